Background: an optimization exercise with open tools, aiming at small area. Do not read the settings as production practice. At most, simulation tests tie the RTL to the original design; equivalence was not proved. The runs stand in the order in which they began. Some may have run side by side, so a run need not build on the results above it, and the first need not be the original design. Not every run is shown, and edits may drop behaviour that the tests do not exercise. Function not checked in run 2: the RTL went through the layout flow alone.

$ cat flow/design.v
module int_action_rom #(
	parameter LC_INT_DEPTH = 13
)
(
	output	[4*LC_INT_DEPTH-1:0] int_func_id,
	output 	[(32*3)*LC_INT_DEPTH-1:0] int_payload,
	output	[2*LC_INT_DEPTH-1:0] int_cmd_len
);
wire	[4-1:0] int_func_array [0:LC_INT_DEPTH-1];
wire	[(32*3)-1:0] int_payload_array [0:LC_INT_DEPTH-1];
wire	[1:0] int_cmd_len_array [0:LC_INT_DEPTH-1];
genvar idx;
generate
	for (idx=0; idx<LC_INT_DEPTH; idx=idx+1)
	begin: INT_ACTION
		assign int_func_id[4*(idx+1)-1:4*idx] = int_func_array[idx];
		assign int_payload[(32*3)*(idx+1)-1:(32*3)*idx] = int_payload_array[idx];
		assign int_cmd_len[2*(idx+1)-1:2*idx] = int_cmd_len_array[idx];
	end
endgenerate
localparam RF_READ_INT_DEPTH = 3;
localparam RF_WRITE_INT_DEPTH = 3;
localparam MEM_READ_INT_DEPTH = 5;
wire	[7:0] rf_read_from [0:RF_READ_INT_DEPTH-1]; 
wire	[7:0] rf_read_length [0:RF_READ_INT_DEPTH-1]; 
wire	[7:0] rf_read_reply_addr[0:RF_READ_INT_DEPTH-1];  
wire	[7:0] rf_read_reply_loc[0:RF_READ_INT_DEPTH-1]; 
wire	[7:0] rf_write_to [0:5];
wire	[23:0] rf_write_data [0:5];
wire	[29:0] mem_read_start_addr [0:MEM_READ_INT_DEPTH-1];
wire	[7:0]  mem_read_reply_addr [0:MEM_READ_INT_DEPTH-1];
wire	[19:0] mem_read_length [0:MEM_READ_INT_DEPTH-1];
wire	[29:0] mem_read_reply_locs [0:MEM_READ_INT_DEPTH-1];
generate
	for (idx=0; idx<RF_READ_INT_DEPTH; idx=idx+1)
	begin: RF_READ_INT
		assign int_payload_array[idx] = (((rf_read_from[idx]<<24 | rf_read_length[idx]<<16 | rf_read_reply_addr[idx]<<8 | rf_read_reply_loc[idx])<<32*2) | {(32*2){1'b0}});	
		assign int_cmd_len_array[idx] = 2'b01;
		assign int_func_array[idx] = 4'h1;
	end
endgenerate
assign rf_read_from[0] = 8'h0;					 
assign rf_read_length[0] = 8'h0;				 
assign rf_read_reply_addr[0] = {4'd4, 4'h0}; 
assign rf_read_reply_loc[0] = 8'h0;				 
assign rf_read_from[1] = 8'h2;					 
assign rf_read_length[1] = 8'h4;				 
assign rf_read_reply_addr[1] = {4'd4, 4'h0};  
assign rf_read_reply_loc[1] = 8'h2;				 
assign rf_read_from[2] = 8'h0;					 
assign rf_read_length[2] = 8'd9;				 
assign rf_read_reply_addr[2] = {4'd4, 2'b01, 2'b00}; 
assign rf_read_reply_loc[2] = 8'd100;			 
generate
	for (idx=0; idx<RF_WRITE_INT_DEPTH; idx=idx+1)
	begin: RF_WRITE_INT
		assign int_func_array[RF_READ_INT_DEPTH+idx] = 4'h0;
	end
endgenerate
assign rf_write_to[0] = 8'b0;						 
assign rf_write_data[0] = 24'habcdef;				
assign int_cmd_len_array[RF_READ_INT_DEPTH] = 2'b01;					 
assign int_payload_array[RF_READ_INT_DEPTH] = (((rf_write_to[0]<<24 | rf_write_data[0])<<(32*2)) | {(32*2){1'b0}});	
assign rf_write_to[1] = 8'd1;						 
assign rf_write_data[1] = 24'h123456;				
assign rf_write_to[2] = 8'd3;						 
assign rf_write_data[2] = 24'h987654;				
assign int_cmd_len_array[RF_READ_INT_DEPTH+1] = 2'b10;					 
assign int_payload_array[RF_READ_INT_DEPTH+1] = (((rf_write_to[1]<<24 | rf_write_data[1])<<(32*2)) | ((rf_write_to[2]<<24 | rf_write_data[2])<<32) | {(32){1'b0}});	
assign rf_write_to[3] = 8'd2;						 
assign rf_write_data[3] = 24'h123321;				
assign rf_write_to[4] = 8'd4;						 
assign rf_write_data[4] = 24'habccba;				
assign rf_write_to[5] = 8'd6;						 
assign rf_write_data[5] = 24'h090785;				
assign int_cmd_len_array[RF_READ_INT_DEPTH+2] = 2'b11;				 
assign int_payload_array[RF_READ_INT_DEPTH+2] = ((rf_write_to[3]<<24 | rf_write_data[3])<<(32*2)) | ((rf_write_to[4]<<24 | rf_write_data[4])<<32) | (rf_write_to[5]<<24 | rf_write_data[5]);
generate
	for (idx=0; idx<MEM_READ_INT_DEPTH; idx=idx+1)
	begin: MEM_READ_INT
		assign int_payload_array[RF_READ_INT_DEPTH + RF_WRITE_INT_DEPTH + idx]	= ((((mem_read_reply_addr[idx]<<24) | (4'b0<<20) | mem_read_length[idx])<<(32*2)) | ((mem_read_start_addr[idx]<<2) | 2'b0)<<32) | ((mem_read_reply_locs[idx]<<2) | 2'b0);
	assign int_func_array[RF_READ_INT_DEPTH + RF_WRITE_INT_DEPTH + idx]		= 4'h3;
	end
endgenerate
assign mem_read_start_addr[0]	= 30'h0;			 
assign mem_read_reply_addr[0]	= {4'd4, 4'h2};  
assign mem_read_length[0]		= 20'd0;			 
assign mem_read_reply_locs[0]	= 30'd1;			 
assign int_cmd_len_array[RF_READ_INT_DEPTH+RF_WRITE_INT_DEPTH]	= 2'b11;
assign mem_read_start_addr[1]	= 30'h1;			 
assign mem_read_reply_addr[1]	= {4'd4, 4'h2};  
assign mem_read_length[1]		= 20'd4;			 
assign mem_read_reply_locs[1]	= 30'd2;			 
assign int_cmd_len_array[RF_READ_INT_DEPTH+RF_WRITE_INT_DEPTH+1]	= 2'b11;
assign mem_read_start_addr[2]	= 30'd100;			 
assign mem_read_reply_addr[2]	= {4'd3, 4'h0};  
assign mem_read_length[2]		= 20'd0;			 
assign mem_read_reply_locs[2]	= 30'd0;			 
assign int_cmd_len_array[RF_READ_INT_DEPTH+RF_WRITE_INT_DEPTH+2]	= 2'b10;
assign mem_read_start_addr[3]	= 30'd101;			 
assign mem_read_reply_addr[3]	= {4'd3, 4'h0};  
assign mem_read_length[3]		= 20'd3;			 
assign mem_read_reply_locs[3]	= 30'd0;			 
assign int_cmd_len_array[RF_READ_INT_DEPTH+RF_WRITE_INT_DEPTH+3]	= 2'b10;
assign mem_read_start_addr[4]	= 30'd0;			 
assign mem_read_reply_addr[4]	= {4'd4, 2'b01, 2'b01};  
assign mem_read_length[4]		= 20'd9;			 
assign mem_read_reply_locs[4]	= 30'd0;			 
assign int_cmd_len_array[RF_READ_INT_DEPTH+RF_WRITE_INT_DEPTH+4]	= 2'b10;
assign int_cmd_len_array[RF_READ_INT_DEPTH + RF_WRITE_INT_DEPTH + MEM_READ_INT_DEPTH]	= 2'b00;	 
assign int_func_array[RF_READ_INT_DEPTH + RF_WRITE_INT_DEPTH + MEM_READ_INT_DEPTH]		= 4'b0;		 
assign int_payload_array[RF_READ_INT_DEPTH + RF_WRITE_INT_DEPTH + MEM_READ_INT_DEPTH]	= 96'b0;	 
assign int_cmd_len_array[RF_READ_INT_DEPTH + RF_WRITE_INT_DEPTH + MEM_READ_INT_DEPTH + 1]	= 2'b01;	
assign int_func_array[RF_READ_INT_DEPTH + RF_WRITE_INT_DEPTH + MEM_READ_INT_DEPTH + 1]		= 4'b1100;	 
assign int_payload_array[RF_READ_INT_DEPTH + RF_WRITE_INT_DEPTH + MEM_READ_INT_DEPTH + 1]	= 96'b0;	 
endmodule
module layer_ctrl_v3 #(
	parameter LC_INT_DEPTH = 13,		
	parameter LC_MEM_STREAM_CHANNELS = 2,
	parameter LC_MEM_ADDR_WIDTH = 32,	 
	parameter LC_MEM_DATA_WIDTH = 32,	 
	parameter LC_RF_DEPTH = 256		 
)
(
	input		CLK,
	input		RESETn,
	output reg	[32-1:0] TX_ADDR,
	output reg	[32-1:0] TX_DATA, 
	output reg	TX_PEND,
	output reg	TX_REQ,
	input		TX_ACK, 
	output reg	TX_PRIORITY,
	input		[32-1:0] RX_ADDR,
	input		[32-1:0] RX_DATA, 
	input		RX_PEND,
	input		RX_REQ,
	output reg	RX_ACK, 
	input		RX_BROADCAST,
	input		RX_FAIL,
	input		TX_FAIL,
	input		TX_SUCC, 
	output reg	TX_RESP_ACK,
	input 		RELEASE_RST_FROM_MBUS,
	output 		MEM_REQ_OUT,
	output 		MEM_WRITE,
	input		MEM_ACK_IN,
	output reg	MEM_PEND,
	output reg	[LC_MEM_DATA_WIDTH-1:0] MEM_WR_DATA,
	input		[LC_MEM_DATA_WIDTH-1:0] MEM_RD_DATA,
	output reg	[LC_MEM_ADDR_WIDTH-3:0] MEM_ADDR,
	input		[4-1:0] PREFIX_ADDR_IN,
	input		[LC_INT_DEPTH-1:0] INT_VECTOR,
	output reg	[LC_INT_DEPTH-1:0] CLR_INT,
	input		[4*LC_INT_DEPTH-1:0] INT_FU_ID,
	input		[(32*3)*LC_INT_DEPTH-1:0] INT_CMD,
	input		[2*LC_INT_DEPTH-1:0] INT_CMD_LEN,
	input		[(24*LC_RF_DEPTH)-1:0] REG_RD_DATA,
	output reg	[24-1:0] REG_WR_DATA,
	output reg	[LC_RF_DEPTH-1:0] REG_WR_EN
);
function integer log2;
	input [31:0] value;
	for (log2=0; value>0; log2=log2+1)
	value = value>>1;
endfunction
function integer log2long;
	input [255:0] value;
	for (log2long=0; value>0; log2long=log2long+1)
	value = value>>1;
endfunction
wire	RESETn_local = (RESETn & (~RELEASE_RST_FROM_MBUS));
wire		[LC_INT_DEPTH-1:0] INT_VECTOR_clocked;
input_stabilizer_layer_ctrl input_stabilizer_layer_ctrl0[LC_INT_DEPTH-1:0]  (
		.clk(CLK),
		.reset(~RESETn_local),
		.a(INT_VECTOR),
		.a_clocked(INT_VECTOR_clocked)
);
parameter MAX_DMA_LENGTH = 20;  
localparam LC_STATE_IDLE		= 4'd0;
localparam LC_STATE_RF_READ 	= 4'd1;
localparam LC_STATE_RF_WRITE 	= 4'd2;
localparam LC_STATE_MEM_READ 	= 4'd3;
localparam LC_STATE_MEM_WRITE 	= 4'd4;
localparam LC_STATE_BUS_TX		= 4'd5;
localparam LC_STATE_WAIT_CPL	= 4'd6;
localparam LC_STATE_ERROR		= 4'd7;
localparam LC_STATE_INT_ARBI	= 4'd8;
localparam LC_STATE_INT_HANDLED	= 4'd9;
localparam LC_STATE_CLR_INT		= 4'd10;
localparam LC_STATE_STREAM_ALERT= 4'd11;
localparam LC_STATE_STREAM_WRITE= 4'd12;
localparam MEM_READ_WAIT_START_ADDRESS	= 3'd1;
localparam MEM_READ_WAIT_DEST_LOCATION	= 3'd2;
localparam MEM_READ_TX_DEST_LOC			= 3'd3;
localparam MEM_READ_ACCESS_READ			= 3'd4;
localparam MEM_READ_ACCESS_WAIT			= 3'd5;
localparam MEM_READ_TX_WAIT				= 3'd6;
localparam RF_WRITE_LOAD			= 3'd1;
localparam RF_WRITE_STREAM_COUNTER	= 3'd2;
localparam RF_WRITE_STREAM_LOAD		= 3'd3;
localparam RF_WRITE_CHECK			= 3'd4;
localparam RF_WRITE_RECEIVE			= 3'd5;
localparam RF_WRITE_INT_COPY		= 3'd6;
localparam STREAM_MEM_WRITE			= 3'd1;
localparam STREAM_MEM_WAIT			= 3'd2;
localparam STREAM_MEM_REG_UPDATE	= 3'd3;
localparam STREAM_RF_WRITE			= 3'd4;
localparam STREAM_RECEIVE			= 3'd5;
localparam STREAM_REG2_UPDATE	= 3'd0;
localparam STREAM_REG2_LOAD		= 3'd1;
localparam STREAM_REG2_WR_DELAY	= 3'd2;
localparam STREAM_REG3_UPDATE	= 3'd3;
localparam STREAM_REG3_LOAD		= 3'd4;
localparam STREAM_REG3_WR_DELAY	= 3'd5;
localparam STREAM_ERROR_CHECK	= 3'd6;
reg		TX_ACK_DL1, TX_ACK_DL2;
reg		RX_REQ_DL1, RX_REQ_DL2;
reg		TX_FAIL_DL1, TX_FAIL_DL2;
reg		TX_SUCC_DL1, TX_SUCC_DL2;
reg		RX_FAIL_DL1, RX_FAIL_DL2;
reg		RX_PEND_DL2;
reg		MEM_ACK_IN_DL1, MEM_ACK_IN_DL2;
reg		[3:0]	lc_state, next_lc_state, lc_return_state, next_lc_return_state;
reg		rx_pend_reg, next_rx_pend_reg;
reg		[2:0]	mem_sub_state, next_mem_sub_state;
reg		[MAX_DMA_LENGTH-1:0] dma_counter, next_dma_counter;
reg		[32-1:0] 	rx_dat_buffer, next_rx_dat_buffer;
reg		[32-1:0] 	next_tx_addr;
reg		[32-1:0]	next_tx_data;
reg		next_tx_pend;
reg		next_tx_req;
reg		next_priority;
reg		next_rx_ack;
reg		next_tx_resp_ack;
wire	[24-1:0] rf_in_array [0:LC_RF_DEPTH-1];
genvar unpk_idx; 
generate 
	for (unpk_idx=0; unpk_idx<(LC_RF_DEPTH); unpk_idx=unpk_idx+1)
	begin: UNPACK
		assign rf_in_array[unpk_idx] = REG_RD_DATA[((24)*(unpk_idx+1)-1):((24)*unpk_idx)]; 
	end
endgenerate
reg		[LC_RF_DEPTH-1:0] next_rf_load;
wire	[LC_RF_DEPTH-1:0] rf_load_temp = (1'b1<<(rx_dat_buffer[32-1:32-8]));
reg		[24-1:0] next_rf_dout;
wire	[8-1:0] rf_dma_length = rx_dat_buffer[23:16];
wire	[log2(LC_RF_DEPTH-1)-1:0] rf_idx_temp = rx_dat_buffer[(24+log2(LC_RF_DEPTH-1)-1):24];
wire	[(4 + 4)-1:0] rf_relay_addr = rx_dat_buffer[15:15-(4 + 4)+1];
reg		[log2(LC_RF_DEPTH-1)-1:0] rf_idx, next_rf_idx;
reg		mem_write, next_mem_write, mem_read, next_mem_read;
assign	MEM_REQ_OUT = (mem_write | mem_read);
assign	MEM_WRITE = mem_write;
reg		[LC_MEM_ADDR_WIDTH-3:0] next_mem_aout;
reg		[LC_MEM_DATA_WIDTH-1:0] next_mem_dout;
reg		next_mem_pend;
reg		[LC_INT_DEPTH-1:0] next_clr_int, int_vector_copied, next_int_vector_copied;
reg		[log2(LC_INT_DEPTH-1)-1:0] int_idx, next_int_idx;
reg		next_layer_interrupted, layer_interrupted;
wire	[4-1:0] interrupt_functional_id [0:LC_INT_DEPTH-1];
wire	[(32*3)-1:0] interrupt_payload [0:LC_INT_DEPTH-1];
wire	[1:0] interrupt_command_length [0:LC_INT_DEPTH-1];
reg		[1:0] int_cmd_cnt, next_int_cmd_cnt;
generate
	for (unpk_idx=0; unpk_idx<(LC_INT_DEPTH); unpk_idx=unpk_idx+1)
	begin: UNPACK_INT
		assign interrupt_functional_id[unpk_idx] = INT_FU_ID[((4)*(unpk_idx+1)-1):((4)*unpk_idx)]; 
		assign interrupt_payload[unpk_idx] = INT_CMD[((32*3)*(unpk_idx+1)-1):((32*3)*unpk_idx)]; 
		assign interrupt_command_length[unpk_idx] = INT_CMD_LEN[(2*(unpk_idx+1)-1):(2*unpk_idx)];
	end
endgenerate
wire	[24-1:0] stream_reg0 [0:LC_MEM_STREAM_CHANNELS-1];
wire	[24-1:0] stream_reg1 [0:LC_MEM_STREAM_CHANNELS-1];
wire	[24-1:0] stream_reg2 [0:LC_MEM_STREAM_CHANNELS-1];
wire	[24-1:0] stream_reg3 [0:LC_MEM_STREAM_CHANNELS-1];
wire	[4-3:0] STREAM_CH = RX_ADDR[4-3:0];
reg		[4-3:0] stream_channel, next_stream_channel;
reg		stream_alert_double_bf, next_stream_alert_double_bf;
reg		stream_alert_overflow, next_stream_alert_overflow;
reg		stream_alert_buf_full, next_stream_alert_buf_full;
reg		[2:0] stream_reg_update_state, next_stream_reg_update_state;
wire	stream_remaining	= (stream_reg3[stream_channel][19:0] < stream_reg2[stream_channel][19:0])? 1'b1 : 1'b0;
wire	stream_enable		= stream_reg2[stream_channel][24-1];
wire	stream_wrapping		= stream_reg2[stream_channel][24-2];
wire	stream_double_bf	= stream_reg2[stream_channel][24-3];
wire	[7:0] stream_alert_dest_address = stream_reg0[stream_channel][24-1:24-8];
wire	[LC_MEM_ADDR_WIDTH-3:0] stream_write_buffer_base = {stream_reg1[stream_channel][15:0], stream_reg0[stream_channel][15:2]};
wire	[LC_MEM_ADDR_WIDTH-3:0] stream_write_buffer_tagt= stream_write_buffer_base + stream_reg3[stream_channel][19:0];
wire	stream_enable_temp = ((rx_dat_buffer[24-1])==1'b1)? 1'b1: 1'b0;
wire	[LC_MEM_STREAM_CHANNELS-1:0] channel_enable_set;
localparam LC_MEM_STREAM_SYSREG_OFFSET = 16;
wire	[31:0] stream_reg2_param = (LC_RF_DEPTH - LC_MEM_STREAM_SYSREG_OFFSET - 1'b1 - (stream_channel<<2) - 1'b1);
wire	[31:0] stream_reg3_param = (LC_RF_DEPTH - LC_MEM_STREAM_SYSREG_OFFSET - 1'b1 - (stream_channel<<2));
wire	[8-1:0] stream_reg2_idx = stream_reg2_param[8-1:0];
wire	[8-1:0] stream_reg3_idx = stream_reg3_param[8-1:0];
generate
	for (unpk_idx=0; unpk_idx<(LC_MEM_STREAM_CHANNELS); unpk_idx=unpk_idx+1)
	begin: UNPACK_STREAM
		assign stream_reg0[unpk_idx] = rf_in_array[LC_RF_DEPTH-LC_MEM_STREAM_SYSREG_OFFSET-1-(4*unpk_idx)-3];	 
		assign stream_reg1[unpk_idx] = rf_in_array[LC_RF_DEPTH-LC_MEM_STREAM_SYSREG_OFFSET-1-(4*unpk_idx)-2];	 
		assign stream_reg2[unpk_idx] = rf_in_array[LC_RF_DEPTH-LC_MEM_STREAM_SYSREG_OFFSET-1-(4*unpk_idx)-1];	 
		assign stream_reg3[unpk_idx] = rf_in_array[LC_RF_DEPTH-LC_MEM_STREAM_SYSREG_OFFSET-1-(4*unpk_idx)];		 
		assign channel_enable_set[unpk_idx] = (rx_dat_buffer[32-1:32-8]==(LC_RF_DEPTH-LC_MEM_STREAM_SYSREG_OFFSET-1-(4*unpk_idx)-1))? stream_enable_temp : 1'b0;
	end
endgenerate
wire	[24-1:0] sys_reg_action	= rf_in_array[LC_RF_DEPTH-1];
wire	[24-1:0] sys_reg_bulk_mem = rf_in_array[LC_RF_DEPTH-LC_MEM_STREAM_SYSREG_OFFSET+2];
wire	bulk_enable = sys_reg_bulk_mem[24-1];
wire	bulk_ctrl_active = sys_reg_bulk_mem[24-2];
wire	[19:0] bulk_max_length = sys_reg_bulk_mem[19:0];
always @ (posedge CLK or negedge RESETn_local) 
begin
	if (~RESETn_local) 
		RX_PEND_DL2 <= 1'b0;
	else if (RX_REQ_DL1 & ~RX_REQ_DL2) 
		RX_PEND_DL2 <= RX_PEND;
	else if (~RX_REQ_DL1) 
		RX_PEND_DL2 <= 1'b0;
end
always @ (posedge CLK or negedge RESETn_local)
begin
	if (~RESETn_local)
	begin
		TX_ACK_DL1 <= 0;
		TX_ACK_DL2 <= 0;
		RX_REQ_DL1 <= 0;
		RX_REQ_DL2 <= 0;
		TX_FAIL_DL1 <= 0;
		TX_FAIL_DL2 <= 0;
		TX_SUCC_DL1 <= 0;
		TX_SUCC_DL2 <= 0;
		RX_FAIL_DL1 <= 0;
		RX_FAIL_DL2 <= 0;
		MEM_ACK_IN_DL1 <= 0;
		MEM_ACK_IN_DL2 <= 0;
	end
	else
	begin
		TX_ACK_DL1 <= TX_ACK;
		TX_ACK_DL2 <= TX_ACK_DL1;
		RX_REQ_DL1 <= RX_REQ;
		RX_REQ_DL2 <= RX_REQ_DL1;
		TX_FAIL_DL1 <= TX_FAIL;
		TX_FAIL_DL2 <= TX_FAIL_DL1;
		TX_SUCC_DL1 <= TX_SUCC;
		TX_SUCC_DL2 <= TX_SUCC_DL1;
		RX_FAIL_DL1 <= RX_FAIL;
		RX_FAIL_DL2 <= RX_FAIL_DL1;
		MEM_ACK_IN_DL1 <= MEM_ACK_IN;
		MEM_ACK_IN_DL2 <= MEM_ACK_IN_DL1;
	end
end
always @ (posedge CLK or negedge RESETn_local)
begin
	if (~RESETn_local)
	begin
		lc_state <= LC_STATE_IDLE;
		lc_return_state <= LC_STATE_IDLE;
		rx_pend_reg <= 0;
		mem_sub_state <= 0;
		dma_counter <= 0;
		rx_dat_buffer <= 0;
		TX_ADDR <= 0;
		TX_DATA <= 0;
		TX_REQ <= 0;
		TX_PEND <= 0;
		TX_PRIORITY<= 0;
		RX_ACK	<= 0;
		TX_RESP_ACK <= 0;
		REG_WR_EN <= 0;
		REG_WR_DATA <= 0;
		rf_idx <= 0;
		CLR_INT <= 0;
		int_idx <= 0;
		int_vector_copied <= 0;
		layer_interrupted <= 0;
		int_cmd_cnt <= 0;
		mem_write 	<= 0;
		mem_read 	<= 0;
		MEM_ADDR <= 0;
		MEM_WR_DATA <= 0;
		MEM_PEND <= 1'b0;
		stream_channel <= 0;
		stream_reg_update_state <= 0;
		stream_alert_double_bf <= 1'b0;
		stream_alert_overflow <= 1'b0;
		stream_alert_buf_full <= 1'b0;
	end
	else
	begin
		lc_state <= next_lc_state;
		lc_return_state <= next_lc_return_state;
		rx_pend_reg <= next_rx_pend_reg;
		mem_sub_state <= next_mem_sub_state;
		dma_counter <= next_dma_counter;
		rx_dat_buffer <= next_rx_dat_buffer;
		TX_ADDR <= next_tx_addr;
		TX_DATA <= next_tx_data;
		TX_REQ <= next_tx_req;
		TX_PEND <= next_tx_pend;
		TX_PRIORITY <= next_priority;
		RX_ACK	<= next_rx_ack;
		TX_RESP_ACK <= next_tx_resp_ack;
		REG_WR_EN <= next_rf_load;
		REG_WR_DATA <= next_rf_dout;
		rf_idx <= next_rf_idx;
		CLR_INT <= next_clr_int;
		int_idx <= next_int_idx;
		int_vector_copied <= next_int_vector_copied;
		layer_interrupted <= next_layer_interrupted;
		int_cmd_cnt <= next_int_cmd_cnt;
		mem_write	<= next_mem_write;
		mem_read 	<= next_mem_read;
		MEM_ADDR <= next_mem_aout;
		MEM_WR_DATA <= next_mem_dout;
		MEM_PEND <= next_mem_pend;
		stream_channel <= next_stream_channel;
		stream_reg_update_state <= next_stream_reg_update_state;
		stream_alert_double_bf <= next_stream_alert_double_bf;
		stream_alert_overflow <= next_stream_alert_overflow;
		stream_alert_buf_full <= next_stream_alert_buf_full;
	end
end
always @ *
begin
	next_lc_state 	= lc_state;
	next_lc_return_state = lc_return_state;
	next_rx_pend_reg= rx_pend_reg;
	next_mem_sub_state = mem_sub_state;
	next_dma_counter = dma_counter;
	next_rx_dat_buffer = rx_dat_buffer;
	next_tx_addr 	= TX_ADDR;
	next_tx_data 	= TX_DATA;
	next_tx_pend 	= TX_PEND;
	next_tx_req 	= TX_REQ;
	next_priority 	= TX_PRIORITY;
	next_rx_ack		= RX_ACK;
	next_tx_resp_ack= TX_RESP_ACK;
	next_rf_load 	= 0;
	next_rf_dout 	= REG_WR_DATA;
	next_rf_idx		= rf_idx;
	next_clr_int = CLR_INT;
	next_int_idx = int_idx;
	next_int_vector_copied = int_vector_copied;
	next_layer_interrupted = layer_interrupted;
	next_int_cmd_cnt = int_cmd_cnt;
	next_mem_aout	= MEM_ADDR;
	next_mem_dout	= MEM_WR_DATA;
	next_mem_write	= mem_write;
	next_mem_read	= mem_read;
	next_mem_pend	= MEM_PEND;
	next_stream_channel = stream_channel;
	next_stream_reg_update_state = stream_reg_update_state;
	next_stream_alert_double_bf = stream_alert_double_bf;
	next_stream_alert_overflow = stream_alert_overflow;
	next_stream_alert_buf_full = stream_alert_buf_full;
	if ((~(RX_REQ_DL2 | RX_FAIL_DL2)) & RX_ACK)
		next_rx_ack = 0;
	if (CLR_INT & (~INT_VECTOR_clocked))
		next_clr_int = 0;
	if (TX_ACK_DL2 & TX_REQ)
		next_tx_req = 0;
	if (TX_SUCC_DL2 | TX_FAIL_DL2)
		next_tx_resp_ack = 1;
	if ((~(TX_SUCC_DL2 | TX_FAIL_DL2)) & TX_RESP_ACK)
		next_tx_resp_ack = 0;
	if (TX_FAIL_DL2 & (~TX_RESP_ACK) & (TX_REQ))
		next_tx_req = 0;
	if (MEM_ACK_IN_DL2 & MEM_REQ_OUT)
	begin
		next_mem_read = 0;
		next_mem_write = 0;
	end
	case (lc_state)
		LC_STATE_IDLE:
		begin
			next_mem_sub_state = 0;
			next_tx_pend = 0;
			next_layer_interrupted = 0;
			next_mem_pend = 0;
			if (stream_alert_overflow | stream_alert_double_bf | stream_alert_buf_full)		 
				next_lc_state = LC_STATE_STREAM_ALERT;
			else
			if ((INT_VECTOR_clocked>0) && (CLR_INT==0))		 
			begin
				next_int_vector_copied = INT_VECTOR_clocked;
				next_lc_state = LC_STATE_INT_ARBI;
				next_int_idx = 0;
			end
			else
			begin
				if (RX_REQ_DL2 | RX_FAIL_DL2)							 
					next_rx_ack = 1;
				if (RX_REQ_DL2 & (~RX_ACK))	  
				begin
					next_rx_dat_buffer = RX_DATA;
					next_rx_pend_reg = RX_PEND_DL2;
					case (RX_ADDR[4-1:0])
						4'h1: begin next_lc_state = LC_STATE_RF_READ; end
						4'h0: begin next_lc_state = LC_STATE_RF_WRITE; end
						4'h3: begin next_lc_state = LC_STATE_MEM_READ; end
						4'h2: begin next_lc_state = LC_STATE_MEM_WRITE; end
						default: 
						begin 
							if ((RX_ADDR[4-1:4-2]==2'b01) && (STREAM_CH < LC_MEM_STREAM_CHANNELS))
							begin
								next_stream_channel = STREAM_CH;
								next_lc_state = LC_STATE_STREAM_WRITE;
							end
							else 
							if (RX_PEND_DL2)   
								next_lc_state = LC_STATE_ERROR; 
						end	
					endcase
				end
			end
		end
		LC_STATE_RF_READ:
		begin
			case (mem_sub_state)
				0:
				begin
					if (~rx_pend_reg)
					begin
						next_dma_counter = {{(MAX_DMA_LENGTH-8){1'b0}}, rf_dma_length};
						next_rf_idx = rf_idx_temp;
						next_mem_sub_state = 1;
						next_tx_addr = {{(32-(4 + 4)){1'b0}}, rf_relay_addr};
					end
					else	 
					begin 
						next_lc_state = LC_STATE_ERROR;
						next_mem_sub_state = 0;
					end
				end
				1:
				begin
					if (~TX_REQ & ~TX_ACK_DL2)
					begin
						next_tx_data = (((rx_dat_buffer[(32-24-1):0] + (rf_idx-rf_idx_temp))<<24) | rf_in_array[rf_idx]);
						next_tx_req = 1;
						next_lc_state = LC_STATE_BUS_TX;
						next_mem_sub_state = 2;
						next_lc_return_state = LC_STATE_RF_READ;
						if (dma_counter)
						begin
							next_tx_pend = 1;
							next_dma_counter = dma_counter - 1'b1;
						end
						else
							next_tx_pend = 0;
					end
				end
				2:
				begin
					if (rf_idx < {8{1'b1}})
						next_rf_idx = rf_idx + 1'b1;
					else
						next_rf_idx = 0;
					next_mem_sub_state = 1;
				end
			endcase
		end
		LC_STATE_RF_WRITE:
		begin
			case (mem_sub_state)
				0:
				begin
					next_rf_dout = rx_dat_buffer[24-1:0];
					next_mem_sub_state = RF_WRITE_LOAD;
				end
				RF_WRITE_LOAD:
				begin
					next_rf_load = rf_load_temp;
					if (channel_enable_set)	 
						next_mem_sub_state = RF_WRITE_STREAM_COUNTER;
					else
						next_mem_sub_state = RF_WRITE_CHECK;
				end
				RF_WRITE_STREAM_COUNTER:
				begin
					next_rf_dout = 0;		 
					next_mem_sub_state = RF_WRITE_STREAM_LOAD;
				end
				RF_WRITE_STREAM_LOAD:
				begin
					next_rf_load = (rf_load_temp<<1);
					next_mem_sub_state = RF_WRITE_CHECK;
				end
				RF_WRITE_CHECK:
				begin
					if (layer_interrupted)
						next_mem_sub_state = RF_WRITE_INT_COPY;
					else
					begin
						if (rx_pend_reg)
							next_mem_sub_state = RF_WRITE_RECEIVE;
						else
							next_lc_state = LC_STATE_IDLE;
					end
				end
				RF_WRITE_RECEIVE:
				begin
					if (RX_REQ_DL2 & (~RX_ACK))
					begin
						next_rx_ack = 1;
						next_mem_sub_state = 0;
						next_rx_dat_buffer = RX_DATA;
						next_rx_pend_reg = RX_PEND_DL2;
					end
					else if ((RX_FAIL_DL2) & (~RX_ACK))
					begin
						next_rx_ack = 1;
						next_lc_state = LC_STATE_IDLE;
					end
				end
				RF_WRITE_INT_COPY:
				begin
					next_mem_sub_state = 0;
					next_int_cmd_cnt = int_cmd_cnt + 1'b1;
					if (rx_pend_reg)
					begin
						if (int_cmd_cnt==interrupt_command_length[int_idx])
							next_rx_pend_reg = 1'b0;
						else
							next_rx_pend_reg = 1'b1;
						case(int_cmd_cnt)
							2'b10: begin next_rx_dat_buffer = interrupt_payload[int_idx][(32<<1)-1:32]; end
							2'b11: begin next_rx_dat_buffer = interrupt_payload[int_idx][32-1:0]; end
						endcase
					end
					else
						next_lc_state = LC_STATE_CLR_INT;
				end
			endcase
		end
		LC_STATE_MEM_READ:
		begin
			case (mem_sub_state)
				0:
				begin
					next_dma_counter = rx_dat_buffer[MAX_DMA_LENGTH-1:0];	
					next_tx_addr = {{(32-(4 + 4)){1'b0}}, rx_dat_buffer[32-1:32-(4 + 4)]};
					if (rx_pend_reg)
						next_mem_sub_state = MEM_READ_WAIT_START_ADDRESS;
					else  
						next_lc_state = LC_STATE_IDLE;
				end
				MEM_READ_WAIT_START_ADDRESS:
				begin
					if (layer_interrupted)
					begin
						next_tx_pend = 1;
						next_mem_aout = interrupt_payload[int_idx][(32<<1)-1:32+2];  
						if (interrupt_command_length[int_idx]==2'b11)
							next_mem_sub_state = MEM_READ_WAIT_DEST_LOCATION;
						else
							next_mem_sub_state = MEM_READ_ACCESS_READ;
					end
					else
					begin
						if (RX_REQ_DL2 & (~RX_ACK))
						begin
							next_tx_pend = 1;
							next_rx_ack = 1;
							next_mem_aout = RX_DATA[32-1:2];  
							if (RX_PEND_DL2)
								next_mem_sub_state = MEM_READ_WAIT_DEST_LOCATION;
							else 
								next_mem_sub_state = MEM_READ_ACCESS_READ;
						end
						else if (RX_FAIL_DL2 & (~RX_ACK))
						begin
							next_rx_ack = 1;
							next_lc_state = LC_STATE_IDLE;
						end
					end
				end
				MEM_READ_WAIT_DEST_LOCATION:
				begin
					if (layer_interrupted)
					begin
						next_tx_data = (interrupt_payload[int_idx][32-1:0] & 32'hfffffffc);  
						next_mem_sub_state = MEM_READ_TX_DEST_LOC;
					end
					else
					begin
						if (RX_REQ_DL2 & (~RX_ACK))
						begin
							next_rx_ack = 1;
							next_tx_data = (RX_DATA & 32'hfffffffc);	 
							if (RX_PEND_DL2)  
							begin
								next_rx_pend_reg = 1;
								next_mem_sub_state = 0;
								next_lc_state = LC_STATE_ERROR;
							end
							else 
								next_mem_sub_state = MEM_READ_TX_DEST_LOC;
						end
						else if (RX_FAIL_DL2 & (~RX_ACK))
						begin
							next_rx_ack = 1;
							next_lc_state = LC_STATE_IDLE;
						end
					end
				end
				MEM_READ_TX_DEST_LOC:
				begin
					if (~TX_REQ & ~TX_ACK_DL2)
					begin
						next_tx_req = 1;
						next_mem_sub_state = MEM_READ_ACCESS_READ;
						next_lc_state = LC_STATE_BUS_TX;
						next_lc_return_state = LC_STATE_MEM_READ;
					end
				end
				MEM_READ_ACCESS_READ:
				begin
					if (~MEM_REQ_OUT)
					begin
						next_mem_read = 1;
						next_mem_sub_state = MEM_READ_ACCESS_WAIT;
						if (dma_counter)
							next_mem_pend = 1'b1;
						else
							next_mem_pend = 1'b0;
					end
				end
				MEM_READ_ACCESS_WAIT:
				begin
					if (MEM_ACK_IN_DL2)  
						next_mem_sub_state = MEM_READ_TX_WAIT;
				end
				MEM_READ_TX_WAIT:
				begin
					if (~TX_REQ & ~TX_ACK_DL2)
					begin
						next_tx_req = 1;
						next_tx_data = MEM_RD_DATA;
						next_lc_state = LC_STATE_BUS_TX;
						next_lc_return_state = LC_STATE_MEM_READ;
						next_mem_sub_state = MEM_READ_ACCESS_READ;
						next_mem_aout = MEM_ADDR + 1'b1;
						if (dma_counter)
						begin
							next_dma_counter = dma_counter - 1'b1;
							next_tx_pend = 1;
						end
						else
							next_tx_pend = 0;
					end
				end
			endcase
		end
		LC_STATE_MEM_WRITE:
		begin
			case (mem_sub_state)
				0:
				begin
					next_mem_aout = rx_dat_buffer[LC_MEM_ADDR_WIDTH-1:2];
					next_dma_counter = bulk_max_length;
					if (~rx_pend_reg)  
						next_lc_state = LC_STATE_IDLE;
					else if (~bulk_enable)	 
					begin
						next_mem_sub_state = 0;
						next_lc_state = LC_STATE_ERROR;
					end
					else
						next_mem_sub_state = 1;
				end
				1:
				begin
					if (RX_REQ_DL2 & (~RX_ACK))
					begin
						next_rx_ack = 1;
						next_mem_sub_state = 2;
						next_mem_dout = RX_DATA[LC_MEM_DATA_WIDTH-1:0];
						next_rx_pend_reg = RX_PEND_DL2;
					end
					else if (RX_FAIL_DL2 & (~RX_ACK))
					begin
						next_rx_ack = 1;
						next_lc_state = LC_STATE_IDLE;
					end
				end
				2:
				begin
					if (~MEM_REQ_OUT)
					begin
						next_mem_write = 1;
						next_mem_sub_state = 3;
						if ((bulk_ctrl_active) && (dma_counter==0))
							next_mem_pend = 0;
						else
							next_mem_pend = rx_pend_reg;
					end
				end
				3:
				begin
					if (MEM_ACK_IN_DL2)
					begin
						if (rx_pend_reg)
						begin
							if ((dma_counter>0) || (~bulk_ctrl_active))
							begin
								if (bulk_ctrl_active)
									next_dma_counter = dma_counter - 1'b1;
								next_mem_aout = MEM_ADDR + 1'b1;
								next_mem_sub_state = 1;
							end
							else
							begin
								next_mem_sub_state = 0;
								next_lc_state = LC_STATE_ERROR;
							end
						end
						else 
							next_lc_state = LC_STATE_IDLE;
					end
				end
			endcase
		end
		LC_STATE_STREAM_WRITE:
		begin
			case (mem_sub_state)
				0:
				begin
					if (stream_enable)
					begin
						next_mem_aout = stream_write_buffer_tagt;
						next_mem_dout = rx_dat_buffer;
						next_mem_pend = ((stream_wrapping & rx_pend_reg) | (rx_pend_reg & stream_remaining));
						next_mem_sub_state = STREAM_MEM_WRITE;
					end
					else
					begin
						if (rx_pend_reg)
						begin
							next_mem_sub_state = 0;
							next_lc_state = LC_STATE_ERROR;
						end
						else
							next_lc_state = LC_STATE_IDLE;
					end
				end
				STREAM_MEM_WRITE:
				begin
					if (~MEM_REQ_OUT)
					begin
						next_mem_write = 1;
						next_mem_sub_state = STREAM_MEM_WAIT;
					end
				end
				STREAM_MEM_WAIT:
				begin
					next_dma_counter = 1;
					next_stream_reg_update_state = STREAM_REG2_UPDATE;
					if (MEM_ACK_IN_DL2)
						next_mem_sub_state = STREAM_MEM_REG_UPDATE;
				end
				STREAM_MEM_REG_UPDATE:
				begin
					case (stream_reg_update_state)
						STREAM_REG2_UPDATE:
						begin
							next_stream_reg_update_state = STREAM_REG3_UPDATE;
							if (~stream_remaining)
							begin
								if (~stream_wrapping)
								begin
									next_rf_dout = (1'b0<<(24-1)) | stream_reg2[stream_channel][24-2:0];  
									next_stream_reg_update_state = STREAM_REG2_LOAD;
								end
								if (stream_alert_buf_full)
									next_stream_alert_overflow = 1'b1;
								else
									next_stream_alert_buf_full = 1'b1;
							end
						end
						STREAM_REG2_LOAD:
						begin
							next_rf_load = (1'b1<<stream_reg2_idx);
							next_stream_reg_update_state = STREAM_REG2_WR_DELAY;
						end
						STREAM_REG2_WR_DELAY:
						begin
							if (dma_counter)
								next_dma_counter = dma_counter - 1'b1;
							else
							begin
								next_dma_counter = 1;
								next_stream_reg_update_state = STREAM_REG3_UPDATE;
							end
						end
						STREAM_REG3_UPDATE:
						begin
							next_stream_reg_update_state = STREAM_ERROR_CHECK;
							if (stream_remaining)
							begin
								next_rf_dout = (4'b0<<20) | (stream_reg3[stream_channel][19:0] + 1'b1);
								next_stream_reg_update_state = STREAM_REG3_LOAD;
								if ((stream_reg3[stream_channel][18:0]==stream_reg2[stream_channel][19:1]) && (stream_double_bf))
									next_stream_alert_double_bf = 1'b1;
							end
							else
							begin
								if (stream_wrapping)
								begin
									next_stream_reg_update_state = STREAM_REG3_LOAD;
									next_rf_dout = 0;		 
								end
							end
						end
						STREAM_REG3_LOAD:
						begin
							next_rf_load = (1'b1<<stream_reg3_idx);
							next_stream_reg_update_state = STREAM_REG3_WR_DELAY;
						end
						STREAM_REG3_WR_DELAY:
						begin
							if (dma_counter)
								next_dma_counter = dma_counter - 1'b1;
							else
							begin
								next_dma_counter = 1;
								next_stream_reg_update_state = STREAM_ERROR_CHECK;
							end
						end
						STREAM_ERROR_CHECK:
						begin
							if ((~stream_enable) & (rx_pend_reg))
							begin
								next_mem_sub_state = 0;
								next_lc_state = LC_STATE_ERROR;
							end
							else if (MEM_PEND)
								next_mem_sub_state = STREAM_RECEIVE;
							else
								next_lc_state = LC_STATE_IDLE;
						end
					endcase
				end
				STREAM_RECEIVE:
				begin
					if (RX_REQ_DL2 & (~RX_ACK))
					begin
						next_rx_ack = 1;
						next_mem_sub_state = 0;
						next_rx_dat_buffer = RX_DATA;
						next_rx_pend_reg = RX_PEND_DL2;
					end
					else if ((RX_FAIL_DL2) & (~RX_ACK))
					begin
						next_rx_ack = 1;
						next_lc_state = LC_STATE_IDLE;
					end
				end
			endcase
		end
		LC_STATE_STREAM_ALERT:
		begin
			if (~TX_REQ & ~TX_ACK_DL2)
			begin
				next_tx_req = 1;
				next_tx_addr = {{(32-(4 + 4)){1'b0}}, stream_alert_dest_address};
				next_tx_data = {stream_reg1[stream_channel][24-1:24-8], PREFIX_ADDR_IN, 2'b01, stream_channel, 
								stream_enable, stream_alert_buf_full, stream_alert_double_bf, stream_alert_overflow, 12'b0};
				next_tx_pend = 0;
				next_lc_state = LC_STATE_BUS_TX;
				next_stream_alert_double_bf = 1'b0;
				next_stream_alert_overflow = 1'b0;
				next_stream_alert_buf_full = 1'b0;
			end
		end
		LC_STATE_BUS_TX:
		begin  
			if (TX_FAIL_DL2)
				next_lc_state = LC_STATE_CLR_INT;
			else if (TX_ACK_DL2)
			begin
				if (TX_PEND)
					next_lc_state = lc_return_state;
				else
					next_lc_state = LC_STATE_WAIT_CPL;
			end
		end
		LC_STATE_WAIT_CPL:
		begin
			if (TX_SUCC_DL2 | TX_FAIL_DL2)
				next_lc_state = LC_STATE_CLR_INT;
		end
		LC_STATE_INT_ARBI:
		begin
			if (int_vector_copied[0])
				next_lc_state = LC_STATE_INT_HANDLED;
			else
			begin
				next_int_vector_copied = (int_vector_copied>>1);
				next_int_idx = int_idx + 1;
			end
		end
		LC_STATE_INT_HANDLED:
		begin
			next_layer_interrupted = 1;
			if ((interrupt_command_length[int_idx])==2'b00)
				next_lc_state = LC_STATE_CLR_INT;
			else
			begin
				next_rx_dat_buffer = interrupt_payload[int_idx][(32*3)-1:(32<<1)];
				case (interrupt_functional_id[int_idx])
					4'h0: begin next_lc_state = LC_STATE_RF_WRITE; next_rx_pend_reg = interrupt_command_length[int_idx][1]; next_int_cmd_cnt = 2; end
					4'h1: begin next_lc_state = LC_STATE_RF_READ; next_rx_pend_reg = 0; end
					4'h3: begin next_lc_state = LC_STATE_MEM_READ; next_rx_pend_reg = 1; end
					default: begin next_lc_state = LC_STATE_CLR_INT; end	 
				endcase
			end
		end
		LC_STATE_ERROR:
		begin
			case (mem_sub_state)
				0:
				begin
					if (RX_REQ_DL2 & (~RX_ACK))
					begin
						next_rx_pend_reg = RX_PEND_DL2;
						next_mem_sub_state = 1;
					end
				end
				1:
				begin
					if (~rx_pend_reg)
					begin
						next_rx_ack = 1;
						next_lc_state = LC_STATE_IDLE;
					end
					else if (RX_FAIL_DL2)
					begin
						next_rx_ack = 1;
						next_lc_state = LC_STATE_IDLE;
					end
				end
			endcase
		end
		LC_STATE_CLR_INT:
		begin
			next_lc_state = LC_STATE_IDLE;
			if (layer_interrupted)
				next_clr_int = (1'b1 << int_idx);
		end
		default:
		begin
		end
	endcase
end
endmodule
module input_stabilizer_layer_ctrl (
	input clk,
	input reset,
	input a,
	output a_clocked
);
	reg [1:0] a_reg;
   always @ (posedge reset or posedge clk)
     if (reset)
       a_reg <= 2'b00;  
     else
       a_reg <= {a,a_reg[1]};
	 assign a_clocked = a_reg[0];
endmodule  
module layer_ctrl_top (
	input		CLK,
	input		RESETn,
	output		[32-1:0] TX_ADDR,
	output		[32-1:0] TX_DATA,
	output		TX_PEND,
	output		TX_REQ,
	input		TX_ACK,
	output		TX_PRIORITY,
	input		[32-1:0] RX_ADDR,
	input		[32-1:0] RX_DATA,
	input		RX_PEND,
	input		RX_REQ,
	output		RX_ACK,
	input		RX_BROADCAST,
	input		RX_FAIL,
	input		TX_FAIL,
	input		TX_SUCC,
	output		TX_RESP_ACK,
	output		MEM_REQ_OUT,
	output		MEM_WRITE,
	input		MEM_ACK_IN,
	output		MEM_PEND,
	output		[31:0] MEM_WR_DATA,
	input		[31:0] MEM_RD_DATA,
	output		[29:0] MEM_ADDR,
	input		[4-1:0] PREFIX_ADDR_IN,
	input		[12:0] INT_VECTOR,
	output		[12:0] CLR_INT,
	input		[24*64-1:0] REG_RD_DATA,
	output		[23:0] REG_WR_DATA,
	output		[63:0] REG_WR_EN
);
wire	[4*13-1:0] int_func_id;
wire	[(32*3)*13-1:0] int_payload;
wire	[2*13-1:0] int_cmd_len;
int_action_rom #(.LC_INT_DEPTH(13)) ir0 (
	.int_func_id(int_func_id),
	.int_payload(int_payload),
	.int_cmd_len(int_cmd_len)
);
layer_ctrl_v3 #(
	.LC_INT_DEPTH(13),
	.LC_MEM_STREAM_CHANNELS(2),
	.LC_MEM_ADDR_WIDTH(32),
	.LC_MEM_DATA_WIDTH(32),
	.LC_RF_DEPTH(64)
) lc0 (
	.CLK(CLK),
	.RESETn(RESETn),
	.TX_ADDR(TX_ADDR),
	.TX_DATA(TX_DATA),
	.TX_PEND(TX_PEND),
	.TX_REQ(TX_REQ),
	.TX_ACK(TX_ACK),
	.TX_PRIORITY(TX_PRIORITY),
	.RX_ADDR(RX_ADDR),
	.RX_DATA(RX_DATA),
	.RX_PEND(RX_PEND),
	.RX_REQ(RX_REQ),
	.RX_ACK(RX_ACK),
	.RX_BROADCAST(RX_BROADCAST),
	.RX_FAIL(RX_FAIL),
	.TX_FAIL(TX_FAIL),
	.TX_SUCC(TX_SUCC),
	.TX_RESP_ACK(TX_RESP_ACK),
	.RELEASE_RST_FROM_MBUS(1'b0),
	.MEM_REQ_OUT(MEM_REQ_OUT),
	.MEM_WRITE(MEM_WRITE),
	.MEM_ACK_IN(MEM_ACK_IN),
	.MEM_PEND(MEM_PEND),
	.MEM_WR_DATA(MEM_WR_DATA),
	.MEM_RD_DATA(MEM_RD_DATA),
	.MEM_ADDR(MEM_ADDR),
	.PREFIX_ADDR_IN(PREFIX_ADDR_IN),
	.INT_VECTOR(INT_VECTOR),
	.CLR_INT(CLR_INT),
	.INT_FU_ID(int_func_id),
	.INT_CMD(int_payload),
	.INT_CMD_LEN(int_cmd_len),
	.REG_RD_DATA(REG_RD_DATA),
	.REG_WR_DATA(REG_WR_DATA),
	.REG_WR_EN(REG_WR_EN)
);
endmodule
$ cat flow/config.mk
export PLATFORM = sky130hd
export DESIGN_NAME = layer_ctrl_top
export DESIGN_NICKNAME = layer_ctrl_top
export VERILOG_FILES = /design/flow/design.v
export SDC_FILE = /design/flow/constraint.sdc
export NUM_CORES = 4
export LEC_CHECK = 0
export CAP_MARGIN = 30
export CORE_AREA = 6 6 674 674
export DIE_AREA = 0 0 680 680
export PLACE_DENSITY = 0.35
export SLEW_MARGIN = 40
$ cat flow/run.sh
#!/bin/bash
# synth_recipe.tcl (not shown) runs the flow's synth.tcl, then flattens the netlist and writes it again
# the make line also repeats each setting of config.mk as NAME=value (left out here)
make -C /OpenROAD-flow-scripts/flow DESIGN_CONFIG=/design/flow/config.mk WORK_HOME=/design/flow/orfs CLKGATE_MAP_FILE= SYNTH_SCRIPT=/design/flow/synth_recipe.tcl finish
$ cat flow/constraint.sdc
create_clock -name core_clock -period 10.0 [get_ports {CLK}]
set_input_delay 2.0000 -clock core_clock [delete_from_list [all_inputs] [get_ports {CLK}]]
set_output_delay 2.0000 -clock core_clock [all_outputs]
set_load 0.01 [all_outputs]
==> impl_results.md, run 1 <==
- Dpl hpwl: ~650,000 um
- Cell Area, Synth: ~34,000 um^2
- Worst EP arrival: around 6.6 ns
- Cells after synthesis: between 4,000 and 5,000
- Sequential-to-total area share from yosys stat: between 20% and 30%
- Clock skew: about 0.12 ns
- First-pass GRT wire length: between 800,000 and 900,000 um
- R2R Setup Slk: 4.47 ns
- Ys flop type: dfrtp_1
- IO Count: about 1,900
- Final count of pins violating max slew: 0
- Crit. Startpoint: REG_RD_DATA[1040]
- Register area: 8650 um^2
- Crit path buf inv count: 2
- Multi-input logic area: about 24,000 um^2
- Distinct cells, synth: around 110
- DRC violations left: 0
- Crit-path cells: clkdlybuf4s50_1 > mux2i_1 > inv_1 > ha_1 > nand2_1 > a211oi_1 > o21ai_1 > a31oi_1 > mux2_2 > o31ai_1 > a31oi_1
- Fillers: 50,813
- Commonest non-fill, non-tap cells in the layout: clkdlybuf4s50_1, a22oi_1, nand2_1, dfrtp_1, nor2_1
- CTS Hold Bufs: 0
- H-tree Lvls: 2
- Pin count of the biggest net entering global routing: between 70 and 80
- Yosys reg bits: around 350
- Tightest Hold Check Type: flip-flop to flip-flop
- Slew margin rel.: 22.7%
- Hold Vio Cnt, Final: 0
- Area grow syn2layout: 90.6%
- CTS sink count: between 300 and 400
- Setup CP Type: input pin to flip-flop
- FMAX: ~0.17 GHz
- Family with the most delay on the worst path: compound AO/OA/AOI/OAI gates
- Crit Reg-Reg Endpoint: lc0.REG_WR_DATA[9]
- Routability-driven placement congestion ratio: around 1
- Core area: 443,000 um^2
- CTS Buf Count: around 50
- Final setup viols: 0
- Tmin final: about 6 ns
- WP data required: about 11 ns
- Critical Path End Type: flip-flop
- Routed WL per cell: ~57 um
- Mean Syn Cell Area: about 7.7 um^2
- Setup_tns: 0 ns
- Hold EP: lc0.TX_FAIL_DL2
- CP max-delay cell: mux2i_1
- Vias in the first global route: 51,558
- Most flops, register: lc0.REG_WR_EN
- CP Launch Type: input pin
- Drt first pass iters: 7
- Max incr delay on CP: approximately 0.7 ns
- Share of layout cells above drive strength 1: about a tenth
- R2R cell count: 13
- Yosys warns: 35
- Most common cell after layout, fill and taps aside: clkdlybuf4s50_1
- Iter 0 DRT Violations: ~8,800
- EDFF count, synth: 0
- Max_cap viols: 0
- Outcome: finished clean
- RSZ-0062 raised after global routing: no
- Vias: 57,763
- Num rows: roughly 240
- IO Port Bufs: 1,839
- ANT nets after route: 0
- Antenna violations before repair: approximately 800
- Hold_ws: about 0.33 ns
- Worst-Skew Late Latency: approximately 0.76 ns
- Post-CTS Repair Setup Buffers: 0
- Root Buffer: clkbuf_16
- Total gr overflow: 0
- Hold Startpoint: lc0.TX_FAIL_DL1
- Fin crit share: ~60%
- Die area: approximately 460,000 um^2
- GRT Util Overall: approximately 30%
- Worst r2r src: lc0.stream_channel[0]
- CTS tree: yes
- Worst hold stages: 0
- Drt total wl: about 730,000 um
- Ys async rst share: 100%
- Cts repair resizes: 0
- CTS clock-pin slew for the worst setup and hold paths: ~0.070 ns
- Worst-margin pin slew: ~1.2 ns
- Vias per cell: between 4 and 5
- Chip width: 680 um
- Die Y: 680 um
- Most repeated library cell on the critical path: a31oi_1
- Peak fanout along the critical path: 5
- Initial Util: under 10%
- CTS max path bufs: 3
- Final Net Count: 7,968
- Max reg flops: 64
## stage by stage
step,util (%),area (um^2),cells,setup WS [ns]
4_1_cts,14.2,62800,12178,4.01
2_1_floorplan,-,34000,4433,5.23
6_report,14.6,64600,12925,3.99
3_3_place_gp,13.6,60400,12043,3.22
3_5_place_dp,13.8,61100,12089,3.23
5_1_grt,14.5,64300,12803,3.97
## metal layers
layer  vias up  share of wire (%)  track usage (%)
met5         -               0.23                0
met4       254                8.9             21.8
met3      1545                 10             11.6
met2      5124                 44             46.2
met1     29327                 37             33.7
li1      21513                  -                -
## cell type report
type | instances | area share, %
diodes | 746 | 2.89
clock inverters | 26 | 0.590
repair buffers | 2133 | 32.1
multi-input cells | 3612 | 37.0
flip-flops and latches | 345 | 13.4
inverters | 96 | 0.557
clock buffers | 63 | 2.04
well taps | 5904 | 11.4
## kinds of logic (layout without fill, tap and decap cells)
logic type               Yosys count  count (layout)  share of synthesized area (%)
AO/OA/AOI/OAI                   1768            1768                           36.2
XOR/XNOR                         106             106                           2.74
adder cells (fa/ha/maj)           72              72                           2.72
buffers and inverters            476            2318                           6.91
flip-flops                       345             345                           25.5
multiplexers                     138             138                           4.39
other                              1             771                         0.0111
AND/OR/NAND/NOR                 1503            1503                           21.5
## worst max path at each step
stage                         end  slack (ns)  cells past startpoint
4_1_cts          lc0.MEM_ADDR[29]        4.01                     11
3_3_place_gp   lc0.REG_WR_DATA[0]        3.22                     12
6_report         lc0.MEM_ADDR[29]        3.99                     11
5_1_grt          lc0.MEM_ADDR[29]        3.97                     11
3_5_place_dp     lc0.MEM_ADDR[29]        3.23                     11
2_1_floorplan    lc0.MEM_ADDR[24]        5.23                     11
## synth_stat cells (33+ instances only)
cell	count	area share (%)
a22o_1	38	0.98
mux2i_1	77	2.3
nand3_1	91	1.3
mux2_2	55	1.8
nor4_1	42	0.77
dfrtp_1	345	25
clkbuf_1	157	1.7
inv_1	95	1.1
nor3_1	115	1.7
and3_1	40	0.74
nand2_1	522	5.8
xor2_1	46	1.2
a31oi_1	65	1.2
buf_4	52	1.2
o22ai_1	97	1.8
xnor2_1	60	1.5
o21ai_0	206	3.0
nor2_1	358	4.0
a22oi_1	710	16
nand4_1	124	2.3
buf_2	128	1.9
ha_1	69	2.5
a221oi_1	44	1.1
a21oi_1	272	4.0
a211oi_1	35	0.77
a222oi_1	33	0.97
## worst reg2reg max path: stages, from the launching register on
cell and delay, ns:
dfrtp_4 0.78, buf_4 0.72, mux2i_1 0.75, inv_1 0.28, ha_1 0.37, nand4_1 0.16, nor3_1 0.07, a22o_1 0.20
a21o_1 0.25, o21ai_1 0.65, mux2i_1 0.24, o32ai_4 0.14, buf_4 0.41, mux2_2 0.45
Power of run 1 is not shown: the default activity estimate is doubtful for this run.
==> run 2: changes to the inputs <==
--- a/flow/design.v
+++ b/flow/design.v
@@ -115,68 +115,50 @@
 assign int_payload_array[RF_READ_INT_DEPTH + RF_WRITE_INT_DEPTH + MEM_READ_INT_DEPTH + 1]	= 96'b0;	 
 endmodule
 module layer_ctrl_v3 #(
-	parameter LC_INT_DEPTH = 13,		
+	parameter LC_INT_DEPTH = 13,
 	parameter LC_MEM_STREAM_CHANNELS = 2,
-	parameter LC_MEM_ADDR_WIDTH = 32,	 
-	parameter LC_MEM_DATA_WIDTH = 32,	 
-	parameter LC_RF_DEPTH = 256		 
+	parameter LC_MEM_ADDR_WIDTH = 32,
+	parameter LC_MEM_DATA_WIDTH = 32,
+	parameter LC_RF_DEPTH = 64
 )
 (
 	input		CLK,
 	input		RESETn,
-	output reg	[32-1:0] TX_ADDR,
-	output reg	[32-1:0] TX_DATA, 
+	output		[31:0] TX_ADDR,
+	output reg	[31:0] TX_DATA,
 	output reg	TX_PEND,
 	output reg	TX_REQ,
-	input		TX_ACK, 
-	output reg	TX_PRIORITY,
-	input		[32-1:0] RX_ADDR,
-	input		[32-1:0] RX_DATA, 
+	input		TX_ACK,
+	output		TX_PRIORITY,
+	input		[31:0] RX_ADDR,
+	input		[31:0] RX_DATA,
 	input		RX_PEND,
 	input		RX_REQ,
-	output reg	RX_ACK, 
+	output reg	RX_ACK,
 	input		RX_BROADCAST,
 	input		RX_FAIL,
 	input		TX_FAIL,
-	input		TX_SUCC, 
+	input		TX_SUCC,
 	output reg	TX_RESP_ACK,
 	input 		RELEASE_RST_FROM_MBUS,
 	output 		MEM_REQ_OUT,
 	output 		MEM_WRITE,
 	input		MEM_ACK_IN,
 	output reg	MEM_PEND,
-	output reg	[LC_MEM_DATA_WIDTH-1:0] MEM_WR_DATA,
-	input		[LC_MEM_DATA_WIDTH-1:0] MEM_RD_DATA,
-	output reg	[LC_MEM_ADDR_WIDTH-3:0] MEM_ADDR,
-	input		[4-1:0] PREFIX_ADDR_IN,
-	input		[LC_INT_DEPTH-1:0] INT_VECTOR,
-	output reg	[LC_INT_DEPTH-1:0] CLR_INT,
-	input		[4*LC_INT_DEPTH-1:0] INT_FU_ID,
-	input		[(32*3)*LC_INT_DEPTH-1:0] INT_CMD,
-	input		[2*LC_INT_DEPTH-1:0] INT_CMD_LEN,
-	input		[(24*LC_RF_DEPTH)-1:0] REG_RD_DATA,
-	output reg	[24-1:0] REG_WR_DATA,
-	output reg	[LC_RF_DEPTH-1:0] REG_WR_EN
+	output		[31:0] MEM_WR_DATA,
+	input		[31:0] MEM_RD_DATA,
+	output reg	[29:0] MEM_ADDR,
+	input		[3:0] PREFIX_ADDR_IN,
+	input		[12:0] INT_VECTOR,
+	output		[12:0] CLR_INT,
+	input		[4*13-1:0] INT_FU_ID,
+	input		[96*13-1:0] INT_CMD,
+	input		[2*13-1:0] INT_CMD_LEN,
+	input		[24*64-1:0] REG_RD_DATA,
+	output		[23:0] REG_WR_DATA,
+	output		[63:0] REG_WR_EN
 );
-function integer log2;
-	input [31:0] value;
-	for (log2=0; value>0; log2=log2+1)
-	value = value>>1;
-endfunction
-function integer log2long;
-	input [255:0] value;
-	for (log2long=0; value>0; log2long=log2long+1)
-	value = value>>1;
-endfunction
 wire	RESETn_local = (RESETn & (~RELEASE_RST_FROM_MBUS));
-wire		[LC_INT_DEPTH-1:0] INT_VECTOR_clocked;
-input_stabilizer_layer_ctrl input_stabilizer_layer_ctrl0[LC_INT_DEPTH-1:0]  (
-		.clk(CLK),
-		.reset(~RESETn_local),
-		.a(INT_VECTOR),
-		.a_clocked(INT_VECTOR_clocked)
-);
-parameter MAX_DMA_LENGTH = 20;  
 localparam LC_STATE_IDLE		= 4'd0;
 localparam LC_STATE_RF_READ 	= 4'd1;
 localparam LC_STATE_RF_WRITE 	= 4'd2;
@@ -205,7 +187,6 @@
 localparam STREAM_MEM_WRITE			= 3'd1;
 localparam STREAM_MEM_WAIT			= 3'd2;
 localparam STREAM_MEM_REG_UPDATE	= 3'd3;
-localparam STREAM_RF_WRITE			= 3'd4;
 localparam STREAM_RECEIVE			= 3'd5;
 localparam STREAM_REG2_UPDATE	= 3'd0;
 localparam STREAM_REG2_LOAD		= 3'd1;
@@ -221,100 +202,91 @@
 reg		RX_FAIL_DL1, RX_FAIL_DL2;
 reg		RX_PEND_DL2;
 reg		MEM_ACK_IN_DL1, MEM_ACK_IN_DL2;
-reg		[3:0]	lc_state, next_lc_state, lc_return_state, next_lc_return_state;
+reg		[12:0] INT_VECTOR_DL1, INT_VECTOR_clocked;
+reg		[3:0]	lc_state, next_lc_state;
 reg		rx_pend_reg, next_rx_pend_reg;
 reg		[2:0]	mem_sub_state, next_mem_sub_state;
-reg		[MAX_DMA_LENGTH-1:0] dma_counter, next_dma_counter;
-reg		[32-1:0] 	rx_dat_buffer, next_rx_dat_buffer;
-reg		[32-1:0] 	next_tx_addr;
-reg		[32-1:0]	next_tx_data;
-reg		next_tx_pend;
-reg		next_tx_req;
-reg		next_priority;
-reg		next_rx_ack;
-reg		next_tx_resp_ack;
-wire	[24-1:0] rf_in_array [0:LC_RF_DEPTH-1];
-genvar unpk_idx; 
-generate 
-	for (unpk_idx=0; unpk_idx<(LC_RF_DEPTH); unpk_idx=unpk_idx+1)
-	begin: UNPACK
-		assign rf_in_array[unpk_idx] = REG_RD_DATA[((24)*(unpk_idx+1)-1):((24)*unpk_idx)]; 
-	end
-endgenerate
-reg		[LC_RF_DEPTH-1:0] next_rf_load;
-wire	[LC_RF_DEPTH-1:0] rf_load_temp = (1'b1<<(rx_dat_buffer[32-1:32-8]));
-reg		[24-1:0] next_rf_dout;
-wire	[8-1:0] rf_dma_length = rx_dat_buffer[23:16];
-wire	[log2(LC_RF_DEPTH-1)-1:0] rf_idx_temp = rx_dat_buffer[(24+log2(LC_RF_DEPTH-1)-1):24];
-wire	[(4 + 4)-1:0] rf_relay_addr = rx_dat_buffer[15:15-(4 + 4)+1];
-reg		[log2(LC_RF_DEPTH-1)-1:0] rf_idx, next_rf_idx;
+reg		next_tx_pend, next_tx_req, next_rx_ack, next_tx_resp_ack;
+reg		wr_v, next_wr_v;
+reg		clr_v, next_clr_v;
+reg		layer_interrupted, next_layer_interrupted;
 reg		mem_write, next_mem_write, mem_read, next_mem_read;
+reg		stream_alert_double_bf, next_stream_alert_double_bf;
+reg		stream_alert_overflow, next_stream_alert_overflow;
+reg		stream_alert_buf_full, next_stream_alert_buf_full;
+reg		[19:0] dma_counter, next_dma_counter;
+reg		[31:0] rx_dat_buffer, next_rx_dat_buffer;
+reg		[7:0]	tx_addr, next_tx_addr;
+reg		[31:0] next_tx_data;
+reg		[5:0]	wr_idx, next_wr_idx;
+reg		[5:0]	rf_idx, next_rf_idx;
+reg		[3:0]	int_idx, next_int_idx;
+reg		[1:0]	int_cmd_cnt, next_int_cmd_cnt;
+reg		[29:0] next_mem_aout;
+reg		next_mem_pend;
+reg		stream_channel, next_stream_channel;
+reg		[2:0] stream_reg_update_state, next_stream_reg_update_state;
+assign	TX_ADDR = {24'b0, tx_addr};
+assign	TX_PRIORITY = 1'b0;
+assign	CLR_INT = clr_v ? (13'd1 << int_idx) : 13'd0;
 assign	MEM_REQ_OUT = (mem_write | mem_read);
 assign	MEM_WRITE = mem_write;
-reg		[LC_MEM_ADDR_WIDTH-3:0] next_mem_aout;
-reg		[LC_MEM_DATA_WIDTH-1:0] next_mem_dout;
-reg		next_mem_pend;
-reg		[LC_INT_DEPTH-1:0] next_clr_int, int_vector_copied, next_int_vector_copied;
-reg		[log2(LC_INT_DEPTH-1)-1:0] int_idx, next_int_idx;
-reg		next_layer_interrupted, layer_interrupted;
-wire	[4-1:0] interrupt_functional_id [0:LC_INT_DEPTH-1];
-wire	[(32*3)-1:0] interrupt_payload [0:LC_INT_DEPTH-1];
-wire	[1:0] interrupt_command_length [0:LC_INT_DEPTH-1];
-reg		[1:0] int_cmd_cnt, next_int_cmd_cnt;
+assign	MEM_WR_DATA = rx_dat_buffer;
+assign	REG_WR_DATA = rx_dat_buffer[23:0];
+assign	REG_WR_EN = wr_v ? (64'd1 << wr_idx) : 64'd0;
+wire	[23:0] rf_in_array [0:63];
+genvar gi;
 generate
-	for (unpk_idx=0; unpk_idx<(LC_INT_DEPTH); unpk_idx=unpk_idx+1)
-	begin: UNPACK_INT
-		assign interrupt_functional_id[unpk_idx] = INT_FU_ID[((4)*(unpk_idx+1)-1):((4)*unpk_idx)]; 
-		assign interrupt_payload[unpk_idx] = INT_CMD[((32*3)*(unpk_idx+1)-1):((32*3)*unpk_idx)]; 
-		assign interrupt_command_length[unpk_idx] = INT_CMD_LEN[(2*(unpk_idx+1)-1):(2*unpk_idx)];
+	for (gi=0; gi<64; gi=gi+1)
+	begin: UNPACK
+		assign rf_in_array[gi] = REG_RD_DATA[24*gi +: 24];
 	end
 endgenerate
-wire	[24-1:0] stream_reg0 [0:LC_MEM_STREAM_CHANNELS-1];
-wire	[24-1:0] stream_reg1 [0:LC_MEM_STREAM_CHANNELS-1];
-wire	[24-1:0] stream_reg2 [0:LC_MEM_STREAM_CHANNELS-1];
-wire	[24-1:0] stream_reg3 [0:LC_MEM_STREAM_CHANNELS-1];
-wire	[4-3:0] STREAM_CH = RX_ADDR[4-3:0];
-reg		[4-3:0] stream_channel, next_stream_channel;
-reg		stream_alert_double_bf, next_stream_alert_double_bf;
-reg		stream_alert_overflow, next_stream_alert_overflow;
-reg		stream_alert_buf_full, next_stream_alert_buf_full;
-reg		[2:0] stream_reg_update_state, next_stream_reg_update_state;
-wire	stream_remaining	= (stream_reg3[stream_channel][19:0] < stream_reg2[stream_channel][19:0])? 1'b1 : 1'b0;
-wire	stream_enable		= stream_reg2[stream_channel][24-1];
-wire	stream_wrapping		= stream_reg2[stream_channel][24-2];
-wire	stream_double_bf	= stream_reg2[stream_channel][24-3];
-wire	[7:0] stream_alert_dest_address = stream_reg0[stream_channel][24-1:24-8];
-wire	[LC_MEM_ADDR_WIDTH-3:0] stream_write_buffer_base = {stream_reg1[stream_channel][15:0], stream_reg0[stream_channel][15:2]};
-wire	[LC_MEM_ADDR_WIDTH-3:0] stream_write_buffer_tagt= stream_write_buffer_base + stream_reg3[stream_channel][19:0];
-wire	stream_enable_temp = ((rx_dat_buffer[24-1])==1'b1)? 1'b1: 1'b0;
-wire	[LC_MEM_STREAM_CHANNELS-1:0] channel_enable_set;
-localparam LC_MEM_STREAM_SYSREG_OFFSET = 16;
-wire	[31:0] stream_reg2_param = (LC_RF_DEPTH - LC_MEM_STREAM_SYSREG_OFFSET - 1'b1 - (stream_channel<<2) - 1'b1);
-wire	[31:0] stream_reg3_param = (LC_RF_DEPTH - LC_MEM_STREAM_SYSREG_OFFSET - 1'b1 - (stream_channel<<2));
-wire	[8-1:0] stream_reg2_idx = stream_reg2_param[8-1:0];
-wire	[8-1:0] stream_reg3_idx = stream_reg3_param[8-1:0];
+wire	[7:0] rf_dma_length = rx_dat_buffer[23:16];
+wire	[5:0] rf_idx_temp = rx_dat_buffer[29:24];
+wire	[7:0] rf_relay_addr = rx_dat_buffer[15:8];
+wire	[3:0] interrupt_functional_id [0:12];
+wire	[95:0] interrupt_payload [0:12];
+wire	[1:0] interrupt_command_length [0:12];
 generate
-	for (unpk_idx=0; unpk_idx<(LC_MEM_STREAM_CHANNELS); unpk_idx=unpk_idx+1)
-	begin: UNPACK_STREAM
-		assign stream_reg0[unpk_idx] = rf_in_array[LC_RF_DEPTH-LC_MEM_STREAM_SYSREG_OFFSET-1-(4*unpk_idx)-3];	 
-		assign stream_reg1[unpk_idx] = rf_in_array[LC_RF_DEPTH-LC_MEM_STREAM_SYSREG_OFFSET-1-(4*unpk_idx)-2];	 
-		assign stream_reg2[unpk_idx] = rf_in_array[LC_RF_DEPTH-LC_MEM_STREAM_SYSREG_OFFSET-1-(4*unpk_idx)-1];	 
-		assign stream_reg3[unpk_idx] = rf_in_array[LC_RF_DEPTH-LC_MEM_STREAM_SYSREG_OFFSET-1-(4*unpk_idx)];		 
-		assign channel_enable_set[unpk_idx] = (rx_dat_buffer[32-1:32-8]==(LC_RF_DEPTH-LC_MEM_STREAM_SYSREG_OFFSET-1-(4*unpk_idx)-1))? stream_enable_temp : 1'b0;
+	for (gi=0; gi<13; gi=gi+1)
+	begin: UNPACK_INT
+		assign interrupt_functional_id[gi] = INT_FU_ID[4*gi +: 4];
+		assign interrupt_payload[gi] = INT_CMD[96*gi +: 96];
+		assign interrupt_command_length[gi] = INT_CMD_LEN[2*gi +: 2];
 	end
 endgenerate
-wire	[24-1:0] sys_reg_action	= rf_in_array[LC_RF_DEPTH-1];
-wire	[24-1:0] sys_reg_bulk_mem = rf_in_array[LC_RF_DEPTH-LC_MEM_STREAM_SYSREG_OFFSET+2];
-wire	bulk_enable = sys_reg_bulk_mem[24-1];
-wire	bulk_ctrl_active = sys_reg_bulk_mem[24-2];
+reg		[3:0] int_first;
+integer k;
+always @*
+begin
+	int_first = 4'd0;
+	for (k=12; k>=0; k=k-1)
+		if (INT_VECTOR_clocked[k])
+			int_first = k;
+end
+wire	[23:0] stream_reg0 = stream_channel ? rf_in_array[40] : rf_in_array[44];
+wire	[23:0] stream_reg1 = stream_channel ? rf_in_array[41] : rf_in_array[45];
+wire	[23:0] stream_reg2 = stream_channel ? rf_in_array[42] : rf_in_array[46];
+wire	[23:0] stream_reg3 = stream_channel ? rf_in_array[43] : rf_in_array[47];
+wire	stream_remaining	= (stream_reg3[19:0] < stream_reg2[19:0]);
+wire	stream_enable		= stream_reg2[23];
+wire	stream_wrapping		= stream_reg2[22];
+wire	stream_double_bf	= stream_reg2[21];
+wire	[29:0] stream_write_buffer_base = {stream_reg1[15:0], stream_reg0[15:2]};
+wire	[29:0] stream_write_buffer_tagt = stream_write_buffer_base + stream_reg3[19:0];
+wire	channel_enable_set = ((rx_dat_buffer[31:24] == 8'd46) | (rx_dat_buffer[31:24] == 8'd42)) & rx_dat_buffer[23];
+wire	[23:0] sys_reg_bulk_mem = rf_in_array[50];
+wire	bulk_enable = sys_reg_bulk_mem[23];
+wire	bulk_ctrl_active = sys_reg_bulk_mem[22];
 wire	[19:0] bulk_max_length = sys_reg_bulk_mem[19:0];
-always @ (posedge CLK or negedge RESETn_local) 
+always @ (posedge CLK or negedge RESETn_local)
 begin
-	if (~RESETn_local) 
+	if (~RESETn_local)
 		RX_PEND_DL2 <= 1'b0;
-	else if (RX_REQ_DL1 & ~RX_REQ_DL2) 
+	else if (RX_REQ_DL1 & ~RX_REQ_DL2)
 		RX_PEND_DL2 <= RX_PEND;
-	else if (~RX_REQ_DL1) 
+	else if (~RX_REQ_DL1)
 		RX_PEND_DL2 <= 1'b0;
 end
 always @ (posedge CLK or negedge RESETn_local)
@@ -333,6 +305,8 @@
 		RX_FAIL_DL2 <= 0;
 		MEM_ACK_IN_DL1 <= 0;
 		MEM_ACK_IN_DL2 <= 0;
+		INT_VECTOR_DL1 <= 0;
+		INT_VECTOR_clocked <= 0;
 	end
 	else
 	begin
@@ -348,6 +322,8 @@
 		RX_FAIL_DL2 <= RX_FAIL_DL1;
 		MEM_ACK_IN_DL1 <= MEM_ACK_IN;
 		MEM_ACK_IN_DL2 <= MEM_ACK_IN_DL1;
+		INT_VECTOR_DL1 <= INT_VECTOR;
+		INT_VECTOR_clocked <= INT_VECTOR_DL1;
 	end
 end
 always @ (posedge CLK or negedge RESETn_local)
@@ -355,33 +331,17 @@
 	if (~RESETn_local)
 	begin
 		lc_state <= LC_STATE_IDLE;
-		lc_return_state <= LC_STATE_IDLE;
 		rx_pend_reg <= 0;
 		mem_sub_state <= 0;
-		dma_counter <= 0;
-		rx_dat_buffer <= 0;
-		TX_ADDR <= 0;
-		TX_DATA <= 0;
 		TX_REQ <= 0;
 		TX_PEND <= 0;
-		TX_PRIORITY<= 0;
 		RX_ACK	<= 0;
 		TX_RESP_ACK <= 0;
-		REG_WR_EN <= 0;
-		REG_WR_DATA <= 0;
-		rf_idx <= 0;
-		CLR_INT <= 0;
-		int_idx <= 0;
-		int_vector_copied <= 0;
+		wr_v <= 0;
+		clr_v <= 0;
 		layer_interrupted <= 0;
-		int_cmd_cnt <= 0;
 		mem_write 	<= 0;
 		mem_read 	<= 0;
-		MEM_ADDR <= 0;
-		MEM_WR_DATA <= 0;
-		MEM_PEND <= 1'b0;
-		stream_channel <= 0;
-		stream_reg_update_state <= 0;
 		stream_alert_double_bf <= 1'b0;
 		stream_alert_overflow <= 1'b0;
 		stream_alert_buf_full <= 1'b0;
@@ -389,63 +349,58 @@
 	else
 	begin
 		lc_state <= next_lc_state;
-		lc_return_state <= next_lc_return_state;
 		rx_pend_reg <= next_rx_pend_reg;
 		mem_sub_state <= next_mem_sub_state;
-		dma_counter <= next_dma_counter;
-		rx_dat_buffer <= next_rx_dat_buffer;
-		TX_ADDR <= next_tx_addr;
-		TX_DATA <= next_tx_data;
 		TX_REQ <= next_tx_req;
 		TX_PEND <= next_tx_pend;
-		TX_PRIORITY <= next_priority;
 		RX_ACK	<= next_rx_ack;
 		TX_RESP_ACK <= next_tx_resp_ack;
-		REG_WR_EN <= next_rf_load;
-		REG_WR_DATA <= next_rf_dout;
-		rf_idx <= next_rf_idx;
-		CLR_INT <= next_clr_int;
-		int_idx <= next_int_idx;
-		int_vector_copied <= next_int_vector_copied;
+		wr_v <= next_wr_v;
+		clr_v <= next_clr_v;
 		layer_interrupted <= next_layer_interrupted;
-		int_cmd_cnt <= next_int_cmd_cnt;
 		mem_write	<= next_mem_write;
 		mem_read 	<= next_mem_read;
-		MEM_ADDR <= next_mem_aout;
-		MEM_WR_DATA <= next_mem_dout;
-		MEM_PEND <= next_mem_pend;
-		stream_channel <= next_stream_channel;
-		stream_reg_update_state <= next_stream_reg_update_state;
 		stream_alert_double_bf <= next_stream_alert_double_bf;
 		stream_alert_overflow <= next_stream_alert_overflow;
 		stream_alert_buf_full <= next_stream_alert_buf_full;
 	end
 end
+always @ (posedge CLK)
+begin
+	dma_counter <= next_dma_counter;
+	rx_dat_buffer <= next_rx_dat_buffer;
+	tx_addr <= next_tx_addr;
+	TX_DATA <= next_tx_data;
+	wr_idx <= next_wr_idx;
+	rf_idx <= next_rf_idx;
+	int_idx <= next_int_idx;
+	int_cmd_cnt <= next_int_cmd_cnt;
+	MEM_ADDR <= next_mem_aout;
+	MEM_PEND <= next_mem_pend;
+	stream_channel <= next_stream_channel;
+	stream_reg_update_state <= next_stream_reg_update_state;
+end
 always @ *
 begin
 	next_lc_state 	= lc_state;
-	next_lc_return_state = lc_return_state;
 	next_rx_pend_reg= rx_pend_reg;
 	next_mem_sub_state = mem_sub_state;
 	next_dma_counter = dma_counter;
 	next_rx_dat_buffer = rx_dat_buffer;
-	next_tx_addr 	= TX_ADDR;
+	next_tx_addr 	= tx_addr;
 	next_tx_data 	= TX_DATA;
 	next_tx_pend 	= TX_PEND;
 	next_tx_req 	= TX_REQ;
-	next_priority 	= TX_PRIORITY;
 	next_rx_ack		= RX_ACK;
 	next_tx_resp_ack= TX_RESP_ACK;
-	next_rf_load 	= 0;
-	next_rf_dout 	= REG_WR_DATA;
+	next_wr_v		= 1'b0;
+	next_wr_idx		= rx_dat_buffer[29:24];
 	next_rf_idx		= rf_idx;
-	next_clr_int = CLR_INT;
+	next_clr_v = clr_v;
 	next_int_idx = int_idx;
-	next_int_vector_copied = int_vector_copied;
 	next_layer_interrupted = layer_interrupted;
 	next_int_cmd_cnt = int_cmd_cnt;
 	next_mem_aout	= MEM_ADDR;
-	next_mem_dout	= MEM_WR_DATA;
 	next_mem_write	= mem_write;
 	next_mem_read	= mem_read;
 	next_mem_pend	= MEM_PEND;
@@ -456,8 +411,8 @@
 	next_stream_alert_buf_full = stream_alert_buf_full;
 	if ((~(RX_REQ_DL2 | RX_FAIL_DL2)) & RX_ACK)
 		next_rx_ack = 0;
-	if (CLR_INT & (~INT_VECTOR_clocked))
-		next_clr_int = 0;
+	if (clr_v & (~INT_VECTOR_clocked[int_idx]))
+		next_clr_v = 0;
 	if (TX_ACK_DL2 & TX_REQ)
 		next_tx_req = 0;
 	if (TX_SUCC_DL2 | TX_FAIL_DL2)
@@ -477,40 +432,37 @@
 			next_mem_sub_state = 0;
 			next_tx_pend = 0;
 			next_layer_interrupted = 0;
-			next_mem_pend = 0;
-			if (stream_alert_overflow | stream_alert_double_bf | stream_alert_buf_full)		 
+			if (stream_alert_overflow | stream_alert_double_bf | stream_alert_buf_full)
 				next_lc_state = LC_STATE_STREAM_ALERT;
-			else
-			if ((INT_VECTOR_clocked>0) && (CLR_INT==0))		 
+			else if ((INT_VECTOR_clocked != 0) && (~clr_v))
 			begin
-				next_int_vector_copied = INT_VECTOR_clocked;
+				next_int_idx = int_first;
+				next_dma_counter = {16'b0, int_first};
 				next_lc_state = LC_STATE_INT_ARBI;
-				next_int_idx = 0;
 			end
 			else
 			begin
-				if (RX_REQ_DL2 | RX_FAIL_DL2)							 
+				if (RX_REQ_DL2 | RX_FAIL_DL2)
 					next_rx_ack = 1;
-				if (RX_REQ_DL2 & (~RX_ACK))	  
+				if (RX_REQ_DL2 & (~RX_ACK))
 				begin
 					next_rx_dat_buffer = RX_DATA;
 					next_rx_pend_reg = RX_PEND_DL2;
-					case (RX_ADDR[4-1:0])
+					case (RX_ADDR[3:0])
 						4'h1: begin next_lc_state = LC_STATE_RF_READ; end
 						4'h0: begin next_lc_state = LC_STATE_RF_WRITE; end
 						4'h3: begin next_lc_state = LC_STATE_MEM_READ; end
 						4'h2: begin next_lc_state = LC_STATE_MEM_WRITE; end
-						default: 
-						begin 
-							if ((RX_ADDR[4-1:4-2]==2'b01) && (STREAM_CH < LC_MEM_STREAM_CHANNELS))
+						default:
+						begin
+							if ((RX_ADDR[3:2]==2'b01) && (RX_ADDR[1]==1'b0))
 							begin
-								next_stream_channel = STREAM_CH;
+								next_stream_channel = RX_ADDR[0];
 								next_lc_state = LC_STATE_STREAM_WRITE;
 							end
-							else 
-							if (RX_PEND_DL2)   
-								next_lc_state = LC_STATE_ERROR; 
-						end	
+							else if (RX_PEND_DL2)   
+								next_lc_state = LC_STATE_ERROR;
+						end
 					endcase
 				end
 			end
@@ -522,13 +474,13 @@
 				begin
 					if (~rx_pend_reg)
 					begin
-						next_dma_counter = {{(MAX_DMA_LENGTH-8){1'b0}}, rf_dma_length};
+						next_dma_counter = {12'b0, rf_dma_length};
 						next_rf_idx = rf_idx_temp;
 						next_mem_sub_state = 1;
-						next_tx_addr = {{(32-(4 + 4)){1'b0}}, rf_relay_addr};
+						next_tx_addr = rf_relay_addr;
 					end
 					else	 
-					begin 
+					begin
 						next_lc_state = LC_STATE_ERROR;
 						next_mem_sub_state = 0;
 					end
@@ -537,12 +489,11 @@
 				begin
 					if (~TX_REQ & ~TX_ACK_DL2)
 					begin
-						next_tx_data = (((rx_dat_buffer[(32-24-1):0] + (rf_idx-rf_idx_temp))<<24) | rf_in_array[rf_idx]);
+						next_tx_data = {rx_dat_buffer[7:0] + {2'b0, rf_idx} - {2'b0, rf_idx_temp}, rf_in_array[rf_idx]};
 						next_tx_req = 1;
 						next_lc_state = LC_STATE_BUS_TX;
 						next_mem_sub_state = 2;
-						next_lc_return_state = LC_STATE_RF_READ;
-						if (dma_counter)
+						if (dma_counter != 0)
 						begin
 							next_tx_pend = 1;
 							next_dma_counter = dma_counter - 1'b1;
@@ -553,10 +504,7 @@
 				end
 				2:
 				begin
-					if (rf_idx < {8{1'b1}})
-						next_rf_idx = rf_idx + 1'b1;
-					else
-						next_rf_idx = 0;
+					next_rf_idx = rf_idx + 1'b1;
 					next_mem_sub_state = 1;
 				end
 			endcase
@@ -566,12 +514,11 @@
 			case (mem_sub_state)
 				0:
 				begin
-					next_rf_dout = rx_dat_buffer[24-1:0];
 					next_mem_sub_state = RF_WRITE_LOAD;
 				end
 				RF_WRITE_LOAD:
 				begin
-					next_rf_load = rf_load_temp;
+					next_wr_v = (rx_dat_buffer[31:30] == 2'b00);
 					if (channel_enable_set)	 
 						next_mem_sub_state = RF_WRITE_STREAM_COUNTER;
 					else
@@ -579,12 +526,13 @@
 				end
 				RF_WRITE_STREAM_COUNTER:
 				begin
-					next_rf_dout = 0;		 
+					next_rx_dat_buffer[23:0] = 24'd0;		 
 					next_mem_sub_state = RF_WRITE_STREAM_LOAD;
 				end
 				RF_WRITE_STREAM_LOAD:
 				begin
-					next_rf_load = (rf_load_temp<<1);
+					next_wr_v = 1'b1;
+					next_wr_idx = {rx_dat_buffer[29:25], 1'b1};
 					next_mem_sub_state = RF_WRITE_CHECK;
 				end
 				RF_WRITE_CHECK:
@@ -625,13 +573,16 @@
 						else
 							next_rx_pend_reg = 1'b1;
 						case(int_cmd_cnt)
-							2'b10: begin next_rx_dat_buffer = interrupt_payload[int_idx][(32<<1)-1:32]; end
-							2'b11: begin next_rx_dat_buffer = interrupt_payload[int_idx][32-1:0]; end
+							2'b10: begin next_rx_dat_buffer = interrupt_payload[int_idx][63:32]; end
+							2'b11: begin next_rx_dat_buffer = interrupt_payload[int_idx][31:0]; end
 						endcase
 					end
 					else
 						next_lc_state = LC_STATE_CLR_INT;
 				end
+				default:
+				begin
+				end
 			endcase
 		end
 		LC_STATE_MEM_READ:
@@ -639,11 +590,11 @@
 			case (mem_sub_state)
 				0:
 				begin
-					next_dma_counter = rx_dat_buffer[MAX_DMA_LENGTH-1:0];	
-					next_tx_addr = {{(32-(4 + 4)){1'b0}}, rx_dat_buffer[32-1:32-(4 + 4)]};
+					next_dma_counter = rx_dat_buffer[19:0];
+					next_tx_addr = rx_dat_buffer[31:24];
 					if (rx_pend_reg)
 						next_mem_sub_state = MEM_READ_WAIT_START_ADDRESS;
-					else  
+					else
 						next_lc_state = LC_STATE_IDLE;
 				end
 				MEM_READ_WAIT_START_ADDRESS:
@@ -651,7 +602,7 @@
 					if (layer_interrupted)
 					begin
 						next_tx_pend = 1;
-						next_mem_aout = interrupt_payload[int_idx][(32<<1)-1:32+2];  
+						next_mem_aout = interrupt_payload[int_idx][63:34];
 						if (interrupt_command_length[int_idx]==2'b11)
 							next_mem_sub_state = MEM_READ_WAIT_DEST_LOCATION;
 						else
@@ -663,10 +614,10 @@
 						begin
 							next_tx_pend = 1;
 							next_rx_ack = 1;
-							next_mem_aout = RX_DATA[32-1:2];  
+							next_mem_aout = RX_DATA[31:2];
 							if (RX_PEND_DL2)
 								next_mem_sub_state = MEM_READ_WAIT_DEST_LOCATION;
-							else 
+							else
 								next_mem_sub_state = MEM_READ_ACCESS_READ;
 						end
 						else if (RX_FAIL_DL2 & (~RX_ACK))
@@ -680,7 +631,7 @@
 				begin
 					if (layer_interrupted)
 					begin
-						next_tx_data = (interrupt_payload[int_idx][32-1:0] & 32'hfffffffc);  
+						next_tx_data = {interrupt_payload[int_idx][31:2], 2'b00};
 						next_mem_sub_state = MEM_READ_TX_DEST_LOC;
 					end
 					else
@@ -688,14 +639,14 @@
 						if (RX_REQ_DL2 & (~RX_ACK))
 						begin
 							next_rx_ack = 1;
-							next_tx_data = (RX_DATA & 32'hfffffffc);	 
+							next_tx_data = {RX_DATA[31:2], 2'b00};
 							if (RX_PEND_DL2)  
 							begin
 								next_rx_pend_reg = 1;
 								next_mem_sub_state = 0;
 								next_lc_state = LC_STATE_ERROR;
 							end
-							else 
+							else
 								next_mem_sub_state = MEM_READ_TX_DEST_LOC;
 						end
 						else if (RX_FAIL_DL2 & (~RX_ACK))
@@ -712,7 +663,6 @@
 						next_tx_req = 1;
 						next_mem_sub_state = MEM_READ_ACCESS_READ;
 						next_lc_state = LC_STATE_BUS_TX;
-						next_lc_return_state = LC_STATE_MEM_READ;
 					end
 				end
 				MEM_READ_ACCESS_READ:
@@ -721,10 +671,7 @@
 					begin
 						next_mem_read = 1;
 						next_mem_sub_state = MEM_READ_ACCESS_WAIT;
-						if (dma_counter)
-							next_mem_pend = 1'b1;
-						else
-							next_mem_pend = 1'b0;
+						next_mem_pend = (dma_counter != 0);
 					end
 				end
 				MEM_READ_ACCESS_WAIT:
@@ -739,10 +686,9 @@
 						next_tx_req = 1;
 						next_tx_data = MEM_RD_DATA;
 						next_lc_state = LC_STATE_BUS_TX;
-						next_lc_return_state = LC_STATE_MEM_READ;
 						next_mem_sub_state = MEM_READ_ACCESS_READ;
 						next_mem_aout = MEM_ADDR + 1'b1;
-						if (dma_counter)
+						if (dma_counter != 0)
 						begin
 							next_dma_counter = dma_counter - 1'b1;
 							next_tx_pend = 1;
@@ -751,6 +697,9 @@
 							next_tx_pend = 0;
 					end
 				end
+				default:
+				begin
+				end
 			endcase
 		end
 		LC_STATE_MEM_WRITE:
@@ -758,7 +707,7 @@
 			case (mem_sub_state)
 				0:
 				begin
-					next_mem_aout = rx_dat_buffer[LC_MEM_ADDR_WIDTH-1:2];
+					next_mem_aout = rx_dat_buffer[31:2];
 					next_dma_counter = bulk_max_length;
 					if (~rx_pend_reg)  
 						next_lc_state = LC_STATE_IDLE;
@@ -776,7 +725,7 @@
 					begin
 						next_rx_ack = 1;
 						next_mem_sub_state = 2;
-						next_mem_dout = RX_DATA[LC_MEM_DATA_WIDTH-1:0];
+						next_rx_dat_buffer = RX_DATA;
 						next_rx_pend_reg = RX_PEND_DL2;
 					end
 					else if (RX_FAIL_DL2 & (~RX_ACK))
@@ -803,7 +752,7 @@
 					begin
 						if (rx_pend_reg)
 						begin
-							if ((dma_counter>0) || (~bulk_ctrl_active))
+							if ((dma_counter != 0) || (~bulk_ctrl_active))
 							begin
 								if (bulk_ctrl_active)
 									next_dma_counter = dma_counter - 1'b1;
@@ -816,10 +765,13 @@
 								next_lc_state = LC_STATE_ERROR;
 							end
 						end
-						else 
+						else
 							next_lc_state = LC_STATE_IDLE;
 					end
 				end
+				default:
+				begin
+				end
 			endcase
 		end
 		LC_STATE_STREAM_WRITE:
@@ -830,7 +782,6 @@
 					if (stream_enable)
 					begin
 						next_mem_aout = stream_write_buffer_tagt;
-						next_mem_dout = rx_dat_buffer;
 						next_mem_pend = ((stream_wrapping & rx_pend_reg) | (rx_pend_reg & stream_remaining));
 						next_mem_sub_state = STREAM_MEM_WRITE;
 					end
@@ -870,7 +821,7 @@
 							begin
 								if (~stream_wrapping)
 								begin
-									next_rf_dout = (1'b0<<(24-1)) | stream_reg2[stream_channel][24-2:0];  
+									next_rx_dat_buffer[23:0] = {1'b0, stream_reg2[22:0]};  
 									next_stream_reg_update_state = STREAM_REG2_LOAD;
 								end
 								if (stream_alert_buf_full)
@@ -881,12 +832,13 @@
 						end
 						STREAM_REG2_LOAD:
 						begin
-							next_rf_load = (1'b1<<stream_reg2_idx);
+							next_wr_v = 1'b1;
+							next_wr_idx = {3'b101, ~stream_channel, 2'b10};
 							next_stream_reg_update_state = STREAM_REG2_WR_DELAY;
 						end
 						STREAM_REG2_WR_DELAY:
 						begin
-							if (dma_counter)
+							if (dma_counter != 0)
 								next_dma_counter = dma_counter - 1'b1;
 							else
 							begin
@@ -899,9 +851,9 @@
 							next_stream_reg_update_state = STREAM_ERROR_CHECK;
 							if (stream_remaining)
 							begin
-								next_rf_dout = (4'b0<<20) | (stream_reg3[stream_channel][19:0] + 1'b1);
+								next_rx_dat_buffer[23:0] = {4'b0, stream_reg3[19:0]} + 24'd1;
 								next_stream_reg_update_state = STREAM_REG3_LOAD;
-								if ((stream_reg3[stream_channel][18:0]==stream_reg2[stream_channel][19:1]) && (stream_double_bf))
+								if ((stream_reg3[18:0]==stream_reg2[19:1]) && (stream_double_bf))
 									next_stream_alert_double_bf = 1'b1;
 							end
 							else
@@ -909,18 +861,19 @@
 								if (stream_wrapping)
 								begin
 									next_stream_reg_update_state = STREAM_REG3_LOAD;
-									next_rf_dout = 0;		 
+									next_rx_dat_buffer[23:0] = 24'd0;		 
 								end
 							end
 						end
 						STREAM_REG3_LOAD:
 						begin
-							next_rf_load = (1'b1<<stream_reg3_idx);
+							next_wr_v = 1'b1;
+							next_wr_idx = {3'b101, ~stream_channel, 2'b11};
 							next_stream_reg_update_state = STREAM_REG3_WR_DELAY;
 						end
 						STREAM_REG3_WR_DELAY:
 						begin
-							if (dma_counter)
+							if (dma_counter != 0)
 								next_dma_counter = dma_counter - 1'b1;
 							else
 							begin
@@ -940,6 +893,9 @@
 							else
 								next_lc_state = LC_STATE_IDLE;
 						end
+						default:
+						begin
+						end
 					endcase
 				end
 				STREAM_RECEIVE:
@@ -957,6 +913,9 @@
 						next_lc_state = LC_STATE_IDLE;
 					end
 				end
+				default:
+				begin
+				end
 			endcase
 		end
 		LC_STATE_STREAM_ALERT:
@@ -964,8 +923,8 @@
 			if (~TX_REQ & ~TX_ACK_DL2)
 			begin
 				next_tx_req = 1;
-				next_tx_addr = {{(32-(4 + 4)){1'b0}}, stream_alert_dest_address};
-				next_tx_data = {stream_reg1[stream_channel][24-1:24-8], PREFIX_ADDR_IN, 2'b01, stream_channel, 
+				next_tx_addr = stream_reg0[23:16];
+				next_tx_data = {stream_reg1[23:16], PREFIX_ADDR_IN, 2'b01, 1'b0, stream_channel,
 								stream_enable, stream_alert_buf_full, stream_alert_double_bf, stream_alert_overflow, 12'b0};
 				next_tx_pend = 0;
 				next_lc_state = LC_STATE_BUS_TX;
@@ -981,7 +940,7 @@
 			else if (TX_ACK_DL2)
 			begin
 				if (TX_PEND)
-					next_lc_state = lc_return_state;
+					next_lc_state = mem_sub_state[1] ? LC_STATE_RF_READ : LC_STATE_MEM_READ;
 				else
 					next_lc_state = LC_STATE_WAIT_CPL;
 			end
@@ -993,13 +952,10 @@
 		end
 		LC_STATE_INT_ARBI:
 		begin
-			if (int_vector_copied[0])
+			if (dma_counter == 0)
 				next_lc_state = LC_STATE_INT_HANDLED;
 			else
-			begin
-				next_int_vector_copied = (int_vector_copied>>1);
-				next_int_idx = int_idx + 1;
-			end
+				next_dma_counter = dma_counter - 1'b1;
 		end
 		LC_STATE_INT_HANDLED:
 		begin
@@ -1008,7 +964,7 @@
 				next_lc_state = LC_STATE_CLR_INT;
 			else
 			begin
-				next_rx_dat_buffer = interrupt_payload[int_idx][(32*3)-1:(32<<1)];
+				next_rx_dat_buffer = interrupt_payload[int_idx][95:64];
 				case (interrupt_functional_id[int_idx])
 					4'h0: begin next_lc_state = LC_STATE_RF_WRITE; next_rx_pend_reg = interrupt_command_length[int_idx][1]; next_int_cmd_cnt = 2; end
 					4'h1: begin next_lc_state = LC_STATE_RF_READ; next_rx_pend_reg = 0; end
@@ -1041,13 +997,16 @@
 						next_lc_state = LC_STATE_IDLE;
 					end
 				end
+				default:
+				begin
+				end
 			endcase
 		end
 		LC_STATE_CLR_INT:
 		begin
 			next_lc_state = LC_STATE_IDLE;
 			if (layer_interrupted)
-				next_clr_int = (1'b1 << int_idx);
+				next_clr_v = 1'b1;
 		end
 		default:
 		begin
@@ -1055,20 +1014,6 @@
 	endcase
 end
 endmodule
-module input_stabilizer_layer_ctrl (
-	input clk,
-	input reset,
-	input a,
-	output a_clocked
-);
-	reg [1:0] a_reg;
-   always @ (posedge reset or posedge clk)
-     if (reset)
-       a_reg <= 2'b00;  
-     else
-       a_reg <= {a,a_reg[1]};
-	 assign a_clocked = a_reg[0];
-endmodule  
 module layer_ctrl_top (
 	input		CLK,
 	input		RESETn,
==> flow/flow/run.sh (new file) <==
#!/bin/bash
# Layout flow: the standard flow (standard.sh), with the smallest buffer
# cell (buf_1) for the port buffers.
set -e
export BUFFER_PORTS_ARGS="-buffer_cell sky130_fd_sc_hd__buf_1"
bash standard.sh > standard.log 2>&1
==> flow/standard.sh (new file) <==
#!/bin/bash
# synth_recipe.tcl (not shown) runs the flow's synth.tcl, then flattens the netlist and writes it again
# the make line also repeats each setting of config.mk as NAME=value (left out here)
make -C /OpenROAD-flow-scripts/flow DESIGN_CONFIG=/design/flow/config.mk WORK_HOME=/design/flow/orfs CLKGATE_MAP_FILE= SYNTH_SCRIPT=/design/flow/synth_recipe.tcl "${@:-finish}"
removed: flow/run.sh
==> run 2 against run 1 <==
Against the previous run: flip-flop and latch count is 141 lower; sequential share of layout area is 0.87 points lower; area after synthesis down 19%; clock skew decreased by 0.070 ns.
==> impl_results.md, run 2 <==
- Outcome: finished clean
- CTS sink count: 204
- Fin crit share: ~60%
- Max_cap viols: 0
- EDFF count, synth: between 100 and 150
- Largest regs: lc0.TX_DATA x32, lc0.rx_dat_buffer x32, lc0.MEM_ADDR x30
- Worst Setup EP: lc0.TX_DATA[18]
- Final setup viols: 0
- Max incr delay on CP: around 0.7 ns
- GRT Util Overall: 27.3%
- IO Count: between 1,500 and 2,000
- Top cells by count, synth: a22oi_1, nand2_1, nor2_1, clkbuf_1, o21ai_0
- WP data required: 10.32 ns
- Antenna violations before repair: 683
- R2R cell count: 11
- Drt total wl: 669,000 um
- Largest area contributor in the netlist: a22oi_1
- Num rows: between 200 and 250
- Xor/xnor share of the synthesized area: around 3.3%
- Mean Syn Cell Area: roughly 7.4 um^2
- Tightest Hold Check Type: flip-flop to flip-flop
- Complex-gate fraction of the synthesized area: roughly two fifths
- Slew margin rel.: around 28%
- Worst r2r src: lc0.rf_idx[0]
- Worst EP arrival: approximately 6.3 ns
- Setup CP Type: flip-flop to flip-flop
- Initial Util: 6.23%
- First-pass GRT wire length: 763,000 um
- Area grow syn2layout: 67.2%
- H-tree Lvls: 1
- Cells after synthesis: roughly 3,700
- Pin count of the biggest net entering global routing: 60
- Critical path depth in cells: 11
- Routability-driven placement congestion ratio: between 0.9 and 1
- Iter 0 DRT Violations: approximately 7,200
- Cts repair resizes: 0
- Chip width: roughly 680 um
- Die area: 462,000 um^2
- Crit. Startpoint: lc0.rf_idx[0]
- IO Port Bufs: 1,839
- Most repeated library cell on the critical path: buf_4
- Vias in the first global route: about 44,000
- Ys async rst share: 28.9%
- Dpl hpwl: between 500,000 and 600,000 um
- Tmin final: approximately 6 ns
- CP Launch Type: flip-flop
- Setup_tns: 0 ns
- Peak fanout along the critical path: 10
- Yosys top cell area share: 20.3%
- CTS tree: yes
- Distinct cells, synth: between 90 and 100
- Yosys reg bits: 204
- ANT nets after route: 0
- Routed WL per cell: about 56 um
- CTS Buf Count: 29
- Die Y: around 680 um
- Worst hold stages: 0
- Root Buffer: clkbuf_16
- Ys flop type: edfxtp_1
- FMAX: roughly 0.17 GHz
- Top-count cell post-synth: a22oi_1
- Setup WS post-layout: 4.01 ns
- Worst-margin pin slew: ~1.1 ns
- Cell Area, Synth: roughly 28,000 um^2
- Worst-Skew Late Latency: approximately 0.65 ns
- Vias: 50,069
- Post-CTS Repair Setup Buffers: 0
- Sequential-to-total area share from yosys stat: a little over a fifth
- Synth Area in Simple Gates: roughly 22%
- Crit-path cells: ha_1 > or3b_1 > nor2_4 > buf_4 > a2111oi_0 > nand4_1 > nor3b_4 > buf_4 > buf_4 > mux2i_1 > o211ai_1
- Clock skew: between 0.04 and 0.05 ns
- Family with the most delay on the worst path: simple AND/OR/NAND/NOR gates
- Crit path buf inv count: 3
- Synth area leaders: a22oi_1, edfxtp_1, nand2_1, dfrtp_1, nor2_1
- Crit Reg-Reg Endpoint: lc0.TX_DATA[18]
- Post-synthesis mux area share: 5.55%
- CTS clock-pin slew for the worst setup and hold paths: ~0.06 ns
- Commonest non-fill, non-tap cells in the layout: buf_1, a22oi_1, nand2_1, buf_4, nor2_1
- Total gr overflow: 0
- Main combinational cell family by area after synthesis: compound AO/OA/AOI/OAI gates
- Hold Vio Cnt, Final: 0
- Final Net Count: around 7,300
- Vias per cell: 4.17
- Adder-cell share of the synthesized area: 3.09%
- CP max-delay cell: nor3b_4
- Core area: around 440,000 um^2
- R2R Setup Slk: roughly 4 ns
- Most common cell after layout, fill and taps aside: buf_1
- Share of layout cells above drive strength 1: 10.8%
- Dpl ws: around 3.7 ns
- DRC violations left: 0
- Critical Path End Type: flip-flop
- RSZ-0062 raised after global routing: no
- CTS max path bufs: 3
- Yosys warns: 2
- Final count of pins violating max slew: 0
- Drt first pass iters: 9
- CTS Hold Bufs: 0
-- run 2: cell count changes in the layout (fill, tap and decap cells not counted), moves of 107 or more --
cell | previous run | this run
a21oi_1 | 272 | 165
buf_1 | 2 | 1817
clkdlybuf4s50_1 | 1829 | 0
dfrtp_1 | 335 | 58
diode_2 | 746 | 510
edfxtp_1 | 0 | 139
-- run 2: worst min-delay path by stage --
| stage | slack (ns) | from | endpoint |
|---|---|---|---|
| after floorplan | 0.33 | lc0.INT_VECTOR_DL1[0] | lc0.INT_VECTOR_clocked[0] |
| after global placement | 0.33 | lc0.INT_VECTOR_DL1[4] | lc0.INT_VECTOR_clocked[4] |
| after detailed placement | 0.33 | lc0.INT_VECTOR_DL1[4] | lc0.INT_VECTOR_clocked[4] |
| after CTS | 0.35 | lc0.INT_VECTOR_DL1[4] | lc0.INT_VECTOR_clocked[4] |
| after global routing | 0.35 | lc0.INT_VECTOR_DL1[5] | lc0.INT_VECTOR_clocked[5] |
| final | 0.35 | lc0.INT_VECTOR_DL1[4] | lc0.INT_VECTOR_clocked[4] |
-- run 2: through the flow --
stage | hold slack [ns] | instances | instance area [um^2] | utilization [%]
after floorplan | 0.331 | 3748 | 27700 | -
after global placement | 0.334 | 11423 | 43200 | 9.75
after detailed placement | 0.335 | 11453 | 43900 | 9.90
after CTS | 0.347 | 11507 | 44800 | 10.1
after global routing | 0.349 | 11893 | 45800 | 10.3
final | 0.346 | 12020 | 46100 | 10.4
-- run 2: cells by family (layout without fill, tap and decap cells) --
kind of cell | after synthesis | count (layout)
multiplexers | 143 | 143
AO/OA/AOI/OAI | 1488 | 1488
flip-flops | 204 | 204
XOR/XNOR | 103 | 103
buffers and inverters | 434 | 2292
adder cells (fa/ha/maj) | 64 | 64
other | 1 | 535
AND/OR/NAND/NOR | 1287 | 1287
-- run 2: cell type report --
cell class / count / area, um^2
tap: 5904 / 7390
antenna: 510 / 1280
inverter: 96 / 363
sequential: 204 / 5770
timing repair buffer: 2142 / 9380
fill: 52550 / 397000
multi-input combinational: 3110 / 21000
clock inverter: 13 / 91.3
clock buffer: 41 / 852
-- run 2: per-layer routing --
| layer | global-route usage [%] | share of wire (%) | routed length [um] | vias to the layer above |
|---|---|---|---|---|
| met3 | 10.1 | 11 | 70400 | 1271 |
| met1 | 31.0 | 37 | 247000 | 25138 |
| met2 | 44.7 | 46 | 308000 | 4528 |
| met4 | 14.2 | 6.2 | 41700 | 246 |
| met5 | 0 | 0.23 | 1550 | - |
| li1 | - | - | - | 18886 |
-- run 2: worst register-to-register path, cell delays in order (launching register included) --
cell and delay, ns:
edfxtp_1 0.54, ha_1 0.51, or3b_1 0.68, nor2_4 0.24, buf_4 0.37, a2111oi_0 0.66
nand4_1 0.27, nor3b_4 0.68, buf_4 0.48, buf_4 0.35, mux2i_1 0.59, o211ai_1 0.31
Power of run 2 is not shown: the default activity estimate is doubtful for this run.
==> run 3: changes to the inputs <==
--- a/flow/design.v
+++ b/flow/design.v
@@ -158,6 +158,55 @@
 	output		[23:0] REG_WR_DATA,
 	output		[63:0] REG_WR_EN
 );
+function [29:0] inc30;
+	input [29:0] a;
+	integer i;
+	reg c;
+	begin
+		c = 1'b1;
+		for (i=0; i<30; i=i+1) begin
+			inc30[i] = a[i] ^ c;
+			c = a[i] & c;
+		end
+	end
+endfunction
+function [19:0] dec20;
+	input [19:0] a;
+	integer i;
+	reg b;
+	begin
+		b = 1'b1;
+		for (i=0; i<20; i=i+1) begin
+			dec20[i] = a[i] ^ b;
+			b = (~a[i]) & b;
+		end
+	end
+endfunction
+function [20:0] inc20c;
+	input [19:0] a;
+	integer i;
+	reg c;
+	begin
+		c = 1'b1;
+		for (i=0; i<20; i=i+1) begin
+			inc20c[i] = a[i] ^ c;
+			c = a[i] & c;
+		end
+		inc20c[20] = c;
+	end
+endfunction
+function lt20;
+	input [19:0] a;
+	input [19:0] b;
+	integer i;
+	reg l;
+	begin
+		l = 1'b0;
+		for (i=0; i<20; i=i+1)
+			l = ((~a[i]) & b[i]) | (~(a[i] ^ b[i]) & l);
+		lt20 = l;
+	end
+endfunction
 wire	RESETn_local = (RESETn & (~RELEASE_RST_FROM_MBUS));
 localparam LC_STATE_IDLE		= 4'd0;
 localparam LC_STATE_RF_READ 	= 4'd1;
@@ -207,7 +256,7 @@
 reg		rx_pend_reg, next_rx_pend_reg;
 reg		[2:0]	mem_sub_state, next_mem_sub_state;
 reg		next_tx_pend, next_tx_req, next_rx_ack, next_tx_resp_ack;
-reg		wr_v, next_wr_v;
+reg		[1:0] wr_mode, next_wr_mode;
 reg		clr_v, next_clr_v;
 reg		layer_interrupted, next_layer_interrupted;
 reg		mem_write, next_mem_write, mem_read, next_mem_read;
@@ -218,7 +267,6 @@
 reg		[31:0] rx_dat_buffer, next_rx_dat_buffer;
 reg		[7:0]	tx_addr, next_tx_addr;
 reg		[31:0] next_tx_data;
-reg		[5:0]	wr_idx, next_wr_idx;
 reg		[5:0]	rf_idx, next_rf_idx;
 reg		[3:0]	int_idx, next_int_idx;
 reg		[1:0]	int_cmd_cnt, next_int_cmd_cnt;
@@ -233,7 +281,29 @@
 assign	MEM_WRITE = mem_write;
 assign	MEM_WR_DATA = rx_dat_buffer;
 assign	REG_WR_DATA = rx_dat_buffer[23:0];
-assign	REG_WR_EN = wr_v ? (64'd1 << wr_idx) : 64'd0;
+reg		[5:0] wr_idx;
+always @*
+begin
+	case (wr_mode)
+		2'd2:	wr_idx = {rx_dat_buffer[29:25], 1'b1};
+		2'd3:	wr_idx = {3'b101, ~stream_channel, 1'b1, stream_reg_update_state[0]};
+		default:	wr_idx = rx_dat_buffer[29:24];
+	endcase
+end
+assign	REG_WR_EN = (wr_mode != 2'd0) ? (64'd1 << wr_idx) : 64'd0;
+wire	[29:0] mem_addr_inc = inc30(MEM_ADDR);
+wire	[19:0] dma_counter_dec = dec20(dma_counter);
+reg		[31:0] ld_next_rx_dat_buffer;
+reg		[7:0] ld_next_tx_addr;
+reg		[31:0] ld_next_tx_data;
+reg		[5:0] ld_next_rf_idx;
+reg		[3:0] ld_next_int_idx;
+reg		[1:0] ld_next_int_cmd_cnt;
+reg		[29:0] ld_next_mem_aout;
+reg		[0:0] ld_next_mem_pend;
+reg		[0:0] ld_next_stream_channel;
+reg		[2:0] ld_next_stream_reg_update_state;
+reg		[19:0] ld_next_dma_counter;
 wire	[23:0] rf_in_array [0:63];
 genvar gi;
 generate
@@ -242,6 +312,15 @@
 		assign rf_in_array[gi] = REG_RD_DATA[24*gi +: 24];
 	end
 endgenerate
+wire	[63:0] rf_sel = 64'd1 << rf_idx;
+reg		[23:0] rf_rd_data;
+integer ri;
+always @*
+begin
+	rf_rd_data = 24'd0;
+	for (ri=0; ri<64; ri=ri+1)
+		rf_rd_data = rf_rd_data | (rf_in_array[ri] & {24{rf_sel[ri]}});
+end
 wire	[7:0] rf_dma_length = rx_dat_buffer[23:16];
 wire	[5:0] rf_idx_temp = rx_dat_buffer[29:24];
 wire	[7:0] rf_relay_addr = rx_dat_buffer[15:8];
@@ -269,7 +348,7 @@
 wire	[23:0] stream_reg1 = stream_channel ? rf_in_array[41] : rf_in_array[45];
 wire	[23:0] stream_reg2 = stream_channel ? rf_in_array[42] : rf_in_array[46];
 wire	[23:0] stream_reg3 = stream_channel ? rf_in_array[43] : rf_in_array[47];
-wire	stream_remaining	= (stream_reg3[19:0] < stream_reg2[19:0]);
+wire	stream_remaining	= lt20(stream_reg3[19:0], stream_reg2[19:0]);
 wire	stream_enable		= stream_reg2[23];
 wire	stream_wrapping		= stream_reg2[22];
 wire	stream_double_bf	= stream_reg2[21];
@@ -337,7 +416,7 @@
 		TX_PEND <= 0;
 		RX_ACK	<= 0;
 		TX_RESP_ACK <= 0;
-		wr_v <= 0;
+		wr_mode <= 2'd0;
 		clr_v <= 0;
 		layer_interrupted <= 0;
 		mem_write 	<= 0;
@@ -355,7 +434,7 @@
 		TX_PEND <= next_tx_pend;
 		RX_ACK	<= next_rx_ack;
 		TX_RESP_ACK <= next_tx_resp_ack;
-		wr_v <= next_wr_v;
+		wr_mode <= next_wr_mode;
 		clr_v <= next_clr_v;
 		layer_interrupted <= next_layer_interrupted;
 		mem_write	<= next_mem_write;
@@ -365,47 +444,57 @@
 		stream_alert_buf_full <= next_stream_alert_buf_full;
 	end
 end
+integer bi;
 always @ (posedge CLK)
 begin
-	dma_counter <= next_dma_counter;
-	rx_dat_buffer <= next_rx_dat_buffer;
-	tx_addr <= next_tx_addr;
-	TX_DATA <= next_tx_data;
-	wr_idx <= next_wr_idx;
-	rf_idx <= next_rf_idx;
-	int_idx <= next_int_idx;
-	int_cmd_cnt <= next_int_cmd_cnt;
-	MEM_ADDR <= next_mem_aout;
-	MEM_PEND <= next_mem_pend;
-	stream_channel <= next_stream_channel;
-	stream_reg_update_state <= next_stream_reg_update_state;
+	for (bi = 0; bi < 20; bi = bi + 1) if (ld_next_dma_counter[bi]) dma_counter[bi] <= next_dma_counter[bi];
+	for (bi = 0; bi < 32; bi = bi + 1) if (ld_next_rx_dat_buffer[bi]) rx_dat_buffer[bi] <= next_rx_dat_buffer[bi];
+	for (bi = 0; bi < 8; bi = bi + 1) if (ld_next_tx_addr[bi]) tx_addr[bi] <= next_tx_addr[bi];
+	for (bi = 0; bi < 32; bi = bi + 1) if (ld_next_tx_data[bi]) TX_DATA[bi] <= next_tx_data[bi];
+	for (bi = 0; bi < 6; bi = bi + 1) if (ld_next_rf_idx[bi]) rf_idx[bi] <= next_rf_idx[bi];
+	for (bi = 0; bi < 4; bi = bi + 1) if (ld_next_int_idx[bi]) int_idx[bi] <= next_int_idx[bi];
+	for (bi = 0; bi < 2; bi = bi + 1) if (ld_next_int_cmd_cnt[bi]) int_cmd_cnt[bi] <= next_int_cmd_cnt[bi];
+	for (bi = 0; bi < 30; bi = bi + 1) if (ld_next_mem_aout[bi]) MEM_ADDR[bi] <= next_mem_aout[bi];
+	if (ld_next_mem_pend) MEM_PEND <= next_mem_pend;
+	if (ld_next_stream_channel) stream_channel <= next_stream_channel;
+	for (bi = 0; bi < 3; bi = bi + 1) if (ld_next_stream_reg_update_state[bi]) stream_reg_update_state[bi] <= next_stream_reg_update_state[bi];
 end
 always @ *
 begin
-	next_lc_state 	= lc_state;
-	next_rx_pend_reg= rx_pend_reg;
+	next_lc_state = lc_state;
+	next_rx_pend_reg = rx_pend_reg;
 	next_mem_sub_state = mem_sub_state;
-	next_dma_counter = dma_counter;
-	next_rx_dat_buffer = rx_dat_buffer;
-	next_tx_addr 	= tx_addr;
-	next_tx_data 	= TX_DATA;
-	next_tx_pend 	= TX_PEND;
-	next_tx_req 	= TX_REQ;
-	next_rx_ack		= RX_ACK;
-	next_tx_resp_ack= TX_RESP_ACK;
-	next_wr_v		= 1'b0;
-	next_wr_idx		= rx_dat_buffer[29:24];
-	next_rf_idx		= rf_idx;
+	next_dma_counter = {20{1'bx}};
+	ld_next_dma_counter = {20{1'b0}};
+	next_rx_dat_buffer = {32{1'bx}};
+	ld_next_rx_dat_buffer = {32{1'b0}};
+	next_tx_addr = {8{1'bx}};
+	ld_next_tx_addr = {8{1'b0}};
+	next_tx_data = {32{1'bx}};
+	ld_next_tx_data = {32{1'b0}};
+	next_tx_pend = TX_PEND;
+	next_tx_req = TX_REQ;
+	next_rx_ack = RX_ACK;
+	next_tx_resp_ack = TX_RESP_ACK;
+	next_wr_mode	= 2'd0;
+	next_rf_idx = {6{1'bx}};
+	ld_next_rf_idx = {6{1'b0}};
 	next_clr_v = clr_v;
-	next_int_idx = int_idx;
+	next_int_idx = {4{1'bx}};
+	ld_next_int_idx = {4{1'b0}};
 	next_layer_interrupted = layer_interrupted;
-	next_int_cmd_cnt = int_cmd_cnt;
-	next_mem_aout	= MEM_ADDR;
-	next_mem_write	= mem_write;
-	next_mem_read	= mem_read;
-	next_mem_pend	= MEM_PEND;
-	next_stream_channel = stream_channel;
-	next_stream_reg_update_state = stream_reg_update_state;
+	next_int_cmd_cnt = {2{1'bx}};
+	ld_next_int_cmd_cnt = {2{1'b0}};
+	next_mem_aout = {30{1'bx}};
+	ld_next_mem_aout = {30{1'b0}};
+	next_mem_write = mem_write;
+	next_mem_read = mem_read;
+	next_mem_pend = {1{1'bx}};
+	ld_next_mem_pend = {1{1'b0}};
+	next_stream_channel = {1{1'bx}};
+	ld_next_stream_channel = {1{1'b0}};
+	next_stream_reg_update_state = {3{1'bx}};
+	ld_next_stream_reg_update_state = {3{1'b0}};
 	next_stream_alert_double_bf = stream_alert_double_bf;
 	next_stream_alert_overflow = stream_alert_overflow;
 	next_stream_alert_buf_full = stream_alert_buf_full;
@@ -436,8 +525,8 @@
 				next_lc_state = LC_STATE_STREAM_ALERT;
 			else if ((INT_VECTOR_clocked != 0) && (~clr_v))
 			begin
-				next_int_idx = int_first;
-				next_dma_counter = {16'b0, int_first};
+				begin next_int_idx = int_first; ld_next_int_idx = {4{1'b1}}; end
+				begin next_dma_counter = {16'b0, int_first}; ld_next_dma_counter = {20{1'b1}}; end
 				next_lc_state = LC_STATE_INT_ARBI;
 			end
 			else
@@ -446,7 +535,7 @@
 					next_rx_ack = 1;
 				if (RX_REQ_DL2 & (~RX_ACK))
 				begin
-					next_rx_dat_buffer = RX_DATA;
+					begin next_rx_dat_buffer = RX_DATA; ld_next_rx_dat_buffer = {32{1'b1}}; end
 					next_rx_pend_reg = RX_PEND_DL2;
 					case (RX_ADDR[3:0])
 						4'h1: begin next_lc_state = LC_STATE_RF_READ; end
@@ -457,7 +546,7 @@
 						begin
 							if ((RX_ADDR[3:2]==2'b01) && (RX_ADDR[1]==1'b0))
 							begin
-								next_stream_channel = RX_ADDR[0];
+								begin next_stream_channel = RX_ADDR[0]; ld_next_stream_channel = {1{1'b1}}; end
 								next_lc_state = LC_STATE_STREAM_WRITE;
 							end
 							else if (RX_PEND_DL2)   
@@ -474,10 +563,10 @@
 				begin
 					if (~rx_pend_reg)
 					begin
-						next_dma_counter = {12'b0, rf_dma_length};
-						next_rf_idx = rf_idx_temp;
+						begin next_dma_counter = {12'b0, rf_dma_length}; ld_next_dma_counter = {20{1'b1}}; end
+						begin next_rf_idx = rf_idx_temp; ld_next_rf_idx = {6{1'b1}}; end
 						next_mem_sub_state = 1;
-						next_tx_addr = rf_relay_addr;
+						begin next_tx_addr = rf_relay_addr; ld_next_tx_addr = {8{1'b1}}; end
 					end
 					else	 
 					begin
@@ -489,14 +578,14 @@
 				begin
 					if (~TX_REQ & ~TX_ACK_DL2)
 					begin
-						next_tx_data = {rx_dat_buffer[7:0] + {2'b0, rf_idx} - {2'b0, rf_idx_temp}, rf_in_array[rf_idx]};
+						begin next_tx_data = {rx_dat_buffer[7:0], rf_rd_data}; ld_next_tx_data = {32{1'b1}}; end
 						next_tx_req = 1;
 						next_lc_state = LC_STATE_BUS_TX;
 						next_mem_sub_state = 2;
 						if (dma_counter != 0)
 						begin
 							next_tx_pend = 1;
-							next_dma_counter = dma_counter - 1'b1;
+							begin next_dma_counter = dma_counter_dec; ld_next_dma_counter = {20{1'b1}}; end
 						end
 						else
 							next_tx_pend = 0;
@@ -504,7 +593,8 @@
 				end
 				2:
 				begin
-					next_rf_idx = rf_idx + 1'b1;
+					begin next_rx_dat_buffer[7:0] = rx_dat_buffer[7:0] + ((&rf_idx) ? 8'hc1 : 8'h01); ld_next_rx_dat_buffer[7:0] = {8{1'b1}}; end
+					begin next_rf_idx = rf_idx + 1'b1; ld_next_rf_idx = {6{1'b1}}; end
 					next_mem_sub_state = 1;
 				end
 			endcase
@@ -518,7 +608,7 @@
 				end
 				RF_WRITE_LOAD:
 				begin
-					next_wr_v = (rx_dat_buffer[31:30] == 2'b00);
+					next_wr_mode = (rx_dat_buffer[31:30] == 2'b00) ? 2'd1 : 2'd0;
 					if (channel_enable_set)	 
 						next_mem_sub_state = RF_WRITE_STREAM_COUNTER;
 					else
@@ -526,13 +616,12 @@
 				end
 				RF_WRITE_STREAM_COUNTER:
 				begin
-					next_rx_dat_buffer[23:0] = 24'd0;		 
+					begin next_rx_dat_buffer[23:0] = 24'd0; ld_next_rx_dat_buffer[23:0] = {24{1'b1}}; end		 
 					next_mem_sub_state = RF_WRITE_STREAM_LOAD;
 				end
 				RF_WRITE_STREAM_LOAD:
 				begin
-					next_wr_v = 1'b1;
-					next_wr_idx = {rx_dat_buffer[29:25], 1'b1};
+					next_wr_mode = 2'd2;
 					next_mem_sub_state = RF_WRITE_CHECK;
 				end
 				RF_WRITE_CHECK:
@@ -553,7 +642,7 @@
 					begin
 						next_rx_ack = 1;
 						next_mem_sub_state = 0;
-						next_rx_dat_buffer = RX_DATA;
+						begin next_rx_dat_buffer = RX_DATA; ld_next_rx_dat_buffer = {32{1'b1}}; end
 						next_rx_pend_reg = RX_PEND_DL2;
 					end
 					else if ((RX_FAIL_DL2) & (~RX_ACK))
@@ -565,7 +654,7 @@
 				RF_WRITE_INT_COPY:
 				begin
 					next_mem_sub_state = 0;
-					next_int_cmd_cnt = int_cmd_cnt + 1'b1;
+					begin next_int_cmd_cnt = int_cmd_cnt + 1'b1; ld_next_int_cmd_cnt = {2{1'b1}}; end
 					if (rx_pend_reg)
 					begin
 						if (int_cmd_cnt==interrupt_command_length[int_idx])
@@ -573,8 +662,8 @@
 						else
 							next_rx_pend_reg = 1'b1;
 						case(int_cmd_cnt)
-							2'b10: begin next_rx_dat_buffer = interrupt_payload[int_idx][63:32]; end
-							2'b11: begin next_rx_dat_buffer = interrupt_payload[int_idx][31:0]; end
+							2'b10: begin begin next_rx_dat_buffer = interrupt_payload[int_idx][63:32]; ld_next_rx_dat_buffer = {32{1'b1}}; end end
+							2'b11: begin begin next_rx_dat_buffer = interrupt_payload[int_idx][31:0]; ld_next_rx_dat_buffer = {32{1'b1}}; end end
 						endcase
 					end
 					else
@@ -590,8 +679,8 @@
 			case (mem_sub_state)
 				0:
 				begin
-					next_dma_counter = rx_dat_buffer[19:0];
-					next_tx_addr = rx_dat_buffer[31:24];
+					begin next_dma_counter = rx_dat_buffer[19:0]; ld_next_dma_counter = {20{1'b1}}; end
+					begin next_tx_addr = rx_dat_buffer[31:24]; ld_next_tx_addr = {8{1'b1}}; end
 					if (rx_pend_reg)
 						next_mem_sub_state = MEM_READ_WAIT_START_ADDRESS;
 					else
@@ -602,7 +691,7 @@
 					if (layer_interrupted)
 					begin
 						next_tx_pend = 1;
-						next_mem_aout = interrupt_payload[int_idx][63:34];
+						begin next_mem_aout = interrupt_payload[int_idx][63:34]; ld_next_mem_aout = {30{1'b1}}; end
 						if (interrupt_command_length[int_idx]==2'b11)
 							next_mem_sub_state = MEM_READ_WAIT_DEST_LOCATION;
 						else
@@ -614,7 +703,7 @@
 						begin
 							next_tx_pend = 1;
 							next_rx_ack = 1;
-							next_mem_aout = RX_DATA[31:2];
+							begin next_mem_aout = RX_DATA[31:2]; ld_next_mem_aout = {30{1'b1}}; end
 							if (RX_PEND_DL2)
 								next_mem_sub_state = MEM_READ_WAIT_DEST_LOCATION;
 							else
@@ -631,7 +720,7 @@
 				begin
 					if (layer_interrupted)
 					begin
-						next_tx_data = {interrupt_payload[int_idx][31:2], 2'b00};
+						begin next_tx_data = {interrupt_payload[int_idx][31:2], 2'b00}; ld_next_tx_data = {32{1'b1}}; end
 						next_mem_sub_state = MEM_READ_TX_DEST_LOC;
 					end
 					else
@@ -639,7 +728,7 @@
 						if (RX_REQ_DL2 & (~RX_ACK))
 						begin
 							next_rx_ack = 1;
-							next_tx_data = {RX_DATA[31:2], 2'b00};
+							begin next_tx_data = {RX_DATA[31:2], 2'b00}; ld_next_tx_data = {32{1'b1}}; end
 							if (RX_PEND_DL2)  
 							begin
 								next_rx_pend_reg = 1;
@@ -671,7 +760,7 @@
 					begin
 						next_mem_read = 1;
 						next_mem_sub_state = MEM_READ_ACCESS_WAIT;
-						next_mem_pend = (dma_counter != 0);
+						begin next_mem_pend = (dma_counter != 0); ld_next_mem_pend = {1{1'b1}}; end
 					end
 				end
 				MEM_READ_ACCESS_WAIT:
@@ -684,13 +773,13 @@
 					if (~TX_REQ & ~TX_ACK_DL2)
 					begin
 						next_tx_req = 1;
-						next_tx_data = MEM_RD_DATA;
+						begin next_tx_data = MEM_RD_DATA; ld_next_tx_data = {32{1'b1}}; end
 						next_lc_state = LC_STATE_BUS_TX;
 						next_mem_sub_state = MEM_READ_ACCESS_READ;
-						next_mem_aout = MEM_ADDR + 1'b1;
+						begin next_mem_aout = mem_addr_inc; ld_next_mem_aout = {30{1'b1}}; end
 						if (dma_counter != 0)
 						begin
-							next_dma_counter = dma_counter - 1'b1;
+							begin next_dma_counter = dma_counter_dec; ld_next_dma_counter = {20{1'b1}}; end
 							next_tx_pend = 1;
 						end
 						else
@@ -707,8 +796,8 @@
 			case (mem_sub_state)
 				0:
 				begin
-					next_mem_aout = rx_dat_buffer[31:2];
-					next_dma_counter = bulk_max_length;
+					begin next_mem_aout = rx_dat_buffer[31:2]; ld_next_mem_aout = {30{1'b1}}; end
+					begin next_dma_counter = bulk_max_length; ld_next_dma_counter = {20{1'b1}}; end
 					if (~rx_pend_reg)  
 						next_lc_state = LC_STATE_IDLE;
 					else if (~bulk_enable)	 
@@ -725,7 +814,7 @@
 					begin
 						next_rx_ack = 1;
 						next_mem_sub_state = 2;
-						next_rx_dat_buffer = RX_DATA;
+						begin next_rx_dat_buffer = RX_DATA; ld_next_rx_dat_buffer = {32{1'b1}}; end
 						next_rx_pend_reg = RX_PEND_DL2;
 					end
 					else if (RX_FAIL_DL2 & (~RX_ACK))
@@ -741,9 +830,9 @@
 						next_mem_write = 1;
 						next_mem_sub_state = 3;
 						if ((bulk_ctrl_active) && (dma_counter==0))
-							next_mem_pend = 0;
+							begin next_mem_pend = 0; ld_next_mem_pend = {1{1'b1}}; end
 						else
-							next_mem_pend = rx_pend_reg;
+							begin next_mem_pend = rx_pend_reg; ld_next_mem_pend = {1{1'b1}}; end
 					end
 				end
 				3:
@@ -755,8 +844,8 @@
 							if ((dma_counter != 0) || (~bulk_ctrl_active))
 							begin
 								if (bulk_ctrl_active)
-									next_dma_counter = dma_counter - 1'b1;
-								next_mem_aout = MEM_ADDR + 1'b1;
+									begin next_dma_counter = dma_counter_dec; ld_next_dma_counter = {20{1'b1}}; end
+								begin next_mem_aout = mem_addr_inc; ld_next_mem_aout = {30{1'b1}}; end
 								next_mem_sub_state = 1;
 							end
 							else
@@ -781,8 +870,8 @@
 				begin
 					if (stream_enable)
 					begin
-						next_mem_aout = stream_write_buffer_tagt;
-						next_mem_pend = ((stream_wrapping & rx_pend_reg) | (rx_pend_reg & stream_remaining));
+						begin next_mem_aout = stream_write_buffer_tagt; ld_next_mem_aout = {30{1'b1}}; end
+						begin next_mem_pend = ((stream_wrapping & rx_pend_reg) | (rx_pend_reg & stream_remaining)); ld_next_mem_pend = {1{1'b1}}; end
 						next_mem_sub_state = STREAM_MEM_WRITE;
 					end
 					else
@@ -806,8 +895,8 @@
 				end
 				STREAM_MEM_WAIT:
 				begin
-					next_dma_counter = 1;
-					next_stream_reg_update_state = STREAM_REG2_UPDATE;
+					begin next_dma_counter = 1; ld_next_dma_counter = {20{1'b1}}; end
+					begin next_stream_reg_update_state = STREAM_REG2_UPDATE; ld_next_stream_reg_update_state = {3{1'b1}}; end
 					if (MEM_ACK_IN_DL2)
 						next_mem_sub_state = STREAM_MEM_REG_UPDATE;
 				end
@@ -816,13 +905,13 @@
 					case (stream_reg_update_state)
 						STREAM_REG2_UPDATE:
 						begin
-							next_stream_reg_update_state = STREAM_REG3_UPDATE;
+							begin next_stream_reg_update_state = STREAM_REG3_UPDATE; ld_next_stream_reg_update_state = {3{1'b1}}; end
 							if (~stream_remaining)
 							begin
 								if (~stream_wrapping)
 								begin
-									next_rx_dat_buffer[23:0] = {1'b0, stream_reg2[22:0]};  
-									next_stream_reg_update_state = STREAM_REG2_LOAD;
+									begin next_rx_dat_buffer[23:0] = {1'b0, stream_reg2[22:0]}; ld_next_rx_dat_buffer[23:0] = {24{1'b1}}; end  
+									begin next_stream_reg_update_state = STREAM_REG2_LOAD; ld_next_stream_reg_update_state = {3{1'b1}}; end
 								end
 								if (stream_alert_buf_full)
 									next_stream_alert_overflow = 1'b1;
@@ -832,27 +921,26 @@
 						end
 						STREAM_REG2_LOAD:
 						begin
-							next_wr_v = 1'b1;
-							next_wr_idx = {3'b101, ~stream_channel, 2'b10};
-							next_stream_reg_update_state = STREAM_REG2_WR_DELAY;
+							next_wr_mode = 2'd3;
+							begin next_stream_reg_update_state = STREAM_REG2_WR_DELAY; ld_next_stream_reg_update_state = {3{1'b1}}; end
 						end
 						STREAM_REG2_WR_DELAY:
 						begin
 							if (dma_counter != 0)
-								next_dma_counter = dma_counter - 1'b1;
+								begin next_dma_counter = dma_counter_dec; ld_next_dma_counter = {20{1'b1}}; end
 							else
 							begin
-								next_dma_counter = 1;
-								next_stream_reg_update_state = STREAM_REG3_UPDATE;
+								begin next_dma_counter = 1; ld_next_dma_counter = {20{1'b1}}; end
+								begin next_stream_reg_update_state = STREAM_REG3_UPDATE; ld_next_stream_reg_update_state = {3{1'b1}}; end
 							end
 						end
 						STREAM_REG3_UPDATE:
 						begin
-							next_stream_reg_update_state = STREAM_ERROR_CHECK;
+							begin next_stream_reg_update_state = STREAM_ERROR_CHECK; ld_next_stream_reg_update_state = {3{1'b1}}; end
 							if (stream_remaining)
 							begin
-								next_rx_dat_buffer[23:0] = {4'b0, stream_reg3[19:0]} + 24'd1;
-								next_stream_reg_update_state = STREAM_REG3_LOAD;
+								begin next_rx_dat_buffer[23:0] = {3'b0, inc20c(stream_reg3[19:0])}; ld_next_rx_dat_buffer[23:0] = {24{1'b1}}; end
+								begin next_stream_reg_update_state = STREAM_REG3_LOAD; ld_next_stream_reg_update_state = {3{1'b1}}; end
 								if ((stream_reg3[18:0]==stream_reg2[19:1]) && (stream_double_bf))
 									next_stream_alert_double_bf = 1'b1;
 							end
@@ -860,25 +948,24 @@
 							begin
 								if (stream_wrapping)
 								begin
-									next_stream_reg_update_state = STREAM_REG3_LOAD;
-									next_rx_dat_buffer[23:0] = 24'd0;		 
+									begin next_stream_reg_update_state = STREAM_REG3_LOAD; ld_next_stream_reg_update_state = {3{1'b1}}; end
+									begin next_rx_dat_buffer[23:0] = 24'd0; ld_next_rx_dat_buffer[23:0] = {24{1'b1}}; end		 
 								end
 							end
 						end
 						STREAM_REG3_LOAD:
 						begin
-							next_wr_v = 1'b1;
-							next_wr_idx = {3'b101, ~stream_channel, 2'b11};
-							next_stream_reg_update_state = STREAM_REG3_WR_DELAY;
+							next_wr_mode = 2'd3;
+							begin next_stream_reg_update_state = STREAM_REG3_WR_DELAY; ld_next_stream_reg_update_state = {3{1'b1}}; end
 						end
 						STREAM_REG3_WR_DELAY:
 						begin
 							if (dma_counter != 0)
-								next_dma_counter = dma_counter - 1'b1;
+								begin next_dma_counter = dma_counter_dec; ld_next_dma_counter = {20{1'b1}}; end
 							else
 							begin
-								next_dma_counter = 1;
-								next_stream_reg_update_state = STREAM_ERROR_CHECK;
+								begin next_dma_counter = 1; ld_next_dma_counter = {20{1'b1}}; end
+								begin next_stream_reg_update_state = STREAM_ERROR_CHECK; ld_next_stream_reg_update_state = {3{1'b1}}; end
 							end
 						end
 						STREAM_ERROR_CHECK:
@@ -904,7 +991,7 @@
 					begin
 						next_rx_ack = 1;
 						next_mem_sub_state = 0;
-						next_rx_dat_buffer = RX_DATA;
+						begin next_rx_dat_buffer = RX_DATA; ld_next_rx_dat_buffer = {32{1'b1}}; end
 						next_rx_pend_reg = RX_PEND_DL2;
 					end
 					else if ((RX_FAIL_DL2) & (~RX_ACK))
@@ -923,9 +1010,9 @@
 			if (~TX_REQ & ~TX_ACK_DL2)
 			begin
 				next_tx_req = 1;
-				next_tx_addr = stream_reg0[23:16];
-				next_tx_data = {stream_reg1[23:16], PREFIX_ADDR_IN, 2'b01, 1'b0, stream_channel,
-								stream_enable, stream_alert_buf_full, stream_alert_double_bf, stream_alert_overflow, 12'b0};
+				begin next_tx_addr = stream_reg0[23:16]; ld_next_tx_addr = {8{1'b1}}; end
+				begin next_tx_data = {stream_reg1[23:16], PREFIX_ADDR_IN, 2'b01, 1'b0, stream_channel,
+								stream_enable, stream_alert_buf_full, stream_alert_double_bf, stream_alert_overflow, 12'b0}; ld_next_tx_data = {32{1'b1}}; end
 				next_tx_pend = 0;
 				next_lc_state = LC_STATE_BUS_TX;
 				next_stream_alert_double_bf = 1'b0;
@@ -955,7 +1042,7 @@
 			if (dma_counter == 0)
 				next_lc_state = LC_STATE_INT_HANDLED;
 			else
-				next_dma_counter = dma_counter - 1'b1;
+				begin next_dma_counter = dma_counter_dec; ld_next_dma_counter = {20{1'b1}}; end
 		end
 		LC_STATE_INT_HANDLED:
 		begin
@@ -964,9 +1051,9 @@
 				next_lc_state = LC_STATE_CLR_INT;
 			else
 			begin
-				next_rx_dat_buffer = interrupt_payload[int_idx][95:64];
+				begin next_rx_dat_buffer = interrupt_payload[int_idx][95:64]; ld_next_rx_dat_buffer = {32{1'b1}}; end
 				case (interrupt_functional_id[int_idx])
-					4'h0: begin next_lc_state = LC_STATE_RF_WRITE; next_rx_pend_reg = interrupt_command_length[int_idx][1]; next_int_cmd_cnt = 2; end
+					4'h0: begin next_lc_state = LC_STATE_RF_WRITE; next_rx_pend_reg = interrupt_command_length[int_idx][1]; begin next_int_cmd_cnt = 2; ld_next_int_cmd_cnt = {2{1'b1}}; end end
 					4'h1: begin next_lc_state = LC_STATE_RF_READ; next_rx_pend_reg = 0; end
 					4'h3: begin next_lc_state = LC_STATE_MEM_READ; next_rx_pend_reg = 1; end
 					default: begin next_lc_state = LC_STATE_CLR_INT; end	 
==> flow/flow/run.sh (replaced) <==
#!/bin/bash
# Layout flow: the standard flow (standard.sh) with
#  - an area-oriented ABC script for the combinational logic in synthesis
#    (flip-flops are mapped before ABC runs, so registers are unchanged),
#  - the smallest buffer cell (buf_1) for the port buffers,
#  - extra settings below.
# Each step's full output is in the ORFS logs; this script's own output
# goes to flow.log.
set -e
HERE=$(pwd)
# ORFS scripts with the ABC script replaced (all other scripts unchanged)
mkdir -p "$HERE/scripts"
for f in "$FLOW_HOME"/scripts/*; do ln -sf "$f" "$HERE/scripts/"; done
rm -f "$HERE/scripts/abc_speed.script"
cp "$HERE/flow/abc_area.script" "$HERE/scripts/abc_speed.script"
export SCRIPTS_DIR="$HERE/scripts"
export BUFFER_PORTS_ARGS="-buffer_cell sky130_fd_sc_hd__buf_1"
if [ -f "$HERE/flow/extra.sh" ]; then source "$HERE/flow/extra.sh"; fi
bash standard.sh > flow.log 2>&1
==> flow/flow/abc_area.script (new file) <==
strash
dc2
resub -K 8
rewrite -z
resub -K 10 -N 2
refactor -z
dc2
resub -K 12
&get -n
&st
&dch -f
&nf -a
&st
&syn2
&dch -f
&nf -a
&put
topo
==> flow/flow/extra.sh (new file) <==
# IO pins also on met4 on the top and bottom edges, so that a smaller die
# holds them at the default pin spacing
export IO_PLACER_V="met2 met4"
==> flow/config.mk (replaced) <==
export PLATFORM = sky130hd
export DESIGN_NAME = layer_ctrl_top
export DESIGN_NICKNAME = layer_ctrl_top
export VERILOG_FILES = /design/flow/design.v
export SDC_FILE = /design/flow/constraint.sdc
export NUM_CORES = 4
export LEC_CHECK = 0
export CAP_MARGIN = 20
export CORE_AREA = 6 6 434 434
export CTS_CLUSTER_DIAMETER = 150
export CTS_CLUSTER_SIZE = 25
export DIE_AREA = 0 0 440 440
export PLACE_DENSITY = 0.35
export SLEW_MARGIN = 20
==> run 3 against run 2 <==
Against the previous run: area after synthesis decreased by 18%; sequential share of layout area grew 3.1 points; cell area fell by 21%; hold slack better by 0.0051 ns; largest cell class unchanged; fmax is 26% lower; register-to-register slack worse by 1.4 ns; setup slack got worse by 2.1 ns; die area is 58% lower; clock skew is 0.031 ns lower; cell count down 35%.
==> impl_results.md, run 3 <==
- Top cells by count, synth: nand2_1, a222oi_1, nor2_1, a22oi_1, edfxtp_1
- IO Count: 1,894
- Post-synthesis mux area share: 4.43%
- Worst-Skew Late Latency: slightly below 0.6 ns
- DRC violations left: 0
- Tightest Hold Check Type: flip-flop to flip-flop
- Outcome: finished clean
- Worst hold stages: 0
- Cell Area, Synth: 22,500 um^2
- Largest area contributor in the netlist: edfxtp_1
- Num rows: between 150 and 200
- Pin count of the biggest net entering global routing: 61
- Cells after synthesis: about 2,700
- Die Y: about 440 um
- Vias in the first global route: between 40,000 and 50,000
- Mean Syn Cell Area: between 8 and 9 um^2
- Ys async rst share: 30.2%
- Initial Util: 12.4%
- Yosys top cell area share: between 10% and 20%
- Synth area leaders: edfxtp_1, a222oi_1, a22oi_1, dfrtp_1, ha_1
- Post-CTS Repair Setup Buffers: 0
- Tmin final: 8.05 ns
- Final count of pins violating max slew: 0
- Most repeated library cell on the critical path: a21oi_1
- Final setup viols: 0
- Critical Path End Type: flip-flop
- Routability-driven placement congestion ratio: between 1 and 1.5
- FMAX: 0.124 GHz
- Largest regs: lc0.TX_DATA x32, lc0.rx_dat_buffer x32, lc0.MEM_ADDR x30
- Cts repair resizes: 0
- Iter 0 DRT Violations: between 9,000 and 10,000
- RSZ-0062 raised after global routing: no
- Commonest non-fill, non-tap cells in the layout: buf_1, nand2_1, a222oi_1, a22oi_1, buf_4
- Synth Area in Simple Gates: about a fifth
- R2R cell count: 27
- Yosys warns: 2
- Drt total wl: approximately 540,000 um
- WP data required: 10.31 ns
- EDFF count, synth: approximately 140
- Fin crit share: 80.5%
- Area grow syn2layout: 61.9%
- Clock skew: 0.0174 ns
- Core area: ~180,000 um^2
- Final Net Count: approximately 6,500
- Max incr delay on CP: 0.72 ns
- CTS sink count: 199
- Xor/xnor share of the synthesized area: under 10%
- Root Buffer: clkbuf_16
- Share of layout cells above drive strength 1: under 10%
- Hold Vio Cnt, Final: 0
- Slew margin rel.: between 10% and 20%
- Vias: 47,080
- CP Launch Type: input pin
- Vias per cell: approximately 6.1
- IO Port Bufs: roughly 1,800
- Most common cell after layout, fill and taps aside: buf_1
- CTS clock-pin slew for the worst setup and hold paths: around 0.090 ns
- Dpl hpwl: roughly 470,000 um
- Sequential-to-total area share from yosys stat: 25.2%
- CP max-delay cell: mux2i_1
- Routed WL per cell: about 70 um
- Die area: slightly below 200,000 um^2
- Max_cap viols: 0
- ANT nets after route: 0
- Main combinational cell family by area after synthesis: compound AO/OA/AOI/OAI gates
- CTS Hold Bufs: 0
- Setup_tns: 0 ns
- Dpl ws: around 1.6 ns
- GRT Util Overall: around 54%
- Worst EP arrival: approximately 8.4 ns
- Top-count cell post-synth: nand2_1
- Complex-gate fraction of the synthesized area: 38.4%
- First-pass GRT wire length: approximately 640,000 um
- Antenna violations before repair: ~750
- CTS Buf Count: 17
- Setup WS post-layout: around 2.0 ns
- Distinct cells, synth: approximately 60
- Drt first pass iters: 12
- Setup CP Type: input pin to flip-flop
- CTS max path bufs: 2
- Worst-margin pin slew: approximately 1.3 ns
- H-tree Lvls: 4
- Chip width: roughly 440 um
- Yosys reg bits: just under 200
- CTS tree: yes
- Peak fanout along the critical path: 4
- Ys flop type: edfxtp_1
- Total gr overflow: 0
- Adder-cell share of the synthesized area: approximately 6.4%
==> run 3: cell families (layout without fill, tap and decap cells) <==
family / count (synthesis) / in the layout
AOI/OAI and AO/OA: 1113 / 1113
xor gates and xnor gates: 39 / 39
adders and majority gates: 115 / 115
buffers and inverters: 127 / 2154
DFF: 199 / 199
muxes: 94 / 94
other: 1 / 679
and+or+nand+nor: 1017 / 1017
==> run 3: critical path: cells and delay by family <==
kind,cells,cell delay [ns]
simple gates,2,0.49
fa+ha+maj,2,0.74
buf+inv,2,0.57
mux,1,0.72
xor+xnor,1,0.15
compound gates,19,3.65
==> run 3: metal layers <==
metal	global-route usage [%]	wire length [um]	up-vias
li1	-	-	16411
met1	52.2	171000	23397
met2	76.7	223000	4911
met3	21.7	57000	2289
met4	71.5	92500	72
met5	1.01	639	-
==> run 3: final cells by class <==
class	instances	area, um^2
Sequential cell	199	5680
Multi-Input combinational cell	2403	16900
Antenna cell	654	1640
Clock buffer	18	429
Tap cell	2370	2970
Clock inverter	14	98.8
Timing Repair Buffer	2044	8470
Inverter	78	293
Fill cell	21523	145000
==> run 3: stage by stage <==
| stage | instance area (um^2) | hold slack, ns | cells | util (%) |
|---|---|---|---|---|
| floorplan | 22600 | 0.331 | 2729 | - |
| global placement | 34200 | 0.333 | 7089 | 18.9 |
| CTS | 34800 | 0.353 | 7126 | 19.2 |
| finish | 36400 | 0.351 | 7780 | 20.1 |
| global route | 35900 | 0.358 | 7574 | 19.8 |
| detailed placement | 34300 | 0.335 | 7094 | 18.9 |
==> run 3: final timing paths <==
check | to | slack [ns] | startpoint
max in group asynchronous | lc0.stream_alert_double_bf | 7.71 | RESETn
worst min-delay path | lc0.INT_VECTOR_clocked[7] | 0.35 | lc0.INT_VECTOR_DL1[7]
min in group asynchronous | lc0.TX_SUCC_DL1 | 1.66 | RESETn
worst max register to register | lc0.MEM_ADDR[26] | 2.62 | lc0.stream_channel
worst max-delay path | lc0.MEM_ADDR[26] | 1.95 | REG_RD_DATA[1032]
worst min register to register | lc0.INT_VECTOR_clocked[7] | 0.35 | lc0.INT_VECTOR_DL1[7]
Power of run 3 is not shown: the default activity estimate is doubtful for this run.
==> run 4: changes to the inputs <==
==> flow/flow/extra.sh (replaced) <==
# IO pins also on met4 on the top and bottom edges, so that a smaller die
# holds them at the default pin spacing
export IO_PLACER_V="met2 met4"
# Pin groups for the register file inputs (see pins.tcl)
export PRE_IO_PLACEMENT_TCL="$HERE/flow/pins.tcl"
==> flow/flow/pins.tcl (new file) <==
# Keep the 24 input bits of each register file register together, in bit
# order, so that the read multiplexer's select line for that register stays
# local.
for {set r 0} {$r < 64} {incr r} {
  set pins {}
  for {set b 0} {$b < 24} {incr b} {
    lappend pins [get_ports "REG_RD_DATA\[[expr {$r * 24 + $b}]\]"]
  }
  set_io_pin_constraint -group -order -pin_names $pins
}
==> run 4 against run 3 <==
Against the previous run: now fails the layout checks on max-slew violations; utilization up 0.095 points; hold slack better by 0.0053 ns; clock skew up 0.0079 ns; die area unchanged; largest cell class unchanged; sequential share of layout area down 0.073 points; wire length up 16%; synthesized cell count unchanged; non-clock buffer count up 52; setup slack worse by 0.097 ns; fmax down 1.2%; register-to-register slack better by 0.10 ns; flip-flop and latch count unchanged.
==> impl_results.md, run 4 <==
- Ys flop type: edfxtp_1
- Most common cell after layout, fill and taps aside: buf_1
- Yosys top cell area share: 18.5%
- CP Launch Type: input pin
- Final Net Count: between 6,000 and 7,000
- Setup_tns: 0 ns
- DRC violations left: 0
- Share of layout cells above drive strength 1: approximately 8%
- Mean Syn Cell Area: roughly 8.3 um^2
- IO Count: roughly 1,900
- IO Port Bufs: between 1,500 and 2,000
- Die area: just under 200,000 um^2
- Core area: ~180,000 um^2
- Final setup viols: 0
- Vias per cell: between 6 and 7
- Area grow syn2layout: 62.7%
- Cells after synthesis: roughly 2,700
- Dpl hpwl: between 500,000 and 600,000 um
- Fin crit share: approximately four fifths
- First-pass GRT wire length: 720,000 um
- Peak fanout along the critical path: 4
- Cell Area, Synth: approximately 23,000 um^2
- Initial Util: approximately an eighth
- Yosys warns: 2
- Drt total wl: ~630,000 um
- Yosys reg bits: roughly 200
- Vias in the first global route: approximately 43,000
- Outcome: failed layout checks
- Vias: about 52,000
- Drt first pass iters: 12
- Pin count of the biggest net entering global routing: 61
- Largest regs: lc0.TX_DATA x32, lc0.rx_dat_buffer x32, lc0.MEM_ADDR x30
- Tmin final: 8.15 ns
- Final count of pins violating max slew: 5
- CP max-delay cell: mux2i_1
- CTS Hold Bufs: 0
- Synth area leaders: edfxtp_1, a222oi_1, a22oi_1, dfrtp_1, ha_1
- RSZ-0062 raised after global routing: no
- ANT nets after route: 0
- Worst-Skew Late Latency: roughly 0.59 ns
- Worst EP arrival: 8.43 ns
- FMAX: 0.123 GHz
- CTS clock-pin slew for the worst setup and hold paths: approximately 0.090 ns
- CTS Buf Count: 17
- Commonest non-fill, non-tap cells in the layout: buf_1, nand2_1, a222oi_1, buf_4, a22oi_1
- Hold Vio Cnt, Final: 0
- SO Viols: max-slew violations
- Antenna violations before repair: approximately 770
- Routed WL per cell: between 80 and 90 um
- Max incr delay on CP: a little under 0.5 ns
- H-tree Lvls: 4
- Slew margin rel.: -7.48%
- Setup CP Type: input pin to flip-flop
- Worst-margin pin slew: ~1.6 ns
- Critical Path End Type: flip-flop
- Most repeated library cell on the critical path: a21oi_1
- Total gr overflow: 0
- Sequential-to-total area share from yosys stat: about 25%
- Largest area contributor in the netlist: edfxtp_1
- CTS sink count: approximately 200
- EDFF count, synth: about 140
- Iter 0 DRT Violations: 11,894
- Tightest Hold Check Type: flip-flop to flip-flop
- CTS tree: yes
- Post-CTS Repair Setup Buffers: 0
- Chip width: 440 um
- Num rows: about 160
- Clock skew: between 0.02 and 0.03 ns
- GRT Util Overall: roughly three fifths
- Routability-driven placement congestion ratio: around 1.2
- WP data required: a little over 10 ns
- Root Buffer: clkbuf_16
- Top-count cell post-synth: nand2_1
- Max_cap viols: 0
- Ys async rst share: 30.2%
- Die Y: ~440 um
- Cts repair resizes: 0
- Distinct cells, synth: 61
- CTS max path bufs: 2
- Top cells by count, synth: nand2_1, a222oi_1, nor2_1, a22oi_1, edfxtp_1
## run 4: path summary, 6_finish.rpt
check / startpoint / endpoint / slack (ns) / cells after the start
max in group asynchronous: RESETn / lc0.stream_alert_double_bf / 7.73 / 2
worst max-delay path: REG_RD_DATA[1128] / lc0.MEM_ADDR[26] / 1.85 / 27
worst min register to register: lc0.INT_VECTOR_DL1[2] / lc0.INT_VECTOR_clocked[2] / 0.36 / 0
min in group asynchronous: RESETn / lc0.RX_REQ_DL1 / 1.65 / 2
worst min-delay path: lc0.INT_VECTOR_DL1[2] / lc0.INT_VECTOR_clocked[2] / 0.36 / 0
worst max register to register: lc0.stream_channel / lc0.MEM_ADDR[26] / 2.72 / 27
## run 4: final cells by class
type / count / area (um^2)
multi-input cells: 2403 / 16600
inverters: 78 / 293
flip-flops and latches: 199 / 5680
well taps: 2370 / 2970
clock inverters: 13 / 148
clock buffers: 19 / 443
repair buffers: 2096 / 8840
fillers: 21530 / 145000
diodes: 635 / 1590
## run 4: through the flow
stage,hold slack (ns),setup slack (ns),cells,area (um^2),util [%]
after floorplan,0.331,2.28,2729,22600,-
after global placement,0.333,1.66,7134,34300,18.9
after detailed placement,0.336,1.63,7140,34300,18.9
after CTS,0.357,2.19,7172,34900,19.3
after global routing,0.362,1.77,7577,36000,19.9
final,0.356,1.85,7813,36600,20.2
## run 4: critical path: cells and delay by family
family	cells	cell delay, ns
AO/OA/AOI/OAI	19	3.84
XOR/XNOR	1	0.16
adder cells (fa/ha/maj)	2	0.79
buffers and inverters	2	0.66
multiplexers	1	0.49
AND/OR/NAND/NOR	2	0.48
## run 4: cell families after synthesis
logic type                 after synthesis  synth area share [%]
muxes                                   94                  4.43
and+or+nand+nor                       1017                  21.1
DFF                                    199                  25.2
adders and majority gates              115                  6.43
buffers and inverters                  127                  2.94
other                                    1                0.0167
AOI/OAI and AO/OA                     1113                  38.4
xor gates and xnor gates                39                  1.52
## run 4: metal layers
metal | global-route usage, % | part of all wire [%]
met1 | 62.7 | 34
met2 | 80.7 | 38
met3 | 37.2 | 14
met4 | 70.6 | 14
met5 | 7.21 | 0.11
Power of run 4 is not shown: the default activity estimate is doubtful for this run.
==> run 5: changes to the inputs <==
--- a/flow/design.v
+++ b/flow/design.v
@@ -304,6 +304,10 @@
 reg		[0:0] ld_next_stream_channel;
 reg		[2:0] ld_next_stream_reg_update_state;
 reg		[19:0] ld_next_dma_counter;
+reg		[3:0] ld_next_lc_state;
+reg		[2:0] ld_next_mem_sub_state;
+reg		[0:0] ld_next_rx_pend_reg;
+reg		[0:0] ld_next_tx_pend;
 wire	[23:0] rf_in_array [0:63];
 genvar gi;
 generate
@@ -427,11 +431,11 @@
 	end
 	else
 	begin
-		lc_state <= next_lc_state;
-		rx_pend_reg <= next_rx_pend_reg;
-		mem_sub_state <= next_mem_sub_state;
+		if (ld_next_lc_state[0]) lc_state <= next_lc_state;
+		if (ld_next_rx_pend_reg[0]) rx_pend_reg <= next_rx_pend_reg;
+		if (ld_next_mem_sub_state[0]) mem_sub_state <= next_mem_sub_state;
 		TX_REQ <= next_tx_req;
-		TX_PEND <= next_tx_pend;
+		if (ld_next_tx_pend[0]) TX_PEND <= next_tx_pend;
 		RX_ACK	<= next_rx_ack;
 		TX_RESP_ACK <= next_tx_resp_ack;
 		wr_mode <= next_wr_mode;
@@ -461,9 +465,12 @@
 end
 always @ *
 begin
-	next_lc_state = lc_state;
-	next_rx_pend_reg = rx_pend_reg;
-	next_mem_sub_state = mem_sub_state;
+	next_lc_state = {4{1'bx}};
+	ld_next_lc_state = {4{1'b0}};
+	next_rx_pend_reg = {1{1'bx}};
+	ld_next_rx_pend_reg = {1{1'b0}};
+	next_mem_sub_state = {3{1'bx}};
+	ld_next_mem_sub_state = {3{1'b0}};
 	next_dma_counter = {20{1'bx}};
 	ld_next_dma_counter = {20{1'b0}};
 	next_rx_dat_buffer = {32{1'bx}};
@@ -472,7 +479,8 @@
 	ld_next_tx_addr = {8{1'b0}};
 	next_tx_data = {32{1'bx}};
 	ld_next_tx_data = {32{1'b0}};
-	next_tx_pend = TX_PEND;
+	next_tx_pend = {1{1'bx}};
+	ld_next_tx_pend = {1{1'b0}};
 	next_tx_req = TX_REQ;
 	next_rx_ack = RX_ACK;
 	next_tx_resp_ack = TX_RESP_ACK;
@@ -518,16 +526,16 @@
 	case (lc_state)
 		LC_STATE_IDLE:
 		begin
-			next_mem_sub_state = 0;
-			next_tx_pend = 0;
+			begin next_mem_sub_state = 0; ld_next_mem_sub_state = {3{1'b1}}; end
+			begin next_tx_pend = 0; ld_next_tx_pend = {1{1'b1}}; end
 			next_layer_interrupted = 0;
 			if (stream_alert_overflow | stream_alert_double_bf | stream_alert_buf_full)
-				next_lc_state = LC_STATE_STREAM_ALERT;
+				begin next_lc_state = LC_STATE_STREAM_ALERT; ld_next_lc_state = {4{1'b1}}; end
 			else if ((INT_VECTOR_clocked != 0) && (~clr_v))
 			begin
 				begin next_int_idx = int_first; ld_next_int_idx = {4{1'b1}}; end
 				begin next_dma_counter = {16'b0, int_first}; ld_next_dma_counter = {20{1'b1}}; end
-				next_lc_state = LC_STATE_INT_ARBI;
+				begin next_lc_state = LC_STATE_INT_ARBI; ld_next_lc_state = {4{1'b1}}; end
 			end
 			else
 			begin
@@ -536,21 +544,21 @@
 				if (RX_REQ_DL2 & (~RX_ACK))
 				begin
 					begin next_rx_dat_buffer = RX_DATA; ld_next_rx_dat_buffer = {32{1'b1}}; end
-					next_rx_pend_reg = RX_PEND_DL2;
+					begin next_rx_pend_reg = RX_PEND_DL2; ld_next_rx_pend_reg = {1{1'b1}}; end
 					case (RX_ADDR[3:0])
-						4'h1: begin next_lc_state = LC_STATE_RF_READ; end
-						4'h0: begin next_lc_state = LC_STATE_RF_WRITE; end
-						4'h3: begin next_lc_state = LC_STATE_MEM_READ; end
-						4'h2: begin next_lc_state = LC_STATE_MEM_WRITE; end
+						4'h1: begin begin next_lc_state = LC_STATE_RF_READ; ld_next_lc_state = {4{1'b1}}; end end
+						4'h0: begin begin next_lc_state = LC_STATE_RF_WRITE; ld_next_lc_state = {4{1'b1}}; end end
+						4'h3: begin begin next_lc_state = LC_STATE_MEM_READ; ld_next_lc_state = {4{1'b1}}; end end
+						4'h2: begin begin next_lc_state = LC_STATE_MEM_WRITE; ld_next_lc_state = {4{1'b1}}; end end
 						default:
 						begin
 							if ((RX_ADDR[3:2]==2'b01) && (RX_ADDR[1]==1'b0))
 							begin
 								begin next_stream_channel = RX_ADDR[0]; ld_next_stream_channel = {1{1'b1}}; end
-								next_lc_state = LC_STATE_STREAM_WRITE;
+								begin next_lc_state = LC_STATE_STREAM_WRITE; ld_next_lc_state = {4{1'b1}}; end
 							end
 							else if (RX_PEND_DL2)   
-								next_lc_state = LC_STATE_ERROR;
+								begin next_lc_state = LC_STATE_ERROR; ld_next_lc_state = {4{1'b1}}; end
 						end
 					endcase
 				end
@@ -565,13 +573,13 @@
 					begin
 						begin next_dma_counter = {12'b0, rf_dma_length}; ld_next_dma_counter = {20{1'b1}}; end
 						begin next_rf_idx = rf_idx_temp; ld_next_rf_idx = {6{1'b1}}; end
-						next_mem_sub_state = 1;
+						begin next_mem_sub_state = 1; ld_next_mem_sub_state = {3{1'b1}}; end
 						begin next_tx_addr = rf_relay_addr; ld_next_tx_addr = {8{1'b1}}; end
 					end
 					else	 
 					begin
-						next_lc_state = LC_STATE_ERROR;
-						next_mem_sub_state = 0;
+						begin next_lc_state = LC_STATE_ERROR; ld_next_lc_state = {4{1'b1}}; end
+						begin next_mem_sub_state = 0; ld_next_mem_sub_state = {3{1'b1}}; end
 					end
 				end
 				1:
@@ -580,22 +588,22 @@
 					begin
 						begin next_tx_data = {rx_dat_buffer[7:0], rf_rd_data}; ld_next_tx_data = {32{1'b1}}; end
 						next_tx_req = 1;
-						next_lc_state = LC_STATE_BUS_TX;
-						next_mem_sub_state = 2;
+						begin next_lc_state = LC_STATE_BUS_TX; ld_next_lc_state = {4{1'b1}}; end
+						begin next_mem_sub_state = 2; ld_next_mem_sub_state = {3{1'b1}}; end
 						if (dma_counter != 0)
 						begin
-							next_tx_pend = 1;
+							begin next_tx_pend = 1; ld_next_tx_pend = {1{1'b1}}; end
 							begin next_dma_counter = dma_counter_dec; ld_next_dma_counter = {20{1'b1}}; end
 						end
 						else
-							next_tx_pend = 0;
+							begin next_tx_pend = 0; ld_next_tx_pend = {1{1'b1}}; end
 					end
 				end
 				2:
 				begin
 					begin next_rx_dat_buffer[7:0] = rx_dat_buffer[7:0] + ((&rf_idx) ? 8'hc1 : 8'h01); ld_next_rx_dat_buffer[7:0] = {8{1'b1}}; end
 					begin next_rf_idx = rf_idx + 1'b1; ld_next_rf_idx = {6{1'b1}}; end
-					next_mem_sub_state = 1;
+					begin next_mem_sub_state = 1; ld_next_mem_sub_state = {3{1'b1}}; end
 				end
 			endcase
 		end
@@ -604,36 +612,36 @@
 			case (mem_sub_state)
 				0:
 				begin
-					next_mem_sub_state = RF_WRITE_LOAD;
+					begin next_mem_sub_state = RF_WRITE_LOAD; ld_next_mem_sub_state = {3{1'b1}}; end
 				end
 				RF_WRITE_LOAD:
 				begin
 					next_wr_mode = (rx_dat_buffer[31:30] == 2'b00) ? 2'd1 : 2'd0;
 					if (channel_enable_set)	 
-						next_mem_sub_state = RF_WRITE_STREAM_COUNTER;
+						begin next_mem_sub_state = RF_WRITE_STREAM_COUNTER; ld_next_mem_sub_state = {3{1'b1}}; end
 					else
-						next_mem_sub_state = RF_WRITE_CHECK;
+						begin next_mem_sub_state = RF_WRITE_CHECK; ld_next_mem_sub_state = {3{1'b1}}; end
 				end
 				RF_WRITE_STREAM_COUNTER:
 				begin
 					begin next_rx_dat_buffer[23:0] = 24'd0; ld_next_rx_dat_buffer[23:0] = {24{1'b1}}; end		 
-					next_mem_sub_state = RF_WRITE_STREAM_LOAD;
+					begin next_mem_sub_state = RF_WRITE_STREAM_LOAD; ld_next_mem_sub_state = {3{1'b1}}; end
 				end
 				RF_WRITE_STREAM_LOAD:
 				begin
 					next_wr_mode = 2'd2;
-					next_mem_sub_state = RF_WRITE_CHECK;
+					begin next_mem_sub_state = RF_WRITE_CHECK; ld_next_mem_sub_state = {3{1'b1}}; end
 				end
 				RF_WRITE_CHECK:
 				begin
 					if (layer_interrupted)
-						next_mem_sub_state = RF_WRITE_INT_COPY;
+						begin next_mem_sub_state = RF_WRITE_INT_COPY; ld_next_mem_sub_state = {3{1'b1}}; end
 					else
 					begin
 						if (rx_pend_reg)
-							next_mem_sub_state = RF_WRITE_RECEIVE;
+							begin next_mem_sub_state = RF_WRITE_RECEIVE; ld_next_mem_sub_state = {3{1'b1}}; end
 						else
-							next_lc_state = LC_STATE_IDLE;
+							begin next_lc_state = LC_STATE_IDLE; ld_next_lc_state = {4{1'b1}}; end
 					end
 				end
 				RF_WRITE_RECEIVE:
@@ -641,33 +649,33 @@
 					if (RX_REQ_DL2 & (~RX_ACK))
 					begin
 						next_rx_ack = 1;
-						next_mem_sub_state = 0;
+						begin next_mem_sub_state = 0; ld_next_mem_sub_state = {3{1'b1}}; end
 						begin next_rx_dat_buffer = RX_DATA; ld_next_rx_dat_buffer = {32{1'b1}}; end
-						next_rx_pend_reg = RX_PEND_DL2;
+						begin next_rx_pend_reg = RX_PEND_DL2; ld_next_rx_pend_reg = {1{1'b1}}; end
 					end
 					else if ((RX_FAIL_DL2) & (~RX_ACK))
 					begin
 						next_rx_ack = 1;
-						next_lc_state = LC_STATE_IDLE;
+						begin next_lc_state = LC_STATE_IDLE; ld_next_lc_state = {4{1'b1}}; end
 					end
 				end
 				RF_WRITE_INT_COPY:
 				begin
-					next_mem_sub_state = 0;
+					begin next_mem_sub_state = 0; ld_next_mem_sub_state = {3{1'b1}}; end
 					begin next_int_cmd_cnt = int_cmd_cnt + 1'b1; ld_next_int_cmd_cnt = {2{1'b1}}; end
 					if (rx_pend_reg)
 					begin
 						if (int_cmd_cnt==interrupt_command_length[int_idx])
-							next_rx_pend_reg = 1'b0;
+							begin next_rx_pend_reg = 1'b0; ld_next_rx_pend_reg = {1{1'b1}}; end
 						else
-							next_rx_pend_reg = 1'b1;
+							begin next_rx_pend_reg = 1'b1; ld_next_rx_pend_reg = {1{1'b1}}; end
 						case(int_cmd_cnt)
 							2'b10: begin begin next_rx_dat_buffer = interrupt_payload[int_idx][63:32]; ld_next_rx_dat_buffer = {32{1'b1}}; end end
 							2'b11: begin begin next_rx_dat_buffer = interrupt_payload[int_idx][31:0]; ld_next_rx_dat_buffer = {32{1'b1}}; end end
 						endcase
 					end
 					else
-						next_lc_state = LC_STATE_CLR_INT;
+						begin next_lc_state = LC_STATE_CLR_INT; ld_next_lc_state = {4{1'b1}}; end
 				end
 				default:
 				begin
@@ -682,37 +690,37 @@
 					begin next_dma_counter = rx_dat_buffer[19:0]; ld_next_dma_counter = {20{1'b1}}; end
 					begin next_tx_addr = rx_dat_buffer[31:24]; ld_next_tx_addr = {8{1'b1}}; end
 					if (rx_pend_reg)
-						next_mem_sub_state = MEM_READ_WAIT_START_ADDRESS;
+						begin next_mem_sub_state = MEM_READ_WAIT_START_ADDRESS; ld_next_mem_sub_state = {3{1'b1}}; end
 					else
-						next_lc_state = LC_STATE_IDLE;
+						begin next_lc_state = LC_STATE_IDLE; ld_next_lc_state = {4{1'b1}}; end
 				end
 				MEM_READ_WAIT_START_ADDRESS:
 				begin
 					if (layer_interrupted)
 					begin
-						next_tx_pend = 1;
+						begin next_tx_pend = 1; ld_next_tx_pend = {1{1'b1}}; end
 						begin next_mem_aout = interrupt_payload[int_idx][63:34]; ld_next_mem_aout = {30{1'b1}}; end
 						if (interrupt_command_length[int_idx]==2'b11)
-							next_mem_sub_state = MEM_READ_WAIT_DEST_LOCATION;
+							begin next_mem_sub_state = MEM_READ_WAIT_DEST_LOCATION; ld_next_mem_sub_state = {3{1'b1}}; end
 						else
-							next_mem_sub_state = MEM_READ_ACCESS_READ;
+							begin next_mem_sub_state = MEM_READ_ACCESS_READ; ld_next_mem_sub_state = {3{1'b1}}; end
 					end
 					else
 					begin
 						if (RX_REQ_DL2 & (~RX_ACK))
 						begin
-							next_tx_pend = 1;
+							begin next_tx_pend = 1; ld_next_tx_pend = {1{1'b1}}; end
 							next_rx_ack = 1;
 							begin next_mem_aout = RX_DATA[31:2]; ld_next_mem_aout = {30{1'b1}}; end
 							if (RX_PEND_DL2)
-								next_mem_sub_state = MEM_READ_WAIT_DEST_LOCATION;
+								begin next_mem_sub_state = MEM_READ_WAIT_DEST_LOCATION; ld_next_mem_sub_state = {3{1'b1}}; end
 							else
-								next_mem_sub_state = MEM_READ_ACCESS_READ;
+								begin next_mem_sub_state = MEM_READ_ACCESS_READ; ld_next_mem_sub_state = {3{1'b1}}; end
 						end
 						else if (RX_FAIL_DL2 & (~RX_ACK))
 						begin
 							next_rx_ack = 1;
-							next_lc_state = LC_STATE_IDLE;
+							begin next_lc_state = LC_STATE_IDLE; ld_next_lc_state = {4{1'b1}}; end
 						end
 					end
 				end
@@ -721,7 +729,7 @@
 					if (layer_interrupted)
 					begin
 						begin next_tx_data = {interrupt_payload[int_idx][31:2], 2'b00}; ld_next_tx_data = {32{1'b1}}; end
-						next_mem_sub_state = MEM_READ_TX_DEST_LOC;
+						begin next_mem_sub_state = MEM_READ_TX_DEST_LOC; ld_next_mem_sub_state = {3{1'b1}}; end
 					end
 					else
 					begin
@@ -731,17 +739,17 @@
 							begin next_tx_data = {RX_DATA[31:2], 2'b00}; ld_next_tx_data = {32{1'b1}}; end
 							if (RX_PEND_DL2)  
 							begin
-								next_rx_pend_reg = 1;
-								next_mem_sub_state = 0;
-								next_lc_state = LC_STATE_ERROR;
+								begin next_rx_pend_reg = 1; ld_next_rx_pend_reg = {1{1'b1}}; end
+								begin next_mem_sub_state = 0; ld_next_mem_sub_state = {3{1'b1}}; end
+								begin next_lc_state = LC_STATE_ERROR; ld_next_lc_state = {4{1'b1}}; end
 							end
 							else
-								next_mem_sub_state = MEM_READ_TX_DEST_LOC;
+								begin next_mem_sub_state = MEM_READ_TX_DEST_LOC; ld_next_mem_sub_state = {3{1'b1}}; end
 						end
 						else if (RX_FAIL_DL2 & (~RX_ACK))
 						begin
 							next_rx_ack = 1;
-							next_lc_state = LC_STATE_IDLE;
+							begin next_lc_state = LC_STATE_IDLE; ld_next_lc_state = {4{1'b1}}; end
 						end
 					end
 				end
@@ -750,8 +758,8 @@
 					if (~TX_REQ & ~TX_ACK_DL2)
 					begin
 						next_tx_req = 1;
-						next_mem_sub_state = MEM_READ_ACCESS_READ;
-						next_lc_state = LC_STATE_BUS_TX;
+						begin next_mem_sub_state = MEM_READ_ACCESS_READ; ld_next_mem_sub_state = {3{1'b1}}; end
+						begin next_lc_state = LC_STATE_BUS_TX; ld_next_lc_state = {4{1'b1}}; end
 					end
 				end
 				MEM_READ_ACCESS_READ:
@@ -759,14 +767,14 @@
 					if (~MEM_REQ_OUT)
 					begin
 						next_mem_read = 1;
-						next_mem_sub_state = MEM_READ_ACCESS_WAIT;
+						begin next_mem_sub_state = MEM_READ_ACCESS_WAIT; ld_next_mem_sub_state = {3{1'b1}}; end
 						begin next_mem_pend = (dma_counter != 0); ld_next_mem_pend = {1{1'b1}}; end
 					end
 				end
 				MEM_READ_ACCESS_WAIT:
 				begin
 					if (MEM_ACK_IN_DL2)  
-						next_mem_sub_state = MEM_READ_TX_WAIT;
+						begin next_mem_sub_state = MEM_READ_TX_WAIT; ld_next_mem_sub_state = {3{1'b1}}; end
 				end
 				MEM_READ_TX_WAIT:
 				begin
@@ -774,16 +782,16 @@
 					begin
 						next_tx_req = 1;
 						begin next_tx_data = MEM_RD_DATA; ld_next_tx_data = {32{1'b1}}; end
-						next_lc_state = LC_STATE_BUS_TX;
-						next_mem_sub_state = MEM_READ_ACCESS_READ;
+						begin next_lc_state = LC_STATE_BUS_TX; ld_next_lc_state = {4{1'b1}}; end
+						begin next_mem_sub_state = MEM_READ_ACCESS_READ; ld_next_mem_sub_state = {3{1'b1}}; end
 						begin next_mem_aout = mem_addr_inc; ld_next_mem_aout = {30{1'b1}}; end
 						if (dma_counter != 0)
 						begin
 							begin next_dma_counter = dma_counter_dec; ld_next_dma_counter = {20{1'b1}}; end
-							next_tx_pend = 1;
+							begin next_tx_pend = 1; ld_next_tx_pend = {1{1'b1}}; end
 						end
 						else
-							next_tx_pend = 0;
+							begin next_tx_pend = 0; ld_next_tx_pend = {1{1'b1}}; end
 					end
 				end
 				default:
@@ -799,28 +807,28 @@
 					begin next_mem_aout = rx_dat_buffer[31:2]; ld_next_mem_aout = {30{1'b1}}; end
 					begin next_dma_counter = bulk_max_length; ld_next_dma_counter = {20{1'b1}}; end
 					if (~rx_pend_reg)  
-						next_lc_state = LC_STATE_IDLE;
+						begin next_lc_state = LC_STATE_IDLE; ld_next_lc_state = {4{1'b1}}; end
 					else if (~bulk_enable)	 
 					begin
-						next_mem_sub_state = 0;
-						next_lc_state = LC_STATE_ERROR;
+						begin next_mem_sub_state = 0; ld_next_mem_sub_state = {3{1'b1}}; end
+						begin next_lc_state = LC_STATE_ERROR; ld_next_lc_state = {4{1'b1}}; end
 					end
 					else
-						next_mem_sub_state = 1;
+						begin next_mem_sub_state = 1; ld_next_mem_sub_state = {3{1'b1}}; end
 				end
 				1:
 				begin
 					if (RX_REQ_DL2 & (~RX_ACK))
 					begin
 						next_rx_ack = 1;
-						next_mem_sub_state = 2;
+						begin next_mem_sub_state = 2; ld_next_mem_sub_state = {3{1'b1}}; end
 						begin next_rx_dat_buffer = RX_DATA; ld_next_rx_dat_buffer = {32{1'b1}}; end
-						next_rx_pend_reg = RX_PEND_DL2;
+						begin next_rx_pend_reg = RX_PEND_DL2; ld_next_rx_pend_reg = {1{1'b1}}; end
 					end
 					else if (RX_FAIL_DL2 & (~RX_ACK))
 					begin
 						next_rx_ack = 1;
-						next_lc_state = LC_STATE_IDLE;
+						begin next_lc_state = LC_STATE_IDLE; ld_next_lc_state = {4{1'b1}}; end
 					end
 				end
 				2:
@@ -828,7 +836,7 @@
 					if (~MEM_REQ_OUT)
 					begin
 						next_mem_write = 1;
-						next_mem_sub_state = 3;
+						begin next_mem_sub_state = 3; ld_next_mem_sub_state = {3{1'b1}}; end
 						if ((bulk_ctrl_active) && (dma_counter==0))
 							begin next_mem_pend = 0; ld_next_mem_pend = {1{1'b1}}; end
 						else
@@ -846,16 +854,16 @@
 								if (bulk_ctrl_active)
 									begin next_dma_counter = dma_counter_dec; ld_next_dma_counter = {20{1'b1}}; end
 								begin next_mem_aout = mem_addr_inc; ld_next_mem_aout = {30{1'b1}}; end
-								next_mem_sub_state = 1;
+								begin next_mem_sub_state = 1; ld_next_mem_sub_state = {3{1'b1}}; end
 							end
 							else
 							begin
-								next_mem_sub_state = 0;
-								next_lc_state = LC_STATE_ERROR;
+								begin next_mem_sub_state = 0; ld_next_mem_sub_state = {3{1'b1}}; end
+								begin next_lc_state = LC_STATE_ERROR; ld_next_lc_state = {4{1'b1}}; end
 							end
 						end
 						else
-							next_lc_state = LC_STATE_IDLE;
+							begin next_lc_state = LC_STATE_IDLE; ld_next_lc_state = {4{1'b1}}; end
 					end
 				end
 				default:
@@ -872,17 +880,17 @@
 					begin
 						begin next_mem_aout = stream_write_buffer_tagt; ld_next_mem_aout = {30{1'b1}}; end
 						begin next_mem_pend = ((stream_wrapping & rx_pend_reg) | (rx_pend_reg & stream_remaining)); ld_next_mem_pend = {1{1'b1}}; end
-						next_mem_sub_state = STREAM_MEM_WRITE;
+						begin next_mem_sub_state = STREAM_MEM_WRITE; ld_next_mem_sub_state = {3{1'b1}}; end
 					end
 					else
 					begin
 						if (rx_pend_reg)
 						begin
-							next_mem_sub_state = 0;
-							next_lc_state = LC_STATE_ERROR;
+							begin next_mem_sub_state = 0; ld_next_mem_sub_state = {3{1'b1}}; end
+							begin next_lc_state = LC_STATE_ERROR; ld_next_lc_state = {4{1'b1}}; end
 						end
 						else
-							next_lc_state = LC_STATE_IDLE;
+							begin next_lc_state = LC_STATE_IDLE; ld_next_lc_state = {4{1'b1}}; end
 					end
 				end
 				STREAM_MEM_WRITE:
@@ -890,7 +898,7 @@
 					if (~MEM_REQ_OUT)
 					begin
 						next_mem_write = 1;
-						next_mem_sub_state = STREAM_MEM_WAIT;
+						begin next_mem_sub_state = STREAM_MEM_WAIT; ld_next_mem_sub_state = {3{1'b1}}; end
 					end
 				end
 				STREAM_MEM_WAIT:
@@ -898,7 +906,7 @@
 					begin next_dma_counter = 1; ld_next_dma_counter = {20{1'b1}}; end
 					begin next_stream_reg_update_state = STREAM_REG2_UPDATE; ld_next_stream_reg_update_state = {3{1'b1}}; end
 					if (MEM_ACK_IN_DL2)
-						next_mem_sub_state = STREAM_MEM_REG_UPDATE;
+						begin next_mem_sub_state = STREAM_MEM_REG_UPDATE; ld_next_mem_sub_state = {3{1'b1}}; end
 				end
 				STREAM_MEM_REG_UPDATE:
 				begin
@@ -972,13 +980,13 @@
 						begin
 							if ((~stream_enable) & (rx_pend_reg))
 							begin
-								next_mem_sub_state = 0;
-								next_lc_state = LC_STATE_ERROR;
+								begin next_mem_sub_state = 0; ld_next_mem_sub_state = {3{1'b1}}; end
+								begin next_lc_state = LC_STATE_ERROR; ld_next_lc_state = {4{1'b1}}; end
 							end
 							else if (MEM_PEND)
-								next_mem_sub_state = STREAM_RECEIVE;
+								begin next_mem_sub_state = STREAM_RECEIVE; ld_next_mem_sub_state = {3{1'b1}}; end
 							else
-								next_lc_state = LC_STATE_IDLE;
+								begin next_lc_state = LC_STATE_IDLE; ld_next_lc_state = {4{1'b1}}; end
 						end
 						default:
 						begin
@@ -990,14 +998,14 @@
 					if (RX_REQ_DL2 & (~RX_ACK))
 					begin
 						next_rx_ack = 1;
-						next_mem_sub_state = 0;
+						begin next_mem_sub_state = 0; ld_next_mem_sub_state = {3{1'b1}}; end
 						begin next_rx_dat_buffer = RX_DATA; ld_next_rx_dat_buffer = {32{1'b1}}; end
-						next_rx_pend_reg = RX_PEND_DL2;
+						begin next_rx_pend_reg = RX_PEND_DL2; ld_next_rx_pend_reg = {1{1'b1}}; end
 					end
 					else if ((RX_FAIL_DL2) & (~RX_ACK))
 					begin
 						next_rx_ack = 1;
-						next_lc_state = LC_STATE_IDLE;
+						begin next_lc_state = LC_STATE_IDLE; ld_next_lc_state = {4{1'b1}}; end
 					end
 				end
 				default:
@@ -1013,8 +1021,8 @@
 				begin next_tx_addr = stream_reg0[23:16]; ld_next_tx_addr = {8{1'b1}}; end
 				begin next_tx_data = {stream_reg1[23:16], PREFIX_ADDR_IN, 2'b01, 1'b0, stream_channel,
 								stream_enable, stream_alert_buf_full, stream_alert_double_bf, stream_alert_overflow, 12'b0}; ld_next_tx_data = {32{1'b1}}; end
-				next_tx_pend = 0;
-				next_lc_state = LC_STATE_BUS_TX;
+				begin next_tx_pend = 0; ld_next_tx_pend = {1{1'b1}}; end
+				begin next_lc_state = LC_STATE_BUS_TX; ld_next_lc_state = {4{1'b1}}; end
 				next_stream_alert_double_bf = 1'b0;
 				next_stream_alert_overflow = 1'b0;
 				next_stream_alert_buf_full = 1'b0;
@@ -1023,24 +1031,24 @@
 		LC_STATE_BUS_TX:
 		begin  
 			if (TX_FAIL_DL2)
-				next_lc_state = LC_STATE_CLR_INT;
+				begin next_lc_state = LC_STATE_CLR_INT; ld_next_lc_state = {4{1'b1}}; end
 			else if (TX_ACK_DL2)
 			begin
 				if (TX_PEND)
-					next_lc_state = mem_sub_state[1] ? LC_STATE_RF_READ : LC_STATE_MEM_READ;
+					begin next_lc_state = mem_sub_state[1] ? LC_STATE_RF_READ : LC_STATE_MEM_READ; ld_next_lc_state = {4{1'b1}}; end
 				else
-					next_lc_state = LC_STATE_WAIT_CPL;
+					begin next_lc_state = LC_STATE_WAIT_CPL; ld_next_lc_state = {4{1'b1}}; end
 			end
 		end
 		LC_STATE_WAIT_CPL:
 		begin
 			if (TX_SUCC_DL2 | TX_FAIL_DL2)
-				next_lc_state = LC_STATE_CLR_INT;
+				begin next_lc_state = LC_STATE_CLR_INT; ld_next_lc_state = {4{1'b1}}; end
 		end
 		LC_STATE_INT_ARBI:
 		begin
 			if (dma_counter == 0)
-				next_lc_state = LC_STATE_INT_HANDLED;
+				begin next_lc_state = LC_STATE_INT_HANDLED; ld_next_lc_state = {4{1'b1}}; end
 			else
 				begin next_dma_counter = dma_counter_dec; ld_next_dma_counter = {20{1'b1}}; end
 		end
@@ -1048,15 +1056,15 @@
 		begin
 			next_layer_interrupted = 1;
 			if ((interrupt_command_length[int_idx])==2'b00)
-				next_lc_state = LC_STATE_CLR_INT;
+				begin next_lc_state = LC_STATE_CLR_INT; ld_next_lc_state = {4{1'b1}}; end
 			else
 			begin
 				begin next_rx_dat_buffer = interrupt_payload[int_idx][95:64]; ld_next_rx_dat_buffer = {32{1'b1}}; end
 				case (interrupt_functional_id[int_idx])
-					4'h0: begin next_lc_state = LC_STATE_RF_WRITE; next_rx_pend_reg = interrupt_command_length[int_idx][1]; begin next_int_cmd_cnt = 2; ld_next_int_cmd_cnt = {2{1'b1}}; end end
-					4'h1: begin next_lc_state = LC_STATE_RF_READ; next_rx_pend_reg = 0; end
-					4'h3: begin next_lc_state = LC_STATE_MEM_READ; next_rx_pend_reg = 1; end
-					default: begin next_lc_state = LC_STATE_CLR_INT; end	 
+					4'h0: begin begin next_lc_state = LC_STATE_RF_WRITE; ld_next_lc_state = {4{1'b1}}; end begin next_rx_pend_reg = interrupt_command_length[int_idx][1]; ld_next_rx_pend_reg = {1{1'b1}}; end begin next_int_cmd_cnt = 2; ld_next_int_cmd_cnt = {2{1'b1}}; end end
+					4'h1: begin begin next_lc_state = LC_STATE_RF_READ; ld_next_lc_state = {4{1'b1}}; end begin next_rx_pend_reg = 0; ld_next_rx_pend_reg = {1{1'b1}}; end end
+					4'h3: begin begin next_lc_state = LC_STATE_MEM_READ; ld_next_lc_state = {4{1'b1}}; end begin next_rx_pend_reg = 1; ld_next_rx_pend_reg = {1{1'b1}}; end end
+					default: begin begin next_lc_state = LC_STATE_CLR_INT; ld_next_lc_state = {4{1'b1}}; end end	 
 				endcase
 			end
 		end
@@ -1067,8 +1075,8 @@
 				begin
 					if (RX_REQ_DL2 & (~RX_ACK))
 					begin
-						next_rx_pend_reg = RX_PEND_DL2;
-						next_mem_sub_state = 1;
+						begin next_rx_pend_reg = RX_PEND_DL2; ld_next_rx_pend_reg = {1{1'b1}}; end
+						begin next_mem_sub_state = 1; ld_next_mem_sub_state = {3{1'b1}}; end
 					end
 				end
 				1:
@@ -1076,12 +1084,12 @@
 					if (~rx_pend_reg)
 					begin
 						next_rx_ack = 1;
-						next_lc_state = LC_STATE_IDLE;
+						begin next_lc_state = LC_STATE_IDLE; ld_next_lc_state = {4{1'b1}}; end
 					end
 					else if (RX_FAIL_DL2)
 					begin
 						next_rx_ack = 1;
-						next_lc_state = LC_STATE_IDLE;
+						begin next_lc_state = LC_STATE_IDLE; ld_next_lc_state = {4{1'b1}}; end
 					end
 				end
 				default:
@@ -1091,7 +1099,7 @@
 		end
 		LC_STATE_CLR_INT:
 		begin
-			next_lc_state = LC_STATE_IDLE;
+			begin next_lc_state = LC_STATE_IDLE; ld_next_lc_state = {4{1'b1}}; end
 			if (layer_interrupted)
 				next_clr_v = 1'b1;
 		end
==> flow/flow/abc_area.script (replaced) <==
strash
dc2
resub -K 8
rewrite -z
resub -K 10 -N 2
refactor -z
dc2
resub -K 12
rewrite -z
resub -K 12 -N 2
dc2
&get -n
&st
&dch -f
&nf -a
&st
&syn2
&dch -f
&nf -a
&st
&dch -f
&nf -a
&put
topo
==> flow/flow/extra.sh (replaced) <==
# IO pins also on met4 on the top and bottom edges, so that a smaller die
# holds them at the default pin spacing
export IO_PLACER_V="met2 met4"
removed: flow/flow/pins.tcl
==> run 5 against run 4 <==
Against the previous run: the run now finishes clean; die area unchanged; first-iteration DRC count is 14% lower; critical path depth unchanged; setup slack worse by 0.20 ns; critical path type unchanged.
==> impl_results.md, run 5 <==
- Outcome: finished clean
- IO Port Bufs: roughly 1,800
- First-pass GRT wire length: 643,000 um
- Fin cells: approximately 7,700
- Tightest Hold Check Type: flip-flop to flip-flop
- Drt total wl: 549,000 um
- Die Y: 440 um
- Vias in the first global route: 42,430
- Yosys top cell area share: 18.7%
- CTS Buf Count: 17
- GRT Util Overall: between 50 and 60%
- Pin count of the biggest net entering global routing: 61
- Synth area leaders: edfxtp_1, a222oi_1, dfrtp_1, a22oi_1, ha_1
- Crit Reg-Reg Endpoint: lc0.rx_dat_buffer[23]
- FMAX: ~0.12 GHz
- Top-count cell post-synth: nand2_1
- CTS clock-pin slew for the worst setup and hold paths: 0.09 ns
- Slew margin rel.: around 16%
- Fin crit share: between 80% and 90%
- Commonest non-fill, non-tap cells in the layout: buf_1, nand2_1, a222oi_1, nor2_1, buf_4
- Max_cap viols: 0
- ANT nets after route: 0
- Iter 0 DRT Violations: approximately 10,000
- CP Launch Type: input pin
- CTS Hold Bufs: 0
- Fillers: 21,542
- Most repeated library cell on the critical path: o21a_1
- Critical Path End Type: flip-flop
- Chip width: between 400 and 500 um
- EDFF count, synth: between 100 and 150
- CP max-delay cell: mux2_1
- Worst EP arrival: about 8.6 ns
- Max incr delay on CP: between 0.6 and 0.7 ns
- Drt first pass iters: 14
- Final Net Count: approximately 6,500
- Mean Syn Cell Area: 8.37 um^2
- Total gr overflow: 0
- Worst-margin pin slew: between 1 and 1.5 ns
- Final count of pins violating max slew: 0
- CTS tree: yes
- Largest regs: lc0.TX_DATA x32, lc0.rx_dat_buffer x32, lc0.MEM_ADDR x30
- Cells after synthesis: roughly 2,700
- Cell Area, Synth: ~22,000 um^2
- Dpl hpwl: between 400,000 and 500,000 um
- Worst-Skew Late Latency: between 0.5 and 0.6 ns
- Hold Vio Cnt, Final: 0
- WP data required: roughly 10 ns
- Final setup viols: 0
- R2R Setup Slk: approximately 2.2 ns
- H-tree Lvls: 4
- CTS sink count: between 150 and 200
- Root Buffer: clkbuf_16
- Sequential-to-total area share from yosys stat: about a quarter
- Distinct cells, synth: 60
- Core area: 181,000 um^2
- Clock skew: about 0.044 ns
- CTS max path bufs: 2
- Routed WL per cell: ~70 um
- Hold EP: lc0.TX_FAIL_DL2
- Setup CP Type: input pin to flip-flop
- Area grow syn2layout: 61.8%
- Most common cell after layout, fill and taps aside: buf_1
- Largest area contributor in the netlist: edfxtp_1
- Ys async rst share: ~30%
- Cts repair resizes: 0
- DP Cell Count: around 7,000
- Crit path buf inv count: 2
- DRC violations left: 0
- Setup_tns: 0 ns
- IO Count: roughly 1,900
- Ys flop type: edfxtp_1
- Peak fanout along the critical path: 16
- R2R cell count: 27
- Tmin final: ~8.3 ns
- Num rows: 156
- Yosys reg bits: approximately 200
- Antenna violations before repair: 732
- Top cells by count, synth: nand2_1, a222oi_1, nor2_1, a22oi_1
- RSZ-0062 raised after global routing: no
- Worst r2r src: lc0.stream_channel
- Vias: 47,759
- Post-CTS Repair Setup Buffers: 0
- Final instance area: between 30,000 and 40,000 um^2
- Family with the most delay on the worst path: compound AO/OA/AOI/OAI gates
- Yosys warns: 2
- Die area: 194,000 um^2
- Worst hold stages: 0
- Core Util, Final: slightly below 20%
- Vias per cell: between 6 and 7
- Hold Startpoint: lc0.TX_FAIL_DL1
- Initial Util: approximately an eighth
- Dpl cell area: about 34,000 um^2
- Routability-driven placement congestion ratio: ~1.1
- Share of layout cells above drive strength 1: 6.75%
==> run 5: changes by cell type after synthesis, moves of 12 or more <==
| cell | before | now |
|---|---|---|
| o21a_1 | 24 | 42 |
| nand4_1 | 135 | 117 |
| a221oi_1 | 55 | 97 |
| nand3_1 | 84 | 103 |
| xnor2_1 | 27 | 11 |
| a222oi_1 | 291 | 306 |
| a21oi_1 | 127 | 100 |
| a22o_1 | 50 | 73 |
| nand2_1 | 327 | 312 |
| or2_0 | 19 | 7 |
| a22oi_1 | 245 | 193 |
==> run 5: cells by family after synthesis <==
logic type | Yosys count | synth area share (%)
adders and majority gates | 115 | 6.49
DFF | 199 | 25.5
AOI/OAI and AO/OA | 1094 | 38.7
xor gates and xnor gates | 19 | 0.747
buffers and inverters | 119 | 2.83
other | 1 | 0.0168
and+or+nand+nor | 1021 | 21.3
muxes | 93 | 4.45
==> run 5: layout make-up <==
class	count	area, um^2	share of cell area (%)
Tap cell	2370	2970	8.23
Inverter	70	263	0.729
Timing Repair Buffer	2041	8410	23.3
Clock buffer	18	450	1.25
Multi-Input combinational cell	2367	16500	45.8
Clock inverter	14	170	0.472
Sequential cell	199	5680	15.7
Antenna cell	645	1610	4.48
==> run 5: worst max-delay path by stage <==
stage | cells past startpoint | slack, ns | to | from
floorplan | 26 | 1.33 | lc0.rx_dat_buffer[0] | lc0.stream_channel
global placement | 27 | 1.31 | lc0.rx_dat_buffer[4] | REG_RD_DATA[1009]
detailed placement | 27 | 1.40 | lc0.rx_dat_buffer[4] | REG_RD_DATA[1009]
CTS | 27 | 1.93 | lc0.rx_dat_buffer[0] | REG_RD_DATA[1009]
global route | 27 | 1.80 | lc0.rx_dat_buffer[7] | REG_RD_DATA[1009]
finish | 27 | 1.65 | lc0.rx_dat_buffer[23] | REG_RD_DATA[1009]
==> run 5: layer usage <==
metal	track usage, %	vias to the layer above	wire, um
li1	-	16267	-
met1	50.7	23601	168000
met2	77.7	5343	223000
met3	23.9	2466	61700
met4	71.9	82	96200
met5	0.932	-	566
==> run 5: through the flow <==
step	setup WS [ns]	hold WS, ns
4_1_cts	1.93	0.353
3_5_place_dp	1.40	0.335
3_3_place_gp	1.31	0.333
2_1_floorplan	1.33	0.331
6_report	1.65	0.355
5_1_grt	1.80	0.360
Power of run 5 is not shown: the default activity estimate is doubtful for this run.
==> run 6: changes to the inputs <==
==> flow/flow/extra.sh (replaced) <==
# IO pins also on met4 on the top and bottom edges, so that a smaller die
# holds them at the default pin spacing
export IO_PLACER_V="met2 met4"
# Downsize gates off the critical paths after global routing
export RECOVER_POWER=100
==> run 6 against run 5 <==
Against the previous run: the layout now fails its checks (max-capacitance violations, max-slew violations); hold slack about the same; non-clock buffer count unchanged; critical path depth unchanged; utilization decreased by 0.11 points; first-iteration DRC count decreased by 0.79%; clock skew increased by 0.00088 ns; sequential share of layout area increased by 0.090 points; cell area decreased by 0.57%; setup slack got worse by 0.86 ns; synthesized cell count unchanged; critical path type unchanged; highest routed layer unchanged.
==> impl_results.md, run 6 <==
- Outcome: failed layout checks
- SO Viols: max-capacitance violations, max-slew violations
- Root Buffer: clkbuf_16
- Commonest non-fill, non-tap cells in the layout: buf_1, nand2_1, a222oi_1, nor2_1, a22oi_1
- Antenna violations before repair: between 700 and 800
- Vias per cell: ~6.2
- Yosys top cell area share: a little under a fifth
- Worst-Skew Late Latency: 0.59 ns
- IO Count: approximately 1,900
- Synth area leaders: edfxtp_1, a222oi_1, dfrtp_1, a22oi_1, ha_1
- Iter 0 DRT Violations: slightly above 10,000
- IO Port Bufs: around 1,800
- Largest area contributor in the netlist: edfxtp_1
- CP Launch Type: input pin
- Most common cell after layout, fill and taps aside: buf_1
- Pin count of the biggest net entering global routing: between 60 and 70
- CTS max path bufs: 2
- Die Y: ~440 um
- Max_cap viols: 12
- Cells after synthesis: roughly 2,700
- Crit. Startpoint: REG_RD_DATA[1009]
- Core area: ~180,000 um^2
- CTS tree: yes
- Share of layout cells above drive strength 1: under 10%
- Worst Setup EP: lc0.rx_dat_buffer[15]
- WP data required: around 10 ns
- ANT nets after route: 0
- Final setup viols: 0
- RSZ-0062 raised after global routing: no
- Distinct cells, synth: 60
- Chip width: roughly 440 um
- R2R Setup Slk: about 1.4 ns
- CTS Buf Count: 17
- CTS Hold Bufs: 0
- Area grow syn2layout: 60.9%
- Top-count cell post-synth: nand2_1
- Post-CTS Repair Setup Buffers: 0
- DRC violations left: 0
- Total gr overflow: 0
- Critical Path End Type: flip-flop
- Yosys warns: 2
- Slew margin rel.: -161%
- Yosys reg bits: around 200
- Tmin final: ~9.2 ns
- Cts repair resizes: 0
- Mean Syn Cell Area: 8.37 um^2
- First-pass GRT wire length: approximately 640,000 um
- Crit Reg-Reg Endpoint: lc0.rx_dat_buffer[15]
- Ys async rst share: about 30%
- Clock skew: about 0.045 ns
- Setup CP Type: input pin to flip-flop
- CTS clock-pin slew for the worst setup and hold paths: approximately 0.1 ns
- Die area: 194,000 um^2
- Worst-margin pin slew: between 3 and 4 ns
- Drt first pass iters: 11
- H-tree Lvls: 4
- Ys flop type: edfxtp_1
- CTS sink count: 199
- Tightest Hold Check Type: flip-flop to flip-flop
- EDFF count, synth: around 140
- Vias: about 48,000
- Sequential-to-total area share from yosys stat: around a quarter
- Final count of pins violating max slew: around 270
- Setup_tns: 0 ns
- Peak fanout along the critical path: 16
- Dpl hpwl: about 470,000 um
- Worst EP arrival: ~9.4 ns
- Fin crit share: around 90%
- Routability-driven placement congestion ratio: about 1.1
- Largest regs: lc0.TX_DATA x32, lc0.rx_dat_buffer x32, lc0.MEM_ADDR x30
- Cell Area, Synth: 22,300 um^2
- Top cells by count, synth: nand2_1, a222oi_1, nor2_1, a22oi_1
- GRT Util Overall: about 54%
- FMAX: 0.109 GHz
- Routed WL per cell: 71.4 um
- Drt total wl: between 500,000 and 600,000 um
- Vias in the first global route: roughly 42,000
- R2R cell count: 27
- Hold Vio Cnt, Final: 0
- Final Net Count: approximately 6,500
- Initial Util: between 10% and 20%
- Worst r2r src: lc0.stream_channel
- Num rows: between 150 and 200
-- run 6: cell counts after synthesis --
No cell type changed its count.
-- run 6: how the worst min path moves through the flow --
| stage | start | slack [ns] | endpoint | cells after the start |
|---|---|---|---|---|
| after floorplan | lc0.INT_VECTOR_DL1[0] | 0.33 | lc0.INT_VECTOR_clocked[0] | 0 |
| after global placement | lc0.RX_FAIL_DL1 | 0.33 | lc0.RX_FAIL_DL2 | 0 |
| after detailed placement | lc0.RX_FAIL_DL1 | 0.33 | lc0.RX_FAIL_DL2 | 0 |
| after CTS | lc0.MEM_ACK_IN_DL1 | 0.35 | lc0.MEM_ACK_IN_DL2 | 0 |
| after global routing | lc0.MEM_ACK_IN_DL1 | 0.36 | lc0.MEM_ACK_IN_DL2 | 0 |
| final | lc0.INT_VECTOR_DL1[12] | 0.36 | lc0.INT_VECTOR_clocked[12] | 0 |
-- run 6: cell families after synthesis --
family | after synthesis | synth area share [%]
flops | 199 | 25.5
compound gates | 1094 | 38.7
simple gates | 1021 | 21.3
buf+inv | 119 | 2.83
xor+xnor | 19 | 0.747
mux | 93 | 4.45
other cells | 1 | 0.0168
fa+ha+maj | 115 | 6.49
-- run 6: layer usage --
layer	track usage (%)	wire [um]	up-vias
li1	-	-	16261
met1	50.7	169000	23584
met2	77.7	225000	5358
met3	23.9	60800	2450
met4	71.9	94100	68
met5	0.932	699	-
-- run 6: stage by stage --
step | area, um^2 | setup WS, ns | utilization (%) | cells | hold slack (ns)
after floorplan | 22400 | 1.33 | - | 2685 | 0.331
after global placement | 33800 | 1.31 | 18.6 | 7042 | 0.333
after detailed placement | 33800 | 1.40 | 18.6 | 7046 | 0.335
after CTS | 34400 | 1.93 | 19.0 | 7078 | 0.353
after global routing | 35400 | 1.07 | 19.5 | 7535 | 0.360
final | 35800 | 0.796 | 19.8 | 7702 | 0.355
-- run 6: worst max-delay path, stage by stage --
cell and delay, ns:
clkbuf_1 0.32, mux2_1 0.68, ha_1 0.35, a21boi_0 0.13
o21a_1 0.18, o21a_1 0.17, o21a_1 0.19, o21a_1 0.19
o21a_1 0.17, o21a_1 0.17, o21a_1 0.21, o21a_1 0.20
o21a_1 0.17, o21a_1 0.18, o21a_1 0.17, o21a_1 0.17
o21a_1 0.17, o21a_1 0.16, o21a_1 0.16, o21a_1 0.16
o21a_1 0.16, o21ai_0 0.51, nor3b_1 0.54, mux2_1 0.29
a21oi_1 0.08, o221ai_1 0.38, clkbuf_1 1.05
-- run 6: cell type report --
type | count | area, um^2
diodes | 623 | 1560
well taps | 2370 | 2970
repair buffers | 2041 | 8300
multi-input cells | 2367 | 16500
clock inverters | 14 | 170
clock buffers | 18 | 450
fillers | 21550 | 145000
inverters | 70 | 263
flip-flops and latches | 199 | 5680
Power of run 6 is not shown: the default activity estimate is doubtful for this run.

## separate check: timing with driven ports
The flow's constraints put no driver on any port. The routed layouts listed below were extracted and timed again, unchanged, in two steps.
Step 1 assumes that a clkbuf_16 drives the clock port and a buf_2 every other input.
Step 2 adds t to the input delays and takes it off the output delays; t is the mean of the earliest and latest rising clock arrival at the registers after step 1. Input paths then give back, and output paths get back, about the clock's delay inside the block.
Three values: no drivers, after step 1, after step 2; two values: the first two.
run | t (ns) | setup WS [ns] | worst setup path at the end
run 1 | 0.790 | 3.992 / 4.066 / 3.276 | input to register
run 2 | 0.705 | 4.007 / 4.007 / 3.544 | input to register
run 3 | 0.665 | 1.952 / 2.022 / 1.357 | input to register
run 4 | 0.673 | 1.855 / 1.923 / 1.250 | input to register
run 5 | 0.652 | 1.654 / 1.700 / 1.048 | input to register
run 6 | 0.653 | 0.796 / 0.844 / 0.190 | input to register
For run 1, which loses most, drivers alone change the setup slack by +0.074 ns; drivers and shift together by -0.716 ns.
